This design comes from an exercise in tuning for a short achievable clock period and few clock cycles on the open sky130 flow, not from production work. Function was checked by simulation only, so behaviour that the tests miss may differ from the original. The runs stand in the order in which they began. Some may have run side by side, so a run need not build on the results above it, and the first need not be the original design. Some runs may be left out. An edit can pass the tests and still lose a function that they never use. Power figures rest on the tool's default switching activity, not on a simulated workload.

$ cat constraint.sdc
create_clock -name core_clock -period 8.7 [get_ports {clk}]
set_input_delay 1.7400 -clock core_clock [delete_from_list [all_inputs] [get_ports {clk}]]
set_output_delay 1.7400 -clock core_clock [all_outputs]
set_load 0.01 [all_outputs]
$ cat config.mk
export PLATFORM = sky130hd
export DESIGN_NAME = CPU
export DESIGN_NICKNAME = CPU
export VERILOG_FILES = /design/flow/design.v
export SDC_FILE = /design/flow/constraint.sdc
export NUM_CORES = 4
export LEC_CHECK = 0
export CAP_MARGIN = 20
export CORE_MARGIN = 2
export CORE_UTILIZATION = 40
export SLEW_MARGIN = 20
$ cat run.sh
#!/bin/bash
# synth_recipe.tcl (not shown) runs the flow's synth.tcl, then flattens the netlist and writes it again
# the make line also repeats each setting of config.mk as NAME=value (left out here)
make -C /OpenROAD-flow-scripts/flow DESIGN_CONFIG=/design/flow/config.mk WORK_HOME=/design/flow/orfs CLKGATE_MAP_FILE= SYNTH_SCRIPT=/design/flow/synth_recipe.tcl finish
$ cat design.v
`timescale 1ns / 1ps
module PC(reset,
          clk,
          i_pc_keep,
          i_pc,
          o_pc);
    input reset;
    input clk;
    input i_pc_keep;
    input [31:0] i_pc;
    output reg [31:0] o_pc;
    reg [31:0] num;
    always@(posedge reset or posedge clk) begin
        if (reset) begin
            o_pc <= 0;
        end
        else if (i_pc_keep) begin
            o_pc <= o_pc;
        end
        else begin
            o_pc <= i_pc;
        end
    end
endmodule
`timescale 1ns / 1ps
module IF_ID_Register(reset,
                      clk,
                      i_pc_4,
                      i_instruction,
                      i_flush,
                      i_keep,
                      o_pc_4,
                      o_instruction);
    input reset;
    input clk;
    input i_flush;
    input i_keep;
    input [31:0] i_pc_4;
    input [31:0] i_instruction;
    output reg [31:0] o_pc_4;
    output reg [31:0] o_instruction;
    reg [31:0] num;
    always @(posedge reset or posedge clk) begin
        if (reset) begin
            o_pc_4        <= 32'b0;
            o_instruction <= 32'b0;
        end
        else begin
            if (i_keep) begin
                o_instruction <= o_instruction;
                o_pc_4        <= o_pc_4;
            end
            else begin  
                if (i_flush) begin
                    o_instruction <= 32'b0;
                end
                else begin
                    o_instruction <= i_instruction;
                end
                o_pc_4 <= i_pc_4;
                num <= num + 1;
            end
        end
    end
endmodule
`timescale 1ns / 1ps
module Control(OpCode,
               Funct,
               PCSource,
               Branch,
               RegWrite,
               RegDst,
               MemRead,
               MemWrite,
               MemtoReg,
               ALUSrcA,
               ALUSrcB,
               Jump,
               ALUOp,
               ExtOp,
               LuiOp);
    input [5:0] OpCode;
    input [5:0] Funct;
    output reg RegWrite;
    output reg MemRead;
    output reg MemWrite;
    output reg ALUSrcA;
    output reg ALUSrcB;
    output reg ExtOp;
    output reg LuiOp;
    output reg [1:0] Jump;
    output reg [1:0] MemtoReg;
    output reg [1:0] RegDst;
    output reg [1:0] PCSource;
    output reg [2:0] ALUOp;
    output reg [2:0] Branch;
    parameter LW_OP  = 6'h23;  
    parameter SW_OP  = 6'h2b;  
    parameter LUI_OP = 6'h0f;  
    parameter ADDI_OP  = 6'h08;  
    parameter ADDIU_OP = 6'h09;  
    parameter ANDI_OP  = 6'h0c;  
    parameter SLTI_OP  = 6'h0a;  
    parameter SLTIU_OP = 6'h0b;  
    parameter BEQ_OP  = 6'h04;  
    parameter BNE_OP  = 6'h05;  
    parameter BLEZ_OP = 6'h06;  
    parameter BGTZ_OP = 6'h07;  
    parameter BLTZ_OP = 6'h01;  
    parameter J_OP   = 6'h02;  
    parameter JAL_OP = 6'h03;  
    parameter R_OP = 6'h00;  
    parameter ADD_FUN  = 6'h20;
    parameter ADDU_FUN = 6'h21;
    parameter SUB_FUN  = 6'h22;
    parameter SUBU_FUN = 6'h23;
    parameter AND_FUN = 6'h24;
    parameter OR_FUN  = 6'h25;
    parameter XOR_FUN = 6'h26;
    parameter NOR_FUN = 6'h27;
    parameter SLL_FUN  = 6'h00;
    parameter SRL_FUN  = 6'h02;
    parameter SRA_FUN  = 6'h03;
    parameter SLT_FUN  = 6'h2a;
    parameter SLTU_FUN = 6'h2b;
    parameter JR_FUN   = 6'h08;
    parameter JALR_FUN = 6'h09;
    always @(*) begin
        case(OpCode)
            J_OP,JAL_OP: begin
                PCSource <= 2'b01;  
            end
            R_OP: begin
                case(Funct)
                    JR_FUN,JALR_FUN:begin
                        PCSource <= 2'b10;  
                    end
                    default:begin
                        PCSource <= 2'b00;  
                    end
                endcase
            end
            default: begin
                PCSource <= 2'b00;  
            end
        endcase
        case(OpCode)
            BEQ_OP:begin
                Branch <= 3'b001;
            end
            BNE_OP:begin
                Branch <= 3'b010;
            end
            BLEZ_OP:begin
                Branch <= 3'b011;
            end
            BGTZ_OP:begin
                Branch <= 3'b100;
            end
            BLTZ_OP:begin
                Branch <= 3'b101;
            end
            default:begin
                Branch <= 3'b000;
            end
        endcase
        case(OpCode)
            SW_OP,BEQ_OP,BNE_OP,BLEZ_OP,BGTZ_OP,BLTZ_OP,J_OP:begin
                RegWrite <= 0;
            end
            R_OP:begin
                case(Funct)
                    JR_FUN:begin
                        RegWrite <= 0;
                    end
                    default:begin
                        RegWrite <= 1;
                    end
                endcase
            end
            default:begin
                RegWrite <= 1;
            end
        endcase
        case(OpCode)
            R_OP:begin
                case(Funct)
                    JALR_FUN:begin
                        RegDst <= 2'b10;  
                    end
                    default:begin
                        RegDst <= 2'b01;  
                    end
                endcase
            end
            JAL_OP:begin
                RegDst <= 2'b10;  
            end
            default:begin
                RegDst <= 2'b00;  
            end
        endcase
        case(OpCode)
            LW_OP:begin
                MemRead <= 1;
            end
            default:begin
                MemRead <= 0;
            end
        endcase
        case(OpCode)
            SW_OP:begin
                MemWrite <= 1;
            end
            default:begin
                MemWrite <= 0;
            end
        endcase
        case(OpCode)
            LW_OP:begin
                MemtoReg <= 2'b01;
            end
            JAL_OP:begin
                MemtoReg <= 2'b10;
            end
            LUI_OP:begin
                MemtoReg <= 2'b11;
            end
            R_OP:begin
                case(Funct)
                    JALR_FUN:begin
                        MemtoReg <= 2'b10;
                    end
                    default:begin
                        MemtoReg <= 2'b00;
                    end
                endcase
            end
            default:begin
                MemtoReg <= 2'b00;
            end
        endcase
        case(OpCode)
            R_OP:begin
                case(Funct)
                    SLL_FUN,SRL_FUN,SRA_FUN:begin
                        ALUSrcA <= 1;
                    end
                    default:begin
                        ALUSrcA <= 0;
                    end
                endcase
            end
            default:begin
                ALUSrcA <= 0;
            end
        endcase
        case(OpCode)
            R_OP,BEQ_OP,BNE_OP,BLEZ_OP,BGTZ_OP,BLTZ_OP:begin
                ALUSrcB <= 0;
            end
            default:begin
                ALUSrcB <= 1;
            end
        endcase
        case(OpCode)
            J_OP,JAL_OP:begin
                Jump <= 2'b01;
            end
            R_OP:begin
                case(Funct)
                    JR_FUN,JALR_FUN:begin
                        Jump <= 2'b10;
                    end
                    default:begin
                        Jump <= 2'b00;
                    end
                endcase
            end
            default:begin
                Jump <= 2'b00;
            end
        endcase
        case(OpCode)
            ANDI_OP:begin
                ExtOp <= 0;
            end
            default:begin
                ExtOp <= 1;
            end
        endcase
        case(OpCode)
            LUI_OP:begin
                LuiOp <= 1;
            end
            default:begin
                LuiOp <= 0;
            end
        endcase
    end
    parameter I1_ALUOP  = 3'b000;  
    parameter I2_ALUOP  = 3'b001;  
    parameter R_ALUOP   = 3'b010;  
    parameter AND_ALUOP = 3'b011;  
    parameter SLT_ALUOP = 3'b100;  
    parameter SLTU_ALUOP = 3'b101;  
    always @(*) begin
        case(OpCode)
            LW_OP,SW_OP,LUI_OP,ADDI_OP,ADDIU_OP:    ALUOp <= I1_ALUOP;
            BEQ_OP,BNE_OP,BLEZ_OP,BGTZ_OP,BLTZ_OP:  ALUOp <= I2_ALUOP;
            ANDI_OP:                                ALUOp <= AND_ALUOP;
            SLTI_OP:                                ALUOp <= SLT_ALUOP;
            SLTIU_OP:                               ALUOp <= SLTU_ALUOP;
            default:                                ALUOp <= R_ALUOP;
        endcase
    end
endmodule
`timescale 1ns / 1ps
module RegisterFile(reset,
                    clk,
                    i_reg_write,
                    i_read_register1,
                    i_read_register2,
                    i_write_register,
                    i_write_data,
                    o_read_data1,
                    o_read_data2);
    input reset, clk;
    input i_reg_write;
    input [4:0] i_read_register1, i_read_register2, i_write_register;
    input [31:0] i_write_data;
    output [31:0] o_read_data1, o_read_data2;
    reg [31:0] RF_data[31:1];
    assign o_read_data1 = (i_read_register1 == 5'b00000)? 32'h00000000: 
    (i_reg_write && i_write_register == i_read_register1)?i_write_data:
    RF_data[i_read_register1];
    assign o_read_data2 = (i_read_register2 == 5'b00000)? 32'h00000000: 
    (i_reg_write && i_write_register == i_read_register2)?i_write_data:
    RF_data[i_read_register2];
    integer i;
    always @(posedge reset or posedge clk) begin
		if (reset) begin
			for (i = 1; i < 32; i = i + 1) begin
				RF_data[i] <= 32'h00000000;
			end
		end else if (i_reg_write && (i_write_register != 5'b00000)) begin
			RF_data[i_write_register] <= i_write_data;
		end
	end
endmodule
`timescale 1ns / 1ps
module ImmediateExtension(i_extop,
                          i_luiop,
                          i_immediate,
                          o_imm_ext,
                          o_imm_ext_shift);
    input i_extop;  
    input i_luiop;  
    input [15:0] i_immediate;
    output [31:0] o_imm_ext;
    output [31:0] o_imm_ext_shift;
    wire [31:0] w_imm_ext;
    assign w_imm_ext       = {i_extop? {16{i_immediate[15]}}: 16'h0000, i_immediate};
    assign o_imm_ext_shift = w_imm_ext << 2;
    assign o_imm_ext       = i_luiop? {i_immediate, 16'h0000}: w_imm_ext;
endmodule
`timescale 1ns / 1ps
module ID_EX_Register(reset,
                      clk,
                      i_flush,
                      i_reg_write,
                      i_mem_to_reg,
                      i_mem_read,
                      i_mem_write,
                      i_reg_dst,
                      i_alu_op,
                      i_alu_src_a,
                      i_alu_src_b,
                      i_branch,
                      i_pc_4,
                      i_data_1,
                      i_data_2,
                      i_imm_ext,
                      i_imm_ext_shift,
                      i_rs,
                      i_rt,
                      i_rd,
                      i_shamt,
                      i_funct,
                      o_reg_write,
                      o_mem_to_reg,
                      o_mem_read,
                      o_mem_write,
                      o_reg_dst,
                      o_alu_op,
                      o_alu_src_a,
                      o_alu_src_b,
                      o_branch,
                      o_pc_4,
                      o_data_1,
                      o_data_2,
                      o_imm_ext,
                      o_imm_ext_shift,
                      o_rs,
                      o_rt,
                      o_rd,
                      o_shamt,
                      o_funct
                      );
    input reset;
    input clk;
    input i_flush;
    input i_reg_write;
    input i_mem_read;
    input i_mem_write;
    input i_alu_src_a;
    input i_alu_src_b;
    input [1:0] i_mem_to_reg;
    input [1:0] i_reg_dst;
    input [2:0] i_branch;
    input [2:0] i_alu_op;
    input [4:0] i_shamt;
    input [4:0] i_rs;
    input [4:0] i_rt;
    input [4:0] i_rd;
    input [5:0] i_funct;
    input [31:0] i_pc_4;
    input [31:0] i_data_1;
    input [31:0] i_data_2;
    input [31:0] i_imm_ext;
    input [31:0] i_imm_ext_shift;
    output reg o_reg_write;
    output reg o_mem_read;
    output reg o_mem_write;
    output reg o_alu_src_a;
    output reg o_alu_src_b;
    output reg [1:0] o_mem_to_reg;
    output reg [1:0] o_reg_dst;
    output reg [2:0] o_branch;
    output reg [2:0] o_alu_op;
    output reg [4:0] o_shamt;
    output reg [4:0] o_rs;
    output reg [4:0] o_rt;
    output reg [4:0] o_rd;
    output reg [5:0] o_funct;
    output reg [31:0] o_pc_4;
    output reg [31:0] o_data_1;
    output reg [31:0] o_data_2;
    output reg [31:0] o_imm_ext;
    output reg [31:0] o_imm_ext_shift;
    always @(posedge clk) begin
        if (!i_flush) begin
            o_reg_write     <= i_reg_write;
            o_mem_write     <= i_mem_write;
            o_mem_read      <= i_mem_read;
            o_alu_src_a     <= i_alu_src_a;
            o_alu_src_b     <= i_alu_src_b;
            o_branch        <= i_branch;
            o_pc_4          <= i_pc_4 ;
            o_data_1        <= i_data_1;
            o_data_2        <= i_data_2 ;
            o_mem_to_reg    <= i_mem_to_reg;
            o_reg_dst       <= i_reg_dst;
            o_alu_op        <= i_alu_op ;
            o_rs            <= i_rs;
            o_rt            <= i_rt;
            o_rd            <= i_rd;
            o_shamt         <= i_shamt;
            o_funct         <= i_funct;
            o_imm_ext       <= i_imm_ext;
            o_imm_ext_shift <= i_imm_ext_shift;
        end
        else begin
            o_reg_write     <= 0;
            o_mem_read      <= 0;
            o_mem_write     <= 0;
            o_alu_src_a     <= 0;
            o_alu_src_b     <= 0;
            o_branch        <= 0;
            o_pc_4          <= 0;
            o_data_1        <= 0;
            o_data_2        <= 0;
            o_mem_to_reg    <= 0;
            o_reg_dst       <= 0;
            o_alu_op        <= 0;
            o_rs            <= 0;
            o_rt            <= 0;
            o_rd            <= 0;
            o_shamt         <= 0;
            o_funct         <= 0;
            o_imm_ext       <= 0;
            o_imm_ext_shift <= 0;
        end
    end
endmodule
module ID_Forward(
    i_IF_ID_Rs,
    i_IF_ID_Rt,
    i_write_register_MEM,
    i_write_register_WB,
    i_EX_MEM_reg_write,
    i_MEM_WB_reg_write,
    o_forward_A,
    o_forward_B
);
input [4:0] i_IF_ID_Rs;
input [4:0] i_IF_ID_Rt;
input [4:0] i_write_register_MEM;
input [4:0] i_write_register_WB;
input i_EX_MEM_reg_write,i_MEM_WB_reg_write;
output [1:0] o_forward_A;
output [1:0] o_forward_B;
assign o_forward_A = (i_EX_MEM_reg_write && (i_write_register_MEM == i_IF_ID_Rs))?2'b01:
                     (i_MEM_WB_reg_write && (i_write_register_WB == i_IF_ID_Rs))?2'b10:
                     2'b00;
assign o_forward_B = (i_EX_MEM_reg_write && (i_write_register_MEM == i_IF_ID_Rt))?2'b01:
                     (i_MEM_WB_reg_write && (i_write_register_WB == i_IF_ID_Rt))?2'b10:
                     2'b00;
endmodule
`timescale 1ns / 1ps
module Hazard(clk,
              reset,
              i_ID_EX_reg_write,
              i_ID_EX_mem_to_reg,
              i_write_register_EX,
              i_ID_EX_Rt,
              i_IF_ID_Rs,
              i_IF_ID_Rt,
              i_EX_MEM_mem_read,
              i_write_register_MEM,
              i_branch,
              i_branch_final,
              i_jump,
              o_IF_ID_flush,
              o_ID_EX_flush,
              o_IF_ID_keep,
              o_pc_keep);
    input clk;
    input reset;
    input i_ID_EX_reg_write;
    input i_EX_MEM_mem_read;
    input i_branch_final;
    input [1:0] i_jump;
    input [1:0] i_ID_EX_mem_to_reg;
    input [2:0] i_branch;
    input [4:0] i_write_register_EX;
    input [4:0] i_ID_EX_Rt;
    input [4:0] i_IF_ID_Rs;
    input [4:0] i_IF_ID_Rt;
    input [4:0] i_write_register_MEM;
    output o_IF_ID_flush;
    output o_ID_EX_flush;
    output o_IF_ID_keep;
    output o_pc_keep;
    reg [31:0] total_stall_or_flush_num;
    wire pc_keep1,pc_keep2,pc_keep3,pc_keep4;
    assign pc_keep1    = ((i_ID_EX_mem_to_reg == 2'b01 || i_ID_EX_mem_to_reg == 2'b11) && ((i_ID_EX_Rt == i_IF_ID_Rs) || (i_ID_EX_Rt == i_IF_ID_Rt)));
    assign pc_keep2    = (i_ID_EX_mem_to_reg == 2'b10 && (i_IF_ID_Rs == 5'b11111 || i_IF_ID_Rt == 5'b11111));
    assign pc_keep3    = ((i_jump == 2'b10 || i_branch) && (i_ID_EX_reg_write && ((i_write_register_EX == i_IF_ID_Rs) || (i_write_register_EX == i_IF_ID_Rt))))?1:0;
    assign pc_keep4    = ((i_jump == 2'b10 || i_branch) && (i_EX_MEM_mem_read && ((i_write_register_MEM == i_IF_ID_Rs) || (i_write_register_MEM == i_IF_ID_Rt))))?1:0;
    assign o_pc_keep   = reset?0:(pc_keep1 || pc_keep2 || pc_keep3 || pc_keep4);
    assign o_IF_ID_keep = o_pc_keep;
    assign o_ID_EX_flush = reset?0:
                           (i_branch_final || o_pc_keep);
    assign o_IF_ID_flush = reset?0:
                           (i_branch_final || i_jump);
endmodule
`timescale 1ns / 1ps
module BranchControl(i_data1,
                     i_data2,
                     i_branch,
                     o_branch);
    input signed [31:0] i_data1;
    input signed [31:0] i_data2;
    input [2:0] i_branch;
    output reg o_branch;
    wire [1:0] w_relation;
    assign w_relation = (i_data1 < i_data2)?2'b00:
    (i_data1 > i_data2)?2'b10:
    2'b01;
    always @(*) begin
        case(i_branch)
            3'b000:begin  
                o_branch <= 0;
            end
            3'b001:begin  
                case(w_relation)
                2'b01:begin
                    o_branch <= 1;
                end
                default:begin
                    o_branch <= 0;
                end
                endcase
            end
            3'b010:begin  
                case(w_relation)
                2'b01:begin
                    o_branch <= 0;
                end
                default:begin
                    o_branch <= 1;
                end
                endcase
            end
            3'b011:begin  
                if (i_data1 < 0 || i_data1 == 0)begin
                    o_branch <= 1;
                end
                else begin
                    o_branch <= 0;
                end
            end
            3'b100:begin  
                if (i_data1>0)begin
                    o_branch <= 1;
                end
                else begin
                    o_branch <= 0;
                end
            end
            3'b101:begin  
                if (i_data1<0)begin
                    o_branch <= 1;
                end
                else begin
                    o_branch <= 0;
                end
            end
            default:begin
                o_branch <= 0;
            end
        endcase
    end
endmodule
`timescale 1ns / 1ps
module ALUControl(i_aluop,
                  i_funct,
                  o_aluconf,
                  o_sign);
    input [2:0] i_aluop;
    input [5:0] i_funct;
    output reg [3:0] o_aluconf;
    output reg o_sign;
    parameter ADD_FUN  = 6'h20;
    parameter ADDU_FUN = 6'h21;
    parameter SUB_FUN  = 6'h22;
    parameter SUBU_FUN = 6'h23;
    parameter AND_FUN = 6'h24;
    parameter OR_FUN  = 6'h25;
    parameter XOR_FUN = 6'h26;
    parameter NOR_FUN = 6'h27;
    parameter SLL_FUN  = 6'h00;
    parameter SRL_FUN  = 6'h02;
    parameter SRA_FUN  = 6'h03;
    parameter SLT_FUN  = 6'h2a;
    parameter SLTU_FUN = 6'h2b;
    parameter JR_FUN   = 6'h08;
    parameter JALR_FUN = 6'h09;
    parameter I1_ALUOP  = 3'b000;  
    parameter I2_ALUOP  = 3'b001;  
    parameter R_ALUOP   = 3'b010;  
    parameter AND_ALUOP = 3'b011;  
    parameter SLT_ALUOP = 3'b100;  
    parameter SLTU_ALUOP = 3'b101;  
    parameter AND_CONF = 4'b0000;  
    parameter OR_CONF  = 4'b0001;  
    parameter ADD_CONF = 4'b0010;  
    parameter SUB_CONF = 4'b0011;  
    parameter SLT_CONF = 4'b0100;  
    parameter NOR_CONF = 4'b0101;  
    parameter XOR_CONF = 4'b0110;  
    parameter SLL_CONF = 4'b0111;  
    parameter SRL_CONF = 4'b1000;  
    parameter SRA_CONF = 4'b1001;  
    always @(*) begin
        case(i_aluop)
        R_ALUOP: begin
            case(i_funct)
                ADDU_FUN,SUBU_FUN,SLTU_FUN: o_sign <= 0;
                default: o_sign                    <= 1;
            endcase
        end
        SLTU_ALUOP:o_sign <= 0;
        default:o_sign <= 1;
        endcase
    end
    always @(*) begin
        case(i_aluop)
        R_ALUOP:begin  
            case(i_funct)
                ADD_FUN,ADDU_FUN:o_aluconf  <= ADD_CONF;
                SUB_FUN,SUBU_FUN:o_aluconf  <= SUB_CONF;
                AND_FUN:o_aluconf <= AND_CONF;
                OR_FUN:o_aluconf  <= OR_CONF;
                XOR_FUN:o_aluconf <= XOR_CONF;
                NOR_FUN:o_aluconf <= NOR_CONF;
                SLT_FUN,SLTU_FUN:o_aluconf  <= SLT_CONF;
                SLL_FUN:o_aluconf  <= SLL_CONF;
                SRL_FUN:o_aluconf  <= SRL_CONF;
                SRA_FUN:o_aluconf  <= SRA_CONF;
                default:o_aluconf  <= ADD_CONF;
            endcase
        end
        I1_ALUOP:  
            o_aluconf <= ADD_CONF;
        I2_ALUOP:  
            o_aluconf <= SUB_CONF;
        AND_ALUOP:  
            o_aluconf <= AND_CONF;
        SLT_ALUOP:  
            o_aluconf <= SLT_CONF;
        SLTU_ALUOP:  
            o_aluconf <= SLT_CONF;
        default:
            o_aluconf <= ADD_CONF;
        endcase
    end
endmodule
`timescale 1ns / 1ps
module ALU(i_alu_conf,
           i_sign,
           i_data_1,
           i_data_2,
           o_result);
    input [3:0] i_alu_conf;
    input i_sign;
    input [31:0] i_data_1;
    input [31:0] i_data_2;
    output reg [31:0] o_result;
    parameter AND_CONF = 4'b0000;  
    parameter OR_CONF  = 4'b0001;  
    parameter ADD_CONF = 4'b0010;  
    parameter SUB_CONF = 4'b0011;  
    parameter SLT_CONF = 4'b0100;  
    parameter NOR_CONF = 4'b0101;  
    parameter XOR_CONF = 4'b0110;  
    parameter SLL_CONF = 4'b0111;  
    parameter SRL_CONF = 4'b1000;  
    parameter SRA_CONF = 4'b1001;  
    always @(*) begin
        case(i_alu_conf)
            AND_CONF: o_result <= i_data_1 & i_data_2;
            OR_CONF: o_result  <= i_data_1 | i_data_2;
            ADD_CONF: o_result <= i_data_1 + i_data_2;
            SUB_CONF: o_result <= i_data_1 - i_data_2;
            SLT_CONF: begin
                if (i_sign) begin  
                    case({i_data_1[31],i_data_2[31]})  
                        2'b01: o_result <= 0;
                        2'b10: o_result <= 1;
                        2'b00: o_result <= (i_data_1<i_data_2);
                        2'b11: o_result <= (i_data_1[30:0]<i_data_2[30:0]);
                    endcase
                end
                else  
                o_result <= (i_data_1 < i_data_2);
            end
            NOR_CONF: o_result <= ~(i_data_1 | i_data_2);
            XOR_CONF: o_result <= (i_data_1 ^ i_data_2);
            SLL_CONF: o_result <= (i_data_2 << i_data_1);
            SRL_CONF: o_result <= (i_data_2 >> i_data_1);
            SRA_CONF: o_result <= ({{32{i_data_2[31]}}, i_data_2} >> i_data_1);  
            default: o_result <= 0;
        endcase
    end
endmodule
`timescale 1ns / 1ps
module EX_Forward(i_ID_EX_Rs,
                  i_ID_EX_Rt,
                  i_write_register_MEM,
                  i_write_register_WB,
                  i_EX_MEM_reg_write,
                  i_MEM_WB_reg_write,
                  o_forward_A,
                  o_forward_B);
    input i_EX_MEM_reg_write;
    input i_MEM_WB_reg_write;
    input [4:0] i_ID_EX_Rs;
    input [4:0] i_ID_EX_Rt;
    input [4:0] i_write_register_MEM;
    input [4:0] i_write_register_WB;
    output [1:0] o_forward_A;
    output [1:0] o_forward_B;
    wire [1:0] w_forward_A;
    wire [1:0] w_forward_B;
    wire w_cond1;
    assign w_cond1 = (i_EX_MEM_reg_write && i_write_register_MEM);
    wire w_cond2;
    assign w_cond2 = (i_MEM_WB_reg_write && i_write_register_WB);
    assign w_forward_A = (w_cond1 && (i_write_register_MEM == i_ID_EX_Rs))?2'b01:2'b00;
    assign w_forward_B = (w_cond1 && (i_write_register_MEM == i_ID_EX_Rt))?2'b01:2'b00;
    assign o_forward_A = (w_cond2 && (i_write_register_WB == i_ID_EX_Rs)&&!w_forward_A)?2'b10:w_forward_A;
    assign o_forward_B = (w_cond2 && (i_write_register_WB == i_ID_EX_Rt)&&!w_forward_B)?2'b10:w_forward_B;
endmodule
`timescale 1ns / 1ps
module EX_MEM_Register(reset,
                       clk,
                       i_reg_write,
                       i_mem_to_reg,
                       i_mem_read,
                       i_mem_write,
                       i_pc_4,
                       i_data_2,
                       i_imm_ext,
                       i_write_register,
                       i_rt,
                       i_rd,
                       i_alu_result,
                       o_reg_write,
                       o_mem_to_reg,
                       o_mem_read,
                       o_mem_write,
                       o_pc_4,
                       o_data_2,
                       o_imm_ext,
                       o_write_register,
                       o_rt,
                       o_rd,
                       o_alu_result);
    input reset;
    input clk;
    input i_reg_write;
    input i_mem_read;
    input i_mem_write;
    input [1:0] i_mem_to_reg;
    input [4:0] i_write_register;
    input [4:0] i_rt;
    input [4:0] i_rd;
    input [31:0] i_pc_4;
    input [31:0] i_data_2;
    input [31:0] i_imm_ext;
    input [31:0] i_alu_result;
    output reg o_reg_write;
    output reg o_mem_read;
    output reg o_mem_write;
    output reg [1:0] o_mem_to_reg;
    output reg [4:0] o_write_register;
    output reg [4:0] o_rt;
    output reg [4:0] o_rd;
    output reg [31:0] o_pc_4;
    output reg [31:0] o_data_2;
    output reg [31:0] o_imm_ext;
    output reg [31:0] o_alu_result;
    always @(posedge clk) begin
            o_reg_write      <= i_reg_write;
            o_mem_write      <= i_mem_write;
            o_mem_read       <= i_mem_read;
            o_pc_4           <= i_pc_4;
            o_data_2         <= i_data_2;
            o_mem_to_reg     <= i_mem_to_reg;
            o_write_register <= i_write_register;
            o_rt             <= i_rt;
            o_rd             <= i_rd;
            o_imm_ext        <= i_imm_ext;
            o_alu_result     <= i_alu_result;
    end
endmodule
`timescale 1ns / 1ps
module MEM_Forward(i_EX_MEM_Rt,
                   i_MEM_WB_Rt,
                   i_EX_MEM_mem_write,
                   i_MEM_WB_mem_to_reg,
                   o_forward);
    input [4:0] i_EX_MEM_Rt;
    input [4:0] i_MEM_WB_Rt;
    input [1:0] i_MEM_WB_mem_to_reg;
    input i_EX_MEM_mem_write;
    output o_forward;
    assign o_forward = (i_EX_MEM_Rt && i_EX_MEM_mem_write && (i_MEM_WB_mem_to_reg == 2'b01 || i_MEM_WB_mem_to_reg == 2'b11) && i_EX_MEM_Rt == i_MEM_WB_Rt)?1:
                       (i_EX_MEM_Rt == 5'b11111 && i_EX_MEM_mem_write && i_MEM_WB_mem_to_reg == 2'b10)?1:0;
endmodule
`timescale 1ns / 1ps
module MEM_WB_Register(reset,
                       clk,
                       i_result,
                       i_mem_read_data,
                       i_pc_4,
                       i_imm_ext_out,
                       i_reg_write,
                       i_mem_to_reg,
                       i_mem_read,
                       i_write_register,
                       i_rt,
                       i_rd,
                       o_result,
                       o_mem_read_data,
                       o_pc_4,
                       o_imm_ext_out,
                       o_reg_write,
                       o_mem_to_reg,
                       o_mem_read,
                       o_write_register,
                       o_rt,
                       o_rd);
    input reset;
    input clk;
    input i_reg_write;
    input i_mem_read;
    input [1:0] i_mem_to_reg;
    input [4:0] i_write_register;
    input [4:0] i_rt;
    input [4:0] i_rd;
    input [31:0] i_result;
    input [31:0] i_mem_read_data;
    input [31:0] i_pc_4;
    input [31:0] i_imm_ext_out;
    output reg o_reg_write;
    output reg o_mem_read;
    output reg [1:0] o_mem_to_reg;
    output reg [4:0] o_write_register;
    output reg [4:0] o_rt;
    output reg [4:0] o_rd;
    output reg [31:0] o_result;
    output reg [31:0] o_mem_read_data;
    output reg [31:0] o_pc_4;
    output reg [31:0] o_imm_ext_out;
    always @(posedge clk) begin
            o_reg_write      <= i_reg_write;
            o_mem_read       <= i_mem_read;
            o_pc_4           <= i_pc_4;
            o_mem_to_reg     <= i_mem_to_reg;
            o_result         <= i_result;
            o_mem_read_data  <= i_mem_read_data;
            o_imm_ext_out    <= i_imm_ext_out;
            o_write_register <= i_write_register;
            o_rt             <= i_rt;
            o_rd             <= i_rd;
    end
endmodule
`timescale 1ns / 1ps
module CPU(reset,
           clk,
           imem_addr,
           imem_data,
           dmem_addr,
           dmem_wdata,
           dmem_we,
           dmem_rdata);
    input reset;
    input clk;
    output [31:0] imem_addr;
    input [31:0] imem_data;
    output [31:0] dmem_addr;
    output [31:0] dmem_wdata;
    output dmem_we;
    input [31:0] dmem_rdata;
    wire [31:0] i_pc;
    wire [31:0] o_pc;
    wire [31:0] pc_IF;
    wire pc_keep;
    PC U_PC(
    .reset(reset),
    .clk(clk),
    .i_pc_keep(pc_keep),
    .i_pc(i_pc),
    .o_pc(o_pc)
    );
    assign pc_IF = o_pc + 4;
    wire [31:0] instruction_IF;
    assign imem_addr      = o_pc;
    assign instruction_IF = imem_data;
    wire flush_IF_ID;
    wire keep_IF_ID;
    wire [31:0] instruction_ID;
    wire [31:0] pc_ID;
    IF_ID_Register U_IF_ID_Register(
    .reset(reset),
    .clk(clk),
    .i_pc_4(pc_IF),
    .i_instruction(instruction_IF),
    .i_flush(flush_IF_ID),
    .i_keep(keep_IF_ID),
    .o_pc_4(pc_ID),
    .o_instruction(instruction_ID)
    );
    wire reg_write_ID;
    wire mem_read_ID;
    wire mem_write_ID;
    wire alu_src_a_ID;
    wire alu_src_b_ID;
    wire ext_op_ID;
    wire lui_op_ID;
    wire [1:0] jump_ID;
    wire [1:0] mem_to_reg_ID;
    wire [1:0] reg_dst_ID;
    wire [1:0] pc_source_ID;
    wire [2:0] alu_op_ID;
    wire [2:0] branch_ID;
    wire [5:0] opcode;
    wire [4:0] rs_ID;
    wire [4:0] rt_ID;
    wire [4:0] rd_ID;
    wire [4:0] shamt_ID;
    wire [5:0] funct_ID;
    wire [15:0] immediate_ID;
    wire [25:0] imm_address_ID;
    assign opcode         = instruction_ID[31:26];
    assign rs_ID          = instruction_ID[25:21];
    assign rt_ID          = instruction_ID[20:16];
    assign rd_ID          = instruction_ID[15:11];
    assign shamt_ID       = instruction_ID[10:6];
    assign funct_ID       = instruction_ID[5:0];
    assign immediate_ID   = {rd_ID,shamt_ID,funct_ID};
    assign imm_address_ID = {rs_ID,rt_ID,immediate_ID};
    wire reg_write_WB;
    wire [4:0] write_register_WB;
    wire [31:0] write_register_data_WB;
    wire [31:0] read_data_1_ID;
    wire [31:0] read_data_2_ID;
    Control U_Control(
    .OpCode(opcode),
    .Funct(funct_ID),
    .PCSource(pc_source_ID),
    .Branch(branch_ID),
    .RegWrite(reg_write_ID),
    .RegDst(reg_dst_ID),
    .MemRead(mem_read_ID),
    .MemWrite(mem_write_ID),
    .MemtoReg(mem_to_reg_ID),
    .ALUSrcA(alu_src_a_ID),
    .ALUSrcB(alu_src_b_ID),
    .Jump(jump_ID),
    .ALUOp(alu_op_ID),
    .ExtOp(ext_op_ID),
    .LuiOp(lui_op_ID)
    );
    RegisterFile U_RegisterFile(
    .reset(reset),
    .clk(clk),
    .i_reg_write(reg_write_WB),
    .i_read_register1(rs_ID),
    .i_read_register2(rt_ID),
    .i_write_register(write_register_WB),
    .i_write_data(write_register_data_WB),
    .o_read_data1(read_data_1_ID),
    .o_read_data2(read_data_2_ID)
    );
    wire [31:0] jump_address;
    assign jump_address = {pc_ID[31:28],imm_address_ID,2'b00};
    wire [31:0] imm_ext_out_ID;
    wire [31:0] imm_ext_shift_ID;
    ImmediateExtension U_ImmediateExtension(
    .i_extop(ext_op_ID),
    .i_luiop(lui_op_ID),
    .i_immediate(immediate_ID),
    .o_imm_ext(imm_ext_out_ID),
    .o_imm_ext_shift(imm_ext_shift_ID)
    );
    wire [31:0] branch_address;
    assign branch_address = pc_ID+imm_ext_shift_ID;
    wire flush_ID_EX;
    wire reg_write_EX;
    wire mem_read_EX;
    wire mem_write_EX;
    wire alu_src_a_EX;
    wire alu_src_b_EX;
    wire ext_op_EX;
    wire lui_op_EX;
    wire [1:0] mem_to_reg_EX;
    wire [1:0] reg_dst_EX;
    wire [2:0] alu_op_EX;
    wire [2:0] branch_EX;
    wire [4:0] rs_EX;
    wire [4:0] rt_EX;
    wire [4:0] rd_EX;
    wire [4:0] shamt_EX;
    wire [5:0] funct_EX;
    wire [31:0] pc_EX;
    wire [31:0] read_data_1_EX;
    wire [31:0] read_data_2_EX;
    wire [31:0] imm_ext_out_EX;
    wire [31:0] imm_ext_shift_EX;
    ID_EX_Register U_ID_EX_Register(
    .reset(reset),
    .clk(clk),
    .i_flush(flush_ID_EX),
    .i_reg_write(reg_write_ID),
    .i_mem_to_reg(mem_to_reg_ID),
    .i_mem_read(mem_read_ID),
    .i_mem_write(mem_write_ID),
    .i_reg_dst(reg_dst_ID),
    .i_alu_op(alu_op_ID),
    .i_alu_src_a(alu_src_a_ID),
    .i_alu_src_b(alu_src_b_ID),
    .i_branch(branch_ID),
    .i_pc_4(pc_ID),
    .i_data_1(read_data_1_ID),
    .i_data_2(read_data_2_ID),
    .i_imm_ext(imm_ext_out_ID),
    .i_imm_ext_shift(imm_ext_shift_ID),
    .i_rs(rs_ID),
    .i_rt(rt_ID),
    .i_rd(rd_ID),
    .i_shamt(shamt_ID),
    .i_funct(funct_ID),
    .o_reg_write(reg_write_EX),
    .o_mem_to_reg(mem_to_reg_EX),
    .o_mem_read(mem_read_EX),
    .o_mem_write(mem_write_EX),
    .o_reg_dst(reg_dst_EX),
    .o_alu_op(alu_op_EX),
    .o_alu_src_a(alu_src_a_EX),
    .o_alu_src_b(alu_src_b_EX),
    .o_branch(branch_EX),
    .o_pc_4(pc_EX),
    .o_data_1(read_data_1_EX),
    .o_data_2(read_data_2_EX),
    .o_imm_ext(imm_ext_out_EX),
    .o_imm_ext_shift(imm_ext_shift_EX),
    .o_rs(rs_EX),
    .o_rt(rt_EX),
    .o_rd(rd_EX),
    .o_shamt(shamt_EX),
    .o_funct(funct_EX)
    );
    wire reg_write_MEM;
    wire mem_read_MEM;
    wire branch_final;
    wire [1:0] forward_A_ID;
    wire [1:0] forward_B_ID;
    wire [4:0] rd_MEM;
    wire [4:0] rd_WB;
    wire [4:0] write_register_MEM;
    wire [4:0] write_register_EX;
    ID_Forward U_ID_Forward(
    .i_IF_ID_Rs(rs_ID),
    .i_IF_ID_Rt(rt_ID),
    .i_write_register_MEM(write_register_MEM),
    .i_write_register_WB(write_register_WB),
    .i_EX_MEM_reg_write(reg_write_MEM),
    .i_MEM_WB_reg_write(reg_write_WB),
    .o_forward_A(forward_A_ID),
    .o_forward_B(forward_B_ID)
    );
    Hazard U_Hazard(
    .clk(clk),
    .reset(reset),
    .i_ID_EX_reg_write(reg_write_EX),
    .i_ID_EX_mem_to_reg(mem_to_reg_EX),
    .i_write_register_EX(write_register_EX),
    .i_ID_EX_Rt(rt_EX),
    .i_IF_ID_Rs(rs_ID),
    .i_IF_ID_Rt(rt_ID),
    .i_EX_MEM_mem_read(mem_read_MEM),
    .i_write_register_MEM(write_register_MEM),
    .i_branch(branch_ID),
    .i_branch_final(branch_final),
    .i_jump(jump_ID),
    .o_IF_ID_flush(flush_IF_ID),
    .o_ID_EX_flush(flush_ID_EX),
    .o_IF_ID_keep(keep_IF_ID),
    .o_pc_keep(pc_keep)
    );
    wire [31:0] compare_data_1;
    wire [31:0] compare_data_2;
    wire [31:0] alu_out_MEM;
    wire [31:0] mem_read_data_WB;
    assign compare_data_1 = (forward_A_ID == 2'b01)?alu_out_MEM:
    (forward_A_ID == 2'b10)?write_register_data_WB:
    read_data_1_ID;
    assign compare_data_2 = (forward_B_ID == 2'b01)?alu_out_MEM:
    (forward_B_ID == 2'b10)?write_register_data_WB:
    read_data_2_ID;
    BranchControl U_BranchControl(
    .i_data1(compare_data_1),
    .i_data2(compare_data_2),
    .i_branch(branch_ID),
    .o_branch(branch_final)
    );
    wire [3:0] alu_conf;
    wire sign;
    ALUControl U_ALUControl(
    .i_aluop(alu_op_EX),
    .i_funct(funct_EX),
    .o_aluconf(alu_conf),
    .o_sign(sign)
    );
    wire [31:0] alu_in1;
    wire [31:0] alu_in2;
    wire [31:0] alu_out_EX;
    ALU U_ALU(
    .i_alu_conf(alu_conf),
    .i_sign(sign),
    .i_data_1(alu_in1),
    .i_data_2(alu_in2),
    .o_result(alu_out_EX)
    );
    wire [1:0] forward_A_EX;
    wire [1:0] forward_B_EX;
    EX_Forward U_EX_Forward(
    .i_ID_EX_Rs(rs_EX),
    .i_ID_EX_Rt(rt_EX),
    .i_write_register_MEM(write_register_MEM),
    .i_write_register_WB(write_register_WB),
    .i_EX_MEM_reg_write(reg_write_MEM),
    .i_MEM_WB_reg_write(reg_write_WB),
    .o_forward_A(forward_A_EX),
    .o_forward_B(forward_B_EX)
    );
    wire mem_write_MEM;
    wire [1:0] mem_to_reg_MEM;
    wire [4:0] rt_MEM;
    wire [31:0] pc_MEM;
    wire [31:0] read_data_2_MEM;
    wire [31:0] imm_ext_out_MEM;
    wire [31:0] w_result_1;
    wire [31:0] w_result_2;
    EX_MEM_Register U_EX_MEM_Register(
    .reset(reset),
    .clk(clk),
    .i_reg_write(reg_write_EX),
    .i_mem_to_reg(mem_to_reg_EX),
    .i_mem_read(mem_read_EX),
    .i_mem_write(mem_write_EX),
    .i_pc_4(pc_EX),
    .i_data_2(w_result_2),
    .i_imm_ext(imm_ext_out_EX),
    .i_write_register(write_register_EX),
    .i_rt(rt_EX),
    .i_rd(rd_EX),
    .i_alu_result(alu_out_EX),
    .o_reg_write(reg_write_MEM),
    .o_mem_to_reg(mem_to_reg_MEM),
    .o_mem_read(mem_read_MEM),
    .o_mem_write(mem_write_MEM),
    .o_pc_4(pc_MEM),
    .o_data_2(read_data_2_MEM),
    .o_imm_ext(imm_ext_out_MEM),
    .o_write_register(write_register_MEM),
    .o_rt(rt_MEM),
    .o_rd(rd_MEM),
    .o_alu_result(alu_out_MEM)
    );
    wire [31:0] forward_num_MEM;
    assign write_register_EX = (reg_dst_EX == 2'b00)?rt_EX:
    (reg_dst_EX == 2'b01)?rd_EX:
    (reg_dst_EX == 2'b10)?5'b11111:
    rt_EX;
    assign w_result_1 = (forward_A_EX == 2'b00)?read_data_1_EX:
    (forward_A_EX == 2'b01)?forward_num_MEM:
    (forward_A_EX == 2'b10)?write_register_data_WB:
    read_data_1_EX;
    assign w_result_2 = (forward_B_EX == 2'b00)?read_data_2_EX:
    (forward_B_EX == 2'b01)?forward_num_MEM:
    (forward_B_EX == 2'b10)?write_register_data_WB:
    read_data_2_EX;
    assign alu_in1 = (alu_src_a_EX == 0)?w_result_1:shamt_EX;
    assign alu_in2 = (alu_src_b_EX == 0)?w_result_2:imm_ext_out_EX;
    assign forward_num_MEM = (mem_to_reg_MEM == 2'b00)?alu_out_MEM:
    (mem_to_reg_MEM == 2'b10)?pc_MEM:
    (mem_to_reg_MEM == 2'b11)?imm_ext_out_MEM:
    alu_out_MEM;
    wire [31:0] mem_write_data;
    assign dmem_addr  = alu_out_MEM;
    assign dmem_wdata = mem_write_data;
    assign dmem_we    = mem_write_MEM;
    wire mem_read_WB;
    wire forward_MEM;
    wire [1:0] mem_to_reg_WB;
    wire [4:0] rt_WB;
    MEM_Forward U_MEM_Forward(
    .i_EX_MEM_Rt(rt_MEM),
    .i_MEM_WB_Rt(rt_WB),
    .i_EX_MEM_mem_write(mem_write_MEM),
    .i_MEM_WB_mem_to_reg(mem_to_reg_WB),
    .o_forward(forward_MEM)
    );
    wire [31:0] alu_out_WB;
    wire [31:0] pc_WB;
    wire [31:0] imm_ext_out_WB;
    wire [31:0] mem_read_data_final_MEM;
    MEM_WB_Register U_MEM_WB_Register(
    .reset(reset),
    .clk(clk),
    .i_result(alu_out_MEM),
    .i_mem_read_data(mem_read_data_final_MEM),
    .i_pc_4(pc_MEM),
    .i_imm_ext_out(imm_ext_out_MEM),
    .i_reg_write(reg_write_MEM),
    .i_mem_to_reg(mem_to_reg_MEM),
    .i_mem_read(mem_read_MEM),
    .i_write_register(write_register_MEM),
    .i_rt(rt_MEM),
    .i_rd(rd_MEM),
    .o_result(alu_out_WB),
    .o_mem_read_data(mem_read_data_WB),
    .o_pc_4(pc_WB),
    .o_imm_ext_out(imm_ext_out_WB),
    .o_reg_write(reg_write_WB),
    .o_mem_to_reg(mem_to_reg_WB),
    .o_mem_read(mem_read_WB),
    .o_write_register(write_register_WB),
    .o_rt(rt_WB),
    .o_rd(rd_WB)
    );
    assign mem_read_data_final_MEM = dmem_rdata;
    assign mem_write_data          = (forward_MEM == 0)?read_data_2_MEM:write_register_data_WB;
    assign write_register_data_WB = (mem_to_reg_WB == 2'b00)?alu_out_WB:
    (mem_to_reg_WB == 2'b01)?mem_read_data_WB:
    (mem_to_reg_WB == 2'b10)?pc_WB:
    (mem_to_reg_WB == 2'b11)?imm_ext_out_WB:
    alu_out_WB;
    wire [31:0] w_pc;
    wire [31:0] jump_reg_address;
    assign jump_reg_address = (forward_A_ID == 2'b01)?alu_out_MEM:
                              (forward_A_ID == 2'b10)?write_register_data_WB:
                              read_data_1_ID;
    assign w_pc = (pc_source_ID == 2'b01)?jump_address:
                  (pc_source_ID == 2'b10)?jump_reg_address:
                  pc_IF;
    assign i_pc = (branch_final == 0)?w_pc:branch_address;
endmodule
==> results of run 1 <==
==> layer usage <==
layer / global-route usage (%) / vias up
met3: 17.19 / 1868
met1: 61.86 / 42184
met2: 62.87 / 7097
met5: 0 / -
met4: 27.90 / 42
li1: - / 34875
==> cell type report <==
cell class | count | area, um^2
Inverter | 183 | 690.7
Tap cell | 2688 | 3363
Timing Repair Buffer | 594 | 5348
Sequential cell | 1542 | 36330
Multi-Input combinational cell | 7027 | 42680
Clock inverter | 78 | 1075
Antenna cell | 38 | 95.09
Clock buffer | 236 | 4932
Fill cell | 19861 | 110100
==> path summary, 6_finish.rpt <==
path / slack (ps) / endpoint / cells after the start / from
setup / recovery: 640 / U_ID_EX_Register.o_data_2[5] / 21 / U_IF_ID_Register.o_instruction[24]
hold / removal: 320 / U_MEM_WB_Register.o_imm_ext_out[20] / 0 / U_EX_MEM_Register.o_imm_ext[20]
setup reg to reg: 640 / U_ID_EX_Register.o_data_2[5] / 21 / U_IF_ID_Register.o_instruction[24]
hold reg to reg: 320 / U_MEM_WB_Register.o_imm_ext_out[20] / 0 / U_EX_MEM_Register.o_imm_ext[20]
max in group asynchronous: 4540 / U_RegisterFile.RF_data[26][12] / 6 / reset
min in group asynchronous: 1540 / U_IF_ID_Register.o_pc_4[26] / 4 / reset
==> cells by family (layout without fill, tap and decap cells) <==
family                   after synthesis  in the layout  share of synthesized area [%]
AO/OA/AOI/OAI                       3044           3044                          23.79
buffers and inverters               1057           1091                          4.959
XOR/XNOR                             129            129                          1.373
flip-flops                          1542           1542                          44.14
adder cells (fa/ha/maj)              167            167                          2.567
AND/OR/NAND/NOR                     3360           3360                          18.86
multiplexers                         327            327                          4.311
other                                  0             38                              0
==> power by group <==
| group | internal, mW | switching, mW |
|---|---|---|
| sequential | 10.2 | 3.75 |
| combinational | 4.83 | 10.3 |
| clock | 4.41 | 3.43 |
| total | 19.5 | 17.5 |
==> layout by cell type, fill, tap and decap left out, types with 178 or more instances in the layout <==
| cell type | instances |
|---|---|
| a21oi_1 | 411 |
| inv_1 | 178 |
| mux2i_1 | 243 |
| a221oi_1 | 199 |
| a22oi_1 | 332 |
| nand2_1 | 1458 |
| buf_4 | 394 |
| dfxtp_1 | 449 |
| and3_1 | 342 |
| clkbuf_16 | 178 |
| nand3_1 | 258 |
| o21ai_0 | 1226 |
| nor2_1 | 571 |
| dfrtp_1 | 1083 |
| nand4_1 | 190 |
==> worst max-delay path: cells and delay by family (launching register included) <==
family / cells / cell delay [ps]
compound gates: 10 / 3280
flops: 1 / 1000
fa+ha+maj: 1 / 390
simple gates: 6 / 1940
buf+inv: 4 / 1220
==> flow_summary_export.csv, run 1 <==
group,metric,value,unit
detailed_routing,wl_per_cell,40.33,um
global_routing,antenna_found_initial,64,
logic_synthesis,ys_ff_latch,1542,
logic_synthesis,seq_area_frac_synth,44.14,%
sta,skew,64.21,ps
power_and_ir_drop,p_per_area,391.1,nW/um^2
worst_setup_path,cp_cell_sequence,"nand3b_1 > nor2_1 > buf_4 > a22o_1 > nor4_1 > a21oi_1 > a221o_1 > ha_1 > a22oi_1 > nand3_1 > a21oi_1 > o221ai_1 > o2111ai_1 > o21ai_0 > and3_1 > o41ai_4 > buf_4 > buf_12 > o21ai_2 > buf_4 > nor2_1",
sta,finalCritPeriodShare,92.63,%
worst_setup_path,worstPathRequired,9470,ps
detailed_routing,num_vias,86066,
die,core_area,204600,um^2
sta,finalSetupViolCount,0,
layout,finalInstanceArea,94520,um^2
layout,fin_cells,12386,
die,start_util,40.22,%
die,die-area,209300,um^2
clock_tree,htree_levels,4,
detailed_routing,vias_per_cell,6.949,
clock_tree,cts_setup_buffers,0,
detailed_routing,drtIter0Drc,14943,
logic_synthesis,yosys_most_used_dff,"dfrtp_1",
logic_synthesis,yosysTopAreaCellShare,33.09,%
logic_synthesis,synth_commonest_cells,"nand2_1, o21ai_0, dfrtp_1, clkbuf_1, nor2_1",
global_routing,grt_pass1_vias,79153,
placed_design,placed_cells,12030,
detailed_routing,wl_met1,195600,um
worst_setup_path,worstPathMaxFanout,49,
global_routing,grt_overflow,0,
worst_setup_path,slowest_delay,1020,ps
layout,regMostFlops,"U_RegisterFile.RF_data",
detailed_routing,dr.pass1.iters,12,
clock_tree,cts_made_buffers,174,
logic_synthesis,postSynthAreaPerCell,8.547,um^2
worst_setup_path,crit_type,"register to register",
sta,rsz0062_at_grt,"no",
power_and_ir_drop,leakage,41.44,nW
status,status,"finished clean",
clock_tree,cts_tree,"done",
detailed_routing,ant_nets,0,
sta,worstMarginPinSlew,1338,ps
die,io_pins,163,
placed_design,portBuffers,162,
layout,post-route-util,46.20,%
logic_synthesis,syn_inst,9626,
detailed_routing,drcViolationCount,0,
logic_synthesis,synth_area,82270,um^2
run,drv_cap,0,
logic_synthesis,synth_cell_types,95,
global_routing,grt_pass1_wl,675400,um
clock_tree,hold_buffers,0,
worst_setup_path,setup.worst_path.end_class,"register",
sta,fin_setup_tns,0,ps
layout,syn_to_final_growth,14.88,%
global_routing,grt_use_total,46.23,%
clock_tree,cts.repair.resized,0,
worst_setup_path,path_common_cell,"buf_4",
detailed_routing,met2_length,195200,um
sta,slew_headroom,10.57,%
sta,slew_violations,0,
sta,finalCriticalPeriod,8059,ps
power_and_ir_drop,p_total,36.96,mW
clock_tree,clock_latency,890,ps
die,die_h,457.5,um
clock_tree,cts.path.max_buffers,3,
die,die_w,457.5,um
worst_setup_path,start_kind,"register",
logic_synthesis,async_flop_share,70.56,%
sta,postLayoutSetupSlackWorst,641.2,ps
layout,largest_reg_flops,992,
die,num_rows,166,
clock_tree,clk_pin_slew_worst_paths,70,ps
placed_design,globalplace.congestion,1.046,
global_routing,grt_max_degree,157,
layout,nets,9755,
worst_setup_path,cp.arrival,8830,ps
worst_hold_path,min-delay-path-class,"register to register",
sta,clock.fmax,124.1,MHz
clock_tree,cts-root-buf,"clkbuf_16",
logic_synthesis,synth_area_leaders,"dfrtp_1, dfxtp_1, o21ai_0",
detailed_routing,wl,499500,um
clock_tree,clkSinkCount,1542,
logic_synthesis,yosysMostFrequentCell,"nand2_1",
placed_design,hpwlAfterDp,346900,um
sta,finalHoldViolCount,0,
logic_synthesis,ys_warn_count,11,
logic_synthesis,yosysTopAreaCell,"dfrtp_1",
worst_setup_path,cp_slowest_cell,"nor2_1",
placed_design,place_ws,1266,ps
layout,drive_gt1_share,10.22,%
logic_synthesis,synth_edf_count,0,
placed_design,place_area,88300,um^2
sta,hold_ws,319.0,ps
detailed_routing,routed.top_layer,"met5",
detailed_routing,wl_met3,70310,um
power_and_ir_drop,vdd_drop_max,237.8,uV
Testbench counts, summed over its fixed seeds: cycles 34,129.
==> inputs of run 2 (changes only) <==
==> design.v (replaced) <==
`timescale 1ns / 1ps
module RegisterFile(reset,
                    clk,
                    i_reg_write,
                    i_read_select1,
                    i_read_select2,
                    i_write_register,
                    i_write_data,
                    o_read_data1,
                    o_read_data2);
    input reset, clk;
    input i_reg_write;
    input [31:0] i_read_select1, i_read_select2;
    input [4:0] i_write_register;
    input [31:0] i_write_data;
    output reg [31:0] o_read_data1, o_read_data2;
    reg [31:0] RF_data[31:1];
    integer i;
    always @(*) begin
        o_read_data1 = 32'h00000000;
        o_read_data2 = 32'h00000000;
        for (i = 1; i < 32; i = i + 1) begin
            o_read_data1 = o_read_data1 | ({32{i_read_select1[i]}} & RF_data[i]);
            o_read_data2 = o_read_data2 | ({32{i_read_select2[i]}} & RF_data[i]);
        end
    end
    always @(posedge reset or posedge clk) begin
        if (reset) begin
            for (i = 1; i < 32; i = i + 1) begin
                RF_data[i] <= 32'h00000000;
            end
        end else if (i_reg_write && (i_write_register != 5'b00000)) begin
            RF_data[i_write_register] <= i_write_data;
        end
    end
endmodule
`timescale 1ns / 1ps
module Adder32(i_a, i_b, i_cin, o_sum, o_cout);
    input [31:0] i_a;
    input [31:0] i_b;
    input i_cin;
    output [31:0] o_sum;
    output o_cout;
    wire [31:0] p0 = i_a ^ i_b;
    wire [31:0] g0 = (i_a & i_b) | {31'b0, p0[0] & i_cin};
    wire [191:0] g;
    wire [191:0] p;
    assign g[31:0] = g0;
    assign p[31:0] = p0;
    genvar l, j;
    generate
        for (l = 0; l < 5; l = l + 1) begin : g_lvl
            for (j = 0; j < 32; j = j + 1) begin : g_bit
                if (j >= (1 << l)) begin : g_comb
                    assign g[32*(l+1) + j] = g[32*l + j] | (p[32*l + j] & g[32*l + j - (1 << l)]);
                    assign p[32*(l+1) + j] = p[32*l + j] & p[32*l + j - (1 << l)];
                end else begin : g_pass
                    assign g[32*(l+1) + j] = g[32*l + j];
                    assign p[32*(l+1) + j] = p[32*l + j];
                end
            end
        end
    endgenerate
    assign o_sum  = p0 ^ {g[190:160], i_cin};
    assign o_cout = g[191];
endmodule
module ALU(i_sel_add,
           i_sel_sub,
           i_sel_slt,
           i_sel_sltu,
           i_sel_and,
           i_sel_or,
           i_sel_xor,
           i_sel_nor,
           i_sel_sll,
           i_sel_srl,
           i_sel_sra,
           i_shamt,
           i_data_1,
           i_data_2,
           i_shift_data,
           o_sum,
           o_diff,
           o_other,
           o_result);
    input i_sel_add, i_sel_sub, i_sel_slt, i_sel_sltu;
    input i_sel_and, i_sel_or, i_sel_xor, i_sel_nor;
    input i_sel_sll, i_sel_srl, i_sel_sra;
    input [4:0] i_shamt;
    input [31:0] i_data_1;
    input [31:0] i_data_2;
    input [31:0] i_shift_data;
    output [31:0] o_sum;
    output [31:0] o_diff;
    output [31:0] o_other;
    output [31:0] o_result;
    wire [31:0] w_add;
    wire [31:0] w_sub;
    wire w_add_c;
    wire w_sub_c;
    Adder32 U_ADD(.i_a(i_data_1), .i_b(i_data_2),  .i_cin(1'b0), .o_sum(w_add), .o_cout(w_add_c));
    Adder32 U_SUB(.i_a(i_data_1), .i_b(~i_data_2), .i_cin(1'b1), .o_sum(w_sub), .o_cout(w_sub_c));
    wire w_sltu = ~w_sub_c;
    wire w_slt  = (i_data_1[31] & ~i_data_2[31]) |
                  (~(i_data_1[31] ^ i_data_2[31]) & w_sub[31]);
    wire [31:0] w_sll = i_shift_data << i_shamt;
    wire [31:0] w_srl = i_shift_data >> i_shamt;
    wire [63:0] w_sra64 = {{32{i_shift_data[31]}}, i_shift_data} >> i_shamt;
    wire [31:0] w_sra = w_sra64[31:0];
    assign o_sum  = w_add;
    assign o_diff = w_sub;
    wire [31:0] w_fast = ({32{i_sel_and}}  & (i_data_1 & i_data_2))
                    | ({32{i_sel_or}}   & (i_data_1 | i_data_2))
                    | ({32{i_sel_xor}}  & (i_data_1 ^ i_data_2))
                    | ({32{i_sel_nor}}  & ~(i_data_1 | i_data_2))
                    | ({32{i_sel_sll}}  & w_sll)
                    | ({32{i_sel_srl}}  & w_srl)
                    | ({32{i_sel_sra}}  & w_sra);
    assign o_other  = {31'b0, (i_sel_slt & w_slt) | (i_sel_sltu & w_sltu)} | w_fast;
    assign o_result = ({32{i_sel_add}} & w_add)
                    | ({32{i_sel_sub}} & w_sub)
                    | o_other;
endmodule
`timescale 1ns / 1ps
module CPU(reset,
           clk,
           imem_addr,
           imem_data,
           dmem_addr,
           dmem_wdata,
           dmem_we,
           dmem_rdata);
    input reset;
    input clk;
    output [31:0] imem_addr;
    input [31:0] imem_data;
    output [31:0] dmem_addr;
    output [31:0] dmem_wdata;
    output dmem_we;
    input [31:0] dmem_rdata;
    wire        mispredict_EX;
    wire [31:0] redirect_pc_EX;
    wire        redirect_ID;
    wire [31:0] btarget_ID;
    wire [31:0] rtarget_ID;
    wire        stall_ID;
    reg  [31:0] pc;
    wire [31:0] pcp4_IF = pc + 32'd4;
    assign imem_addr = pc;
    wire [5:0] op_IF    = imem_data[31:26];
    wire [5:0] fn_IF    = imem_data[5:0];
    wire       rtype_IF = (op_IF == 6'h00);
    wire       jmp_IF   = (op_IF[5:1] == 5'b00001);                                    
    wire       link_IF  = (op_IF == 6'h03) || (rtype_IF && fn_IF == 6'h09);            
    wire [31:0] jtarget_IF = {pcp4_IF[31:28], imem_data[25:0], 2'b00};
    reg [31:0] shadow_ra;
    localparam NB = 4;
    localparam NR = 4;
    reg [NB-1:0] btb_v;
    reg [29:0]   btb_tag [0:NB-1];
    reg [29:0]   btb_tgt [0:NB-1];
    reg [1:0]    btb_ptr;
    reg [NR-1:0] ret_v;
    reg [29:0]   ret_tag [0:NR-1];
    reg [1:0]    ret_ptr;
    reg          btb_hit;
    reg [29:0]   btb_out;
    integer k;
    always @(*) begin
        btb_hit = 1'b0;
        btb_out = 30'b0;
        for (k = 0; k < NB; k = k + 1) begin
            if (btb_v[k] && btb_tag[k] == pc[31:2]) begin
                btb_hit = 1'b1;
                btb_out = btb_out | btb_tgt[k];
            end
        end
        for (k = 0; k < NR; k = k + 1) begin
            if (ret_v[k] && ret_tag[k] == pc[31:2]) begin
                btb_hit = 1'b1;
                btb_out = btb_out | shadow_ra[31:2];
            end
        end
    end
    wire        pred_IF  = btb_hit;
    wire        hold_IF  = redirect_ID | stall_ID | btb_hit;
    wire [31:0] early_pc = redirect_ID ? rtarget_ID :
                           stall_ID    ? pc :
                           btb_hit     ? {btb_out, 2'b00} :
                           pcp4_IF;
    wire [31:0] fetch_pc = hold_IF ? early_pc :
                           jmp_IF  ? jtarget_IF :
                           pcp4_IF;
    wire [31:0] next_pc  = mispredict_EX ? redirect_pc_EX : fetch_pc;
    always @(posedge clk or posedge reset) begin
        if (reset) pc <= 32'd0;
        else       pc <= next_pc;
    end
    always @(posedge clk or posedge reset) begin
        if (reset) shadow_ra <= 32'd0;
        else if (link_IF && !stall_ID && !redirect_ID) shadow_ra <= pcp4_IF;
    end
    reg        valid_ID;
    reg [31:0] ins_ID;
    reg [31:0] pc_ID;
    reg [31:0] pcp4_ID;
    reg        pred_ID;
    reg [31:0] ptgt_ID;
    reg [31:0] rs_sel_ID;
    reg [31:0] rt_sel_ID;
    always @(posedge clk or posedge reset) begin
        if (reset)                              valid_ID <= 1'b0;
        else if (mispredict_EX || redirect_ID)  valid_ID <= 1'b0;
        else if (!stall_ID)                     valid_ID <= 1'b1;
    end
    always @(posedge clk) begin
        if (!stall_ID) begin
            ins_ID    <= imem_data;
            pc_ID     <= pc;
            pcp4_ID   <= pcp4_IF;
            pred_ID   <= pred_IF;
            ptgt_ID   <= shadow_ra;
            rs_sel_ID <= 32'd1 << imem_data[25:21];
            rt_sel_ID <= 32'd1 << imem_data[20:16];
        end
    end
    wire [5:0]  op  = ins_ID[31:26];
    wire [4:0]  rs  = ins_ID[25:21];
    wire [4:0]  rt  = ins_ID[20:16];
    wire [4:0]  rd  = ins_ID[15:11];
    wire [4:0]  sh  = ins_ID[10:6];
    wire [5:0]  fn  = ins_ID[5:0];
    wire [15:0] imm = ins_ID[15:0];
    wire rtype   = (op == 6'h00);
    wire r_jr    = rtype && fn == 6'h08;
    wire r_jalr  = rtype && fn == 6'h09;
    wire r_sub   = rtype && (fn == 6'h22 || fn == 6'h23);
    wire r_and   = rtype && fn == 6'h24;
    wire r_or    = rtype && fn == 6'h25;
    wire r_xor   = rtype && fn == 6'h26;
    wire r_nor   = rtype && fn == 6'h27;
    wire r_slt   = rtype && fn == 6'h2a;
    wire r_sltu  = rtype && fn == 6'h2b;
    wire r_sll   = rtype && fn == 6'h00;
    wire r_srl   = rtype && fn == 6'h02;
    wire r_sra   = rtype && fn == 6'h03;
    wire r_add   = rtype && !(r_jr || r_jalr || r_sub || r_and || r_or || r_xor || r_nor ||
                              r_slt || r_sltu || r_sll || r_srl || r_sra);
    wire r_alu   = rtype && !(r_jr || r_jalr);
    wire i_j     = (op == 6'h02);
    wire i_jal   = (op == 6'h03);
    wire i_beq   = (op == 6'h04);
    wire i_bne   = (op == 6'h05);
    wire i_blez  = (op == 6'h06);
    wire i_bgtz  = (op == 6'h07);
    wire i_bltz  = (op == 6'h01);
    wire i_addi  = (op == 6'h08) || (op == 6'h09);
    wire i_slti  = (op == 6'h0a);
    wire i_sltiu = (op == 6'h0b);
    wire i_andi  = (op == 6'h0c);
    wire i_lui   = (op == 6'h0f);
    wire i_lw    = (op == 6'h23);
    wire i_sw    = (op == 6'h2b);
    wire i_cond  = i_beq || i_bne || i_blez || i_bgtz || i_bltz;
    wire i_imm   = i_addi || i_slti || i_sltiu || i_andi || i_lui || i_lw || i_sw;
    wire link    = i_jal || r_jalr;
    wire [4:0] dest = link ? 5'd31 :
                      r_alu ? rd :
                      (i_addi || i_slti || i_sltiu || i_andi || i_lui || i_lw) ? rt :
                      5'd0;
    wire use_rs = !(i_j || i_jal || i_lui);
    wire use_rt = r_alu || i_beq || i_bne;
    reg        valid_EX;
    reg [4:0]  dest_EX;
    reg        wrd_EX;
    reg        ld_EX;
    reg        wr_MEM;
    reg [4:0]  dest_MEM;
    reg        ld_MEM;
    reg [31:0] res_MEM;
    reg        wr_WB;
    reg [4:0]  dest_WB;
    reg [31:0] val_WB;
    wire [31:0] alu_out;
    wire [31:0] alu_sum;
    wire [31:0] alu_diff;
    wire [31:0] alu_other;
    reg         sel_add_EX, sel_sub_EX;
    wire wr_EX = valid_EX && wrd_EX;
    assign stall_ID = valid_ID && valid_EX && ld_EX && wrd_EX &&
                      ((use_rs && dest_EX == rs) || (use_rt && dest_EX == rt));
    wire [31:0] rf1;
    wire [31:0] rf2;
    RegisterFile U_RegisterFile(
    .reset(reset),
    .clk(clk),
    .i_reg_write(wr_WB),
    .i_read_select1(rs_sel_ID),
    .i_read_select2(rt_sel_ID),
    .i_write_register(dest_WB),
    .i_write_data(val_WB),
    .o_read_data1(rf1),
    .o_read_data2(rf2)
    );
    wire [31:0] val_MEM = ld_MEM ? dmem_rdata : res_MEM;
    wire [31:0] rsv = (wr_MEM && dest_MEM == rs) ? val_MEM :
                      (wr_WB  && dest_WB  == rs) ? val_WB  :
                      rf1;
    wire [31:0] rtv = (wr_MEM && dest_MEM == rt) ? val_MEM :
                      (wr_WB  && dest_WB  == rt) ? val_WB  :
                      rf2;
    wire xs = wr_EX && !ld_EX && dest_EX == rs;
    wire xt = wr_EX && !ld_EX && dest_EX == rt;
    wire ld_sd = wr_EX && ld_EX && dest_EX == rt;
    wire [31:0] immext = i_lui  ? {imm, 16'h0000} :
                         i_andi ? {16'h0000, imm} :
                         {{16{imm[15]}}, imm};
    wire [31:0] a_in = i_lui ? 32'd0 : link ? pcp4_ID : rsv;
    wire [31:0] b_in = i_imm ? immext : link ? 32'd0 : rtv;
    wire        a_x  = xs && !(i_lui || link);
    wire        b_x  = xt && !(i_imm || link);
    wire static_taken = i_cond && (imm[15] || i_bne || (i_beq && rs == rt));
    wire btarget_c;
    Adder32 U_BTARGET(.i_a(pcp4_ID), .i_b({{14{imm[15]}}, imm, 2'b00}), .i_cin(1'b0),
                      .o_sum(btarget_ID), .o_cout(btarget_c));
    wire jr31 = r_jr && rs == 5'd31;
    assign redirect_ID = valid_ID && !pred_ID && (static_taken || jr31) && !stall_ID;
    assign rtarget_ID  = jr31 ? shadow_ra : btarget_ID;
    always @(posedge clk or posedge reset) begin
        if (reset) begin
            btb_v   <= {NB{1'b0}};
            btb_ptr <= 2'd0;
            ret_v   <= {NR{1'b0}};
            ret_ptr <= 2'd0;
        end else if (redirect_ID) begin
            if (jr31) begin
                ret_v[ret_ptr] <= 1'b1;
                ret_ptr        <= ret_ptr + 2'd1;
            end else begin
                btb_v[btb_ptr] <= 1'b1;
                btb_ptr        <= btb_ptr + 2'd1;
            end
        end
    end
    always @(posedge clk) begin
        if (redirect_ID) begin
            if (jr31) begin
                ret_tag[ret_ptr] <= pc_ID[31:2];
            end else begin
                btb_tag[btb_ptr] <= pc_ID[31:2];
                btb_tgt[btb_ptr] <= btarget_ID[31:2];
            end
        end
    end
    reg [31:0] a_EX, b_EX, s_EX, t_EX;
    reg        ld_sd_EX;
    reg [4:0]  sh_EX;
    reg        sel_slt_EX, sel_sltu_EX;
    reg        sel_and_EX, sel_or_EX, sel_xor_EX, sel_nor_EX;
    reg        sel_sll_EX, sel_srl_EX, sel_sra_EX;
    reg        st_EX;
    reg        beq_EX, bne_EX, blez_EX, bgtz_EX, bltz_EX, cond_EX, jr_EX;
    reg        pred_EX;
    reg [31:0] ptgt_EX;
    reg [31:0] alt_EX;
    always @(posedge clk or posedge reset) begin
        if (reset) valid_EX <= 1'b0;
        else       valid_EX <= valid_ID && !stall_ID && !mispredict_EX;
    end
    always @(posedge clk) begin
        a_EX     <= ({32{a_x & sel_add_EX}} & alu_sum) | ({32{a_x & sel_sub_EX}} & alu_diff) |
                    (a_x ? alu_other : a_in);
        b_EX     <= ({32{b_x & sel_add_EX}} & alu_sum) | ({32{b_x & sel_sub_EX}} & alu_diff) |
                    (b_x ? alu_other : b_in);
        s_EX     <= ({32{xs & sel_add_EX}} & alu_sum) | ({32{xs & sel_sub_EX}} & alu_diff) |
                    (xs ? alu_other : rsv);
        t_EX     <= ({32{xt & sel_add_EX}} & alu_sum) | ({32{xt & sel_sub_EX}} & alu_diff) |
                    (xt ? alu_other : rtv);
        ld_sd_EX <= ld_sd;
        sh_EX    <= sh;
        sel_add_EX  <= r_add || i_addi || i_lw || i_sw || i_lui || link;
        sel_sub_EX  <= r_sub;
        sel_slt_EX  <= r_slt || i_slti;
        sel_sltu_EX <= r_sltu || i_sltiu;
        sel_and_EX  <= r_and || i_andi;
        sel_or_EX   <= r_or;
        sel_xor_EX  <= r_xor;
        sel_nor_EX  <= r_nor;
        sel_sll_EX  <= r_sll;
        sel_srl_EX  <= r_srl;
        sel_sra_EX  <= r_sra;
        dest_EX <= dest;
        wrd_EX  <= (dest != 5'd0);
        ld_EX   <= i_lw;
        st_EX   <= i_sw;
        beq_EX  <= i_beq;
        bne_EX  <= i_bne;
        blez_EX <= i_blez;
        bgtz_EX <= i_bgtz;
        bltz_EX <= i_bltz;
        cond_EX <= i_cond;
        jr_EX   <= r_jr || r_jalr;
        pred_EX <= pred_ID || redirect_ID;
        ptgt_EX <= pred_ID ? ptgt_ID : shadow_ra;
        alt_EX  <= (i_cond && !(pred_ID || redirect_ID)) ? btarget_ID : pcp4_ID;
    end
    ALU U_ALU(
    .i_sel_add(sel_add_EX),
    .i_sel_sub(sel_sub_EX),
    .i_sel_slt(sel_slt_EX),
    .i_sel_sltu(sel_sltu_EX),
    .i_sel_and(sel_and_EX),
    .i_sel_or(sel_or_EX),
    .i_sel_xor(sel_xor_EX),
    .i_sel_nor(sel_nor_EX),
    .i_sel_sll(sel_sll_EX),
    .i_sel_srl(sel_srl_EX),
    .i_sel_sra(sel_sra_EX),
    .i_shamt(sh_EX),
    .i_data_1(a_EX),
    .i_data_2(b_EX),
    .i_shift_data(t_EX),
    .o_sum(alu_sum),
    .o_diff(alu_diff),
    .o_other(alu_other),
    .o_result(alu_out)
    );
    wire s_eq_t = (s_EX == t_EX);
    wire s_zero = (s_EX == 32'd0);
    wire s_neg  = s_EX[31];
    wire taken  = (beq_EX && s_eq_t) || (bne_EX && !s_eq_t) ||
                  (blez_EX && (s_neg || s_zero)) || (bgtz_EX && !(s_neg || s_zero)) ||
                  (bltz_EX && s_neg);
    assign mispredict_EX = valid_EX && (cond_EX ? (taken != pred_EX) :
                                        jr_EX   ? (!pred_EX || s_EX != ptgt_EX) :
                                        pred_EX);
    assign redirect_pc_EX = jr_EX ? s_EX : alt_EX;
    wire [31:0] sd = ld_sd_EX ? dmem_rdata : t_EX;
    reg        st_MEM;
    reg [31:0] sd_MEM;
    reg [31:0] addr_MEM;
    always @(posedge clk or posedge reset) begin
        if (reset) begin
            wr_MEM <= 1'b0;
            st_MEM <= 1'b0;
        end else begin
            wr_MEM <= wr_EX;
            st_MEM <= valid_EX && st_EX;
        end
    end
    always @(posedge clk) begin
        res_MEM  <= alu_out;
        addr_MEM <= alu_sum;
        sd_MEM   <= sd;
        dest_MEM <= dest_EX;
        ld_MEM   <= ld_EX;
    end
    assign dmem_addr  = addr_MEM;
    assign dmem_wdata = sd_MEM;
    assign dmem_we    = st_MEM;
    always @(posedge clk or posedge reset) begin
        if (reset) wr_WB <= 1'b0;
        else       wr_WB <= wr_MEM;
    end
    always @(posedge clk) begin
        val_WB  <= val_MEM;
        dest_WB <= dest_MEM;
    end
endmodule
--- a/config.mk
+++ b/config.mk
@@ -10,2 +10,3 @@
 export CORE_UTILIZATION = 40
+export SETUP_SLACK_MARGIN = 5
 export SLEW_MARGIN = 20
==> flow_summary_export.csv, run 2 <==
group,metric,value,unit
status,status,"finished clean",
logic_synthesis,seq_area_frac_synth,51.65,%
layout,layout_common_cells,"mux2_2, dfrtp_1, edfxtp_1, a22oi_1, nor2_1",
logic_synthesis,async_flop_share,54.03,%
power_and_ir_drop,p_clk_share,35.5,%
global_routing,grt_pass1_vias,79007,
worst_setup_path,rrSetupSlack,4770,ps
worst_setup_path,crit_type,"register to register",
layout,syn_to_final_growth,15.88,%
detailed_routing,dr.pass1.iters,12,
clock_tree,cts_made_buffers,209,
logic_synthesis,yosys_most_used_dff,"dfrtp_1",
detailed_routing,drtIter0Drc,13678,
worst_hold_path,min-delay-path-class,"register to register",
sta,worstMarginPinSlew,1284,ps
sta,slew_violations,0,
logic_synthesis,synth_area_leaders,"dfrtp_1, edfxtp_1, mux2_2",
global_routing,grt_max_degree,177,
power_and_ir_drop,p_int,18.04,mW
clock_tree,cts-root-buf,"clkbuf_16",
sta,clock.fmax,254.6,MHz
worst_setup_path,cp.arrival,4690,ps
detailed_routing,wl,463700,um
sta,hold_ws,384.7,ps
clock_tree,clkSinkCount,1986,
logic_synthesis,yosysTopAreaCellShare,27.39,%
sta,finalHoldViolCount,0,
detailed_routing,drcViolationCount,0,
die,core_area,243500,um^2
logic_synthesis,synth_commonest_cells,"mux2_2, dfrtp_1, edfxtp_1, clkbuf_1, nor2_1",
sta,finalCriticalPeriod,3928,ps
worst_setup_path,start_kind,"register",
layout,drive_gt1_share,25.99,%
layout,regMostFlops,"U_RegisterFile.RF_data",
clock_tree,htree_levels,4,
die,die_w,499.0,um
sta,rsz0062_at_grt,"yes",
global_routing,antenna_found_initial,42,
power_and_ir_drop,p_per_area,235.6,nW/um^2
run,drv_cap,0,
global_routing,grt_use_total,35.81,%
logic_synthesis,syn_inst,8409,
worst_setup_path,cp_cell_sequence,"buf_4 > buf_4 > a22o_1 > a221oi_1 > nand4_1 > nor3_2 > a21oi_1 > a211oi_1 > o22a_1 > a21oi_1",
placed_design,portBuffers,162,
sta,finalSetupViolCount,0,
layout,mostFrequentLayoutCell,"mux2_2",
layout,nets,8665,
layout,fin_cells,11874,
die,io_pins,163,
placed_design,globalplace.congestion,1.040,
global_routing,grt_pass1_wl,631800,um
power_and_ir_drop,switching_share,32.59,%
worst_setup_path,setup.worst_path.end_class,"register",
power_and_ir_drop,power_frac_seq,43.6,%
sta,finalCritPeriodShare,45.15,%
power_and_ir_drop,leakage,47.16,nW
sta,fin_setup_tns,0,ps
detailed_routing,wl_per_cell,39.05,um
logic_synthesis,yosysMostFrequentCell,"mux2_2",
worst_setup_path,worstPathRequired,9460,ps
die,die_h,499.0,um
die,die-area,249000,um^2
sta,slew_headroom,14.17,%
logic_synthesis,postSynthAreaPerCell,11.66,um^2
logic_synthesis,synth_edf_count,549,
logic_synthesis,synth_area,98020,um^2
worst_setup_path,cp_slowest_cell,"nor3_2",
power_and_ir_drop,p_sw,8.724,mW
detailed_routing,num_vias,83221,
die,num_rows,181,
placed_design,hpwlAfterDp,281500,um
global_routing,grt_overflow,0,
sta,skew,115.0,ps
logic_synthesis,ys_warn_count,3,
worst_setup_path,worstPathMaxFanout,19,
logic_synthesis,synth_cell_types,98,
detailed_routing,ant_nets,0,
detailed_routing,vias_per_cell,7.009,
placed_design,placed_cells,11331,
power_and_ir_drop,vdd_drop_max,265.9,uV
clock_tree,clock_latency,930,ps
power_and_ir_drop,pwr-share-comb,20.8,%
worst_setup_path,slowest_delay,610,ps
clock_tree,cts.path.max_buffers,3,
logic_synthesis,yosysTopAreaCell,"dfrtp_1",
layout,largest_reg_flops,992,
die,start_util,40.26,%
logic_synthesis,ys_ff_latch,1986,
clock_tree,cts_tree,"done",
clock_tree,clk_pin_slew_worst_paths,60,ps
-- run 2: cell types whose count changed after synthesis, moves of 146 or more --
cell / before / now
and3_1: 344 / 41
nor2_1: 625 / 429
mux2_2: 58 / 1106
clkbuf_1: 747 / 520
mux2i_1: 252 / 106
a22o_1: 124 / 289
o21ai_0: 1236 / 160
edfxtp_1: 0 / 549
nand2_1: 1481 / 318
xnor2_1: 82 / 334
-- run 2: layer usage --
metal  wire, um  GRT usage, %
met1     170100         46.04
met2     186600         49.88
met3      67870         13.66
met4      38810         23.55
met5        233        0.5595
-- run 2: kinds of logic (layout without fill, tap and decap cells) --
kind of cell               after synthesis  after routing  synth area share, %
AOI/OAI and AO/OA                     2067           2069                15.74
xor gates and xnor gates               436            436                3.896
adders and majority gates              142            142                1.843
buffers and inverters                  939           1169                3.754
DFF                                   1986           1986                51.65
muxes                                 1274           1274                15.21
other                                    0             30                    0
and+or+nand+nor                       1565           1566                7.903
-- run 2: cell type report --
type | instances | area [um^2]
Clock buffer | 288 | 5839
Clock inverter | 108 | 1423
Inverter | 223 | 873.3
Tap cell | 3202 | 4006
Multi-Input combinational cell | 5487 | 45300
Timing Repair Buffer | 550 | 5333
Fill cell | 21882 | 129900
Sequential cell | 1986 | 50730
Antenna cell | 30 | 75.07
-- run 2: metrics by stage --
| step | total power, mW | util [%] | setup WS, ps | instance area, um^2 |
|---|---|---|---|---|
| finish | 26.76 | 46.65 | 4772 | 113600 |
| global route | 27.41 | 46.63 | 4770 | 113500 |
| CTS | 26.39 | 46.10 | 4868 | 112200 |
| detailed placement | 16.60 | 42.46 | 3856 | 103400 |
| global placement | 16.56 | 42.44 | 3972 | 103300 |
| floorplan | 14.18 | - | -7839 | 98030 |
-- run 2: path summary, 6_finish.rpt --
| path | from | to | cells past startpoint |
|---|---|---|---|
| max | rt_sel_ID[12] | b_EX[23] | 10 |
| max reg2reg | rt_sel_ID[12] | b_EX[23] | 10 |
| min reg2reg | dest_MEM[1] | dest_WB[1] | 0 |
| min | dest_MEM[1] | dest_WB[1] | 0 |
| max in group asynchronous | reset | U_RegisterFile.RF_data[8][14] | 4 |
| min in group asynchronous | reset | U_RegisterFile.RF_data[8][24] | 2 |
-- run 2: repair_timing --
action / 4_1_cts / 5_1_grt
gates cloned: 2 / 6
setup buffers: 50 / 58
pin swaps: 27 / 43
hold buffers: 0 / 0
endpoints found under the setup margin: 724 / 274
gates resized for setup: 320 / 163
-- run 2: critical path: cells and delay by family (launching register included) --
family / cells / cell delay (ps)
buf+inv: 2 / 700
compound gates: 6 / 1930
simple gates: 2 / 810
flops: 1 / 360
-- run 2: power by group through the flow --
stage / clock network (mW) / registers (mW) / logic, mW
detailed placement: 0 / 11.8 / 4.77
global placement: 0 / 11.8 / 4.74
finish: 9.51 / 11.7 / 5.58
global route: 9.91 / 11.7 / 5.81
floorplan: 0 / 11.2 / 2.96
CTS: 9.53 / 11.6 / 5.24
Testbench counts for the RTL of run 2, summed over its fixed seeds: cycles 31,064.
==> inputs of run 3 (changes only) <==
--- a/design.v
+++ b/design.v
@@ -1,2 +1,118 @@
 `timescale 1ns / 1ps
+module Control(i_instruction,
+               o_rtype_alu,
+               o_jr,
+               o_jr31,
+               o_link,
+               o_j,
+               o_beq,
+               o_bne,
+               o_blez,
+               o_bgtz,
+               o_bltz,
+               o_cond,
+               o_static_taken,
+               o_zero_test,
+               o_lui,
+               o_andi,
+               o_imm,
+               o_lw,
+               o_sw,
+               o_use_rs,
+               o_use_rt,
+               o_dest,
+               o_sel_add,
+               o_sel_sub,
+               o_sel_slt,
+               o_sel_sltu,
+               o_sel_and,
+               o_sel_or,
+               o_sel_xor,
+               o_sel_nor,
+               o_sel_sll,
+               o_sel_srl,
+               o_sel_sra);
+    input [31:0] i_instruction;
+    output o_rtype_alu, o_jr, o_jr31, o_link, o_j;
+    output o_beq, o_bne, o_blez, o_bgtz, o_bltz, o_cond, o_static_taken, o_zero_test;
+    output o_lui, o_andi, o_imm, o_lw, o_sw, o_use_rs, o_use_rt;
+    output [4:0] o_dest;
+    output o_sel_add, o_sel_sub, o_sel_slt, o_sel_sltu;
+    output o_sel_and, o_sel_or, o_sel_xor, o_sel_nor;
+    output o_sel_sll, o_sel_srl, o_sel_sra;
+    wire [5:0]  op  = i_instruction[31:26];
+    wire [4:0]  rs  = i_instruction[25:21];
+    wire [4:0]  rt  = i_instruction[20:16];
+    wire [4:0]  rd  = i_instruction[15:11];
+    wire [5:0]  fn  = i_instruction[5:0];
+    wire        neg = i_instruction[15];
+    wire rtype   = (op == 6'h00);
+    wire r_jr    = rtype && fn == 6'h08;
+    wire r_jalr  = rtype && fn == 6'h09;
+    wire r_sub   = rtype && (fn == 6'h22 || fn == 6'h23);
+    wire r_and   = rtype && fn == 6'h24;
+    wire r_or    = rtype && fn == 6'h25;
+    wire r_xor   = rtype && fn == 6'h26;
+    wire r_nor   = rtype && fn == 6'h27;
+    wire r_slt   = rtype && fn == 6'h2a;
+    wire r_sltu  = rtype && fn == 6'h2b;
+    wire r_sll   = rtype && fn == 6'h00;
+    wire r_srl   = rtype && fn == 6'h02;
+    wire r_sra   = rtype && fn == 6'h03;
+    wire r_add   = rtype && !(r_jr || r_jalr || r_sub || r_and || r_or || r_xor || r_nor ||
+                              r_slt || r_sltu || r_sll || r_srl || r_sra);
+    wire r_alu   = rtype && !(r_jr || r_jalr);
+    wire i_j     = (op == 6'h02);
+    wire i_jal   = (op == 6'h03);
+    wire i_beq   = (op == 6'h04);
+    wire i_bne   = (op == 6'h05);
+    wire i_blez  = (op == 6'h06);
+    wire i_bgtz  = (op == 6'h07);
+    wire i_bltz  = (op == 6'h01);
+    wire i_addi  = (op == 6'h08) || (op == 6'h09);
+    wire i_slti  = (op == 6'h0a);
+    wire i_sltiu = (op == 6'h0b);
+    wire i_andi  = (op == 6'h0c);
+    wire i_lui   = (op == 6'h0f);
+    wire i_lw    = (op == 6'h23);
+    wire i_sw    = (op == 6'h2b);
+    wire i_cond  = i_beq || i_bne || i_blez || i_bgtz || i_bltz;
+    wire link    = i_jal || r_jalr;
+    assign o_rtype_alu = r_alu;
+    assign o_jr        = r_jr || r_jalr;
+    assign o_jr31      = r_jr && rs == 5'd31;
+    assign o_link      = link;
+    assign o_j         = i_j;
+    assign o_beq       = i_beq;
+    assign o_bne       = i_bne;
+    assign o_blez      = i_blez;
+    assign o_bgtz      = i_bgtz;
+    assign o_bltz      = i_bltz;
+    assign o_cond      = i_cond;
+    assign o_static_taken = i_cond && (neg || i_bne || (i_beq && rs == rt));
+    assign o_zero_test = i_bgtz || i_blez || ((i_bne || i_beq) && rt == 5'd0);
+    assign o_lui       = i_lui;
+    assign o_andi      = i_andi;
+    assign o_imm       = i_addi || i_slti || i_sltiu || i_andi || i_lui || i_lw || i_sw;
+    assign o_lw        = i_lw;
+    assign o_sw        = i_sw;
+    assign o_use_rs    = !(i_j || i_jal || i_lui);
+    assign o_use_rt    = r_alu || i_beq || i_bne;
+    assign o_dest      = link ? 5'd31 :
+                         r_alu ? rd :
+                         (i_addi || i_slti || i_sltiu || i_andi || i_lui || i_lw) ? rt :
+                         5'd0;
+    assign o_sel_add   = r_add || i_addi || i_lw || i_sw || i_lui || link;
+    assign o_sel_sub   = r_sub;
+    assign o_sel_slt   = r_slt || i_slti;
+    assign o_sel_sltu  = r_sltu || i_sltiu;
+    assign o_sel_and   = r_and || i_andi;
+    assign o_sel_or    = r_or;
+    assign o_sel_xor   = r_xor;
+    assign o_sel_nor   = r_nor;
+    assign o_sel_sll   = r_sll;
+    assign o_sel_srl   = r_srl;
+    assign o_sel_sra   = r_sra;
+endmodule
+`timescale 1ns / 1ps
 module RegisterFile(reset,
@@ -84,2 +200,3 @@
            o_other,
+           o_lt,
            o_result);
@@ -95,2 +212,3 @@
     output [31:0] o_other;
+    output o_lt;
     output [31:0] o_result;
@@ -118,5 +236,7 @@
                     | ({32{i_sel_sra}}  & w_sra);
-    assign o_other  = {31'b0, (i_sel_slt & w_slt) | (i_sel_sltu & w_sltu)} | w_fast;
+    assign o_other  = w_fast;
+    assign o_lt     = (i_sel_slt & w_slt) | (i_sel_sltu & w_sltu);
     assign o_result = ({32{i_sel_add}} & w_add)
                     | ({32{i_sel_sub}} & w_sub)
+                    | {31'b0, o_lt}
                     | o_other;
@@ -156,3 +276,3 @@
     reg [31:0] shadow_ra;
-    localparam NB = 4;
+    localparam NB = 8;
     localparam NR = 4;
@@ -161,3 +281,3 @@
     reg [29:0]   btb_tgt [0:NB-1];
-    reg [1:0]    btb_ptr;
+    reg [2:0]    btb_ptr;
     reg [NR-1:0] ret_v;
@@ -200,4 +320,40 @@
         if (reset) shadow_ra <= 32'd0;
-        else if (link_IF && !stall_ID && !redirect_ID) shadow_ra <= pcp4_IF;
+        else if (link_IF && !stall_ID) shadow_ra <= pcp4_IF;
     end
+    wire [35:0] dec_IF;
+    Control U_Control(
+    .i_instruction(imem_data),
+    .o_rtype_alu(dec_IF[0]),
+    .o_jr(dec_IF[1]),
+    .o_jr31(dec_IF[2]),
+    .o_link(dec_IF[3]),
+    .o_j(dec_IF[4]),
+    .o_beq(dec_IF[5]),
+    .o_bne(dec_IF[6]),
+    .o_blez(dec_IF[7]),
+    .o_bgtz(dec_IF[8]),
+    .o_bltz(dec_IF[9]),
+    .o_cond(dec_IF[10]),
+    .o_static_taken(dec_IF[11]),
+    .o_zero_test(dec_IF[12]),
+    .o_lui(dec_IF[13]),
+    .o_andi(dec_IF[14]),
+    .o_imm(dec_IF[15]),
+    .o_lw(dec_IF[16]),
+    .o_sw(dec_IF[17]),
+    .o_use_rs(dec_IF[18]),
+    .o_use_rt(dec_IF[19]),
+    .o_dest(dec_IF[24:20]),
+    .o_sel_add(dec_IF[25]),
+    .o_sel_sub(dec_IF[26]),
+    .o_sel_slt(dec_IF[27]),
+    .o_sel_sltu(dec_IF[28]),
+    .o_sel_and(dec_IF[29]),
+    .o_sel_or(dec_IF[30]),
+    .o_sel_xor(dec_IF[31]),
+    .o_sel_nor(dec_IF[32]),
+    .o_sel_sll(dec_IF[33]),
+    .o_sel_srl(dec_IF[34]),
+    .o_sel_sra(dec_IF[35])
+    );
     reg        valid_ID;
@@ -210,2 +366,3 @@
     reg [31:0] rt_sel_ID;
+    reg [35:0] dec_ID;
     always @(posedge clk or posedge reset) begin
@@ -224,2 +381,3 @@
             rt_sel_ID <= 32'd1 << imem_data[20:16];
+            dec_ID    <= dec_IF;
         end
@@ -233,41 +391,16 @@
     wire [15:0] imm = ins_ID[15:0];
-    wire rtype   = (op == 6'h00);
-    wire r_jr    = rtype && fn == 6'h08;
-    wire r_jalr  = rtype && fn == 6'h09;
-    wire r_sub   = rtype && (fn == 6'h22 || fn == 6'h23);
-    wire r_and   = rtype && fn == 6'h24;
-    wire r_or    = rtype && fn == 6'h25;
-    wire r_xor   = rtype && fn == 6'h26;
-    wire r_nor   = rtype && fn == 6'h27;
-    wire r_slt   = rtype && fn == 6'h2a;
-    wire r_sltu  = rtype && fn == 6'h2b;
-    wire r_sll   = rtype && fn == 6'h00;
-    wire r_srl   = rtype && fn == 6'h02;
-    wire r_sra   = rtype && fn == 6'h03;
-    wire r_add   = rtype && !(r_jr || r_jalr || r_sub || r_and || r_or || r_xor || r_nor ||
-                              r_slt || r_sltu || r_sll || r_srl || r_sra);
-    wire r_alu   = rtype && !(r_jr || r_jalr);
-    wire i_j     = (op == 6'h02);
-    wire i_jal   = (op == 6'h03);
-    wire i_beq   = (op == 6'h04);
-    wire i_bne   = (op == 6'h05);
-    wire i_blez  = (op == 6'h06);
-    wire i_bgtz  = (op == 6'h07);
-    wire i_bltz  = (op == 6'h01);
-    wire i_addi  = (op == 6'h08) || (op == 6'h09);
-    wire i_slti  = (op == 6'h0a);
-    wire i_sltiu = (op == 6'h0b);
-    wire i_andi  = (op == 6'h0c);
-    wire i_lui   = (op == 6'h0f);
-    wire i_lw    = (op == 6'h23);
-    wire i_sw    = (op == 6'h2b);
-    wire i_cond  = i_beq || i_bne || i_blez || i_bgtz || i_bltz;
-    wire i_imm   = i_addi || i_slti || i_sltiu || i_andi || i_lui || i_lw || i_sw;
-    wire link    = i_jal || r_jalr;
-    wire [4:0] dest = link ? 5'd31 :
-                      r_alu ? rd :
-                      (i_addi || i_slti || i_sltiu || i_andi || i_lui || i_lw) ? rt :
-                      5'd0;
-    wire use_rs = !(i_j || i_jal || i_lui);
-    wire use_rt = r_alu || i_beq || i_bne;
+    wire r_alu   = dec_ID[0];
+    wire r_jrx   = dec_ID[1];
+    wire jr31    = dec_ID[2];
+    wire link    = dec_ID[3];
+    wire i_cond  = dec_ID[10];
+    wire static_taken = dec_ID[11];
+    wire i_lui   = dec_ID[13];
+    wire i_andi  = dec_ID[14];
+    wire i_imm   = dec_ID[15];
+    wire i_lw    = dec_ID[16];
+    wire i_sw    = dec_ID[17];
+    wire use_rs  = dec_ID[18];
+    wire use_rt  = dec_ID[19];
+    wire [4:0] dest = dec_ID[24:20];
     reg        valid_EX;
@@ -287,2 +420,3 @@
     wire [31:0] alu_other;
+    wire        alu_lt;
     reg         sel_add_EX, sel_sub_EX;
@@ -321,3 +455,2 @@
     wire        b_x  = xt && !(i_imm || link);
-    wire static_taken = i_cond && (imm[15] || i_bne || (i_beq && rs == rt));
     wire btarget_c;
@@ -325,5 +458,20 @@
                       .o_sum(btarget_ID), .o_cout(btarget_c));
-    wire jr31 = r_jr && rs == 5'd31;
     assign redirect_ID = valid_ID && !pred_ID && (static_taken || jr31) && !stall_ID;
     assign rtarget_ID  = jr31 ? shadow_ra : btarget_ID;
+    reg        btb_ins, ret_ins;
+    reg [29:0] ins_tag, ins_tgt;
+    wire       ins_EX;
+    always @(posedge clk or posedge reset) begin
+        if (reset) begin
+            btb_ins <= 1'b0;
+            ret_ins <= 1'b0;
+        end else begin
+            btb_ins <= ins_EX || (redirect_ID && !jr31);
+            ret_ins <= !ins_EX && redirect_ID && jr31;
+        end
+    end
+    always @(posedge clk) begin
+        ins_tag <= ins_EX ? pc_EX[31:2]  : pc_ID[31:2];
+        ins_tgt <= ins_EX ? alt_EX[31:2] : btarget_ID[31:2];
+    end
     always @(posedge clk or posedge reset) begin
@@ -331,13 +479,11 @@
             btb_v   <= {NB{1'b0}};
-            btb_ptr <= 2'd0;
+            btb_ptr <= 3'd0;
             ret_v   <= {NR{1'b0}};
             ret_ptr <= 2'd0;
-        end else if (redirect_ID) begin
-            if (jr31) begin
-                ret_v[ret_ptr] <= 1'b1;
-                ret_ptr        <= ret_ptr + 2'd1;
-            end else begin
-                btb_v[btb_ptr] <= 1'b1;
-                btb_ptr        <= btb_ptr + 2'd1;
-            end
+        end else if (btb_ins) begin
+            btb_v[btb_ptr] <= 1'b1;
+            btb_ptr        <= btb_ptr + 3'd1;
+        end else if (ret_ins) begin
+            ret_v[ret_ptr] <= 1'b1;
+            ret_ptr        <= ret_ptr + 2'd1;
         end
@@ -345,9 +491,7 @@
     always @(posedge clk) begin
-        if (redirect_ID) begin
-            if (jr31) begin
-                ret_tag[ret_ptr] <= pc_ID[31:2];
-            end else begin
-                btb_tag[btb_ptr] <= pc_ID[31:2];
-                btb_tgt[btb_ptr] <= btarget_ID[31:2];
-            end
+        if (btb_ins) begin
+            btb_tag[btb_ptr] <= ins_tag;
+            btb_tgt[btb_ptr] <= ins_tgt;
+        end else if (ret_ins) begin
+            ret_tag[ret_ptr] <= ins_tag;
         end
@@ -365,2 +509,3 @@
     reg [31:0] alt_EX;
+    reg [31:0] pc_EX;
     always @(posedge clk or posedge reset) begin
@@ -371,22 +516,22 @@
         a_EX     <= ({32{a_x & sel_add_EX}} & alu_sum) | ({32{a_x & sel_sub_EX}} & alu_diff) |
-                    (a_x ? alu_other : a_in);
+                    {31'b0, a_x & alu_lt} | (a_x ? alu_other : a_in);
         b_EX     <= ({32{b_x & sel_add_EX}} & alu_sum) | ({32{b_x & sel_sub_EX}} & alu_diff) |
-                    (b_x ? alu_other : b_in);
+                    {31'b0, b_x & alu_lt} | (b_x ? alu_other : b_in);
         s_EX     <= ({32{xs & sel_add_EX}} & alu_sum) | ({32{xs & sel_sub_EX}} & alu_diff) |
-                    (xs ? alu_other : rsv);
+                    {31'b0, xs & alu_lt} | (xs ? alu_other : rsv);
         t_EX     <= ({32{xt & sel_add_EX}} & alu_sum) | ({32{xt & sel_sub_EX}} & alu_diff) |
-                    (xt ? alu_other : rtv);
+                    {31'b0, xt & alu_lt} | (xt ? alu_other : rtv);
         ld_sd_EX <= ld_sd;
         sh_EX    <= sh;
-        sel_add_EX  <= r_add || i_addi || i_lw || i_sw || i_lui || link;
-        sel_sub_EX  <= r_sub;
-        sel_slt_EX  <= r_slt || i_slti;
-        sel_sltu_EX <= r_sltu || i_sltiu;
-        sel_and_EX  <= r_and || i_andi;
-        sel_or_EX   <= r_or;
-        sel_xor_EX  <= r_xor;
-        sel_nor_EX  <= r_nor;
-        sel_sll_EX  <= r_sll;
-        sel_srl_EX  <= r_srl;
-        sel_sra_EX  <= r_sra;
+        sel_add_EX  <= dec_ID[25];
+        sel_sub_EX  <= dec_ID[26];
+        sel_slt_EX  <= dec_ID[27];
+        sel_sltu_EX <= dec_ID[28];
+        sel_and_EX  <= dec_ID[29];
+        sel_or_EX   <= dec_ID[30];
+        sel_xor_EX  <= dec_ID[31];
+        sel_nor_EX  <= dec_ID[32];
+        sel_sll_EX  <= dec_ID[33];
+        sel_srl_EX  <= dec_ID[34];
+        sel_sra_EX  <= dec_ID[35];
         dest_EX <= dest;
@@ -395,11 +540,12 @@
         st_EX   <= i_sw;
-        beq_EX  <= i_beq;
-        bne_EX  <= i_bne;
-        blez_EX <= i_blez;
-        bgtz_EX <= i_bgtz;
-        bltz_EX <= i_bltz;
+        beq_EX  <= dec_ID[5];
+        bne_EX  <= dec_ID[6];
+        blez_EX <= dec_ID[7];
+        bgtz_EX <= dec_ID[8];
+        bltz_EX <= dec_ID[9];
         cond_EX <= i_cond;
-        jr_EX   <= r_jr || r_jalr;
+        jr_EX   <= r_jrx;
         pred_EX <= pred_ID || redirect_ID;
         ptgt_EX <= pred_ID ? ptgt_ID : shadow_ra;
+        pc_EX   <= pc_ID;
         alt_EX  <= (i_cond && !(pred_ID || redirect_ID)) ? btarget_ID : pcp4_ID;
@@ -425,2 +571,3 @@
     .o_other(alu_other),
+    .o_lt(alu_lt),
     .o_result(alu_out)
@@ -437,2 +584,3 @@
     assign redirect_pc_EX = jr_EX ? s_EX : alt_EX;
+    assign ins_EX = valid_EX && cond_EX && taken && !pred_EX;
     wire [31:0] sd = ld_sd_EX ? dmem_rdata : t_EX;
==> flow_summary_export.csv, run 3 <==
group,metric,value,unit
worst_hold_path,min-delay-path-class,"register to register",
logic_synthesis,yosysMostFrequentCell,"mux2_2",
detailed_routing,drcViolationCount,0,
worst_setup_path,worstPathBufferInverterCount,2,
worst_setup_path,r2r-end,"a_EX[0]",
detailed_routing,dr.pass1.iters,14,
global_routing,grt_pass1_vias,84214,
placed_design,place_ws,3795,ps
clock_tree,cts-root-buf,"clkbuf_16",
layout,largest_reg_flops,992,
logic_synthesis,synth_area,110900,um^2
logic_synthesis,yosysTopAreaCellShare,24.36,%
logic_synthesis,synth_area_leaders,"dfrtp_1, edfxtp_1, mux2_2",
layout,post-route-util,46.21,%
global_routing,grt_max_degree,181,
sta,worstMarginPinSlew,1248,ps
placed_design,globalplace.congestion,0.9883,
sta,finalHoldViolCount,0,
worst_setup_path,path_common_cell,"inv_1",
worst_hold_path,hold_depth,0,
worst_setup_path,slowest_delay,430,ps
worst_setup_path,r2r_cells,20,
logic_synthesis,ys_ff_latch,2350,
die,io_pins,163,
worst_setup_path,rrSetupSlack,4550,ps
global_routing,grt_overflow,0,
detailed_routing,drtIter0Drc,15766,
power_and_ir_drop,pwr-share-comb,20.7,%
placed_design,place_area,116400,um^2
worst_setup_path,worstPathRequired,9520,ps
die,die-area,281600,um^2
logic_synthesis,synth_edf_count,816,
global_routing,antenna_found_initial,48,
layout,mostFrequentLayoutCell,"mux2_2",
layout,syn_to_final_growth,15.07,%
logic_synthesis,ys_warn_count,3,
power_and_ir_drop,leakage,52.31,nW
die,die_w,530.6,um
logic_synthesis,synth_commonest_cells,"mux2_2, dfrtp_1, edfxtp_1, clkbuf_1, dfxtp_1",
clock_tree,cts_tree,"done",
detailed_routing,wl,502500,um
die,num_rows,193,
detailed_routing,wl_per_cell,38.62,um
clock_tree,cts.path.max_buffers,4,
detailed_routing,vias_per_cell,6.876,
worst_setup_path,crit_type,"register to register",
sta,hold_ws,321.4,ps
detailed_routing,ant_nets,0,
worst_setup_path,worstPathMaxFanout,7,
sta,finalCriticalPeriod,4147,ps
global_routing,use_met3,12.86,%
worst_setup_path,setup.worst_path.end_class,"register",
layout,drive_gt1_share,25.91,%
placed_design,portBuffers,162,
sta,skew,102.5,ps
power_and_ir_drop,p_int,21.20,mW
clock_tree,clk_pin_slew_worst_paths,70,ps
global_routing,grt.busiest_layer,"met2",
logic_synthesis,yosysTopAreaCell,"dfrtp_1",
placed_design,hpwlAfterDp,295100,um
global_routing,grt_pass1_wl,682000,um
sta,finalSetupViolCount,0,
layout,regMostFlops,"U_RegisterFile.RF_data",
layout,nets,9278,
run,drv_cap,0,
worst_setup_path,cp_slowest_cell,"fa_1",
clock_tree,cts_made_buffers,247,
worst_setup_path,cp.arrival,4960,ps
clock_tree,htree_levels,4,
sta,slew_headroom,16.81,%
worst_setup_path,r2r_start,"a_EX[10]",
power_and_ir_drop,vdd_drop_max,263.0,uV
sta,clock.fmax,241.2,MHz
layout,layout_common_cells,"mux2_2, dfrtp_1, edfxtp_1, nor2_1, dfxtp_1",
worst_hold_path,hold_end,"dest_WB[4]",
sta,slew_violations,0,
logic_synthesis,yosys_most_used_dff,"dfrtp_1",
power_and_ir_drop,p_clk_share,33.7,%
global_routing,grtUsageMet2,49.05,%
logic_synthesis,seq_area_frac_synth,54.65,%
detailed_routing,num_vias,89465,
clock_tree,clock_latency,960,ps
logic_synthesis,async_flop_share,45.96,%
die,core_area,276300,um^2
worst_setup_path,start_kind,"register",
power_and_ir_drop,p_total,31.31,mW
layout,finalInstanceArea,127700,um^2
power_and_ir_drop,p_sw,10.11,mW
status,status,"finished clean",
power_and_ir_drop,p_per_area,245.3,nW/um^2
global_routing,met1_usage,44.40,%
worst_hold_path,min-delay-start,"dest_MEM[4]",
sta,postLayoutSetupSlackWorst,4553,ps
sta,rsz0062_at_grt,"yes",
power_and_ir_drop,switching_share,32.28,%
power_and_ir_drop,power_frac_seq,45.7,%
logic_synthesis,syn_inst,8976,
worst_setup_path,cp_cell_sequence,"inv_1 > ha_4 > nor2_4 > nand2_4 > nor3_4 > a2111o_1 > nand3_2 > o41a_4 > a31oi_4 > nand2_2 > a21oi_4 > o31ai_4 > fa_1 > a22oi_2 > nand2_1 > a31oi_1 > o2111ai_1 > inv_1 > a311oi_1 > o21ba_2",
die,die_h,530.6,um
clock_tree,hold_buffers,0,
clock_tree,clkSinkCount,2350,
logic_synthesis,synth_cell_types,112,
worst_setup_path,crit_family,"compound AO/OA/AOI/OAI gates",
die,start_util,40.15,%
layout,reg_top3,"U_RegisterFile.RF_data (992), btb_tag (240), btb_tgt (240)",
sta,finalCritPeriodShare,47.66,%
logic_synthesis,postSynthAreaPerCell,12.36,um^2
global_routing,grt_use_total,34.38,%
## run 3: changes by cell type after synthesis, moves of 54 or more
| cell | previous run | this run |
|---|---|---|
| dfxtp_1 | 364 | 454 |
| a21oi_1 | 341 | 253 |
| a221oi_1 | 332 | 386 |
| mux2_2 | 1106 | 1180 |
| a22o_1 | 289 | 369 |
| xor2_1 | 102 | 179 |
| a22oi_1 | 414 | 338 |
| edfxtp_1 | 549 | 816 |
## run 3: how the worst max path moves through the flow
stage	cells past startpoint	startpoint	to
after CTS	18	b_EX[1]	a_EX[31]
after global routing	18	b_EX[10]	t_EX[31]
final	20	a_EX[10]	a_EX[0]
after detailed placement	18	a_EX[1]	a_EX[31]
after floorplan	1	reset	U_RegisterFile.RF_data[10][0]
after global placement	18	a_EX[12]	a_EX[31]
## run 3: kinds of logic (layout without fill, tap and decap cells)
logic type / Yosys count / count (layout) / share of synthesized area [%]
flops: 2350 / 2350 / 54.65
compound gates: 2098 / 2098 / 14.42
simple gates: 1497 / 1500 / 6.712
mux: 1387 / 1387 / 14.48
buf+inv: 940 / 1234 / 3.677
xor+xnor: 564 / 564 / 4.453
fa+ha+maj: 140 / 140 / 1.606
other cells: 0 / 34 / 0
## run 3: stage by stage
step	instances	TNS (ps)
2_1_floorplan	8976	-8572220
3_3_place_gp	12376	0
3_5_place_dp	12376	0
4_1_cts	12938	0
5_1_grt	12982	0
6_report	13012	0
## run 3: cell type report
type                       instances  area, um^2
fill                           24725      148600
antenna                           34       85.08
inverter                         189       737.0
timing repair buffer             595        5861
clock inverter                    93       775.7
sequential                      2350       60740
tap                             3705        4636
multi-input combinational       5689       47720
clock buffer                     357        7101
## run 3: routing by layer
layer  vias up  share of wire (%)
met5         -               0.11
met4        40                7.5
met3      2074                 14
met2      7542                 41
met1     45334                 37
li1      34475                  -
## run 3: power by group through the flow
stage / combinational (mW) / clock, mW / sequential [mW]
finish: 6.47 / 10.5 / 14.3
global route: 6.65 / 11.0 / 14.4
CTS: 6.13 / 10.5 / 14.3
detailed placement: 5.21 / 0 / 14.5
global placement: 5.18 / 0 / 14.4
floorplan: 3.30 / 0 / 13.6
## run 3: worst reg2reg max path, cell delays in order, from the launching register on
cell and delay (ps):
dfxtp_2 350, inv_1 70, ha_4 280, nor2_4 160, nand2_4 90, nor3_4 220
a2111o_1 210, nand3_2 140, o41a_4 410, a31oi_4 260, nand2_2 100, a21oi_4 230
o31ai_4 110, fa_1 430, a22oi_2 140, nand2_1 70, a31oi_1 150, o2111ai_1 130
inv_1 140, a311oi_1 120, o21ba_2 240
## run 3: what timing repair did
item / CTS / global route
gates resized for setup: 353 / 130
setup endpoints to repair: 378 / 201
setup buffers: 103 / 29
pin swaps: 47 / 24
gates cloned: 9 / 11
Testbench counts for the RTL of run 3, summed over its fixed seeds: cycles 30,635.
==> inputs of run 4 (changes only) <==
--- a/config.mk
+++ b/config.mk
@@ -12 +12,2 @@
 export SLEW_MARGIN = 20
+export SYNTH_HIERARCHICAL = 1
==> flow_summary_export.csv, run 4 <==
group,metric,value,unit
detailed_routing,wl_per_cell,39.08,um
worst_setup_path,crit_type,"register to register",
status,status,"finished clean",
sta,skew,84.59,ps
layout,mostFrequentLayoutCell,"mux2_2",
run,drv_cap,0,
global_routing,grt_overflow,0,
detailed_routing,vias_per_cell,6.828,
global_routing,grt_pass1_wl,706000,um
sta,finalCriticalPeriod,3874,ps
clock_tree,hold_buffers,0,
worst_setup_path,start_kind,"register",
worst_setup_path,path_common_cell,"buf_4",
sta,clock.fmax,258.1,MHz
worst_setup_path,crit_family,"simple AND/OR/NAND/NOR gates",
logic_synthesis,syn_inst,9073,
layout,drive_gt1_share,27.20,%
clock_tree,clock_latency,880,ps
logic_synthesis,ys_warn_count,9,
sta,slew_violations,0,
placed_design,place_ws,3638,ps
sta,finalSetupViolCount,0,
layout,ff_latch_area,60700,um^2
power_and_ir_drop,p_total,32.26,mW
die,die_w,535.2,um
power_and_ir_drop,leakage,53.70,nW
clock_tree,htree_levels,5,
die,die_h,535.2,um
layout,syn_to_final_growth,15.84,%
sta,slew_headroom,15.70,%
worst_setup_path,worstPathRequired,9400,ps
detailed_routing,drcViolationCount,0,
layout,n_fill_cell,25118,
die,start_util,40.08,%
worst_setup_path,cp_cell_sequence,"buf_4 > buf_4 > a22o_1 > a221oi_1 > nand3_1 > or4_1 > mux2i_4 > nand2_1 > o211ai_1 > o21ai_4 > mux2i_2 > nor2_1",
worst_hold_path,min-delay-path-class,"register to register",
global_routing,antenna_found_initial,39,
placed_design,globalplace.congestion,1.023,
sta,postLayoutSetupSlackWorst,4826,ps
die,num_rows,195,
clock_tree,clk_pin_slew_worst_paths,60,ps
power_and_ir_drop,p_per_area,246.8,nW/um^2
worst_setup_path,cp.arrival,4580,ps
die,die-area,286400,um^2
layout,multi_input_area,49870,um^2
logic_synthesis,postSynthAreaPerCell,12.44,um^2
clock_tree,cts-root-buf,"clkbuf_16",
sta,rsz0062_at_grt,"yes",
power_and_ir_drop,vdd_drop_max,264.8,uV
die,core_area,281600,um^2
die,io_pins,163,
worst_setup_path,cp_slowest_cell,"or4_1",
layout,reg_top3,"U_RegisterFile.RF_data (992), btb_tag (240), btb_tgt (240)",
worst_setup_path,worstPathBufferInverterCount,2,
detailed_routing,ant_nets,0,
layout,layout_common_cells,"mux2_2, dfrtp_1, a22oi_1, edfxtp_1, xnor2_1",
clock_tree,cts_made_buffers,267,
placed_design,place_area,118600,um^2
global_routing,grt_use_total,34.99,%
worst_setup_path,worstPathMaxFanout,17,
clock_tree,cts_tree,"done",
layout,post-route-util,46.43,%
logic_synthesis,synth_area,112900,um^2
clock_tree,cts.path.max_buffers,4,
layout,regMostFlops,"U_RegisterFile.RF_data",
placed_design,hpwlAfterDp,312200,um
global_routing,grt_max_degree,192,
worst_setup_path,slowest_delay,680,ps
sta,worstMarginPinSlew,1264,ps
sta,hold_ws,334.8,ps
placed_design,portBuffers,162,
layout,nets,9499,
detailed_routing,wl,517100,um
sta,finalHoldViolCount,0,
layout,finalInstanceArea,130700,um^2
worst_setup_path,setup.worst_path.end_class,"register",
global_routing,grt_pass1_vias,87145,
detailed_routing,dr.pass1.iters,20,
sta,finalCritPeriodShare,44.53,%
detailed_routing,drtIter0Drc,14757,
clock_tree,clkSinkCount,2350,
layout,largest_reg_flops,992,
detailed_routing,num_vias,90336,
-- run 4: final timing paths --
| check | start | end | slack, ps | depth (start not counted) |
|---|---|---|---|---|
| worst min-delay path | dec_ID[26] | sel_sub_EX | 330 | 0 |
| worst max-delay path | rs_sel_ID[1] | a_EX[28] | 4830 | 12 |
| min in group asynchronous | reset | U_RegisterFile.RF_data[13][2] | 1390 | 2 |
| worst min register to register | dec_ID[26] | sel_sub_EX | 330 | 0 |
| worst max register to register | rs_sel_ID[1] | a_EX[28] | 4830 | 12 |
| max in group asynchronous | reset | U_RegisterFile.RF_data[4][27] | 5330 | 5 |
-- run 4: repair_timing --
action | CTS | global route
resized for setup | 307 | 121
buffers inserted | 121 | 34
endpoints found under the setup margin | 242 | 133
pin swaps | 38 | 37
gates cloned | 7 | 1
-- run 4: power breakdown --
group | internal, mW | switching (mW)
Combinational | 2.59 | 3.88
Clock | 6.79 | 4.75
Sequential | 12.8 | 1.44
-- run 4: cell type report --
cell class / instances / share of cell area [%]
Antenna cell: 27 / 0.05168
Clock buffer: 375 / 5.809
Clock inverter: 97 / 0.8958
Inverter: 128 / 0.3867
Multi-Input combinational cell: 5877 / 38.15
Sequential cell: 2350 / 46.43
Tap cell: 3743 / 3.582
Timing Repair Buffer: 633 / 4.695
-- run 4: metrics by stage --
stage / setup TNS [ps] / std cells
CTS: 0 / 13166
detailed placement: 0 / 12566
finish: 0 / 13230
global placement: 0 / 12566
global route: 0 / 13205
floorplan: -6652680 / 9076
-- run 4: routing by layer --
layer / wire length, um / vias up / share of wire [%] / track usage [%]
li1: - / 35128 / - / -
met1: 193500 / 45733 / 37 / 45.33
met2: 212500 / 7375 / 41 / 49.90
met3: 68890 / 2064 / 13 / 12.06
met4: 41870 / 36 / 8.1 / 21.87
met5: 336 / - / 0.065 / 0.1332
==> inputs of run 5 (changes only) <==
--- a/design.v
+++ b/design.v
@@ -310,6 +310,7 @@
                            pcp4_IF;
-    wire [31:0] fetch_pc = hold_IF ? early_pc :
-                           jmp_IF  ? jtarget_IF :
+    wire [31:0] other_pc = mispredict_EX ? redirect_pc_EX :
+                           hold_IF       ? early_pc :
                            pcp4_IF;
-    wire [31:0] next_pc  = mispredict_EX ? redirect_pc_EX : fetch_pc;
+    wire        take_jmp = jmp_IF && !hold_IF && !mispredict_EX;
+    wire [31:0] next_pc  = take_jmp ? jtarget_IF : other_pc;
     always @(posedge clk or posedge reset) begin
@@ -413,5 +414,2 @@
     reg [31:0] res_MEM;
-    reg        wr_WB;
-    reg [4:0]  dest_WB;
-    reg [31:0] val_WB;
     wire [31:0] alu_out;
@@ -422,2 +420,3 @@
     reg         sel_add_EX, sel_sub_EX;
+    reg [31:0]  a_EX, b_EX, s_EX, t_EX;
     wire wr_EX = valid_EX && wrd_EX;
@@ -430,7 +429,7 @@
     .clk(clk),
-    .i_reg_write(wr_WB),
+    .i_reg_write(wr_MEM),
     .i_read_select1(rs_sel_ID),
     .i_read_select2(rt_sel_ID),
-    .i_write_register(dest_WB),
-    .i_write_data(val_WB),
+    .i_write_register(dest_MEM),
+    .i_write_data(val_MEM),
     .o_read_data1(rf1),
@@ -440,6 +439,4 @@
     wire [31:0] rsv = (wr_MEM && dest_MEM == rs) ? val_MEM :
-                      (wr_WB  && dest_WB  == rs) ? val_WB  :
                       rf1;
     wire [31:0] rtv = (wr_MEM && dest_MEM == rt) ? val_MEM :
-                      (wr_WB  && dest_WB  == rt) ? val_WB  :
                       rf2;
@@ -458,4 +455,16 @@
                       .o_sum(btarget_ID), .o_cout(btarget_c));
-    assign redirect_ID = valid_ID && !pred_ID && (static_taken || jr31) && !stall_ID;
-    assign rtarget_ID  = jr31 ? shadow_ra : btarget_ID;
+    wire        zero_test = dec_ID[12];
+    wire [31:0] zx_p  = a_EX ^ b_EX;
+    wire [31:0] zx_o  = a_EX | b_EX;
+    wire        z_add = !zx_p[0] && (zx_p[31:1] == zx_o[30:0]);
+    wire        z_sub = (zx_p == 32'd0);
+    wire        z_res = sel_add_EX ? z_add : z_sub;
+    wire        z_use = xs && (sel_add_EX || sel_sub_EX) && zero_test;
+    wire        z_taken = (dec_ID[5] || dec_ID[7]) ? z_res : !z_res;    
+    wire        br_pred = z_use ? z_taken : (pred_ID || static_taken);
+    wire redirect_br  = i_cond && (br_pred != pred_ID);
+    wire li_jr        = r_jrx && xs && sel_add_EX && (a_EX == 32'd0);
+    wire redirect_ret = (jr31 || li_jr) && !pred_ID;
+    assign redirect_ID = valid_ID && !stall_ID && (redirect_br || redirect_ret);
+    assign rtarget_ID  = li_jr ? b_EX : jr31 ? shadow_ra : pred_ID ? pcp4_ID : btarget_ID;
     reg        btb_ins, ret_ins;
@@ -468,4 +477,4 @@
         end else begin
-            btb_ins <= ins_EX || (redirect_ID && !jr31);
-            ret_ins <= !ins_EX && redirect_ID && jr31;
+            btb_ins <= ins_EX || (redirect_ID && i_cond && br_pred);
+            ret_ins <= !ins_EX && redirect_ID && jr31 && !li_jr;
         end
@@ -498,3 +507,2 @@
     end
-    reg [31:0] a_EX, b_EX, s_EX, t_EX;
     reg        ld_sd_EX;
@@ -547,6 +555,6 @@
         jr_EX   <= r_jrx;
-        pred_EX <= pred_ID || redirect_ID;
-        ptgt_EX <= pred_ID ? ptgt_ID : shadow_ra;
+        pred_EX <= i_cond ? br_pred : (pred_ID || jr31 || li_jr);
+        ptgt_EX <= pred_ID ? ptgt_ID : li_jr ? b_EX : shadow_ra;
         pc_EX   <= pc_ID;
-        alt_EX  <= (i_cond && !(pred_ID || redirect_ID)) ? btarget_ID : pcp4_ID;
+        alt_EX  <= (i_cond && !br_pred) ? btarget_ID : pcp4_ID;
     end
@@ -608,10 +616,2 @@
     assign dmem_we    = st_MEM;
-    always @(posedge clk or posedge reset) begin
-        if (reset) wr_WB <= 1'b0;
-        else       wr_WB <= wr_MEM;
-    end
-    always @(posedge clk) begin
-        val_WB  <= val_MEM;
-        dest_WB <= dest_MEM;
-    end
 endmodule
==> flow_summary_export.csv, run 5 <==
group,metric,value,unit
placed_design,place_area,118300,um^2
clock_tree,cts_tree,"done",
clock_tree,clock_latency,1000,ps
die,core_area,279600,um^2
sta,slew_headroom,16.29,%
sta,finalCritPeriodShare,44.92,%
detailed_routing,wl_per_cell,39.71,um
logic_synthesis,synth_area,112600,um^2
clock_tree,htree_levels,4,
layout,drive_gt1_share,26.39,%
worst_setup_path,cp_cell_sequence,"inv_4 > fa_2 > fa_2 > a21o_1 > a221oi_4 > or4b_4 > a311oi_4 > buf_6 > o21ai_4 > or3_4 > a21oi_2 > o21ai_4 > a211o_1 > a21oi_2 > o21ai_2 > a22o_1",
detailed_routing,num_vias,92369,
worst_setup_path,worstPathMaxFanout,5,
status,status,"finished clean",
global_routing,antenna_found_initial,50,
worst_setup_path,crit_family,"compound AO/OA/AOI/OAI gates",
layout,mostFrequentLayoutCell,"mux2_2",
worst_setup_path,worstPathRequired,9510,ps
worst_hold_path,min-delay-path-class,"register to register",
sta,finalHoldViolCount,0,
layout,largest_reg_flops,992,
sta,skew,155.9,ps
sta,finalCriticalPeriod,3908,ps
power_and_ir_drop,p_per_area,240.1,nW/um^2
die,die_w,534.5,um
clock_tree,cts_made_buffers,244,
layout,finalInstanceArea,131300,um^2
layout,layout_common_cells,"mux2_2, dfrtp_1, a22oi_1, edfxtp_1, buf_4",
logic_synthesis,ys_warn_count,9,
worst_setup_path,crit_type,"register to register",
worst_setup_path,cp.arrival,4720,ps
logic_synthesis,syn_inst,9278,
worst_setup_path,r2r_start,"b_EX[0]",
global_routing,grt_overflow,0,
layout,nets,9748,
layout,regMostFlops,"U_RegisterFile.RF_data",
global_routing,grt_pass1_vias,87339,
layout,reg_top3,"U_RegisterFile.RF_data (992), btb_tag (240), btb_tgt (240)",
placed_design,globalplace.congestion,1.052,
sta,finalSetupViolCount,0,
layout,syn_to_final_growth,16.68,%
global_routing,grt_use_total,35.90,%
worst_setup_path,crit_path_end,"b_EX[0]",
worst_setup_path,startpoint,"b_EX[0]",
clock_tree,clkSinkCount,2313,
run,drv_cap,0,
die,die_h,534.5,um
clock_tree,cts-root-buf,"clkbuf_16",
worst_setup_path,r2r-end,"b_EX[0]",
detailed_routing,wl,534000,um
layout,fin_cells,13447,
detailed_routing,ant_nets,0,
global_routing,grt_max_degree,185,
worst_setup_path,cp_slowest_cell,"or4b_4",
worst_setup_path,rrSetupSlack,4790,ps
placed_design,portBuffers,162,
logic_synthesis,postSynthAreaPerCell,12.13,um^2
worst_setup_path,start_kind,"register",
clock_tree,cts.path.max_buffers,4,
clock_tree,clk_pin_slew_worst_paths,70,ps
worst_setup_path,cp.depth,16,
die,start_util,40.26,%
placed_design,placed_cells,12713,
detailed_routing,drcViolationCount,0,
worst_setup_path,r2r_cells,16,
worst_setup_path,worstPathBufferInverterCount,2,
power_and_ir_drop,vdd_drop_max,224.9,uV
die,die-area,285700,um^2
detailed_routing,drtIter0Drc,15239,
sta,hold_ws,302.4,ps
detailed_routing,vias_per_cell,6.869,
die,io_pins,163,
sta,rsz0062_at_grt,"yes",
worst_setup_path,slowest_delay,520,ps
power_and_ir_drop,leakage,53.74,nW
worst_setup_path,setup.worst_path.end_class,"register",
global_routing,grt_pass1_wl,720900,um
placed_design,hpwlAfterDp,319500,um
sta,slew_violations,0,
sta,worstMarginPinSlew,1231,ps
detailed_routing,dr.pass1.iters,11,
clock_tree,hold_buffers,0,
sta,clock.fmax,255.9,MHz
die,num_rows,194,
-- run 5: changes by cell type in the layout (fill, tap and decap cells not counted), sizes merged, moves of 30 or more --
cell | before | now
mux2 | 1305 | 1160
inv | 134 | 235
nand2 | 283 | 379
xor2 | 155 | 243
xnor2 | 425 | 353
o21ai | 135 | 204
a21oi | 275 | 221
a22oi | 880 | 831
buf | 463 | 510
mux2i | 200 | 246
dfxtp | 454 | 417
o211ai | 56 | 88
ha | 170 | 201
a22o | 98 | 128
-- run 5: final cells by class --
| class | count | area [um^2] |
|---|---|---|
| Timing Repair Buffer | 685 | 6698 |
| Multi-Input combinational cell | 6003 | 50630 |
| Tap cell | 3724 | 4659 |
| Inverter | 228 | 864.6 |
| Clock inverter | 99 | 1335 |
| Fill cell | 25031 | 148300 |
| Antenna cell | 39 | 97.59 |
| Clock buffer | 356 | 7018 |
| Sequential cell | 2313 | 60040 |
-- run 5: how the worst min path moves through the flow --
stage               startpoint    endpoint  cells past startpoint
finish               pc_ID[27]   pc_EX[27]                      0
global route        dec_ID[25]  sel_add_EX                      0
CTS                  pc_ID[27]   pc_EX[27]                      0
detailed placement  dec_ID[26]  sel_sub_EX                      0
global placement    dec_ID[26]  sel_sub_EX                      0
floorplan            dec_ID[8]     bgtz_EX                      0
-- run 5: routing by layer --
| metal | global-route usage [%] | vias to the layer above | share of wire [%] |
|---|---|---|---|
| met5 | 0.4830 | - | 0.075 |
| met2 | 51.89 | 7568 | 42 |
| met3 | 12.97 | 2143 | 14 |
| li1 | - | 35855 | - |
| met1 | 45.97 | 46775 | 37 |
| met4 | 21.24 | 28 | 7.2 |
-- run 5: repair_timing --
action,in CTS,in global routing
hold endpoints to repair,0,0
gates cloned,7,9
gates resized for setup,383,213
setup buffers,163,58
endpoints found under the setup margin,310,104
pin swaps,54,83
-- run 5: stage by stage --
stage | power (mW) | util, % | TNS, ps | worst slack, ps
global route | 32.28 | 46.94 | 0 | 4739
detailed placement | 19.35 | 42.31 | 0 | 3519
finish | 31.53 | 46.97 | 0 | 4792
global placement | 19.28 | 42.28 | 0 | 3646
floorplan | 16.61 | - | -6652680 | -6706
CTS | 31.13 | 46.36 | 0 | 4809
-- run 5: power by group --
group          internal, mW  leakage, nW  switching (mW)
clock                  6.27         4.05            4.70
combinational          2.70         23.4            4.05
sequential             12.5         26.3            1.31
total                  21.5         53.7            10.0
Testbench counts for the RTL of run 5, summed over its fixed seeds: cycles 29,751.
==> inputs of run 6 (changes only) <==
==> flow/run.sh (new file) <==
#!/bin/bash
# The standard layout, with stronger buffers on the ports: ORFS's default
# port buffer here is a slow delay cell, which sits on every path from an
# input (the memories' read data arrive 20% of the period after the edge).
# Every tool's output goes to standard.log and to ORFS's own logs under orfs/.
export BUFFER_PORTS_ARGS="-buffer_cell sky130_fd_sc_hd__buf_4"
bash standard.sh > standard.log 2>&1
status=$?
tail -20 standard.log
exit $status
==> standard.sh (new file) <==
#!/bin/bash
# synth_recipe.tcl (not shown) runs the flow's synth.tcl, then flattens the netlist and writes it again
# the make line also repeats each setting of config.mk as NAME=value (left out here)
make -C /OpenROAD-flow-scripts/flow DESIGN_CONFIG=/design/flow/config.mk WORK_HOME=/design/flow/orfs CLKGATE_MAP_FILE= SYNTH_SCRIPT=/design/flow/synth_recipe.tcl "${@:-finish}"
removed: run.sh
==> flow_summary_export.csv, run 6 <==
group,metric,value,unit
status,status,"finished clean",
sta,finalSetupViolCount,0,
sta,slew_violations,0,
layout,finalInstanceArea,129700,um^2
layout,multi_input_area,50590,um^2
layout,layout_common_cells,"mux2_2, dfrtp_1, a22oi_1, edfxtp_1, buf_4",
sta,skew,85.73,ps
worst_setup_path,crit_type,"register to register",
global_routing,grt_overflow,0,
worst_setup_path,cp_slowest_cell,"dfxtp_2",
sta,worstMarginPinSlew,1238,ps
power_and_ir_drop,vdd_drop_max,187.3,uV
worst_setup_path,startpoint,"b_EX[8]",
worst_setup_path,crit_path_end,"a_EX[0]",
die,die-area,285700,um^2
layout,reg_top3,"U_RegisterFile.RF_data (992), btb_tag (240), btb_tgt (240)",
detailed_routing,vias_per_cell,6.855,
global_routing,grt_pass1_vias,86766,
worst_setup_path,path_common_cell,"o21ai_2",
sta,finalHoldViolCount,0,
clock_tree,cts_made_buffers,268,
detailed_routing,num_vias,90991,
worst_setup_path,worstPathRequired,9450,ps
layout,nets,9594,
worst_setup_path,r2r_cells,16,
placed_design,globalplace.congestion,1.025,
sta,clock.fmax,255.2,MHz
worst_setup_path,slowest_delay,490,ps
placed_design,place_area,117700,um^2
worst_setup_path,worstPathMaxFanout,6,
detailed_routing,drcViolationCount,0,
clock_tree,hold_buffers,0,
sta,finalCriticalPeriod,3919,ps
clock_tree,cts_tree,"done",
die,die_h,534.5,um
layout,syn_to_final_growth,15.20,%
run,drv_cap,0,
sta,slew_headroom,15.11,%
sta,rsz0062_at_grt,"yes",
detailed_routing,drtIter0Drc,14611,
detailed_routing,wl,518400,um
die,core_area,279600,um^2
clock_tree,clkSinkCount,2313,
die,start_util,40.26,%
placed_design,portBuffers,162,
worst_setup_path,cp.arrival,4670,ps
clock_tree,cts.path.max_buffers,4,
power_and_ir_drop,leakage,53.08,nW
placed_design,hpwlAfterDp,313600,um
sta,hold_ws,331.4,ps
layout,mostFrequentLayoutCell,"mux2_2",
global_routing,grt_pass1_wl,704900,um
layout,regMostFlops,"U_RegisterFile.RF_data",
die,die_w,534.5,um
logic_synthesis,ys_warn_count,9,
sta,finalCritPeriodShare,45.04,%
detailed_routing,dr.pass1.iters,17,
die,num_rows,194,
worst_setup_path,crit_family,"compound AO/OA/AOI/OAI gates",
clock_tree,htree_levels,5,
layout,largest_reg_flops,992,
clock_tree,clk_pin_slew_worst_paths,60,ps
worst_setup_path,worstPathBufferInverterCount,1,
layout,n_fill_cell,25283,
power_and_ir_drop,p_per_area,240.4,nW/um^2
global_routing,antenna_found_initial,52,
logic_synthesis,synth_area,112600,um^2
die,io_pins,163,
worst_setup_path,r2r_start,"b_EX[8]",
worst_setup_path,cp_cell_sequence,"inv_1 > ha_1 > a21oi_1 > o211ai_1 > o21a_2 > o31ai_4 > a311oi_2 > a2bb2oi_2 > nor2b_1 > o21ai_2 > o21ai_4 > a211o_1 > a21oi_4 > o21ai_2 > mux2i_1 > nor2_1",
worst_hold_path,min-delay-path-class,"register to register",
logic_synthesis,syn_inst,9278,
layout,drive_gt1_share,26.78,%
worst_setup_path,start_kind,"register",
clock_tree,cts-root-buf,"clkbuf_16",
worst_setup_path,cp.depth,16,
worst_setup_path,setup.worst_path.end_class,"register",
clock_tree,clock_latency,910,ps
detailed_routing,wl_per_cell,39.05,um
global_routing,grt_use_total,34.93,%
worst_setup_path,rrSetupSlack,4780,ps
worst_setup_path,r2r-end,"a_EX[0]",
detailed_routing,ant_nets,0,
global_routing,grt_max_degree,171,
layout,ff_latch_area,60080,um^2
logic_synthesis,postSynthAreaPerCell,12.13,um^2
run 6: metal layers:
layer | vias to the layer above | GRT usage [%] | wire (um)
met5 | - | 0.4664 | 390
met4 | 26 | 19.84 | 37170
met3 | 2088 | 13.45 | 72940
met2 | 7284 | 50.89 | 217200
met1 | 46074 | 44.18 | 190700
li1 | 35519 | - | -
run 6: timing repair:
action                     4_1_cts  5_1_grt
gates cloned                     2        4
pin swaps                       34       69
buffers inserted                29       44
setup endpoints to repair      269      130
resized for setup              270      238
run 6: worst reg2reg max path: stages (launching register included):
cell and delay, ps:
dfxtp_2 490, inv_1 110, ha_1 380, a21oi_1 250, o211ai_1 230, o21a_2 310, o31ai_4 370, a311oi_2 180
a2bb2oi_2 180, nor2b_1 160, o21ai_2 190, o21ai_4 120, a211o_1 290, a21oi_4 170, o21ai_2 120, mux2i_1 190
nor2_1 70
run 6: area by class of cell:
class	instances	area share [%]
antenna	19	0.03666
clock buffer	359	5.835
clock inverter	120	1.066
inverter	228	0.6677
multi-input combinational	6001	39.01
sequential	2313	46.33
tap	3724	3.593
timing repair buffer	509	3.460
run 6: through the flow:
step | power, mW | setup TNS, ps | util, % | instances | setup slack, ps
floorplan | 16.61 | -6652680 | - | 9281 | -6706
detailed placement | 19.22 | 0 | 42.11 | 12694 | 3902
global placement | 19.17 | 0 | 42.11 | 12694 | 3693
finish | 31.18 | 0 | 46.38 | 13273 | 4781
global route | 31.99 | 0 | 46.36 | 13259 | 4725
CTS | 30.86 | 0 | 45.81 | 13204 | 4811
run 6: power breakdown:
part	total, mW	internal, mW	switching, mW
sequential	13.8	12.5	1.24
combinational	5.79	2.14	3.66
clock	11.6	6.76	4.88
run 6: how the worst min path moves through the flow:
| stage | depth (start not counted) | start | slack [ps] | end |
|---|---|---|---|---|
| finish | 0 | pc_ID[16] | 330 | pc_EX[16] |
| global route | 0 | dec_ID[26] | 350 | sel_sub_EX |
| CTS | 0 | pc_ID[16] | 340 | pc_EX[16] |
| detailed placement | 0 | dec_ID[16] | 330 | ld_EX |
| global placement | 0 | dec_ID[16] | 330 | ld_EX |
| floorplan | 0 | dec_ID[8] | 320 | bgtz_EX |
==> inputs of run 7 (changes only) <==
--- a/design.v
+++ b/design.v
@@ -244,2 +244,22 @@
 `timescale 1ns / 1ps
+module EX_Forward(i_take_sum,
+                  i_take_diff,
+                  i_take_lt,
+                  i_take_other,
+                  i_sum,
+                  i_diff,
+                  i_lt,
+                  i_other,
+                  i_value,
+                  o_value);
+    input i_take_sum, i_take_diff, i_take_lt, i_take_other;
+    input [31:0] i_sum, i_diff, i_other, i_value;
+    input i_lt;
+    output [31:0] o_value;
+    assign o_value = ({32{i_take_sum}}  & i_sum)
+                   | ({32{i_take_diff}} & i_diff)
+                   | {31'b0, i_take_lt & i_lt}
+                   | (i_take_other ? i_other : i_value);
+endmodule
+`timescale 1ns / 1ps
 module CPU(reset,
@@ -507,2 +527,54 @@
     end
+    wire [31:0] a_next;
+    EX_Forward U_A_FWD(
+    .i_take_sum(a_x & sel_add_EX),
+    .i_take_diff(a_x & sel_sub_EX),
+    .i_take_lt(a_x),
+    .i_take_other(a_x),
+    .i_sum(alu_sum),
+    .i_diff(alu_diff),
+    .i_lt(alu_lt),
+    .i_other(alu_other),
+    .i_value(a_in),
+    .o_value(a_next)
+    );
+    wire [31:0] b_next;
+    EX_Forward U_B_FWD(
+    .i_take_sum(b_x & sel_add_EX),
+    .i_take_diff(b_x & sel_sub_EX),
+    .i_take_lt(b_x),
+    .i_take_other(b_x),
+    .i_sum(alu_sum),
+    .i_diff(alu_diff),
+    .i_lt(alu_lt),
+    .i_other(alu_other),
+    .i_value(b_in),
+    .o_value(b_next)
+    );
+    wire [31:0] s_next;
+    EX_Forward U_S_FWD(
+    .i_take_sum(xs & sel_add_EX),
+    .i_take_diff(xs & sel_sub_EX),
+    .i_take_lt(xs),
+    .i_take_other(xs),
+    .i_sum(alu_sum),
+    .i_diff(alu_diff),
+    .i_lt(alu_lt),
+    .i_other(alu_other),
+    .i_value(rsv),
+    .o_value(s_next)
+    );
+    wire [31:0] t_next;
+    EX_Forward U_T_FWD(
+    .i_take_sum(xt & sel_add_EX),
+    .i_take_diff(xt & sel_sub_EX),
+    .i_take_lt(xt),
+    .i_take_other(xt),
+    .i_sum(alu_sum),
+    .i_diff(alu_diff),
+    .i_lt(alu_lt),
+    .i_other(alu_other),
+    .i_value(rtv),
+    .o_value(t_next)
+    );
     reg        ld_sd_EX;
@@ -523,10 +595,6 @@
     always @(posedge clk) begin
-        a_EX     <= ({32{a_x & sel_add_EX}} & alu_sum) | ({32{a_x & sel_sub_EX}} & alu_diff) |
-                    {31'b0, a_x & alu_lt} | (a_x ? alu_other : a_in);
-        b_EX     <= ({32{b_x & sel_add_EX}} & alu_sum) | ({32{b_x & sel_sub_EX}} & alu_diff) |
-                    {31'b0, b_x & alu_lt} | (b_x ? alu_other : b_in);
-        s_EX     <= ({32{xs & sel_add_EX}} & alu_sum) | ({32{xs & sel_sub_EX}} & alu_diff) |
-                    {31'b0, xs & alu_lt} | (xs ? alu_other : rsv);
-        t_EX     <= ({32{xt & sel_add_EX}} & alu_sum) | ({32{xt & sel_sub_EX}} & alu_diff) |
-                    {31'b0, xt & alu_lt} | (xt ? alu_other : rtv);
+        a_EX     <= a_next;
+        b_EX     <= b_next;
+        s_EX     <= s_next;
+        t_EX     <= t_next;
         ld_sd_EX <= ld_sd;
==> flow/run.sh (replaced) <==
#!/bin/bash
# The standard layout (standard.sh, unchanged synthesis and steps) with two
# settings changed through the environment:
# * stronger buffers on the ports: ORFS's default port buffer here is a slow
#   delay cell, which sits on every path from an input (the memories' read
#   data arrive 20% of the period after the edge);
export BUFFER_PORTS_ARGS="-buffer_cell sky130_fd_sc_hd__buf_4"
export SETUP_SLACK_MARGIN=6
bash standard.sh > standard.log 2>&1
status=$?
tail -20 standard.log
exit $status
--- a/config.mk
+++ b/config.mk
@@ -10,3 +10,2 @@
 export CORE_UTILIZATION = 40
-export SETUP_SLACK_MARGIN = 5
 export SLEW_MARGIN = 20
==> flow_summary_export.csv, run 7 <==
group,metric,value,unit
power_and_ir_drop,p_per_area,227.5,nW/um^2
clock_tree,clk_pin_slew_worst_paths,60,ps
global_routing,grt_max_degree,164,
worst_setup_path,r2r-end,"pc[17]",
power_and_ir_drop,p_sw,11.64,mW
worst_setup_path,cp.arrival,4410,ps
clock_tree,htree_levels,5,
logic_synthesis,synth_area,116100,um^2
power_and_ir_drop,power_frac_seq,40.4,%
sta,finalHoldViolCount,0,
worst_setup_path,crit_path_end,"pc[17]",
layout,post-route-util,52.94,%
worst_setup_path,startpoint,"ins_ID[22]",
sta,finalCriticalPeriod,3635,ps
die,num_rows,197,
clock_tree,hold_buffers,0,
detailed_routing,ant_nets,0,
layout,regMostFlops,"U_RegisterFile.RF_data",
status,status,"finished clean",
sta,slew_violations,0,
sta,skew,64.91,ps
detailed_routing,drcViolationCount,0,
power_and_ir_drop,switching_share,33.51,%
sta,clock.fmax,275.1,MHz
placed_design,portBuffers,162,
placed_design,place_ws,3600,ps
power_and_ir_drop,vdd_drop_max,164.6,uV
die,io_pins,163,
worst_setup_path,worstPathMaxFanout,5,
die,die-area,294600,um^2
power_and_ir_drop,leakage,62.12,nW
clock_tree,cts.path.max_buffers,4,
run,drv_cap,0,
worst_setup_path,worstPathRequired,9480,ps
die,die_h,542.7,um
worst_setup_path,rrSetupSlack,5070,ps
sta,postLayoutSetupSlackWorst,5065,ps
layout,reg_top3,"U_RegisterFile.RF_data (992), btb_tag (240), btb_tgt (240)",
logic_synthesis,ys_warn_count,9,
detailed_routing,wl_per_cell,43.82,um
layout,nets,10943,
placed_design,hpwlAfterDp,366000,um
worst_setup_path,setup.worst_path.end_class,"register",
placed_design,placed_cells,13175,
global_routing,grt_overflow,0,
detailed_routing,dr.pass1.iters,12,
sta,worstMarginPinSlew,1258,ps
power_and_ir_drop,pwr-share-comb,25.8,%
detailed_routing,wl,645000,um
detailed_routing,num_vias,106157,
worst_setup_path,r2r_start,"ins_ID[22]",
worst_hold_path,min-delay-path-class,"register to register",
logic_synthesis,syn_inst,9665,
sta,slew_headroom,16.04,%
global_routing,antenna_found_initial,64,
layout,fin_cells,14720,
logic_synthesis,postSynthAreaPerCell,12.01,um^2
worst_setup_path,r2r_cells,12,
die,start_util,40.26,%
layout,n_fill_cell,24097,
clock_tree,cts-root-buf,"clkbuf_16",
clock_tree,cts_tree,"done",
sta,finalCritPeriodShare,41.78,%
sta,rsz0062_at_grt,"yes",
layout,layout_common_cells,"mux2_2, dfrtp_1, edfxtp_1, a22oi_1, buf_4",
layout,largest_reg_flops,992,
global_routing,grt_pass1_vias,98795,
layout,drive_gt1_share,41.35,%
clock_tree,clkSinkCount,2313,
detailed_routing,vias_per_cell,7.212,
layout,multi_input_area,59660,um^2
sta,finalSetupViolCount,0,
placed_design,globalplace.congestion,1.044,
worst_setup_path,crit_type,"register to register",
clock_tree,cts_made_buffers,264,
layout,mostFrequentLayoutCell,"mux2_2",
die,core_area,288400,um^2
global_routing,grt_use_total,41.94,%
layout,ff_latch_area,60400,um^2
power_and_ir_drop,p_int,23.09,mW
global_routing,grt_pass1_wl,850800,um
layout,syn_to_final_growth,31.50,%
clock_tree,clock_latency,970,ps
worst_setup_path,start_kind,"register",
power_and_ir_drop,p_clk_share,33.8,%
die,die_w,542.7,um
detailed_routing,drtIter0Drc,19830,
==> run 7: how the worst min path moves through the flow <==
stage / from / end / slack [ps] / cells past startpoint
after floorplan: dec_ID[8] / bgtz_EX / 320 / 0
after global placement: dec_ID[27] / sel_slt_EX / 330 / 0
after detailed placement: dec_ID[26] / sel_sub_EX / 330 / 0
after CTS: dec_ID[26] / sel_sub_EX / 340 / 0
after global routing: dec_ID[26] / sel_sub_EX / 340 / 0
final: dec_ID[25] / sel_add_EX / 330 / 0
==> run 7: cell type report <==
type / count / area share, %
well taps: 3781 / 3.099
diodes: 55 / 0.09015
clock inverters: 102 / 0.7655
inverters: 223 / 0.6442
multi-input cells: 6394 / 39.08
repair buffers: 1448 / 11.56
repair inverters: 26 / 0.1221
clock buffers: 378 / 5.077
flip-flops and latches: 2313 / 39.56
==> run 7: worst max-delay path: stages (launching register included) <==
cell,delay (ps)
edfxtp_1,420
xor2_2,220
or3_1,350
or2_4,270
o211ai_1,460
a31oi_4,170
buf_12,160
o31ai_4,410
buf_12,210
buf_6,110
nand4_1,300
a21oi_2,290
o31ai_1,110
==> run 7: what timing repair did <==
| item | in CTS | in global routing |
|---|---|---|
| endpoints found under the hold margin | 0 | 0 |
| pin swaps | 397 | 349 |
| endpoints found under the setup margin | 2105 | 1154 |
| cloned | 99 | 22 |
| buffers inserted | 642 | 246 |
| gates resized for setup | 1933 | 559 |
==> run 7: layer usage <==
layer  track usage (%)  up-vias  part of all wire, %  routed length, um
met5             1.332        -                 0.15                974
met4             33.60       42                   11              69040
met3             19.29     3703                   16             103100
met2             57.48    10589                   39             253100
met1             50.10    52634                   34             218700
li1                  -    39189                    -                  -
==> run 7: power by group through the flow <==
stage / Sequential, mW / Clock, mW / Combinational [mW]
final: 14.0 / 11.7 / 8.98
after global routing: 14.0 / 12.1 / 9.10
after CTS: 13.9 / 11.7 / 7.73
after detailed placement: 14.2 / 0 / 5.81
after global placement: 14.2 / 0 / 5.80
after floorplan: 13.2 / 0 / 3.61
==> run 7: metrics by stage <==
stage / TNS [ps] / power (mW) / hold WS, ps / cell area, um^2
finish: 0 / 34.73 / 330.4 / 152700
global placement: 0 / 19.99 / 325.2 / 121900
global route: 0 / 35.24 / 343.0 / 152600
floorplan: -6652680 / 16.84 / 323.3 / 116600
detailed placement: 0 / 20.03 / 330.4 / 121900
CTS: 0 / 33.32 / 342.7 / 147300
Testbench counts for the RTL of run 7, summed over its fixed seeds: cycles 29,751.
==> inputs of run 8 (changes only) <==
--- a/design.v
+++ b/design.v
@@ -387,2 +387,4 @@
     reg [31:0] rt_sel_ID;
+    reg        rs_ex_ID;
+    reg        rt_ex_ID;
     reg [35:0] dec_ID;
@@ -405,2 +407,11 @@
     end
+    always @(posedge clk) begin
+        if (stall_ID) begin
+            rs_ex_ID <= 1'b0;
+            rt_ex_ID <= 1'b0;
+        end else begin
+            rs_ex_ID <= (imem_data[25:21] == dec_ID[24:20]) && (dec_ID[24:20] != 5'd0);
+            rt_ex_ID <= (imem_data[20:16] == dec_ID[24:20]) && (dec_ID[24:20] != 5'd0);
+        end
+    end
     wire [5:0]  op  = ins_ID[31:26];
@@ -442,4 +453,4 @@
     wire wr_EX = valid_EX && wrd_EX;
-    assign stall_ID = valid_ID && valid_EX && ld_EX && wrd_EX &&
-                      ((use_rs && dest_EX == rs) || (use_rt && dest_EX == rt));
+    assign stall_ID = valid_ID && valid_EX && ld_EX &&
+                      ((use_rs && rs_ex_ID) || (use_rt && rt_ex_ID));
     wire [31:0] rf1;
@@ -462,5 +473,5 @@
                       rf2;
-    wire xs = wr_EX && !ld_EX && dest_EX == rs;
-    wire xt = wr_EX && !ld_EX && dest_EX == rt;
-    wire ld_sd = wr_EX && ld_EX && dest_EX == rt;
+    wire xs = valid_EX && !ld_EX && rs_ex_ID;
+    wire xt = valid_EX && !ld_EX && rt_ex_ID;
+    wire ld_sd = valid_EX && ld_EX && rt_ex_ID;
     wire [31:0] immext = i_lui  ? {imm, 16'h0000} :
==> flow_summary_export.csv, run 8 <==
group,metric,value,unit
clock_tree,clk_pin_slew_worst_paths,60,ps
layout,reg_top3,"U_RegisterFile.RF_data (992), btb_tag (240), btb_tgt (240)",
worst_setup_path,worstPathMaxFanout,4,
global_routing,grt_max_degree,171,
worst_setup_path,cp.arrival,4250,ps
layout,nets,10737,
clock_tree,cts_tree,"done",
worst_setup_path,r2r_start,"b_EX[0]",
global_routing,grt_use_total,39.91,%
placed_design,place_ws,3985,ps
die,die_h,541.6,um
detailed_routing,ant_nets,0,
layout,regMostFlops,"U_RegisterFile.RF_data",
logic_synthesis,syn_inst,9620,
sta,rsz0062_at_grt,"yes",
layout,layout_common_cells,"mux2_2, dfrtp_1, a22oi_1, edfxtp_1, buf_4",
worst_setup_path,worstPathBufferInverterCount,2,
placed_design,portBuffers,162,
detailed_routing,wl,611600,um
worst_hold_path,hold_depth,0,
layout,n_fill_cell,24628,
die,core_area,287900,um^2
worst_setup_path,r2r_cells,13,
clock_tree,cts_made_buffers,267,
clock_tree,clock_latency,950,ps
power_and_ir_drop,leakage,60.98,nW
worst_hold_path,hold_end,"dest_MEM[4]",
detailed_routing,vias_per_cell,6.965,
placed_design,globalplace.congestion,1.022,
sta,postLayoutSetupSlackWorst,5160,ps
power_and_ir_drop,vdd_drop_max,205.5,uV
power_and_ir_drop,p_per_area,239.6,nW/um^2
logic_synthesis,postSynthAreaPerCell,12.02,um^2
sta,skew,90.53,ps
clock_tree,cts.path.max_buffers,4,
die,num_rows,197,
worst_hold_path,min-delay-start,"dest_EX[4]",
clock_tree,htree_levels,5,
worst_setup_path,setup.worst_path.end_class,"register",
layout,post-route-util,51.67,%
worst_hold_path,min-delay-path-class,"register to register",
die,start_util,40.16,%
sta,finalSetupViolCount,0,
layout,ff_latch_area,60460,um^2
global_routing,antenna_found_initial,53,
global_routing,grt_pass1_vias,95200,
sta,clock.fmax,282.5,MHz
clock_tree,clkSinkCount,2315,
detailed_routing,drcViolationCount,0,
sta,hold_ws,307.7,ps
layout,mostFrequentLayoutCell,"mux2_2",
detailed_routing,wl_per_cell,42.19,um
detailed_routing,drtIter0Drc,17789,
layout,multi_input_area,58600,um^2
worst_setup_path,cp_cell_sequence,"inv_2 > fa_2 > fa_2 > a21oi_4 > o211ai_4 > a21o_1 > a21oi_2 > o21bai_1 > a21oi_1 > xnor2_1 > buf_4 > a222oi_1 > nand3_2",
run,drv_cap,0,
sta,slew_headroom,11.80,%
sta,finalHoldViolCount,0,
layout,largest_reg_flops,992,
status,status,"finished clean",
global_routing,grt_pass1_wl,811900,um
sta,finalCritPeriodShare,40.69,%
worst_setup_path,crit_type,"register to register",
worst_setup_path,path_common_cell,"fa_2",
worst_setup_path,r2r-end,"res_MEM[10]",
worst_setup_path,worstPathRequired,9410,ps
worst_setup_path,rrSetupSlack,5160,ps
die,die_w,541.6,um
layout,syn_to_final_growth,28.68,%
global_routing,grt_overflow,0,
placed_design,hpwlAfterDp,351600,um
clock_tree,hold_buffers,0,
detailed_routing,num_vias,100960,
worst_setup_path,start_kind,"register",
power_and_ir_drop,p_total,35.64,mW
detailed_routing,dr.pass1.iters,13,
worst_setup_path,slowest_delay,630,ps
sta,slew_violations,0,
sta,worstMarginPinSlew,1323,ps
logic_synthesis,ys_warn_count,9,
die,io_pins,163,
logic_synthesis,synth_area,115600,um^2
die,die-area,293300,um^2
layout,drive_gt1_share,39.87,%
clock_tree,cts-root-buf,"clkbuf_16",
worst_setup_path,crit_family,"compound AO/OA/AOI/OAI gates",
worst_setup_path,cp_slowest_cell,"a222oi_1",
sta,finalCriticalPeriod,3540,ps
[run 8: report_power, final]
part	switching, mW	total [mW]	internal [mW]
Combinational	5.61	9.80	4.20
Sequential	1.53	14.1	12.6
Clock	4.86	11.7	6.85
[run 8: worst max-delay path by stage]
stage	slack [ps]	depth (start not counted)	to	start
2_1_floorplan	-6710	1	U_RegisterFile.RF_data[10][0]	reset
3_3_place_gp	3830	13	pc[0]	b_EX[20]
3_5_place_dp	3990	13	pc[1]	b_EX[30]
4_1_cts	5230	13	res_MEM[10]	b_EX[0]
5_1_grt	5150	13	pc[25]	pc[19]
6_report	5160	13	res_MEM[10]	b_EX[0]
[run 8: worst register-to-register path, cell delays in order (launching register included)]
cell	delay, ps
dfxtp_4	380
inv_2	50
fa_2	370
fa_2	410
a21oi_4	190
o211ai_4	120
a21o_1	180
a21oi_2	160
o21bai_1	90
a21oi_1	190
xnor2_1	110
buf_4	190
a222oi_1	640
nand3_2	300
[run 8: layout make-up]
cell class	instances	area share (%)
repair buffers	1301	10.04
well taps	3781	3.180
clock buffers	372	5.170
inverters	211	0.6165
multi-input cells	6351	39.39
clock inverters	105	0.8074
diodes	42	0.07065
repair inverters	17	0.08579
flip-flops and latches	2315	40.64
[run 8: routing by layer]
layer  global-route usage [%]  routed length [um]
met2                    56.59              248700
met1                    48.60              214300
met3                    16.46               89800
met5                  0.06576                 369
met4                    28.95               58380
[run 8: per-stage QoR]
stage	TNS [ps]	std cells	cell area, um^2
final	0	14495	148800
after floorplan	-6652680	9623	115800
after global placement	0	13091	120600
after global routing	0	14458	148700
after CTS	0	14269	144500
after detailed placement	0	13093	120700
[run 8: what timing repair did]
action                      CTS  global route
setup buffers               629           162
hold endpoints to repair      0             0
resized for setup          1884           502
cloned                       70            22
pin swaps                   446           254
setup endpoints to repair  1447           998
Testbench counts for the RTL of run 8, summed over its fixed seeds: cycles 29,751.

what the ideal ports hide:
In the flow no input, the clock included, has a driving cell. The finished layouts below were timed again as built, in two steps. Step 1: set_driving_cell puts a clkbuf_16 on clk and a buf_2 on each other input, an assumption about the parent block. Step 2 moves the port delays by t, midway between the first and last clock arrival at a register: inputs arrive t later, outputs are due t later. That takes back most of the time a late clock gives input paths. Slacks: no drivers / after step 1 / after step 2; pairs: no drivers / after step 1.
| run | shift t [ns] | setup slack, ns | worst hold slack (ns) | latest minus earliest clock arrival (ns) |
|---|---|---|---|---|
| run 1 | 0.958 | 0.641 / 0.641 / 0.641 | 0.319 / 0.319 / 0.319 | 0.070 / 0.070 |
| run 2 | 0.957 | 4.772 / 4.772 / 4.267 | 0.385 / 0.385 / 0.385 | 0.117 / 0.118 |
| run 3 | 1.006 | 4.553 / 4.553 / 4.262 | 0.321 / 0.321 / 0.321 | 0.111 / 0.111 |
| run 4 | 0.934 | 4.826 / 4.826 / 4.362 | 0.335 / 0.335 / 0.335 | 0.101 / 0.101 |
| run 5 | 1.004 | 4.792 / 4.792 / 4.004 | 0.302 / 0.302 / 0.302 | 0.161 / 0.161 |
| run 6 | 0.980 | 4.781 / 4.781 / 4.271 | 0.331 / 0.331 / 0.331 | 0.099 / 0.099 |
| run 7 | 1.043 | 5.065 / 5.020 / 4.625 | 0.330 / 0.330 / 0.330 | 0.073 / 0.073 |
| run 8 | 1.002 | 5.160 / 5.094 / 4.701 | 0.308 / 0.308 / 0.308 | 0.091 / 0.091 |
After both steps every run listed still meets setup and hold. For run 5, which loses most, drivers alone change the setup slack by 0.000 ns; drivers and shift together by -0.788 ns.
